What follows belongs to an exercise in optimizing a design on an open flow for small area; a production flow would make more cautious choices.
Where RTL was checked, it was by simulation tests only, not by an equivalence proof against the original.
Order is by start time. A run may have started before the one above it ended, and the first run may already hold edits.
Some runs may be left out. An edit can pass the tests and still lose a function that they never use.
The RTL of runs 4, 5, 8, 9, 16 and 19 was laid out without a check of its function.
The clock cells of runs 14 to 21 come from the design's own scripts or RTL, not from TritonCTS.
No driver is modelled on the clock port, so clock power and skew are understated where the tree is cut down; a real chip needs a root buffer or a tree.
Power figures rest on the tool's default switching activity, not on a simulated workload.

**design.v**
```verilog
module SimpleSend(dataOut,Ready2Go,Seg,Anode,Go,clk,reset);
  output dataOut, Ready2Go;
  output [0:6] Seg;
  output [3:0] Anode;
  input Go, clk, reset;
  parameter   [3:1]  NumLEDs = 3'b101;
  wire shipGRB, Done, allDone, Run, Flag;
  wire [1:0] qmode;
  wire LoadGRBPattern, ShiftPattern, StartCoding, ClrCounter, IncCounter, theBit, bdone, Cycle, Refresh;
  wire [7:0] Count;
  wire [119:0] GRBSeq, GRBout;
  wire [2:0] Lvl;
  SSStateMachine  sssm(shipGRB,Done,Cycle,clk,reset,allDone,Ready2Go);
  GRBStateMachine grbsm(qmode,Done,LoadGRBPattern,ShiftPattern,StartCoding,ClrCounter,
                        IncCounter,shipGRB,theBit,bdone,Count,NumLEDs,clk,reset,allDone);
  ShiftRegister   shftr(theBit,GRBSeq,LoadGRBPattern,ShiftPattern,clk,reset);
  BitCounter      btcnt(Count,ClrCounter,IncCounter,clk,reset);
  NZRbitGEN       nzrgn(dataOut,bdone,qmode,StartCoding,clk,reset);
  GameEngine1     game1(GRBout,Refresh,Flag,Go,clk,reset,Run,Lvl);
  GameEngine2     game2(GRBSeq,Cycle,Run,Lvl,Go,clk,reset,GRBout,Refresh,Flag);
  Display         dsply(Seg,Anode,clk,reset,Lvl);
endmodule
module SSStateMachine(shipGRB,Done,Cycle,clk,reset,allDone,Ready2Go);
  output shipGRB, Ready2Go;
  input allDone, Done, Cycle;
  input clk, reset;
  reg [1:0] S, nS;
  parameter SWAIT=2'b00, SSHIP=2'b01, SRET=2'b10;
  always @(posedge clk)
    if(reset) S <= SWAIT;
    else S <= nS;
  always @(S, Cycle, Done, allDone)
    case(S)
      SWAIT  : nS = Cycle   ? SSHIP : SWAIT;
      SSHIP  : nS = Done    ? SRET  : SSHIP;
      SRET   : nS = allDone ? SWAIT : SRET;
      default: nS = SWAIT;
    endcase
  assign Ready2Go = (S==SWAIT);   
  assign shipGRB  = (S==SSHIP);   
endmodule
module GRBStateMachine(qmode,Done,LoadGRBPattern,ShiftPattern,StartCoding,
          ClrCounter,IncCounter,ShipGRB,theBit,bdone,Count,NumLEDs,clk,reset,allDone);
  output [1:0] qmode;
  output allDone, Done, LoadGRBPattern, ShiftPattern, StartCoding, ClrCounter, IncCounter;
  input ShipGRB, theBit, bdone;
  input [7:0] Count;
  input [3:1] NumLEDs;
  input clk, reset;
  reg S, nS;
  parameter SSHIPRET=1'b0, SSHIPGRB=1'b1;
  reg [7:0] COMPAREVAL;
  reg [14:0] rCount;   
  always @(posedge clk)
    if(reset) S <= SSHIPRET;
    else S <= nS;
  always @(S, ShipGRB, bdone, Count, COMPAREVAL)
    case(S)
      SSHIPRET: nS = ShipGRB ? SSHIPGRB : SSHIPRET;
      SSHIPGRB: nS = (bdone && (Count==COMPAREVAL)) ? SSHIPRET : SSHIPGRB;
      default : nS = SSHIPRET;
		endcase
  assign LoadGRBPattern = (S==SSHIPRET)&&ShipGRB;
  assign ClrCounter     = (S==SSHIPRET)&&ShipGRB;
  assign StartCoding    = (S==SSHIPRET)&&ShipGRB;
  assign ShiftPattern   = (S==SSHIPGRB)&&bdone;
  assign IncCounter     = (S==SSHIPGRB)&&bdone;
  assign qmode          = (S==SSHIPRET) ? 2'b10 : {1'b0,theBit};
  assign Done           = (S==SSHIPGRB)&&bdone&&(Count==COMPAREVAL);
  assign allDone        = (S==SSHIPRET)&&(rCount==15'd28100);  
  always @(NumLEDs)
    case(NumLEDs)   
      3'b001:  COMPAREVAL = 23;   
      3'b010:  COMPAREVAL = 47;   
      3'b011:  COMPAREVAL = 71;   
      3'b100:  COMPAREVAL = 95;   
      3'b101:  COMPAREVAL = 119;  
      default: COMPAREVAL = 23;   
    endcase
  always @(posedge clk)
    begin
      if(reset || Done)   
        rCount <= 0;
      else if (S==SSHIPRET)
        rCount <= rCount+1; 
      else rCount <= rCount;
    end
endmodule
module ShiftRegister(CurrentBit,GRBSeq,LoadRegister,RotateRegisterLeft,clk,reset);
  output CurrentBit;
  input  [119:0] GRBSeq;
  input  LoadRegister, RotateRegisterLeft;
  input  clk, reset;
  parameter DEFAULTREG=120'h000000_000000_000000_000000_000000;   
  reg [119:0]  TheReg, nTheReg;   
  always @(posedge clk)
    if(reset) TheReg <= DEFAULTREG;
    else  TheReg <= nTheReg;
  always @(TheReg, LoadRegister, RotateRegisterLeft, GRBSeq)
    if(LoadRegister)
      nTheReg = GRBSeq;
    else if(RotateRegisterLeft)
      nTheReg = {TheReg[118:0],TheReg[119]};
    else
      nTheReg = TheReg;
  assign  CurrentBit = TheReg[119];
endmodule
module BitCounter(Count,ClearCounter,IncCounter,clk,reset);
  output  [7:0] Count;
  input   ClearCounter, IncCounter;
  input   clk, reset;
  reg [7:0] Count, nCount;
  always @(posedge clk)
    if(reset) Count <= 0;
    else Count <= nCount;
  always @(reset, Count, ClearCounter, IncCounter)
    if(reset || ClearCounter)
      nCount = 0;
    else if(IncCounter)
      nCount = Count+1;
    else
      nCount = Count;
endmodule
module NZRbitGEN(bout, bdone, qmode, startcoding, clk, reset);
  output  bout, bdone;   
  input   [1:0] qmode;   
  input   startcoding;   
  input   clk, reset;    
  reg     bout;          
  reg     [6:0] bcount;  
  always @(posedge clk)
  begin
    if(reset || startcoding)
      bcount <= 0;
    else
      bcount <= bcount+1; 
   end
  always @(qmode or bcount)  
  begin
    case(qmode)         
      2'b00:  bout = (bcount < 36) ? 1 : 0 ;  
      2'b01:  bout = (bcount < 92) ? 1 : 0 ;  
      2'b10:  bout = 0;  
      2'b11:  bout = 1;  
      default: bout = 0;
    endcase
  end
  assign bdone = (bcount == 127);   
endmodule
module GameEngine1(GRBout,Cycle,Flag,Go,clk,reset,Run,Lvl);
  output reg [119:0] GRBout;
  output Cycle;
  output Flag;
  input [2:0] Lvl; 
  input Go, clk, reset, Run;
  reg [3:0] S, nS;
  reg [15:0] Count, nCount;
  reg [23:0] color;  
  reg [3:0] N;  
  parameter OFF = 24'h000000, RED = 24'h00FF00, ORANGE = 24'h44FF00, GREEN = 24'hFF0000;
  parameter CYAN = 24'hFF00FF, BLUE = 24'h0000FF, VIOLET = 24'h0088FF;
  always @(posedge clk)
    begin
      if(reset) begin
        Count <= 0;
        S <= 0; end
      else if (Go || (Count[15:12]==N)) begin
        S <= nS;
        Count <= nCount; end
      else begin
        S <= S;
        Count <= nCount; end
    end
  always @(*)
    begin
      if((Count[15:12]==N))
        nCount = 0;
      else if (Run)
        nCount = Count+1;
      else
        nCount = Count;
    end
  always @(*)
    case(S)
      4'b0000: begin GRBout = {RED,   color, OFF,   color, color}; nS = (Go ? S : S+1); end
      4'b0001: begin GRBout = {color, RED,   OFF,   color, color}; nS = (Go ? S : S+1); end
      4'b0010: begin GRBout = {color, color, RED,   color, color}; nS = (Go ? 4'b1000 : S+1); end
      4'b0011: begin GRBout = {color, color, OFF,   RED,   color}; nS = (Go ? S : S+1); end
      4'b0100: begin GRBout = {color, color, OFF,   color, RED  }; nS = (Go ? S : S+1); end
      4'b0101: begin GRBout = {color, color, OFF,   RED,   color}; nS = (Go ? S : S+1); end
      4'b0110: begin GRBout = {color, color, RED,   color, color}; nS = (Go ? 4'b1000 : S+1); end
      4'b0111: begin GRBout = {color, RED,   OFF,   color, color}; nS = (Go ? S : 4'b0000); end
      4'b1000: begin GRBout = {color, color, color, color, color}; nS = (Run ? 4'b0000 : 4'b1000); end 
      default: begin GRBout = {OFF,   OFF,   OFF,   OFF,   OFF  }; nS = 4'b0000; end
    endcase
  always @ (Lvl)
    case (Lvl)
      3'b000:  begin color = ORANGE; N = 4'b1110; end
      3'b001:  begin color = GREEN;  N = 4'b1000; end
      3'b010:  begin color = CYAN;   N = 4'b0110; end
      3'b011:  begin color = BLUE;   N = 4'b0100; end
      3'b100:  begin color = VIOLET; N = 4'b0011; end
      default: begin color = OFF;    N = 4'b1100; end
    endcase
  assign Flag = (S==4'b1000) ? 1'b1 : 1'b0;  
  assign Cycle = Count[12];  
endmodule
module GameEngine2(GRBSeq,Refresh,Run,Lvl,Go,clk,reset,GRBin,Cycle,Flag);
  output reg [119:0] GRBSeq;
  output Refresh, Run;
  output [2:0] Lvl;
  input Go, clk, reset, Cycle;
  input [119:0] GRBin;  
  input Flag;  
  reg [1:0] S, nS;
  reg [19:0] Count, nCount;
  reg [2:0] Lvl, nLvl;
  parameter PLAY = 2'b00, FLASH = 2'b01, WIN = 2'b10;
  parameter OFF = 24'h000000_000000_000000_000000_000000;
  always @(posedge clk)
    if (reset) begin
      Count <= 0;
      S <= 0; 
      Lvl <= 0; end
    else begin
      S <= nS;
      Count <= nCount; 
      Lvl <= nLvl; end
  always @(*)
    if (Count[19]) begin
      if (Flag) nLvl = Lvl+1;
      else nLvl = 0; end
    else
      nLvl = Lvl;
  always @(*)
    begin
      if(S!=FLASH || Count[19])
        nCount = 0;
      else if (S==FLASH)
        nCount = Count+1;
      else
        nCount = Count;
    end
  always @(*)
    case(S)
      PLAY   : begin if (Lvl==3'b101) 
                   nS = WIN;
                 else
                   nS = (Go ? FLASH : PLAY); end 
      FLASH  : nS = (Count[19] ? PLAY : FLASH);
      WIN    : nS = (reset ? PLAY : WIN);
      default: nS = PLAY;
    endcase
  always @(*)
    if (S==FLASH && Count[15]) GRBSeq = OFF;
    else GRBSeq = GRBin;	
  assign Refresh = (Cycle || Count[14]);  
  assign Run = (S==PLAY);  
endmodule
module Display(Seg,Anode,clk,reset,Lvl);
  input  clk, reset;
  input  [2:0] Lvl;
  output [0:6] Seg;
  output [3:0] Anode;
  wire [2:0] Dig;
  wire Ghost;
  SevenSegment d1 (Seg,Dig,Ghost);
  Mux4Machine	 m1 (Dig,Anode,Ghost,Lvl,clk,reset);
endmodule
module SevenSegment(Seg,Dig,Ghost);
  input [2:0] Dig;
  input Ghost;
  output reg [0:6] Seg;
  always @(*)
    case(Dig)
      3'b000:  Seg = (Ghost) ? 7'b111_1111 : 7'b000_0001;  
      3'b001:  Seg = (Ghost) ? 7'b111_1111 : 7'b100_1111;  
      3'b010:  Seg = (Ghost) ? 7'b111_1111 : 7'b001_0010;  
      3'b011:  Seg = (Ghost) ? 7'b111_1111 : 7'b000_0110;  
      3'b100:  Seg = (Ghost) ? 7'b111_1111 : 7'b100_1100;  
      3'b101:  Seg = (Ghost) ? 7'b111_1111 : 7'b010_0100;  
      default: Seg = 7'b111_1111;  
    endcase
endmodule
module Mux4Machine(Dig,Anode,Ghost,Lvl,clk,reset);
  output reg [2:0] Dig;  
  output reg [3:0] Anode;   
  output Ghost; 
  input  [2:0] Lvl;
  input  clk, reset;
  parameter NUMSVAR=7;
  reg [15:0] NS, S;  
  reg [1:0] NSel, Sel;  
  always @(posedge clk)
    if (reset) S <= 0;
    else S <= NS;
  always @(posedge clk)
    if (reset) Sel <= 0;
    else if (NS[NUMSVAR] && !S[NUMSVAR]) Sel <= NSel;
  always @(*)
    NS = S + 1;
  always @(*)
    NSel = Sel + 1;
  always @(*)
    case(Sel)
      2'b00:   begin Dig = 3'h0; Anode=4'b1111; end  
      2'b01:   begin Dig = Lvl;  Anode=(Lvl==3'b101 && S[15]) ? 4'b1111 : 4'b1011; end  
      2'b10:   begin Dig = 3'h0; Anode=(Lvl==3'b101 && S[15]) ? 4'b1111 : 4'b1101; end
      2'b11:   begin Dig=3'h0;   Anode=(Lvl==3'b101 && S[15]) ? 4'b1111 : 4'b1110; end
      default: begin Dig=3'h0;   Anode=4'b1111; end
    endcase
  assign Ghost = S[8];  
endmodule
```
**run.sh**
```bash
#!/bin/bash
# synth_recipe.tcl (not shown) runs the flow's synth.tcl, then flattens the netlist and writes it again
# the make line also repeats each setting of config.mk as NAME=value (left out here)
make -C /OpenROAD-flow-scripts/flow DESIGN_CONFIG=/design/flow/config.mk WORK_HOME=/design/flow/orfs CLKGATE_MAP_FILE= SYNTH_SCRIPT=/design/flow/synth_recipe.tcl finish
```
**config.mk**
```make
export PLATFORM = sky130hd
export DESIGN_NAME = SimpleSend
export DESIGN_NICKNAME = SimpleSend
export VERILOG_FILES = /design/flow/design.v
export SDC_FILE = /design/flow/constraint.sdc
export NUM_CORES = 4
export LEC_CHECK = 0
export CAP_MARGIN = 20
export CORE_MARGIN = 2
export CORE_UTILIZATION = 40
export SLEW_MARGIN = 20
```
**constraint.sdc**
```tcl
create_clock -name core_clock -period 10.0 [get_ports {clk}]
set_input_delay 2.0000 -clock core_clock [delete_from_list [all_inputs] [get_ports {clk}]]
set_output_delay 2.0000 -clock core_clock [all_outputs]
set_load 0.01 [all_outputs]
```
==> results.sh, run 1 <==
export IMPL_outcome="complete, no violations"
export IMPL_yosysSeqAreaShare_pct=44.7
export IMPL_drc=0
export IMPL_path_cells="inv_1 > ha_1 > and3_1 > a2111o_1 > clkdlybuf4s50_1"
export IMPL_timing_final_hold_violations=0
export IMPL_yosys_warnings=9
export IMPL_synth_xor_area_share_pct=6.62
export IMPL_numCtsBuffers=24
export IMPL_drt_wl_total_mm=19.9
export IMPL_start_util_pct=40.9
export IMPL_synth_compound_area_share_pct=17.3
export IMPL_p_leak_nw=3.67
export IMPL_cellPowerDensity_mw_per_mm2=169
export IMPL_ios=16
export IMPL_synth_nets=1174
export IMPL_grt_pass1_wl_mm=35.2
export IMPL_area_delta_synth_final_pct=11.6
export IMPL_crit_buf_inv=2
export IMPL_multiInputGateArea_mm2=0.00496
export IMPL_tightest_slew_ps=899
export IMPL_synth_top_family_by_area="simple AND/OR/NAND/NOR gates"
export IMPL_fin_setup_tns_ps=0
export IMPL_critPathMaxFanout=8
export IMPL_muxShareOfSynthArea_pct=1.14
export IMPL_synth_most_common_cell="nor2_1"
export IMPL_grt_max_degree=84
export IMPL_cp_end_kind="output pin"
export IMPL_grt_usage_pct=15.7
export IMPL_rsz0062_at_grt="false"
export IMPL_dp_hpwl_mm=12.1
export IMPL_clk_pin_slew_ps=60
export IMPL_die_area_mm2=0.0254
export IMPL_synth_area_mm2=0.00966
export IMPL_cp_required_ps=8000
export IMPL_place_congestion=0.768
export IMPL_die_x_um=159
export IMPL_register_area_mm2=0.00432
export IMPL_drtPass1Iterations=5
export IMPL_synthArstFlopShare_pct=0
export IMPL_syn_inst=1149
export IMPL_synth_edf_count=0
export IMPL_synth_area_per_cell_um2=8.41
export IMPL_clock_sinks=216
export IMPL_hold_path_class="flip-flop to flip-flop"
export IMPL_yosys_area_share_simple_pct=23.2
export IMPL_synthTopCellsByArea="dfxtp_1 (45%), a211oi_1 (9.3%), nor2_1 (8.7%), xor2_1 (4.4%), a21oi_1 (3.7%)"
export IMPL_critPathLaunchType="flip-flop"
export IMPL_antenna_found_initial=0
export IMPL_slew_viol_final=0
export IMPL_vias=7767
export IMPL_drt_iter0_markers=605
export IMPL_slowest_delay_ps=490
export IMPL_cts_buffer_depth=3
export IMPL_peakVddDrop_uv=102
export IMPL_criticalPathCategory="flip-flop to output pin"
export IMPL_maxCapViolations=0
export IMPL_ctsHoldBuffers=0
export IMPL_portBuffers=14
export IMPL_antenna_left=0
export IMPL_slowest_stage="dfxtp_1"
export IMPL_synth_top_cells_by_count="nor2_1 (225), dfxtp_1 (216), a211oi_1 (120), nand2_1 (94), a21oi_1 (72)"
export IMPL_synth_distinct_cells=64
export IMPL_yosysTopAreaCell="dfxtp_1"
export IMPL_post_route_period_util_pct=45.3
export IMPL_viasPerCell=5.32
export IMPL_grt_overflow_total=0
export IMPL_synthFlopType="dfxtp_1"
export IMPL_first_global_vias=7308
export IMPL_cts_setup_buffers=0
export IMPL_rows=56
export IMPL_nets=1148
export IMPL_cts_tree="built"
export IMPL_max_freq_mhz=221
export IMPL_finClkSkew_ps=15.4
export IMPL_clock_latency_ps=510
export IMPL_place_ws_ps=5620
export IMPL_fillCellCount=2315
export IMPL_wl_per_cell_um=13.6
export IMPL_min_period_ps=4530
export IMPL_ys_ff_latch=216
export IMPL_setup_violations=0
export IMPL_setup_ws_ps=5470
export IMPL_diodes=0
export IMPL_arrival_ps=2530
export IMPL_core_mm2=0.0236
export IMPL_die_y_um=159
export IMPL_synthAdderAreaFrac_pct=2.85
export IMPL_cts_resized=0
export IMPL_cts_root_buf="clkbuf_16"
export IMPL_layout_drive_gt1_share_pct=5.87
export IMPL_cts_max_level=1
export IMPL_cp_top_family="buffers and inverters"
export IMPL_synth_top_area_share_pct=44.7
export IMPL_slew_headroom_pct=40.1
==> logic make-up (layout without fill, tap and decap cells) <==
| kind of cell | after synthesis | after routing |
|---|---|---|
| AO/OA/AOI/OAI | 245 | 245 |
| XOR/XNOR | 73 | 73 |
| adder cells (fa/ha/maj) | 22 | 22 |
| buffers and inverters | 94 | 86 |
| flip-flops | 216 | 216 |
| multiplexers | 11 | 11 |
| other | 1 | 1 |
| AND/OR/NAND/NOR | 487 | 487 |
==> report_power, final <==
part	switching [mW]	internal, mW	leakage (nW)	total, mW
combinational	0.0288	0.0124	1.51	0.0411
sequential	0.00624	0.867	1.74	0.873
clock	0.341	0.566	0.417	0.907
total	0.376	1.45	3.67	1.82
==> state kept, by name, indices dropped and copies added (netlist names) <==
name,cells
game2.Count,20
game2.Lvl,3
btcnt.Count,8
nzrgn.bcount,7
game1.S,4
game2.S,2
dsply.m1.S,16
sssm.S,2
dsply.m1.Sel,2
grbsm.rCount,15
game1.Count,16
grbsm.S,1
shftr.TheReg,120
==> area by class of cell <==
cell class / count / share of cell area [%]
multi-input cells: 839 / 46.0
flip-flops and latches: 216 / 40.1
clock buffers: 36 / 6.93
well taps: 319 / 3.70
repair buffers: 20 / 1.69
clock inverters: 8 / 0.858
inverters: 22 / 0.766
==> stage by stage <==
step	total power [mW]	util (%)	hold WS (ps)	cell area, um^2	instances
6_report	1.82	45.7	450	10800	1460
5_1_grt	1.89	45.7	470	10800	1460
4_1_cts	1.85	45.7	457	10800	1460
3_5_place_dp	0.934	42.1	434	9950	1416
3_3_place_gp	0.933	42.1	427	9950	1416
2_1_floorplan	0.924	-	413	9660	1149
==> cell usage in the layout, fill, tap and decap left out, drive strengths merged, types with 7 or more instances in the layout <==
cell,count
nor2,228
dfxtp,216
a211oi,120
nand2,94
a21oi,73
xor2,48
nor3,40
clkbuf,36
nand3,30
xnor2,25
ha,22
inv,21
and3,19
nand4,16
o21ai,16
clkdlybuf4s50,13
mux2i,11
nor2b,10
nor4,9
nand2b,8
and4,7
buf,7
==> per-layer routing <==
| layer | up-vias | wire length [um] | global-route usage, % |
|---|---|---|---|
| met5 | - | 0 | 0 |
| met4 | 0 | 277 | 3.06 |
| met3 | 27 | 571 | 2.21 |
| met2 | 101 | 8720 | 24.6 |
| met1 | 3664 | 10300 | 23.0 |
| li1 | 3975 | - | - |
==> worst paths after layout <==
| check | startpoint | end | slack, ps | cells past startpoint |
|---|---|---|---|---|
| worst min-delay path | game2.Count[0]$_SDFFE_PP0N_ | game2.Count[0]$_SDFFE_PP0N_ | 450 | 1 |
| worst min register to register | game2.Count[0]$_SDFFE_PP0N_ | game2.Count[0]$_SDFFE_PP0N_ | 450 | 1 |
| worst max-delay path | game2.Lvl[1]$_SDFFE_PP0P_ | Anode[2] | 5470 | 5 |
| worst max register to register | grbsm.S$_SDFF_PP0_ | shftr.TheReg[51]$_SDFFE_PP0P_ | 7000 | 7 |
==> run 2: changes to the inputs <==
==> design.v (replaced) <==
module SimpleSend(dataOut,Ready2Go,Seg,Anode,Go,clk,reset);
  output dataOut, Ready2Go;
  output [0:6] Seg;
  output [3:0] Anode;
  input Go, clk, reset;
  reg        W;         
  reg [2:0]  P;         
  reg [15:0] C1;        
  reg        FL, WN;    
  reg [19:0] C2;        
  reg [2:0]  Lvl;
  reg [15:0] D;         
  reg        A, B;      
  reg [14:0] C;         
  reg [2:0]  rp;        
  reg [2:0]  col;       
  wire Run = !FL & !WN;
  reg [3:0] N;
  always @(*)
    case (Lvl)
      3'd0:    N = 4'd14;
      3'd1:    N = 4'd8;
      3'd2:    N = 4'd6;
      3'd3:    N = 4'd4;
      3'd4:    N = 4'd3;
      default: N = 4'd12;
    endcase
  wire top = (C1[15:12] == N);
  always @(posedge clk)
    if (reset) begin
      W <= 1'b0; P <= 3'd0;
    end else if (Go || top) begin
      if (W) begin
        if (Run) begin W <= 1'b0; P <= 3'd0; end
      end else if (Go) begin
        if (P[1:0] == 2'b10) W <= 1'b1;
      end else
        P <= P + 3'd1;
    end
  always @(posedge clk)
    if (reset || top) C1 <= 16'd0;
    else if (Run) C1 <= C1 + 16'd1;
  wire fend = C2[19];
  always @(posedge clk)
    if (reset || !FL || fend) C2 <= 20'd0;
    else C2 <= C2 + 20'd1;
  always @(posedge clk)
    if (reset) begin
      FL <= 1'b0; WN <= 1'b0; Lvl <= 3'd0;
    end else begin
      if (fend) Lvl <= W ? Lvl + 3'd1 : 3'd0;
      if (FL) begin
        if (fend) FL <= 1'b0;
      end else if (!WN) begin
        if (Lvl == 3'd5) WN <= 1'b1;
        else if (Go) FL <= 1'b1;
      end
    end
  wire off     = FL & C2[15];
  wire Refresh = C1[12] | C2[14];
  wire Done    = A &  B & (&C[13:11]) & (&C[9:0]);                  
  wire allDone = A & !B & C[14] & C[13] & C[11] & C[10] & C[8]
                       & C[7] & C[6] & C[2];                         
  always @(posedge clk)
    if (reset) begin
      A <= 1'b0; B <= 1'b0;
    end else begin
      A <= A ? !allDone | B : B;
      B <= A ? B & !Done : Refresh | B;
    end
  always @(posedge clk)
    if (!A || Done) C <= 15'd0;
    else C <= C + 15'd1;
  reg [2:0] pos;
  always @(*)
    case (P)
      3'd0: pos = 3'd0;
      3'd1: pos = 3'd1;
      3'd2: pos = 3'd2;
      3'd3: pos = 3'd3;
      3'd4: pos = 3'd4;
      3'd5: pos = 3'd3;
      3'd6: pos = 3'd2;
      default: pos = 3'd1;
    endcase
  always @(posedge clk)
    if (!A) begin
      rp  <= (off || W) ? 3'd5 : pos;
      col <= off ? 3'd5 : Lvl;
    end
  wire [6:0] bidx = C[13:7];
  wire [6:0] ph   = C[6:0];
  reg  [2:0] led;
  reg  [4:0] k;
  always @(*) begin
    if      (bidx < 7'd24) begin led = 3'd0; k = bidx[4:0]; end
    else if (bidx < 7'd48) begin led = 3'd1; k = bidx - 7'd24; end
    else if (bidx < 7'd72) begin led = 3'd2; k = bidx - 7'd48; end
    else if (bidx < 7'd96) begin led = 3'd3; k = bidx - 7'd72; end
    else                   begin led = 3'd4; k = bidx - 7'd96; end
  end
  wire redbit = (k[4:3] == 2'b01);
  reg  colbit;
  always @(*)
    case (col)
      3'd0: colbit = (k == 5'd1) || (k == 5'd5) || (k[4:3] == 2'b01);  
      3'd1: colbit = (k[4:3] == 2'b00);                               
      3'd2: colbit = (k[4:3] != 2'b01);                               
      3'd3: colbit = (k[4:3] == 2'b10);                               
      3'd4: colbit = (k == 5'd8) || (k == 5'd12) || (k[4:3] == 2'b10);  
      default: colbit = 1'b0;
    endcase
  wire theBit = (led == rp) ? redbit :
                ((led == 3'd2) && (rp != 3'd5)) ? 1'b0 : colbit;
  assign dataOut  = A & B & (theBit ? (ph < 7'd92) : (ph < 7'd36));
  assign Ready2Go = !A & !B;
  always @(posedge clk)
    if (reset) D <= 16'd0;
    else D <= D + 16'd1;
  wire [1:0] Sel = {D[9] ^ (D[8] & D[7]), D[8] ^ D[7]};
  wire blink = (Lvl == 3'd5) & D[15];
  wire [2:0] Dig = (Sel == 2'd1) ? Lvl : 3'd0;
  reg [3:0] an;
  always @(*)
    case (Sel)
      2'd0: an = 4'b1111;
      2'd1: an = 4'b1011;
      2'd2: an = 4'b1101;
      default: an = 4'b1110;
    endcase
  assign Anode = blink ? 4'b1111 : an;
  reg [0:6] sg;
  always @(*)
    case (Dig)
      3'd0: sg = 7'b000_0001;
      3'd1: sg = 7'b100_1111;
      3'd2: sg = 7'b001_0010;
      3'd3: sg = 7'b000_0110;
      3'd4: sg = 7'b100_1100;
      3'd5: sg = 7'b010_0100;
      default: sg = 7'b111_1111;
    endcase
  assign Seg = D[8] ? 7'b111_1111 : sg;
endmodule
==> results.sh, run 2 <==
export IMPL_max_freq_mhz=189
export IMPL_outcome="complete, no violations"
export IMPL_diodes=0
export IMPL_numCtsBuffers=9
export IMPL_place_congestion=0.834
export IMPL_synth_top_cells_by_count="nor2_1 (100), dfxtp_1 (78), nand2_1 (40), xor2_1 (37), xnor2_1 (28)"
export IMPL_area_delta_synth_final_pct=9.83
export IMPL_die_y_um=107
export IMPL_yosysTopAreaCell="dfxtp_1"
export IMPL_grt_usage_pct=14.6
export IMPL_yosysSeqAreaShare_pct=41.0
export IMPL_critPathMaxFanout=16
export IMPL_arrival_ps=3290
export IMPL_finClkSkew_ps=7.84
export IMPL_setup_violations=0
export IMPL_min_path_cells=1
export IMPL_dp_hpwl_mm=5.46
export IMPL_nets=532
export IMPL_core_mm2=0.0103
export IMPL_syn_inst=511
export IMPL_wl_per_cell_um=11.8
export IMPL_drtPass1Iterations=7
export IMPL_peakVddDrop_uv=70.2
export IMPL_largestRegisters="C2: 20 flops, C1: 16 flops, D: 16 flops"
export IMPL_cp_required_ps=8000
export IMPL_maxCapViolations=0
export IMPL_cp_end_kind="output pin"
export IMPL_grt_pass1_wl_mm=13.7
export IMPL_synth_top_area_share_pct=36.7
export IMPL_cts_buffer_depth=2
export IMPL_die_x_um=107
export IMPL_cts_resized=0
export IMPL_die_area_mm2=0.0115
export IMPL_synthTopCellsByArea="dfxtp_1 (37%), nor2_1 (8.8%), xor2_1 (7.6%), xnor2_1 (5.8%), ha_1 (4.7%)"
export IMPL_synth_edf_count=6
export IMPL_rsz0062_at_grt="false"
export IMPL_hold_path_class="flip-flop to flip-flop"
export IMPL_start_util_pct=41.2
export IMPL_final_util_pct=45.2
export IMPL_criticalPathCategory="flip-flop to output pin"
export IMPL_cts_root_buf="clkbuf_8"
export IMPL_ys_ff_latch=84
export IMPL_cellPowerDensity_mw_per_mm2=133
export IMPL_clock_sinks=84
export IMPL_placed_area_mm2=0.00446
export IMPL_min_period_ps=5290
export IMPL_synthArstFlopShare_pct=0
export IMPL_critPathLaunchType="flip-flop"
export IMPL_whs_ps=450
export IMPL_viasPerCell=5.02
export IMPL_cts_max_level=3
export IMPL_layout_common_cells="nor2_1 (100), dfxtp_1 (78), nand2_1 (40)"
export IMPL_min_delay_start="C[0]$_SDFF_PP0_"
export IMPL_cts_setup_buffers=0
export IMPL_fin_setup_tns_ps=0
export IMPL_timing_final_hold_violations=0
export IMPL_r2r_start="Lvl[1]$_SDFFE_PP0P_"
export IMPL_vias=3284
export IMPL_rows=37
export IMPL_grt_max_degree=31
export IMPL_dp_cells=638
export IMPL_setup_ws_ps=4710
export IMPL_place_ws_ps=5100
export IMPL_top_register="C2"
export IMPL_drt_iter0_markers=205
export IMPL_final_common_cell="nor2_1"
export IMPL_slew_viol_final=0
export IMPL_first_global_vias=3042
export IMPL_grt_overflow_total=0
export IMPL_drt_wl_total_mm=7.74
export IMPL_clk_pin_slew_ps=80
export IMPL_synth_nets=530
export IMPL_synth_most_common_cell="nor2_1"
export IMPL_layout_cells_non_filler=654
export IMPL_synthFlopType="dfxtp_1"
export IMPL_synth_area_per_cell_um2=8.32
export IMPL_yosys_warnings=1
export IMPL_largest_reg_flops=20
export IMPL_slew_headroom_pct=30.4
export IMPL_cts_tree="built"
export IMPL_drc=0
export IMPL_final_area_mm2=0.00467
export IMPL_clock_latency_ps=350
export IMPL_post_route_period_util_pct=52.9
export IMPL_p_leak_nw=1.57
export IMPL_antenna_left=0
export IMPL_antenna_found_initial=0
export IMPL_synth_area_mm2=0.00425
export IMPL_crit_start="C[11]$_SDFF_PP0_"
export IMPL_tightest_slew_ps=1040
export IMPL_synth_distinct_cells=53
export IMPL_ctsHoldBuffers=0
export IMPL_reg2reg_depth=8
export IMPL_ios=16
export IMPL_portBuffers=14
export IMPL_power_mw=0.621
export IMPL_layout_drive_gt1_share_pct=3.86
-- run 2: final timing paths --
check	end	slack, ps
setup / recovery	dataOut	4710
hold / removal	C[0]$_SDFF_PP0_	450
setup reg to reg	P[2]$_SDFFE_PP0P_	7380
hold reg to reg	C[0]$_SDFF_PP0_	450
-- run 2: metal layers --
layer	vias to the layer above	share of wire [%]	global-route usage [%]
met5	-	0	0
met4	0	0.96	5.01
met3	8	2.4	3.10
met2	29	48	23.7
met1	1505	49	19.2
li1	1742	-	-
-- run 2: power breakdown --
group / leakage (nW) / internal (mW) / switching [mW]
clock: 0.105 / 0.141 / 0.119
combinational: 0.765 / 0.00522 / 0.0100
sequential: 0.704 / 0.341 / 0.00394
-- run 2: logic make-up after synthesis --
family	Yosys count	share of synthesized area, %
AO/OA/AOI/OAI	68	10.4
multiplexers	3	0.736
other	1	0.0882
flip-flops	84	41.0
AND/OR/NAND/NOR	232	25.6
XOR/XNOR	65	13.4
buffers and inverters	41	3.86
adder cells (fa/ha/maj)	17	4.95
-- run 2: area by class of cell --
class                           count  area (um^2)
Clock buffer                       12          135
Tap cell                          136          170
Clock inverter                      4         73.8
Inverter                           18         67.6
Fill cell                         993         5660
Timing Repair Buffer               14          135
Sequential cell                    84         1740
Multi-Input combinational cell    386         2340
-- run 2: worst max-delay path, stage by stage, from the launching register on --
cell and delay, ps:
dfxtp_1 640, inv_1 120, ha_1 350, nor2_1 110, o21ai_0 80, a311oi_1 560, maj3_1 250, a31oi_1 90
a31oi_1 200, clkdlybuf4s50_1 560
==> run 3: changes to the inputs <==
==> design.v (replaced) <==
module SimpleSend(dataOut,Ready2Go,Seg,Anode,Go,clk,reset);
  output dataOut, Ready2Go;
  output [0:6] Seg;
  output [3:0] Anode;
  input Go, clk, reset;
  reg        W;         
  reg [2:0]  P;         
  reg [15:0] C1;        
  reg        FL, WN;    
  reg [19:0] C2;        
  reg [2:0]  Lvl;
  reg [15:0] D;         
  reg [1:0]  Q;
  reg [2:0]  j;
  reg [1:0]  y;
  reg        h;
  reg [1:0]  kb;
  reg [6:0]  ph;
  reg [2:0]  rp;        
  reg [2:0]  col;       
  wire Run = !FL & !WN;
  reg [3:0] N;
  always @(*)
    case (Lvl)
      3'd0:    N = 4'd14;
      3'd1:    N = 4'd8;
      3'd2:    N = 4'd6;
      3'd3:    N = 4'd4;
      3'd4:    N = 4'd3;
      default: N = 4'd12;
    endcase
  wire top = (C1[15:12] == N);
  always @(posedge clk)
    if (reset) begin
      W <= 1'b0; P <= 3'd0;
    end else if (Go || top) begin
      if (W) begin
        if (Run) begin W <= 1'b0; P <= 3'd0; end
      end else if (Go) begin
        if (P[1:0] == 2'b10) W <= 1'b1;
      end else
        P <= P + 3'd1;
    end
  wire [15:0] C1i, Di;
  wire [19:0] C2i;
  wire [6:0]  phi;
  wire        phc;
  Inc #(16) i_c1 (C1, Run,  C1i, );
  Inc #(20) i_c2 (C2, 1'b1, C2i, );
  Inc #(16) i_d  (D,  1'b1, Di,  );
  always @(posedge clk)
    if (reset || top) C1 <= 16'd0;
    else C1 <= C1i;
  wire fend = C2[19];
  always @(posedge clk)
    if (reset || !FL || fend) C2 <= 20'd0;
    else C2 <= C2i;
  always @(posedge clk)
    if (reset) begin
      FL <= 1'b0; WN <= 1'b0; Lvl <= 3'd0;
    end else begin
      if (fend) Lvl <= W ? Lvl + 3'd1 : 3'd0;
      if (FL) begin
        if (fend) FL <= 1'b0;
      end else if (!WN) begin
        if (Lvl == 3'd5) WN <= 1'b1;
        else if (Go) FL <= 1'b1;
      end
    end
  wire off     = FL & C2[15];
  wire Refresh = C1[12] | C2[14];
  wire idle  = (Q == 2'd0) & !ph[0];
  wire cin   = (Q != 2'd0) | ph[0] | Refresh;
  Inc #(7) i_ph (ph, cin, phi, phc);
  wire ckb   = phc & kb[1] & kb[0];
  wire ch    = ckb & h;
  wire cy    = ch & y[1];           
  wire cj    = cy & j[2];           
  wire allDone = (Q == 2'd3) & j[2] & kb[1] & kb[0] & ph[6] & ph[2];
  wire setIdle = reset | allDone;
  always @(posedge clk)
    if (setIdle) begin
      Q <= 2'd0; j <= 3'd4; y <= 2'd2; h <= 1'b1; kb <= 2'd3; ph <= 7'd126;
    end else begin
      Q  <= Q + cj;
      ph <= phi;
      if (phc) kb <= kb + 2'd1;
      if (ckb) h <= !h;
      if (ch)  y <= {y[0], !y[1] & !y[0]};
      if (cy)  j <= j[2] ? 3'd0 : j + 3'd1;
    end
  reg [2:0] pos;
  always @(*)
    case (P)
      3'd0: pos = 3'd0;
      3'd1: pos = 3'd1;
      3'd2: pos = 3'd2;
      3'd3: pos = 3'd3;
      3'd4: pos = 3'd4;
      3'd5: pos = 3'd3;
      3'd6: pos = 3'd2;
      default: pos = 3'd1;
    endcase
  reg [2:0] lcol;
  always @(*)
    case (Lvl)
      3'd0: lcol = 3'b100;    
      3'd1: lcol = 3'b010;    
      3'd2: lcol = 3'b011;    
      3'd3: lcol = 3'b001;    
      3'd4: lcol = 3'b101;    
      default: lcol = 3'b000;
    endcase
  always @(posedge clk)
    if (Q == 2'd0) begin
      rp  <= (off || W) ? 3'd7 : pos;
      col <= off ? 3'b000 : lcol;
    end
  wire cx = col[2], cg = col[1], cb = col[0];
  wire isRed = (j == rp);
  wire isOff = j[1] & !j[0] & !(rp[2] & rp[1]);      
  wire G = cg | (cx & !cb & !kb[1] & kb[0]);
  wire R = cx & (!cb | (!kb[1] & !kb[0]));
  wire theBit = isRed ? y[0] : !isOff & (y[1] ? cb : y[0] ? R : G);
  wire lt36 = !ph[6] & !(ph[5] & (ph[4] | ph[3] | ph[2]));
  wire lt92 = !(ph[6] & (ph[5] | (ph[4] & ph[3] & ph[2])));
  assign dataOut  = (Q == 2'd1) & (theBit ? lt92 : lt36);
  assign Ready2Go = idle;
  always @(posedge clk)
    if (reset) D <= 16'd0;
    else D <= Di;
  wire [1:0] Sel = {D[9] ^ (D[8] & D[7]), D[8] ^ D[7]};
  wire blink = (Lvl == 3'd5) & D[15];
  wire [2:0] Dig = (Sel == 2'd1) ? Lvl : 3'd0;
  reg [3:0] an;
  always @(*)
    case (Sel)
      2'd0: an = 4'b1111;
      2'd1: an = 4'b1011;
      2'd2: an = 4'b1101;
      default: an = 4'b1110;
    endcase
  assign Anode = blink ? 4'b1111 : an;
  reg [0:6] sg;
  always @(*)
    case (Dig)
      3'd0: sg = 7'b000_0001;
      3'd1: sg = 7'b100_1111;
      3'd2: sg = 7'b001_0010;
      3'd3: sg = 7'b000_0110;
      3'd4: sg = 7'b100_1100;
      3'd5: sg = 7'b010_0100;
      default: sg = 7'b111_1111;
    endcase
  assign Seg = D[8] ? 7'b111_1111 : sg;
endmodule
module Inc #(parameter W = 8) (input [W-1:0] q, input ci, output [W-1:0] n, output co);
  wire [W:0] c;
  assign c[0] = ci;
  genvar i;
  generate for (i = 0; i < W; i = i + 1) begin : g
    assign n[i]   = q[i] ^ c[i];
    assign c[i+1] = q[i] & c[i];
  end endgenerate
  assign co = c[W];
endmodule
==> results.sh, run 3 <==
export IMPL_outcome="complete, no violations"
export IMPL_yosysSeqAreaShare_pct=44.3
export IMPL_post_route_period_util_pct=46.2
export IMPL_cts_tree="built"
export IMPL_portBuffers=14
export IMPL_dp_hpwl_mm=3.99
export IMPL_cp_required_ps=8000
export IMPL_setup_ws_ps=5380
export IMPL_slew_viol_final=0
export IMPL_nets=452
export IMPL_cts_resized=0
export IMPL_antenna_left=0
export IMPL_drc=0
export IMPL_synth_area_mm2=0.00393
export IMPL_cellPowerDensity_mw_per_mm2=134
export IMPL_synth_distinct_cells=50
export IMPL_rsz0062_at_grt="false"
export IMPL_rows=36
export IMPL_clock_sinks=84
export IMPL_synth_top_area_share_pct=39.7
export IMPL_die_x_um=103
export IMPL_cts_buffer_depth=2
export IMPL_criticalPathCategory="flip-flop to output pin"
export IMPL_ys_ff_latch=84
export IMPL_synthTopCellsByArea="dfxtp_1 (40%), ha_1 (21%), and2_1 (5.9%), edfxtp_1 (4.6%), nor2b_1 (3.0%)"
export IMPL_vias=2442
export IMPL_layout_cells_non_filler=520
export IMPL_core_mm2=0.00964
export IMPL_synthFlopType="dfxtp_1"
export IMPL_drt_wl_total_mm=5.60
export IMPL_wl_per_cell_um=10.8
export IMPL_clock_latency_ps=340
export IMPL_synth_most_common_cell="dfxtp_1"
export IMPL_place_congestion=0.796
export IMPL_drtPass1Iterations=5
export IMPL_antenna_found_initial=0
export IMPL_synth_edf_count=6
export IMPL_setup_violations=0
export IMPL_syn_inst=369
export IMPL_grt_overflow_total=0
export IMPL_peakVddDrop_uv=77.7
export IMPL_slew_headroom_pct=58.1
export IMPL_synthArstFlopShare_pct=0
export IMPL_tightest_slew_ps=629
export IMPL_area_delta_synth_final_pct=11.1
export IMPL_clk_pin_slew_ps=90
export IMPL_ctsHoldBuffers=0
export IMPL_arrival_ps=2620
export IMPL_synth_top_cells_by_count="dfxtp_1 (78), ha_1 (67), and2_1 (37), nor2_1 (19), nor2b_1 (19)"
export IMPL_yosysTopAreaCell="dfxtp_1"
export IMPL_grt_pass1_wl_mm=10.2
export IMPL_place_ws_ps=5720
export IMPL_fin_setup_tns_ps=0
export IMPL_p_leak_nw=2.01
export IMPL_die_area_mm2=0.0106
export IMPL_synth_nets=439
export IMPL_layout_drive_gt1_share_pct=8.01
export IMPL_viasPerCell=4.70
export IMPL_first_global_vias=2358
export IMPL_max_freq_mhz=216
export IMPL_hold_path_class="flip-flop to flip-flop"
export IMPL_layout_common_cells="dfxtp_1 (78), ha_1 (67), and2_1 (37)"
export IMPL_final_common_cell="dfxtp_1"
export IMPL_timing_final_hold_violations=0
export IMPL_largest_reg_flops=20
export IMPL_top_register="C2"
export IMPL_critPathLaunchType="flip-flop"
export IMPL_yosys_warnings=1
export IMPL_drt_iter0_markers=42
export IMPL_dp_cells=504
export IMPL_finClkSkew_ps=13.0
export IMPL_diodes=0
export IMPL_largestRegisters="C2: 20 flops, C1: 16 flops, D: 16 flops"
export IMPL_maxCapViolations=0
export IMPL_critPathMaxFanout=3
export IMPL_cts_max_level=3
export IMPL_min_period_ps=4620
export IMPL_grt_max_degree=30
export IMPL_ios=16
export IMPL_synth_area_per_cell_um2=10.7
export IMPL_cts_setup_buffers=0
export IMPL_cp_end_kind="output pin"
export IMPL_die_y_um=103
export IMPL_start_util_pct=40.8
export IMPL_numCtsBuffers=9
export IMPL_grt_usage_pct=12.2
export IMPL_cts_root_buf="clkbuf_8"
==> run 3: cell types whose count changed in the layout (fill, tap and decap cells not counted), sizes merged, moves of 5 or more <==
cell / before / now
nand2: 40 / 13
xnor2: 28 / 11
and4: 5 / 0
a21oi: 16 / 10
nor2b: 4 / 19
o21ai: 15 / 7
and2: 3 / 37
nand4: 14 / 0
nor2: 100 / 20
nand3: 27 / 7
xor2: 37 / 1
ha: 16 / 67
==> run 3: area by class of cell <==
cell class | instances | area [um^2]
fillers | 929 | 5270
multi-input cells | 259 | 2080
flip-flops and latches | 84 | 1740
well taps | 133 | 166
repair buffers | 16 | 155
clock buffers | 10 | 138
clock inverters | 6 | 45.0
inverters | 12 | 45.0
==> run 3: critical path: stages, from the launching register on <==
cell	delay (ps)
dfxtp_1	340
inv_1	80
ha_1	150
nor2b_1	40
o32ai_1	110
a221oi_1	110
o32ai_1	390
nand2_1	110
a2111oi_2	360
clkdlybuf4s50_1	590
==> run 3: cell families (layout without fill, tap and decap cells) <==
logic type	count (synthesis)	in the layout	synth area share, %
muxes	3	3	0.859
buffers and inverters	26	44	3.02
DFF	84	84	44.3
adders and majority gates	67	67	21.3
AOI/OAI and AO/OA	50	50	9.57
other	1	1	0.0953
and+or+nand+nor	126	126	17.8
xor gates and xnor gates	12	12	3.05
==> run 3: final timing paths <==
path                                          from                 to  slack, ps  cells after the start
worst max-delay path            kb[0]$_SDFFE_PP1P_            dataOut       5380                      9
worst min-delay path              C2[0]$_SDFF_PP0_   C2[0]$_SDFF_PP0_        430                      1
worst max register to register    C2[0]$_SDFF_PP0_  C2[18]$_SDFF_PP0_       6110                     19
worst min register to register    C2[0]$_SDFF_PP0_   C2[0]$_SDFF_PP0_        430                      1
==> run 3: metrics by stage <==
stage / area (um^2) / utilization [%] / total power [mW] / hold slack, ps
3_3_place_gp: 4180 / 43.4 / 0.372 / 407
4_1_cts: 4360 / 45.3 / 0.595 / 430
6_report: 4370 / 45.4 / 0.585 / 426
5_1_grt: 4370 / 45.4 / 0.612 / 451
2_1_floorplan: 3930 / - / 0.368 / 398
3_5_place_dp: 4180 / 43.4 / 0.373 / 418
==> run 3: where the power goes <==
group	total, mW	switching [mW]	internal, mW	leakage [nW]
Clock	0.221	0.122	0.0989	0.0936
Sequential	0.346	0.00267	0.343	0.699
Combinational	0.0189	0.0111	0.00781	1.22
Total	0.585	0.136	0.450	2.01
==> run 3: metal layers <==
metal / wire length, um / GRT usage, % / vias up
li1: - / - / 1293
met1: 2750 / 14.8 / 1128
met3: 102 / 2.62 / 7
met4: 115 / 6.07 / 0
met2: 2620 / 20.6 / 14
met5: 0 / 0 / -
==> run 4: changes to the inputs <==
--- a/design.v
+++ b/design.v
@@ -7,8 +7,10 @@
   reg [2:0]  P;         
   reg [15:0] C1;        
-  reg        FL, WN;    
-  reg [19:0] C2;        
-  reg [2:0]  Lvl;
-  reg [15:0] D;         
+  reg        FL;        
+  reg [2:0]  Lvl;       
+  reg [13:0] L2;        
+  reg [5:0]  U2;        
+  reg [6:0]  DL;        
+  reg [15:7] D;         
   reg [1:0]  Q;
   reg [2:0]  j;
@@ -19,5 +21,7 @@
   reg [2:0]  rp;        
   reg [2:0]  col;       
-  wire Run = !FL & !WN;
+  wire isL5  = Lvl[2] & !Lvl[1] & Lvl[0];
+  wire isWIN = Lvl[2] & Lvl[1];
+  wire Run   = !FL & !isWIN;
   reg [3:0] N;
   always @(*)
@@ -31,62 +35,63 @@
     endcase
   wire top = (C1[15:12] == N);
-  always @(posedge clk)
-    if (reset) begin
-      W <= 1'b0; P <= 3'd0;
-    end else if (Go || top) begin
-      if (W) begin
-        if (Run) begin W <= 1'b0; P <= 3'd0; end
-      end else if (Go) begin
-        if (P[1:0] == 2'b10) W <= 1'b1;
-      end else
-        P <= P + 3'd1;
-    end
-  wire [15:0] C1i, Di;
-  wire [19:0] C2i;
-  wire [6:0]  phi;
-  wire        phc;
-  Inc #(16) i_c1 (C1, Run,  C1i, );
-  Inc #(20) i_c2 (C2, 1'b1, C2i, );
-  Inc #(16) i_d  (D,  1'b1, Di,  );
+  wire upd = Go | top;
+  wire [2:0] Pi;
+  Inc #(3) i_p (P, top & !Go & !W, Pi, );
+  always @(posedge clk) begin
+    if (reset || (upd && W && Run)) P <= 3'd0;
+    else P <= Pi;
+    W <= !reset & (W ? !(upd & Run) : (Go & P[1] & !P[0]));
+  end
+  wire [15:0] C1i;
+  Inc #(16) i_c1 (C1, Run, C1i, );
   always @(posedge clk)
     if (reset || top) C1 <= 16'd0;
     else C1 <= C1i;
-  wire fend = C2[19];
+  wire fend = U2[5];
+  wire nz2  = ~|L2[12:0];
+  wire T2   = L2[13] & nz2;               
   always @(posedge clk)
-    if (reset || !FL || fend) C2 <= 20'd0;
-    else C2 <= C2i;
+    if (reset) L2 <= 14'd0;
+    else L2 <= {L2[12:0], L2[13] ^ L2[12] ^ L2[11] ^ L2[1] ^ (nz2 & FL & !fend)};
+  wire [5:0] U2i;
+  Inc #(6) i_u2 (U2, T2, U2i, );
   always @(posedge clk)
-    if (reset) begin
-      FL <= 1'b0; WN <= 1'b0; Lvl <= 3'd0;
-    end else begin
-      if (fend) Lvl <= W ? Lvl + 3'd1 : 3'd0;
-      if (FL) begin
-        if (fend) FL <= 1'b0;
-      end else if (!WN) begin
-        if (Lvl == 3'd5) WN <= 1'b1;
-        else if (Go) FL <= 1'b1;
-      end
-    end
-  wire off     = FL & C2[15];
-  wire Refresh = C1[12] | C2[14];
+    if (reset || fend) U2 <= 6'd0;
+    else U2 <= U2i;
+  wire [2:0] Lvli;
+  Inc #(3) i_l (Lvl, (fend & W) | isL5, Lvli, );
+  always @(posedge clk) begin
+    if (reset || (fend && !W)) Lvl <= 3'd0;
+    else Lvl <= Lvli;
+    FL <= !reset & (FL ? !fend : (Run & !isL5 & Go));
+  end
+  wire off     = U2[1];                   
+  wire Refresh = C1[12] | U2[0];
   wire idle  = (Q == 2'd0) & !ph[0];
   wire cin   = (Q != 2'd0) | ph[0] | Refresh;
+  wire [6:0] phi;
+  wire phc;
   Inc #(7) i_ph (ph, cin, phi, phc);
-  wire ckb   = phc & kb[1] & kb[0];
+  wire [1:0] kbi;
+  wire ckb;
+  Inc #(2) i_kb (kb, phc, kbi, ckb);
   wire ch    = ckb & h;
   wire cy    = ch & y[1];           
   wire cj    = cy & j[2];           
-  wire allDone = (Q == 2'd3) & j[2] & kb[1] & kb[0] & ph[6] & ph[2];
-  wire setIdle = reset | allDone;
+  wire allDone = Q[1] & Q[0] & j[2] & kb[1] & kb[0] & ph[6] & ph[2];
+  wire [1:0] Qi;
+  Inc #(2) i_q (Q, cj, Qi, );
+  wire [2:0] ji;
+  Inc #(3) i_j (j, cy, ji, );
   always @(posedge clk)
-    if (setIdle) begin
+    if (reset || allDone) begin
       Q <= 2'd0; j <= 3'd4; y <= 2'd2; h <= 1'b1; kb <= 2'd3; ph <= 7'd126;
     end else begin
-      Q  <= Q + cj;
+      Q  <= Qi;
       ph <= phi;
-      if (phc) kb <= kb + 2'd1;
-      if (ckb) h <= !h;
-      if (ch)  y <= {y[0], !y[1] & !y[0]};
-      if (cy)  j <= j[2] ? 3'd0 : j + 3'd1;
+      kb <= kbi;
+      h  <= h ^ ckb;
+      y  <= ch ? {y[0], !y[1] & !y[0]} : y;
+      j  <= cj ? 3'd0 : ji;
     end
   reg [2:0] pos;
@@ -125,11 +130,17 @@
   wire lt36 = !ph[6] & !(ph[5] & (ph[4] | ph[3] | ph[2]));
   wire lt92 = !(ph[6] & (ph[5] | (ph[4] & ph[3] & ph[2])));
-  assign dataOut  = (Q == 2'd1) & (theBit ? lt92 : lt36);
+  assign dataOut  = !Q[1] & Q[0] & (theBit ? lt92 : lt36);
   assign Ready2Go = idle;
+  wire nz7 = ~|DL[5:0];
   always @(posedge clk)
-    if (reset) D <= 16'd0;
+    if (reset) DL <= 7'd0;
+    else DL <= {DL[5:0], DL[6] ^ DL[5] ^ nz7};
+  wire [15:7] Di;
+  Inc #(9) i_d (D, DL[6] & nz7, Di, );
+  always @(posedge clk)
+    if (reset) D <= 9'd0;
     else D <= Di;
   wire [1:0] Sel = {D[9] ^ (D[8] & D[7]), D[8] ^ D[7]};
-  wire blink = (Lvl == 3'd5) & D[15];
+  wire blink = Lvl[2] & (Lvl[1] ^ Lvl[0]) & D[15];    
   wire [2:0] Dig = (Sel == 2'd1) ? Lvl : 3'd0;
   reg [3:0] an;
@@ -151,4 +162,5 @@
       3'd4: sg = 7'b100_1100;
       3'd5: sg = 7'b010_0100;
+      3'd6: sg = 7'b010_0100;
       default: sg = 7'b111_1111;
     endcase
--- a/config.mk
+++ b/config.mk
@@ -8,4 +8,5 @@
 export CAP_MARGIN = 20
 export CORE_MARGIN = 2
-export CORE_UTILIZATION = 40
+export CORE_UTILIZATION = 60
+export CTS_BUF_LIST = sky130_fd_sc_hd__clkbuf_8
 export SLEW_MARGIN = 20
==> results.sh, run 4 <==
export IMPL_outcome="complete, no violations"
export IMPL_yosysTopAreaCell="dfxtp_1"
export IMPL_vias=2393
export IMPL_slowest_delay_ps=780
export IMPL_synthFlopType="dfxtp_1"
export IMPL_yosys_warnings=1
export IMPL_finClkSkew_ps=8.04
export IMPL_place_congestion=0.829
export IMPL_clk_pin_slew_ps=80
export IMPL_timing_final_hold_violations=0
export IMPL_ys_ff_latch=83
export IMPL_cts_resized=0
export IMPL_first_global_vias=2335
export IMPL_largest_reg_flops=16
export IMPL_p_leak_nw=1.88
export IMPL_grt_overflow_total=0
export IMPL_layout_drive_gt1_share_pct=9.07
export IMPL_critPathMaxFanout=21
export IMPL_synth_nets=408
export IMPL_tightest_slew_ps=703
export IMPL_cts_setup_buffers=0
export IMPL_antenna_found_initial=0
export IMPL_post_route_period_util_pct=42.8
export IMPL_nets=423
export IMPL_yosysSeqAreaShare_pct=45.5
export IMPL_area_delta_synth_final_pct=10.2
export IMPL_synth_top_area_share_pct=40.7
export IMPL_min_period_ps=4280
export IMPL_synth_most_common_cell="dfxtp_1"
export IMPL_die_area_mm2=0.00696
export IMPL_cp_required_ps=8000
export IMPL_cellPowerDensity_mw_per_mm2=147
export IMPL_layout_common_cells="dfxtp_1 (77), ha_1 (50), nor2b_1 (33)"
export IMPL_rows=28
export IMPL_rsz0062_at_grt="false"
export IMPL_ios=16
export IMPL_synth_area_mm2=0.00379
export IMPL_grt_usage_pct=18.3
export IMPL_grt_max_degree=40
export IMPL_maxCapViolations=0
export IMPL_fin_setup_tns_ps=0
export IMPL_clock_latency_ps=340
export IMPL_synth_top_cells_by_count="dfxtp_1 (77), ha_1 (50), nor2b_1 (33), nor2_1 (24), and2_1 (18)"
export IMPL_max_freq_mhz=234
export IMPL_drtPass1Iterations=4
export IMPL_slew_viol_final=0
export IMPL_wl_per_cell_um=13.2
export IMPL_arrival_ps=2280
export IMPL_path_cells="nand2_1 > nor2_1 > a21oi_1 > o21bai_1 > clkdlybuf4s50_1"
export IMPL_slew_headroom_pct=53.1
export IMPL_portBuffers=14
export IMPL_numCtsBuffers=9
export IMPL_viasPerCell=5.32
export IMPL_final_common_cell="dfxtp_1"
export IMPL_antenna_left=0
export IMPL_drc=0
export IMPL_peakVddDrop_uv=128
export IMPL_final_util_pct=69.3
export IMPL_criticalPathCategory="flip-flop to output pin"
export IMPL_synth_area_per_cell_um2=10.7
export IMPL_critPathLaunchType="flip-flop"
export IMPL_start_util_pct=62.9
export IMPL_ctsHoldBuffers=0
export IMPL_timing_reg2reg_setup_slack_ps=5900
export IMPL_die_y_um=83.5
export IMPL_slowest_stage="dfxtp_1"
export IMPL_core_mm2=0.00603
export IMPL_drt_iter0_markers=100
export IMPL_drt_wl_total_mm=5.93
export IMPL_diodes=0
export IMPL_setup_violations=0
export IMPL_cts_root_buf="clkbuf_8"
export IMPL_top_register="C1"
export IMPL_synthArstFlopShare_pct=0
export IMPL_die_x_um=83.5
export IMPL_place_ws_ps=5880
export IMPL_cts_max_level=3
export IMPL_largestRegisters="C1: 16 flops, L2: 14 flops, D: 9 flops"
export IMPL_clock_sinks=83
export IMPL_power_mw=0.615
export IMPL_synth_edf_count=6
export IMPL_synth_distinct_cells=53
export IMPL_dp_hpwl_mm=4.15
export IMPL_grt_pass1_wl_mm=10.4
export IMPL_setup_ws_ps=5720
export IMPL_syn_inst=355
export IMPL_synthTopCellsByArea="dfxtp_1 (41%), ha_1 (17%), nor2b_1 (5.5%), edfxtp_1 (4.8%), and2_1 (3.0%)"
export IMPL_hold_path_class="flip-flop to flip-flop"
export IMPL_cts_buffer_depth=2
export IMPL_cp_end_kind="output pin"
export IMPL_cts_tree="built"
run 4: kinds of logic (layout without fill, tap and decap cells):
family / count (synthesis) / in the layout / synth area share (%)
fa+ha+maj: 50 / 50 / 16.5
mux: 4 / 4 / 1.19
other cells: 1 / 1 / 0.0990
xor+xnor: 15 / 15 / 3.47
compound gates: 40 / 40 / 8.26
simple gates: 143 / 143 / 22.4
buf+inv: 19 / 39 / 2.61
flops: 83 / 83 / 45.5
run 4: power by group:
| part | switching, mW | internal [mW] | total, mW |
|---|---|---|---|
| clock | 0.118 | 0.140 | 0.258 |
| combinational | 0.0101 | 0.00727 | 0.0174 |
| sequential | 0.00184 | 0.338 | 0.339 |
run 4: layout make-up:
cell class / instances / area (um^2)
Timing Repair Buffer: 15 / 148
Multi-Input combinational cell: 253 / 1970
Sequential cell: 83 / 1720
Fill cell: 483 / 1850
Clock buffer: 9 / 124
Tap cell: 75 / 93.8
Inverter: 8 / 30.0
Clock inverter: 7 / 91.3
run 4: per-stage QoR:
| stage | area [um^2] | cells | hold WS (ps) |
|---|---|---|---|
| after floorplan | 3790 | 355 | 428 |
| after global placement | 3960 | 434 | 436 |
| after detailed placement | 3960 | 434 | 456 |
| after CTS | 4180 | 450 | 463 |
| after global routing | 4180 | 450 | 475 |
| final | 4180 | 450 | 461 |
run 4: routing by layer:
layer / wire (um) / track usage, % / vias up
li1: - / - / 1249
met1: 2900 / 23.2 / 1116
met2: 2800 / 30.1 / 18
met3: 136 / 5.84 / 10
met4: 93 / 5.43 / 0
met5: 0 / 0 / -
run 4: path summary, 6_finish.rpt:
kind                     start                 to  cells after the start
min reg2reg   DL[3]$_SDFF_PP0_   DL[4]$_SDFF_PP0_                      1
max reg2reg  Lvl[2]$_SDFF_PP0_  C1[15]$_SDFF_PP0_                     18
min           DL[3]$_SDFF_PP0_   DL[4]$_SDFF_PP0_                      1
max          Lvl[2]$_SDFF_PP0_             Seg[3]                      5
run 4: worst max-delay path, delay by kind of cell, from the launching register on:
| kind | cells | cell delay (ps) |
|---|---|---|
| AND/OR/NAND/NOR | 2 | 360 |
| flip-flops | 1 | 780 |
| AO/OA/AOI/OAI | 2 | 230 |
| buffers and inverters | 1 | 560 |
==> run 5: changes to the inputs <==
--- a/config.mk
+++ b/config.mk
@@ -8,5 +8,7 @@
 export CAP_MARGIN = 20
 export CORE_MARGIN = 2
-export CORE_UTILIZATION = 60
-export CTS_BUF_LIST = sky130_fd_sc_hd__clkbuf_8
+export CORE_UTILIZATION = 70
+export CTS_BUF_LIST = sky130_fd_sc_hd__clkbuf_4
+export CTS_CLUSTER_DIAMETER = 30
+export CTS_CLUSTER_SIZE = 10
 export SLEW_MARGIN = 20
==> results.sh, run 5 <==
export IMPL_slowest_delay_ps=790
export IMPL_vias=2422
export IMPL_rows=26
export IMPL_cellPowerDensity_mw_per_mm2=129
export IMPL_synthTopCellsByArea="dfxtp_1 (41%), ha_1 (17%), nor2b_1 (5.5%), edfxtp_1 (4.8%), and2_1 (3.0%)"
export IMPL_ctsHoldBuffers=0
export IMPL_power_mw=0.525
export IMPL_synth_nets=408
export IMPL_synthArstFlopShare_pct=0
export IMPL_yosysTopAreaCell="dfxtp_1"
export IMPL_r2r_start="Lvl[2]$_SDFF_PP0_"
export IMPL_synth_distinct_cells=53
export IMPL_cts_root_buf="clkbuf_4"
export IMPL_maxCapViolations=0
export IMPL_regToRegEndpoint="C1[15]$_SDFF_PP0_"
export IMPL_die_x_um=77.6
export IMPL_arrival_ps=2400
export IMPL_finClkSkew_ps=12.3
export IMPL_wl_per_cell_um=13.4
export IMPL_path_cells="nand2_1 > nor2_1 > a21oi_1 > o21bai_1 > clkdlybuf4s50_1"
export IMPL_yosysSeqAreaShare_pct=45.5
export IMPL_antenna_found_initial=0
export IMPL_largest_reg_flops=16
export IMPL_place_congestion=0.795
export IMPL_rsz0062_at_grt="false"
export IMPL_holdPathEnd="DL[4]$_SDFF_PP0_"
export IMPL_critPathLaunchType="flip-flop"
export IMPL_nets=423
export IMPL_drc=0
export IMPL_clock_latency_ps=420
export IMPL_synth_area_per_cell_um2=10.7
export IMPL_start_util_pct=73.2
export IMPL_criticalPathCategory="flip-flop to output pin"
export IMPL_slowest_stage="dfxtp_1"
export IMPL_max_freq_mhz=227
export IMPL_synth_area_mm2=0.00379
export IMPL_min_period_ps=4400
export IMPL_post_route_period_util_pct=44.0
export IMPL_cts_max_level=3
export IMPL_slew_viol_final=0
export IMPL_ys_ff_latch=83
export IMPL_clk_pin_slew_ps=120
export IMPL_outcome="complete, no violations"
export IMPL_layout_drive_gt1_share_pct=9.07
export IMPL_place_ws_ps=5880
export IMPL_cp_required_ps=8000
export IMPL_tightest_slew_ps=736
export IMPL_setup_ws_ps=5600
export IMPL_cts_tree="built"
export IMPL_grt_max_degree=40
export IMPL_portBuffers=14
export IMPL_grt_usage_pct=23.0
export IMPL_final_area_mm2=0.00407
export IMPL_critPathMaxFanout=21
export IMPL_top_register="C1"
export IMPL_grt_pass1_wl_mm=10.8
export IMPL_drtPass1Iterations=4
export IMPL_synthFlopType="dfxtp_1"
export IMPL_numCtsBuffers=9
export IMPL_drt_wl_total_mm=5.95
export IMPL_setup_violations=0
export IMPL_area_delta_synth_final_pct=7.37
export IMPL_diodes=0
export IMPL_placed_area_mm2=0.00395
export IMPL_grt_overflow_total=0
export IMPL_min_delay_start="DL[3]$_SDFF_PP0_"
export IMPL_dp_hpwl_mm=4.31
export IMPL_synth_most_common_cell="dfxtp_1"
export IMPL_drt_iter0_markers=102
export IMPL_reg2reg_depth=18
export IMPL_fin_setup_tns_ps=0
export IMPL_yosys_warnings=1
export IMPL_first_global_vias=2424
export IMPL_fillCellCount=358
export IMPL_synth_edf_count=6
export IMPL_timing_reg2reg_setup_slack_ps=5830
export IMPL_die_area_mm2=0.00601
export IMPL_synth_top_cells_by_count="dfxtp_1 (77), ha_1 (50), nor2b_1 (33), nor2_1 (24), and2_1 (18)"
export IMPL_hold_path_class="flip-flop to flip-flop"
export IMPL_core_mm2=0.00517
export IMPL_clock_sinks=83
export IMPL_p_leak_nw=1.83
export IMPL_timing_final_hold_violations=0
export IMPL_ios=16
export IMPL_largestRegisters="C1: 16 flops, L2: 14 flops, D: 9 flops"
export IMPL_viasPerCell=5.44
export IMPL_cts_buffer_depth=2
export IMPL_final_common_cell="dfxtp_1"
export IMPL_slew_headroom_pct=50.9
export IMPL_cts_resized=0
export IMPL_die_y_um=77.6
export IMPL_cts_setup_buffers=0
export IMPL_antenna_left=0
export IMPL_cp_end_kind="output pin"
export IMPL_layout_common_cells="dfxtp_1 (77), ha_1 (50), nor2b_1 (33)"
export IMPL_synth_top_area_share_pct=40.7
export IMPL_min_path_cells=1
export IMPL_peakVddDrop_uv=113
export IMPL_syn_inst=355
-- run 5: how the worst max path moves through the flow --
stage | startpoint | end | cells past startpoint
global placement | Lvl[2]$_SDFF_PP0_ | C1[15]$_SDFF_PP0_ | 18
floorplan | Lvl[2]$_SDFF_PP0_ | C1[15]$_SDFF_PP0_ | 19
global route | Lvl[2]$_SDFF_PP0_ | Seg[0] | 5
finish | Lvl[2]$_SDFF_PP0_ | Seg[3] | 5
CTS | Lvl[2]$_SDFF_PP0_ | Seg[3] | 5
detailed placement | Lvl[2]$_SDFF_PP0_ | C1[15]$_SDFF_PP0_ | 18
-- run 5: cell type report --
| class | count | area (um^2) | share of cell area (%) |
|---|---|---|---|
| Inverter | 8 | 30.0 | 0.738 |
| Timing Repair Buffer | 15 | 148 | 3.63 |
| Tap cell | 70 | 87.6 | 2.15 |
| Multi-Input combinational cell | 253 | 1970 | 48.4 |
| Sequential cell | 83 | 1720 | 42.3 |
| Clock inverter | 3 | 15.0 | 0.369 |
| Clock buffer | 13 | 97.6 | 2.40 |
-- run 5: cell families after synthesis --
kind of cell | after synthesis | synth area share, %
AND/OR/NAND/NOR | 143 | 22.4
flip-flops | 83 | 45.5
adder cells (fa/ha/maj) | 50 | 16.5
AO/OA/AOI/OAI | 40 | 8.26
buffers and inverters | 19 | 2.61
XOR/XNOR | 15 | 3.47
multiplexers | 4 | 1.19
other | 1 | 0.0990
-- run 5: routing by layer --
metal / vias to the layer above / part of all wire, % / routed length (um) / GRT usage (%)
li1: 1242 / - / - / -
met1: 1144 / 46 / 2760 / 27.5
met2: 28 / 50 / 2990 / 39.4
met3: 8 / 2.0 / 119 / 5.58
met4: 0 / 1.3 / 80 / 9.82
met5: - / 0 / 0 / 0
-- run 5: worst max-delay path: cells and delay by family (launching register included) --
family,cells,cell delay [ps]
flip-flops,1,790
buffers and inverters,1,580
AND/OR/NAND/NOR,2,360
AO/OA/AOI/OAI,2,260
-- run 5: report_power, final --
group / switching [mW] / internal (mW)
logic: 0.0104 / 0.00747
registers: 0.00188 / 0.338
clock network: 0.106 / 0.0617
-- run 5: per-stage QoR --
step	utilization (%)	hold slack [ps]	std cells
finish	78.6	463	445
global route	78.6	473	445
CTS	78.6	458	445
detailed placement	76.4	454	429
global placement	76.4	441	429
floorplan	-	428	355
==> run 6: changes to the inputs <==
--- a/design.v
+++ b/design.v
@@ -34,5 +34,10 @@
       default: N = 4'd12;
     endcase
-  wire top = (C1[15:12] == N);
+  wire [3:0] H = C1[15:12];
+  wire n1 = !Lvl[0] & !isWIN;                       
+  wire n0 = Lvl[2] & !Lvl[1] & !Lvl[0];             
+  wire n3 = (!Lvl[1] & (!Lvl[2] | Lvl[0])) | isWIN;  
+  wire n2 = Lvl[2] ? (Lvl[0] | Lvl[1]) : (Lvl[1] | !Lvl[0]);  
+  wire top = (H[3] ~^ n3) & (H[2] ~^ n2) & (H[1] ~^ n1) & (H[0] ~^ n0);
   wire upd = Go | top;
   wire [2:0] Pi;
==> results.sh, run 6 <==
export IMPL_rows=26
export IMPL_drtPass1Iterations=4
export IMPL_die_area_mm2=0.00587
export IMPL_synthAdderAreaFrac_pct=16.9
export IMPL_synth_compound_area_share_pct=7.42
export IMPL_vias=2343
export IMPL_critPathCapture="Anode[1]"
export IMPL_die_y_um=76.6
export IMPL_synth_top_family_by_area="simple AND/OR/NAND/NOR gates"
export IMPL_arrival_ps=2450
export IMPL_regToRegEndpoint="C1[15]$_SDFF_PP0_"
export IMPL_peakVddDrop_uv=107
export IMPL_ys_ff_latch=83
export IMPL_nets=421
export IMPL_setup_violations=0
export IMPL_largest_reg_flops=16
export IMPL_cts_max_level=3
export IMPL_slew_viol_final=0
export IMPL_timing_final_hold_violations=0
export IMPL_clock_sinks=83
export IMPL_cts_root_buf="clkbuf_4"
export IMPL_min_delay_start="DL[4]$_SDFF_PP0_"
export IMPL_numCtsBuffers=9
export IMPL_muxShareOfSynthArea_pct=0.271
export IMPL_synth_distinct_cells=52
export IMPL_start_util_pct=72.3
export IMPL_rsz0062_at_grt="false"
export IMPL_largestRegisters="C1: 16 flops, L2: 14 flops, D: 9 flops"
export IMPL_synthFlopType="dfxtp_1"
export IMPL_place_congestion=0.866
export IMPL_clock_latency_ps=410
export IMPL_max_freq_mhz=225
export IMPL_dp_hpwl_mm=4.15
export IMPL_outcome="complete, no violations"
export IMPL_yosys_area_share_simple_pct=21.2
export IMPL_layout_cells_non_filler=442
export IMPL_post_route_period_util_pct=44.5
export IMPL_synth_nets=405
export IMPL_grt_pass1_wl_mm=10.3
export IMPL_synth_top_area_share_pct=41.7
export IMPL_syn_inst=352
export IMPL_grt_usage_pct=22.4
export IMPL_finClkSkew_ps=12.9
export IMPL_drt_wl_total_mm=5.65
export IMPL_reg2reg_depth=18
export IMPL_core_mm2=0.00511
export IMPL_ctsHoldBuffers=0
export IMPL_wl_per_cell_um=12.8
export IMPL_viasPerCell=5.30
export IMPL_cellPowerDensity_mw_per_mm2=140
export IMPL_cp_end_kind="output pin"
export IMPL_antenna_found_initial=0
export IMPL_fin_setup_tns_ps=0
export IMPL_diodes=0
export IMPL_r2r_start="Lvl[2]$_SDFF_PP0_"
export IMPL_grt_max_degree=38
export IMPL_crit_start="Lvl[0]$_SDFF_PP0_"
export IMPL_yosysSeqAreaShare_pct=46.6
export IMPL_critPathLaunchType="flip-flop"
export IMPL_hold_path_class="flip-flop to flip-flop"
export IMPL_criticalPathCategory="flip-flop to output pin"
export IMPL_first_global_vias=2358
export IMPL_cts_buffer_depth=2
export IMPL_top_register="C1"
export IMPL_synth_area_per_cell_um2=10.5
export IMPL_layout_common_cells="dfxtp_1 (77), ha_1 (50), nor2b_1 (30)"
export IMPL_critPathMaxFanout=13
export IMPL_drc=0
export IMPL_yosys_warnings=1
export IMPL_synthTopCellsByArea="dfxtp_1 (42%), ha_1 (17%), nor2b_1 (5.1%), edfxtp_1 (4.9%), and2_1 (3.4%)"
export IMPL_portBuffers=14
export IMPL_area_delta_synth_final_pct=8.98
export IMPL_die_x_um=76.6
export IMPL_register_area_mm2=0.00172
export IMPL_maxCapViolations=0
export IMPL_slew_headroom_pct=56.1
export IMPL_timing_reg2reg_setup_slack_ps=5870
export IMPL_cts_tree="built"
export IMPL_synth_area_mm2=0.00369
export IMPL_layout_drive_gt1_share_pct=7.80
export IMPL_synth_most_common_cell="dfxtp_1"
export IMPL_antenna_left=0
export IMPL_min_period_ps=4450
export IMPL_final_common_cell="dfxtp_1"
export IMPL_cts_resized=0
export IMPL_cts_setup_buffers=0
export IMPL_min_path_cells=1
export IMPL_multiInputGateArea_mm2=0.00185
export IMPL_p_leak_nw=1.84
export IMPL_synth_xor_area_share_pct=4.03
export IMPL_tightest_slew_ps=650
export IMPL_drt_iter0_markers=131
export IMPL_synthArstFlopShare_pct=0
export IMPL_synth_edf_count=6
export IMPL_dp_cells=427
export IMPL_grt_overflow_total=0
export IMPL_cp_required_ps=8000
export IMPL_synth_top_cells_by_count="dfxtp_1 (77), ha_1 (50), nor2b_1 (30), nor2_1 (23), and2_1 (20)"
export IMPL_ios=16
export IMPL_yosysTopAreaCell="dfxtp_1"
export IMPL_clk_pin_slew_ps=110
export IMPL_fillCellCount=341
-- run 6: cell type report --
cell class / count / area share, %
flip-flops and latches: 83 / 42.8
inverters: 16 / 1.49
repair buffers: 16 / 3.85
clock buffers: 10 / 1.87
well taps: 70 / 2.18
clock inverters: 5 / 1.96
multi-input cells: 242 / 45.9
-- run 6: worst min path at each step --
stage / to
after CTS: DL[5]$_SDFF_PP0_
after detailed placement: DL[5]$_SDFF_PP0_
final: DL[5]$_SDFF_PP0_
after global placement: DL[5]$_SDFF_PP0_
after global routing: DL[5]$_SDFF_PP0_
after floorplan: ph[0]$_SDFF_PP0_
-- run 6: cell families (layout without fill, tap and decap cells) --
group | Yosys count | in the layout
multiplexers | 1 | 1
AO/OA/AOI/OAI | 39 | 39
flip-flops | 83 | 83
buffers and inverters | 27 | 47
AND/OR/NAND/NOR | 134 | 134
other | 1 | 1
adder cells (fa/ha/maj) | 50 | 50
XOR/XNOR | 17 | 17
-- run 6: worst max-delay path: stages (launching register included) --
cell	delay (ps)
dfxtp_1	630
inv_1	190
ha_1	320
nand3_1	90
nor2b_1	190
nand2b_1	90
clkdlybuf4s50_1	530
-- run 6: metrics by stage --
stage	setup slack (ps)	area (um^2)	utilization [%]	hold WS (ps)	power, mW
2_1_floorplan	6410	3690	-	428	0.360
6_report	5550	4030	78.8	461	0.563
3_5_place_dp	5890	3870	75.8	446	0.364
5_1_grt	5380	4030	78.8	477	0.584
4_1_cts	5560	4030	78.8	464	0.569
3_3_place_gp	6000	3870	75.8	436	0.364
-- run 6: routing by layer --
metal  global-route usage (%)  vias to the layer above  share of wire (%)
met5                        0                        -                  0
met4                     6.55                        0                1.2
met3                     7.82                        7                3.5
met2                     36.8                       31                 48
met1                     27.9                     1079                 47
li1                         -                     1226                  -
-- run 6: where the power goes --
part           leakage [nW]  switching [mW]  internal, mW  total (mW)
clock                0.0862           0.103         0.103       0.206
sequential            0.692         0.00182         0.338       0.340
combinational          1.06         0.00990       0.00743      0.0173
total                  1.84           0.115         0.448       0.563
==> run 7: changes to the inputs <==
==> flow/run.sh (new file) <==
#!/bin/bash
# The standard layout, with two changes: the ports get the smallest
# buffer, and clock tree synthesis inserts no dummy loads.
set -o pipefail
bash standard.sh \
  BUFFER_PORTS_ARGS="-buffer_cell sky130_fd_sc_hd__buf_1" \
  CTS_ARGS="-sink_clustering_enable -repair_clock_nets -sink_clustering_size 10 -sink_clustering_max_diameter 30 -buf_list sky130_fd_sc_hd__clkbuf_4 -dont_use_dummy_load" \
  finish > standard.log 2>&1
==> standard.sh (new file) <==
#!/bin/bash
# synth_recipe.tcl (not shown) runs the flow's synth.tcl, then flattens the netlist and writes it again
# the make line also repeats each setting of config.mk as NAME=value (left out here)
make -C /OpenROAD-flow-scripts/flow DESIGN_CONFIG=/design/flow/config.mk WORK_HOME=/design/flow/orfs CLKGATE_MAP_FILE= SYNTH_SCRIPT=/design/flow/synth_recipe.tcl "${@:-finish}"
removed: run.sh
==> results.sh, run 7 <==
export IMPL_outcome="complete, no violations"
export IMPL_layout_drive_gt1_share_pct=6.28
export IMPL_post_route_period_util_pct=40.5
export IMPL_start_util_pct=72.3
export IMPL_final_util_pct=75.4
export IMPL_crit_buf_inv=2
export IMPL_yosys_warnings=1
export IMPL_synth_nets=405
export IMPL_critPathMaxFanout=13
export IMPL_die_y_um=76.6
export IMPL_grt_pass1_wl_mm=9.96
export IMPL_synth_top_cells_by_count="dfxtp_1 (77), ha_1 (50), nor2b_1 (30), nor2_1 (23), and2_1 (20)"
export IMPL_hold_path_class="flip-flop to flip-flop"
export IMPL_cts_buffer_depth=2
export IMPL_synth_most_common_cell="dfxtp_1"
export IMPL_synthFlopType="dfxtp_1"
export IMPL_largestRegisters="C1: 16 flops, L2: 14 flops, D: 9 flops"
export IMPL_portBuffers=14
export IMPL_top_usage_layer="met2"
export IMPL_largest_reg_flops=16
export IMPL_place_congestion=0.795
export IMPL_grt_usage_pct=21.8
export IMPL_power_mw=0.489
export IMPL_final_common_cell="dfxtp_1"
export IMPL_register_area_mm2=0.00172
export IMPL_first_global_vias=2322
export IMPL_slew_headroom_pct=57.2
export IMPL_timing_final_hold_violations=0
export IMPL_synth_distinct_cells=52
export IMPL_met3_usage_pct=8.77
export IMPL_die_x_um=76.6
export IMPL_grt_max_degree=38
export IMPL_whs_ps=462
export IMPL_vias=2347
export IMPL_ctsHoldBuffers=0
export IMPL_p_leak_nw=1.76
export IMPL_drt_iter0_markers=131
export IMPL_layout_common_cells="dfxtp_1 (77), ha_1 (50), nor2b_1 (30)"
export IMPL_antenna_found_initial=0
export IMPL_place_ws_ps=5960
export IMPL_core_mm2=0.00511
export IMPL_nets=421
export IMPL_final_area_mm2=0.00385
export IMPL_top_register="C1"
export IMPL_synth_area_per_cell_um2=10.5
export IMPL_die_area_mm2=0.00587
export IMPL_gr_usage_met1_pct=26.1
export IMPL_max_freq_mhz=247
export IMPL_multiInputGateArea_mm2=0.00185
export IMPL_drt_wl_total_mm=5.54
export IMPL_cp_end_kind="output pin"
export IMPL_peakVddDrop_uv=115
export IMPL_slowest_stage="dfxtp_1"
export IMPL_synth_edf_count=6
export IMPL_viasPerCell=5.38
export IMPL_synth_top_area_share_pct=41.7
export IMPL_slew_viol_final=0
export IMPL_finClkSkew_ps=22.4
export IMPL_synthTopCellsByArea="dfxtp_1 (42%), ha_1 (17%), nor2b_1 (5.1%), edfxtp_1 (4.9%), and2_1 (3.4%)"
export IMPL_syn_inst=352
export IMPL_diodes=0
export IMPL_dp_cells=427
export IMPL_wl_per_cell_um=12.7
export IMPL_clk_pin_slew_ps=110
export IMPL_grt_met2_usage_pct=34.4
export IMPL_cts_setup_buffers=0
export IMPL_numCtsBuffers=9
export IMPL_rsz0062_at_grt="false"
export IMPL_cts_resized=0
export IMPL_cts_root_buf="clkbuf_4"
export IMPL_cellPowerDensity_mw_per_mm2=127
export IMPL_min_period_ps=4050
export IMPL_cp_required_ps=8000
export IMPL_ios=16
export IMPL_critPathLaunchType="flip-flop"
export IMPL_yosysSeqAreaShare_pct=46.6
export IMPL_layout_cells_non_filler=436
export IMPL_dp_hpwl_mm=4.05
export IMPL_yosysTopAreaCell="dfxtp_1"
export IMPL_clock_sinks=83
export IMPL_ys_ff_latch=83
export IMPL_area_delta_synth_final_pct=4.27
export IMPL_fin_setup_tns_ps=0
export IMPL_fillCellCount=379
export IMPL_rows=26
export IMPL_setup_ws_ps=5950
export IMPL_drtPass1Iterations=4
export IMPL_tightest_slew_ps=634
export IMPL_path_cells="inv_1 > ha_1 > nand3_1 > nor2b_1 > nand2_1 > buf_1"
export IMPL_maxCapViolations=0
export IMPL_antenna_left=0
export IMPL_drc=0
export IMPL_grt_overflow_total=0
export IMPL_slowest_delay_ps=620
export IMPL_criticalPathCategory="flip-flop to output pin"
export IMPL_setup_violations=0
export IMPL_cts_tree="built"
export IMPL_placed_area_mm2=0.00378
export IMPL_cp_top_family="flip-flops"
export IMPL_synthArstFlopShare_pct=0
export IMPL_arrival_ps=2050
export IMPL_synth_area_mm2=0.00369
export IMPL_cts_max_level=3
export IMPL_clock_latency_ps=420
[run 7: cell counts after synthesis]
No cell type changed its count.
[run 7: cells by family after synthesis]
logic type | share of synthesized area [%]
simple gates | 21.2
flops | 46.6
fa+ha+maj | 16.9
compound gates | 7.42
buf+inv | 3.39
xor+xnor | 4.03
other cells | 0.102
mux | 0.271
[run 7: power breakdown]
group          internal, mW  switching, mW
registers             0.338        0.00188
logic               0.00681        0.00956
clock network        0.0418         0.0910
[run 7: final cells by class]
type | instances | share of cell area [%]
tap | 70 | 2.27
sequential | 83 | 44.7
clock buffer | 9 | 1.75
timing repair buffer | 16 | 1.75
inverter | 16 | 1.56
multi-input combinational | 242 | 48.0
[run 7: routing by layer]
| metal | part of all wire [%] | vias up |
|---|---|---|
| li1 | - | 1230 |
| met4 | 2.5 | 0 |
| met2 | 45 | 29 |
| met5 | 0 | - |
| met1 | 49 | 1075 |
| met3 | 3.8 | 13 |
[run 7: path summary, 6_finish.rpt]
path / startpoint / slack, ps / to / cells past startpoint
max: Lvl[0]$_SDFF_PP0_ / 5950 / Anode[0] / 6
min: ph[0]$_SDFF_PP0_ / 460 / ph[0]$_SDFF_PP0_ / 1
max reg2reg: Lvl[2]$_SDFF_PP0_ / 5980 / C1[15]$_SDFF_PP0_ / 18
min reg2reg: ph[0]$_SDFF_PP0_ / 460 / ph[0]$_SDFF_PP0_ / 1
==> run 8: changes to the inputs <==
--- a/design.v
+++ b/design.v
@@ -146,29 +146,19 @@
     if (reset) D <= 9'd0;
     else D <= Di;
-  wire [1:0] Sel = {D[9] ^ (D[8] & D[7]), D[8] ^ D[7]};
-  wire blink = Lvl[2] & (Lvl[1] ^ Lvl[0]) & D[15];    
-  wire [2:0] Dig = (Sel == 2'd1) ? Lvl : 3'd0;
-  reg [3:0] an;
-  always @(*)
-    case (Sel)
-      2'd0: an = 4'b1111;
-      2'd1: an = 4'b1011;
-      2'd2: an = 4'b1101;
-      default: an = 4'b1110;
-    endcase
-  assign Anode = blink ? 4'b1111 : an;
-  reg [0:6] sg;
-  always @(*)
-    case (Dig)
-      3'd0: sg = 7'b000_0001;
-      3'd1: sg = 7'b100_1111;
-      3'd2: sg = 7'b001_0010;
-      3'd3: sg = 7'b000_0110;
-      3'd4: sg = 7'b100_1100;
-      3'd5: sg = 7'b010_0100;
-      3'd6: sg = 7'b010_0100;
-      default: sg = 7'b111_1111;
-    endcase
-  assign Seg = D[8] ? 7'b111_1111 : sg;
+  wire s1 = !D[9] & (D[8] ^ D[7]);
+  wire s2 = (D[9] ^ D[8]) & (D[8] ~^ D[7]);
+  wire s3 = D[9] & (D[8] ^ D[7]);
+  wire l5 = Lvl[2] & (Lvl[1] | Lvl[0]);              
+  wire blink = l5 & D[15];
+  assign Anode = {1'b1, !s1 | blink, !s2 | blink, !s3 | blink};
+  wire a = !D[8] & !D[9] & D[7];
+  wire f14  = !Lvl[1] & (Lvl[2] ^ Lvl[0]);          
+  wire f2   = !Lvl[2] & Lvl[1] & !Lvl[0];           
+  wire f1x  = Lvl[2] | Lvl[0];                      
+  wire f123 = !Lvl[2] & (Lvl[1] | Lvl[0]);          
+  wire f01  = !Lvl[2] & !Lvl[1];                    
+  wire g = D[8];
+  assign Seg = {g | (a & f14), g | (a & l5), g | (a & f2), g | (a & f14), g | (a & f1x),
+                g | (a & f123), !a | f01};
 endmodule
 module Inc #(parameter W = 8) (input [W-1:0] q, input ci, output [W-1:0] n, output co);
==> flow/run.sh (replaced) <==
#!/bin/bash
# The standard layout, with two changes: the ports get the smallest
# buffer, and clock tree synthesis inserts no dummy loads.
set -o pipefail
bash standard.sh \
  BUFFER_PORTS_ARGS="-buffer_cell sky130_fd_sc_hd__buf_1" \
  CTS_ARGS="-sink_clustering_enable -repair_clock_nets -sink_clustering_size 30 -sink_clustering_max_diameter 80 -buf_list sky130_fd_sc_hd__clkbuf_8 -dont_use_dummy_load" \
  finish > standard.log 2>&1
==> results.sh, run 8 <==
export IMPL_syn_inst=333
export IMPL_setup_violations=0
export IMPL_cp_end_kind="flip-flop"
export IMPL_grt_usage_pct=21.3
export IMPL_arrival_ps=4180
export IMPL_layout_drive_gt1_share_pct=3.76
export IMPL_largest_reg_flops=16
export IMPL_p_leak_nw=1.72
export IMPL_yosysSeqAreaShare_pct=48.1
export IMPL_diodes=0
export IMPL_antenna_left=0
export IMPL_hold_path_class="flip-flop to flip-flop"
export IMPL_tightest_slew_ps=618
export IMPL_place_congestion=0.741
export IMPL_timing_final_hold_violations=0
export IMPL_final_common_cell="dfxtp_1"
export IMPL_synth_top_area_share_pct=43.0
export IMPL_post_route_period_util_pct=39.6
export IMPL_area_delta_synth_final_pct=5.83
export IMPL_drtPass1Iterations=4
export IMPL_largestRegisters="C1: 16 flops, L2: 14 flops, D: 9 flops"
export IMPL_regToRegEndpoint="C1[14]$_SDFF_PP0_"
export IMPL_portBuffers=14
export IMPL_min_period_ps=3960
export IMPL_synth_top_cells_by_count="dfxtp_1 (77), ha_1 (47), and2_1 (27), nor2b_1 (27), nor2_1 (16)"
export IMPL_synthArstFlopShare_pct=0
export IMPL_r2r_start="Lvl[2]$_SDFF_PP0_"
export IMPL_drt_wl_total_mm=5.36
export IMPL_cp_required_ps=10220
export IMPL_critPathLaunchType="flip-flop"
export IMPL_ctsHoldBuffers=0
export IMPL_die_y_um=75.5
export IMPL_critPathCapture="C1[14]$_SDFF_PP0_"
export IMPL_crit_start="Lvl[2]$_SDFF_PP0_"
export IMPL_synthTopCellsByArea="dfxtp_1 (43%), ha_1 (16%), edfxtp_1 (5.0%), and2_1 (4.7%), nor2b_1 (4.7%)"
export IMPL_peakVddDrop_uv=105
export IMPL_wl_per_cell_um=12.9
export IMPL_criticalPathCategory="flip-flop to flip-flop"
export IMPL_grt_overflow_total=0
export IMPL_synth_distinct_cells=50
export IMPL_nets=398
export IMPL_min_path_cells=1
export IMPL_yosys_warnings=1
export IMPL_grt_pass1_wl_mm=9.06
export IMPL_cts_resized=0
export IMPL_grt_max_degree=41
export IMPL_cts_root_buf="clkbuf_8"
export IMPL_slew_headroom_pct=58.2
export IMPL_cts_tree="built"
export IMPL_cts_setup_buffers=0
export IMPL_timing_reg2reg_setup_slack_ps=6040
export IMPL_synth_edf_count=6
export IMPL_max_freq_mhz=253
export IMPL_final_area_mm2=0.00379
export IMPL_synth_nets=383
export IMPL_drt_iter0_markers=91
export IMPL_layout_common_cells="dfxtp_1 (77), ha_1 (47), and2_1 (27), nor2b_1 (27), nor2_1 (16)"
export IMPL_fin_setup_tns_ps=0
export IMPL_synth_most_common_cell="dfxtp_1"
export IMPL_viasPerCell=5.46
export IMPL_numCtsBuffers=9
export IMPL_synthFlopType="dfxtp_1"
export IMPL_clock_latency_ps=340
export IMPL_reg2reg_depth=17
export IMPL_die_x_um=75.5
export IMPL_clock_sinks=83
export IMPL_ios=16
export IMPL_outcome="complete, no violations"
export IMPL_critPathMaxFanout=16
export IMPL_vias=2271
export IMPL_clk_pin_slew_ps=80
export IMPL_first_global_vias=2142
export IMPL_core_mm2=0.00501
export IMPL_placed_area_mm2=0.00367
export IMPL_synth_area_per_cell_um2=10.8
export IMPL_synth_area_mm2=0.00358
export IMPL_finClkSkew_ps=27.2
export IMPL_ys_ff_latch=83
export IMPL_rsz0062_at_grt="false"
export IMPL_antenna_found_initial=0
export IMPL_cts_max_level=3
export IMPL_die_area_mm2=0.00570
export IMPL_cts_buffer_depth=2
export IMPL_start_util_pct=71.5
export IMPL_rows=26
export IMPL_cellPowerDensity_mw_per_mm2=140
export IMPL_slew_viol_final=0
export IMPL_yosysTopAreaCell="dfxtp_1"
export IMPL_top_register="C1"
export IMPL_drc=0
export IMPL_fillCellCount=369
export IMPL_dp_hpwl_mm=3.87
export IMPL_maxCapViolations=0
## run 8: changes by cell type after synthesis, moves of 3 or more
cell	before	now
and2_1	20	27
and2_4	9	0
and3b_1	0	3
ha_1	50	47
inv_1	16	11
nand2_1	13	10
nor2_1	23	16
nor2b_1	30	27
o21ai_0	11	5
## run 8: how the worst min path moves through the flow
stage | from | end | slack (ps)
3_5_place_dp | DL[0]$_SDFF_PP0_ | DL[1]$_SDFF_PP0_ | 440
4_1_cts | DL[2]$_SDFF_PP0_ | DL[3]$_SDFF_PP0_ | 450
3_3_place_gp | DL[2]$_SDFF_PP0_ | DL[3]$_SDFF_PP0_ | 440
5_1_grt | DL[2]$_SDFF_PP0_ | DL[3]$_SDFF_PP0_ | 470
2_1_floorplan | DL[4]$_SDFF_PP0_ | DL[5]$_SDFF_PP0_ | 430
6_report | DL[2]$_SDFF_PP0_ | DL[3]$_SDFF_PP0_ | 440
## run 8: kinds of logic after synthesis
| logic type | after synthesis | share of synthesized area [%] |
|---|---|---|
| and+or+nand+nor | 126 | 20.9 |
| muxes | 1 | 0.280 |
| buffers and inverters | 23 | 3.11 |
| adders and majority gates | 47 | 16.4 |
| DFF | 83 | 48.1 |
| AOI/OAI and AO/OA | 33 | 6.46 |
| xor gates and xnor gates | 19 | 4.65 |
| other | 1 | 0.105 |
## run 8: routing by layer
layer  vias up  track usage, %  share of wire (%)
li1       1169               -                  -
met1      1069            24.1                 45
met2        25            37.0                 50
met3         8            7.14                3.3
met4         0            8.77                1.3
met5         -               0                  0
## run 8: layout make-up
class / instances / area [um^2] / share of cell area (%)
clock buffers: 9 / 124 / 3.27
multi-input cells: 227 / 1750 / 46.1
inverters: 11 / 41.3 / 1.09
flip-flops and latches: 83 / 1720 / 45.4
repair buffers: 16 / 67.6 / 1.78
well taps: 70 / 87.6 / 2.31
## run 8: per-stage QoR
step	util [%]	std cells	power, mW	setup WS [ps]	hold WS [ps]
after floorplan	-	333	0.359	6330	429
after global placement	73.2	407	0.363	6180	436
after detailed placement	73.2	407	0.363	6060	445
after CTS	75.6	416	0.540	6040	446
after global routing	75.6	416	0.554	5790	467
final	75.6	416	0.532	6040	443
## run 8: power by group
group	leakage [nW]	total, mW	internal [mW]	switching (mW)
Sequential	0.692	0.340	0.338	0.00184
Clock	0.0647	0.177	0.0804	0.0962
Combinational	0.967	0.0157	0.00636	0.00933
Total	1.72	0.532	0.425	0.107
## run 8: critical path: stages (launching register included)
cell,delay [ps]
dfxtp_1,650
a21oi_1,220
ha_1,230
ha_1,180
ha_1,180
ha_1,180
ha_1,180
ha_1,180
ha_1,180
ha_1,170
ha_1,170
ha_1,170
ha_1,190
ha_1,190
ha_1,190
ha_1,180
ha_1,260
and2_1,140
==> run 9: changes to the inputs <==
==> flow/run.sh (replaced) <==
#!/bin/bash
# The standard layout with three changes:
#  1. after the standard synthesis, the combinational logic (not the
#     flip-flops, which keep their instances, names and cells) is mapped again
#     with area-oriented ABC scripts, and the smallest result is kept;
#  2. the ports get the smallest buffer;
#  3. clock tree synthesis uses clkbuf_8 and inserts no dummy loads.
# Each tool's output goes to a log file of its own in this folder.
set -euo pipefail
here=$(pwd)
R=$here/orfs/results/$FLOW_PLATFORM/SimpleSend/base
LIB=$FLOW_HOME/platforms/$FLOW_PLATFORM/lib/sky130_fd_sc_hd__tt_025C_1v80.lib

bash standard.sh synth > 1_standard_synth.log 2>&1
cp "$R/1_2_yosys.v" "$here/standard_synth.v"

SEQ=$(grep -oE 'sky130_fd_sc_hd__[a-z0-9]*(df|dl)[a-z0-9_]*' standard_synth.v | sort -u | tr '\n' ' ')
DONTUSE=$(sed 's/^/-dont_use /' flow/dont_use.txt | tr '\n' ' ')
best=""; best_area=""
for s in a b c; do
  sed -e "s#@LIB@#$LIB#g" -e "s#@IN@#$here/standard_synth.v#" -e "s#@TOP@#$FLOW_TOP#g" \
      -e "s#@SEQ@#$SEQ#" -e "s#@SCRIPT@#$here/flow/map_$s.abc#" -e "s#@DONTUSE@#$DONTUSE#" \
      -e "s#@STAT@#$here/resyn_$s.stat#" -e "s#@OUT@#$here/resyn_$s.v#" flow/resyn.ys.in > resyn_$s.ys
  if yosys -s resyn_$s.ys > 2_resyn_$s.log 2>&1; then
    area=$(grep -oE 'Chip area for module .*: [0-9.]+' resyn_$s.stat | awk '{print $NF}')
    echo "script $s: area $area" >> 2_resyn_choice.log
    if [[ -z "$best" ]] || awk -v a="$area" -v b="$best_area" 'BEGIN{exit !(a<b)}'; then
      best=$s; best_area=$area
    fi
  fi
done
if [[ -n "$best" ]]; then
  echo "kept script $best ($best_area)" >> 2_resyn_choice.log
  cp "resyn_$best.v" "$R/1_2_yosys.v"
  touch "$R/1_2_yosys.v"
fi

bash standard.sh \
  BUFFER_PORTS_ARGS="-buffer_cell sky130_fd_sc_hd__buf_1" \
  CTS_ARGS="-sink_clustering_enable -repair_clock_nets -sink_clustering_size 30 -sink_clustering_max_diameter 80 -buf_list sky130_fd_sc_hd__clkbuf_8 -dont_use_dummy_load" \
  finish > 3_standard_layout.log 2>&1
==> flow/dont_use.txt (new file) <==
sky130_fd_sc_hd__lpflow_bleeder_1
sky130_fd_sc_hd__lpflow_clkbufkapwr_1
sky130_fd_sc_hd__lpflow_clkbufkapwr_16
sky130_fd_sc_hd__lpflow_clkbufkapwr_2
sky130_fd_sc_hd__lpflow_clkbufkapwr_4
sky130_fd_sc_hd__lpflow_clkbufkapwr_8
sky130_fd_sc_hd__lpflow_clkinvkapwr_1
sky130_fd_sc_hd__lpflow_clkinvkapwr_16
sky130_fd_sc_hd__lpflow_clkinvkapwr_2
sky130_fd_sc_hd__lpflow_clkinvkapwr_4
sky130_fd_sc_hd__lpflow_clkinvkapwr_8
sky130_fd_sc_hd__lpflow_decapkapwr_12
sky130_fd_sc_hd__lpflow_decapkapwr_3
sky130_fd_sc_hd__lpflow_decapkapwr_4
sky130_fd_sc_hd__lpflow_decapkapwr_6
sky130_fd_sc_hd__lpflow_decapkapwr_8
sky130_fd_sc_hd__lpflow_inputiso0n_1
sky130_fd_sc_hd__lpflow_inputiso0p_1
sky130_fd_sc_hd__lpflow_inputiso1n_1
sky130_fd_sc_hd__lpflow_inputiso1p_1
sky130_fd_sc_hd__lpflow_inputisolatch_1
sky130_fd_sc_hd__lpflow_isobufsrc_1
sky130_fd_sc_hd__lpflow_isobufsrc_16
sky130_fd_sc_hd__lpflow_isobufsrc_2
sky130_fd_sc_hd__lpflow_isobufsrc_4
sky130_fd_sc_hd__lpflow_isobufsrc_8
sky130_fd_sc_hd__lpflow_isobufsrckapwr_16
sky130_fd_sc_hd__lpflow_lsbuf_lh_hl_isowell_tap_1
sky130_fd_sc_hd__lpflow_lsbuf_lh_hl_isowell_tap_2
sky130_fd_sc_hd__lpflow_lsbuf_lh_hl_isowell_tap_4
sky130_fd_sc_hd__lpflow_lsbuf_lh_isowell_4
sky130_fd_sc_hd__lpflow_lsbuf_lh_isowell_tap_1
sky130_fd_sc_hd__lpflow_lsbuf_lh_isowell_tap_2
sky130_fd_sc_hd__lpflow_lsbuf_lh_isowell_tap_4
sky130_fd_sc_hd__probe_p_8
sky130_fd_sc_hd__probec_p_8
==> flow/map_a.abc (new file) <==
strash
dch -f
amap
topo
==> flow/map_b.abc (new file) <==
strash
dch -f
map -a
mfs2
strash
dch -f
map -a
topo
==> flow/map_c.abc (new file) <==
strash
&get -n
&st
&dch
&nf -a
&put
topo
==> flow/resyn.ys.in (new file) <==
# Re-map the combinational logic of the standard synthesis for area.
# The flip-flops are kept as they are: same instances, names and cells.
read_liberty -ignore_miss_func @LIB@
read_verilog @IN@
hierarchy -top @TOP@
blackbox @SEQ@
flatten
delete t:$scopeinfo
hierarchy -top @TOP@
opt_clean -purge
abc -script @SCRIPT@ -liberty @LIB@ @DONTUSE@
opt_clean -purge
hilomap -singleton -hicell sky130_fd_sc_hd__conb_1 HI -locell sky130_fd_sc_hd__conb_1 LO
insbuf -buf sky130_fd_sc_hd__buf_1 A X
splitnets
opt_clean -purge
tee -o @STAT@ stat -liberty @LIB@
write_verilog -noattr -noexpr -nohex -nodec @OUT@
==> results.sh, run 9 <==
export IMPL_outcome="complete, no violations"
export IMPL_portBuffers=14
export IMPL_first_global_vias=2524
export IMPL_synth_nets=398
export IMPL_drt_wl_total_mm=5.98
export IMPL_placed_area_mm2=0.00339
export IMPL_final_util_pct=79.7
export IMPL_reg2reg_depth=14
export IMPL_largestRegisters="C1: 16 flops, L2: 14 flops, D: 9 flops"
export IMPL_cts_max_level=3
export IMPL_dp_hpwl_mm=4.24
export IMPL_drtPass1Iterations=5
export IMPL_grt_overflow_total=0
export IMPL_setup_ws_ps=6120
export IMPL_tightest_slew_ps=861
export IMPL_p_int_mw=0.423
export IMPL_nets=423
export IMPL_wl_per_cell_um=12.7
export IMPL_slew_viol_final=0
export IMPL_diodes=0
export IMPL_viasPerCell=5.71
export IMPL_seqPwrFrac_pct=63.1
export IMPL_cts_root_buf="clkbuf_8"
export IMPL_final_area_mm2=0.00352
export IMPL_critPathCapture="Anode[0]"
export IMPL_crit_start="Lvl[2]$_SDFF_PP0_"
export IMPL_setup_violations=0
export IMPL_path_cells="clkinv_1 > nor2_1 > clkinv_1 > o21ai_0 > or2_0 > buf_1"
export IMPL_top_register="C1"
export IMPL_cp_end_kind="output pin"
export IMPL_max_freq_mhz=257
export IMPL_switching_share_pct=21.3
export IMPL_cts_setup_buffers=0
export IMPL_cellPowerDensity_mw_per_mm2=153
export IMPL_rsz0062_at_grt="false"
export IMPL_ios=16
export IMPL_rows=24
export IMPL_largest_reg_flops=16
export IMPL_start_util_pct=74.0
export IMPL_r2r_start="Lvl[1]$_SDFF_PP0_"
export IMPL_maxCapViolations=0
export IMPL_cp_required_ps=8000
export IMPL_p_sw_mw=0.115
export IMPL_syn_inst=395
export IMPL_dp_cells=461
export IMPL_layout_drive_gt1_share_pct=2.63
export IMPL_cts_resized=0
export IMPL_place_congestion=0.829
export IMPL_p_leak_nw=1.28
export IMPL_arrival_ps=1880
export IMPL_die_x_um=72.3
export IMPL_grt_usage_pct=25.2
export IMPL_whs_ps=423
export IMPL_drt_iter0_markers=102
export IMPL_drc=0
export IMPL_layout_common_cells="dfxtp_1 (77), nor2_1 (74), clkinv_1 (48)"
export IMPL_ctsHoldBuffers=0
export IMPL_finClkSkew_ps=25.5
export IMPL_regToRegEndpoint="C1[15]$_SDFF_PP0_"
export IMPL_power_mw=0.538
export IMPL_fin_setup_tns_ps=0
export IMPL_peakVddDrop_uv=110
export IMPL_antenna_found_initial=0
export IMPL_post_route_period_util_pct=38.8
export IMPL_criticalPathCategory="flip-flop to output pin"
export IMPL_cts_tree="built"
export IMPL_critPathLaunchType="flip-flop"
export IMPL_slowest_delay_ps=410
export IMPL_slew_headroom_pct=42.6
export IMPL_yosys_warnings=1
export IMPL_grt_pass1_wl_mm=10.4
export IMPL_multiInputGateArea_mm2=0.00136
export IMPL_grt_max_degree=34
export IMPL_core_mm2=0.00441
export IMPL_area_delta_synth_final_pct=7.62
export IMPL_critPathMaxFanout=9
export IMPL_min_path_cells=2
export IMPL_timing_final_hold_violations=0
export IMPL_place_ws_ps=6520
export IMPL_crit_top_cell="clkinv_1"
export IMPL_numCtsBuffers=9
export IMPL_cts_buffer_depth=2
export IMPL_clock_sinks=83
export IMPL_min_period_ps=3880
export IMPL_timing_reg2reg_setup_slack_ps=7040
export IMPL_p_comb_share_pct=3.1
export IMPL_layout_cells_non_filler=470
export IMPL_die_area_mm2=0.00523
export IMPL_register_area_mm2=0.00172
export IMPL_hold_path_class="flip-flop to flip-flop"
export IMPL_die_y_um=72.3
export IMPL_fillCellCount=300
export IMPL_vias=2686
export IMPL_synth_area_per_cell_um2=8.27
export IMPL_final_common_cell="dfxtp_1"
export IMPL_slowest_stage="dfxtp_1"
export IMPL_clk_pin_slew_ps=80
export IMPL_clock_latency_ps=360
export IMPL_clkPwrFrac_pct=33.9
export IMPL_antenna_left=0
export IMPL_synth_area_mm2=0.00327
==> run 9: changes by cell type in the layout (fill, tap and decap cells not counted), moves of 9 or more <==
cell,before,now
nor2_1,16,74
clkinv_1,0,48
ha_1,47,0
nor3_1,5,35
and2_1,27,0
o21ai_0,5,24
a211oi_1,1,15
nand2_1,10,24
nor2b_1,27,14
xnor2_1,13,0
inv_1,11,0
nand2b_1,10,0
and3_1,4,13
==> run 9: how the worst min path moves through the flow <==
stage          slack [ps]              from          endpoint
2_1_floorplan         400  DL[4]$_SDFF_PP0_  DL[5]$_SDFF_PP0_
3_3_place_gp          410  DL[1]$_SDFF_PP0_  DL[2]$_SDFF_PP0_
3_5_place_dp          410  DL[1]$_SDFF_PP0_  DL[2]$_SDFF_PP0_
4_1_cts               430  DL[1]$_SDFF_PP0_  DL[2]$_SDFF_PP0_
5_1_grt               460  DL[1]$_SDFF_PP0_  DL[2]$_SDFF_PP0_
6_report              420  DL[1]$_SDFF_PP0_  DL[2]$_SDFF_PP0_
==> run 9: worst max-delay path, delay by kind of cell (launching register included) <==
kind                   cells  cell delay (ps)
AO/OA/AOI/OAI              1              220
flip-flops                 1              410
AND/OR/NAND/NOR            2              350
buffers and inverters      3              570
==> run 9: per-layer routing <==
metal / share of wire [%] / global-route usage [%]
met5: 0 / 0
met2: 46 / 40.6
met3: 4.7 / 7.92
met4: 1.8 / 9.64
met1: 47 / 31.8
==> run 9: cell type report <==
class	count	area share, %
tap	52	1.85
timing repair buffer	16	1.92
inverter	48	5.12
sequential	83	49.0
clock buffer	9	3.52
multi-input combinational	262	38.6
==> run 9: power by group through the flow <==
| stage | registers (mW) | logic (mW) | clock network [mW] |
|---|---|---|---|
| 6_report | 0.339 | 0.0165 | 0.182 |
| 5_1_grt | 0.339 | 0.0186 | 0.197 |
| 4_1_cts | 0.339 | 0.0164 | 0.185 |
| 3_5_place_dp | 0.347 | 0.0162 | 0 |
| 3_3_place_gp | 0.346 | 0.0155 | 0 |
| 2_1_floorplan | 0.346 | 0.0108 | 0 |
==> run 10: changes to the inputs <==
--- a/design.v
+++ b/design.v
@@ -9,7 +9,7 @@
   reg        FL;        
   reg [2:0]  Lvl;       
-  reg [13:0] L2;        
+  reg [13:0] L2s;       
   reg [5:0]  U2;        
-  reg [6:0]  DL;        
+  reg [6:0]  DLs;       
   reg [15:7] D;         
   reg [1:0]  Q;
@@ -21,4 +21,8 @@
   reg [2:0]  rp;        
   reg [2:0]  col;       
+  localparam [13:0] M14 = 14'b10101010101010;
+  localparam [6:0]  M7  = 7'b0101010;
+  wire [13:0] L2 = L2s ^ M14;
+  wire [6:0]  DL = DLs ^ M7;
   wire isL5  = Lvl[2] & !Lvl[1] & Lvl[0];
   wire isWIN = Lvl[2] & Lvl[1];
@@ -57,6 +61,6 @@
   wire T2   = L2[13] & nz2;               
   always @(posedge clk)
-    if (reset) L2 <= 14'd0;
-    else L2 <= {L2[12:0], L2[13] ^ L2[12] ^ L2[11] ^ L2[1] ^ (nz2 & FL & !fend)};
+    if (reset) L2s <= M14;
+    else L2s <= {L2[12:0], L2[13] ^ L2[12] ^ L2[11] ^ L2[1] ^ (nz2 & FL & !fend)} ^ M14;
   wire [5:0] U2i;
   Inc #(6) i_u2 (U2, T2, U2i, );
@@ -139,6 +143,6 @@
   wire nz7 = ~|DL[5:0];
   always @(posedge clk)
-    if (reset) DL <= 7'd0;
-    else DL <= {DL[5:0], DL[6] ^ DL[5] ^ nz7};
+    if (reset) DLs <= M7;
+    else DLs <= {DL[5:0], DL[6] ^ DL[5] ^ nz7} ^ M7;
   wire [15:7] Di;
   Inc #(9) i_d (D, DL[6] & nz7, Di, );
==> results.sh, run 10 <==
export IMPL_setup_violations=0
export IMPL_power_mw=0.538
export IMPL_rsz0062_at_grt="false"
export IMPL_grt_max_degree=26
export IMPL_yosys_warnings=1
export IMPL_final_area_mm2=0.00346
export IMPL_rows=24
export IMPL_largest_reg_flops=16
export IMPL_crit_start="Lvl[1]$_SDFF_PP0_"
export IMPL_whs_ps=374
export IMPL_place_congestion=0.829
export IMPL_layout_cells_non_filler=427
export IMPL_vias=2511
export IMPL_cts_root_buf="clkbuf_8"
export IMPL_clock_sinks=83
export IMPL_die_area_mm2=0.00514
export IMPL_drt_iter0_markers=107
export IMPL_cts_resized=0
export IMPL_antenna_found_initial=0
export IMPL_area_delta_synth_final_pct=7.76
export IMPL_fillCellCount=308
export IMPL_antenna_left=0
export IMPL_viasPerCell=5.88
export IMPL_maxCapViolations=0
export IMPL_grt_overflow_total=0
export IMPL_diodes=0
export IMPL_cts_buffer_depth=2
export IMPL_ctsHoldBuffers=0
export IMPL_reg2reg_depth=6
export IMPL_min_period_ps=3820
export IMPL_switching_share_pct=21.2
export IMPL_post_route_period_util_pct=38.2
export IMPL_final_common_cell="dfxtp_1"
export IMPL_regToRegEndpoint="C1[2]$_SDFF_PP0_"
export IMPL_final_util_pct=78.8
export IMPL_multiInputGateArea_mm2=0.00147
export IMPL_hold_path_class="flip-flop to flip-flop"
export IMPL_core_mm2=0.00438
export IMPL_drt_wl_total_mm=5.84
export IMPL_nets=380
export IMPL_grt_usage_pct=25.2
export IMPL_clkPwrFrac_pct=33.6
export IMPL_clk_pin_slew_ps=70
export IMPL_timing_final_hold_violations=0
export IMPL_clock_latency_ps=340
export IMPL_synth_nets=356
export IMPL_die_y_um=71.7
export IMPL_p_leak_nw=1.30
export IMPL_r2r_start="Lvl[1]$_SDFF_PP0_"
export IMPL_timing_reg2reg_setup_slack_ps=7150
export IMPL_critPathLaunchType="flip-flop"
export IMPL_cp_required_ps=8000
export IMPL_wl_per_cell_um=13.7
export IMPL_place_ws_ps=6330
export IMPL_max_freq_mhz=262
export IMPL_cellPowerDensity_mw_per_mm2=156
export IMPL_p_sw_mw=0.114
export IMPL_outcome="complete, no violations"
export IMPL_cts_tree="built"
export IMPL_register_area_mm2=0.00172
export IMPL_cts_max_level=3
export IMPL_finClkSkew_ps=19.7
export IMPL_seqPwrFrac_pct=63.2
export IMPL_criticalPathCategory="flip-flop to output pin"
export IMPL_start_util_pct=73.1
export IMPL_setup_ws_ps=6180
export IMPL_tightest_slew_ps=822
export IMPL_peakVddDrop_uv=111
export IMPL_slew_headroom_pct=44.4
export IMPL_cp_end_kind="output pin"
export IMPL_arrival_ps=1820
export IMPL_critPathMaxFanout=13
export IMPL_drtPass1Iterations=5
export IMPL_placed_area_mm2=0.00332
export IMPL_grt_pass1_wl_mm=10.2
export IMPL_fin_setup_tns_ps=0
export IMPL_layout_common_cells="dfxtp_1 (77), nor2_1 (49), nand2_1 (40)"
export IMPL_synth_area_per_cell_um2=9.08
export IMPL_p_comb_share_pct=3.1
export IMPL_ios=16
export IMPL_p_int_mw=0.424
export IMPL_critPathCapture="Anode[0]"
export IMPL_cts_setup_buffers=0
export IMPL_top_register="C1"
export IMPL_numCtsBuffers=9
export IMPL_die_x_um=71.7
export IMPL_synth_area_mm2=0.00321
export IMPL_drc=0
export IMPL_dp_hpwl_mm=4.11
export IMPL_largestRegisters="C1: 16 flops, L2s: 14 flops, D: 9 flops"
export IMPL_syn_inst=353
export IMPL_portBuffers=14
export IMPL_slew_viol_final=0
export IMPL_layout_drive_gt1_share_pct=2.93
export IMPL_first_global_vias=2384
export IMPL_dp_cells=418
==> run 10: worst max-delay path, stage by stage, from the launching register on <==
cell	delay, ps
dfxtp_1	430
o21ai_0	430
nand2b_1	190
o21ai_0	80
a21oi_1	160
nand2_1	70
buf_1	130
==> run 10: worst min path at each step <==
stage | endpoint | startpoint | slack, ps | cells after the start
after floorplan | DLs[5]$_SDFF_PP1_ | DLs[4]$_SDFF_PP0_ | 350 | 1
after global placement | DLs[1]$_SDFF_PP1_ | DLs[0]$_SDFF_PP0_ | 360 | 1
after detailed placement | L2s[11]$_SDFF_PP1_ | L2s[10]$_SDFF_PP0_ | 360 | 1
after CTS | DLs[5]$_SDFF_PP1_ | DLs[4]$_SDFF_PP0_ | 380 | 1
after global routing | L2s[10]$_SDFF_PP0_ | L2s[9]$_SDFF_PP1_ | 400 | 1
final | DLs[5]$_SDFF_PP1_ | DLs[4]$_SDFF_PP0_ | 370 | 1
==> run 10: per-layer routing <==
metal	global-route usage, %	routed length [um]	up-vias	share of wire (%)
met4	10.5	51	0	0.87
li1	-	-	1295	-
met2	42.0	2810	47	48
met3	7.31	227	6	3.9
met1	30.6	2750	1163	47
met5	0	0	-	0
==> run 10: cell type report <==
| class | instances | area share, % |
|---|---|---|
| tap | 52 | 1.88 |
| sequential | 83 | 49.8 |
| inverter | 4 | 0.434 |
| multi-input combinational | 264 | 42.5 |
| timing repair buffer | 15 | 1.74 |
| clock buffer | 9 | 3.58 |
==> run 10: power by group through the flow <==
stage	clock network [mW]	registers (mW)	logic, mW
detailed placement	0	0.348	0.0169
floorplan	0	0.347	0.0118
global placement	0	0.348	0.0163
finish	0.181	0.340	0.0169
global route	0.199	0.341	0.0195
CTS	0.184	0.340	0.0169
==> run 11: changes to the inputs <==
--- a/flow/run.sh
+++ b/flow/run.sh
@@ -3,5 +3,6 @@
 #  1. after the standard synthesis, the combinational logic (not the
 #     flip-flops, which keep their instances, names and cells) is mapped again
-#     with area-oriented ABC scripts, and the smallest result is kept;
+#     with area-oriented ABC scripts (run side by side), and the smallest
+#     result is kept;
 #  2. the ports get the smallest buffer;
 #  3. clock tree synthesis uses clkbuf_8 and inserts no dummy loads.
@@ -18,14 +19,19 @@
 DONTUSE=$(sed 's/^/-dont_use /' flow/dont_use.txt | tr '\n' ' ')
 best=""; best_area=""
-for s in a b c; do
+scripts="a d e"
+for s in $scripts; do
   sed -e "s#@LIB@#$LIB#g" -e "s#@IN@#$here/standard_synth.v#" -e "s#@TOP@#$FLOW_TOP#g" \
       -e "s#@SEQ@#$SEQ#" -e "s#@SCRIPT@#$here/flow/map_$s.abc#" -e "s#@DONTUSE@#$DONTUSE#" \
       -e "s#@STAT@#$here/resyn_$s.stat#" -e "s#@OUT@#$here/resyn_$s.v#" flow/resyn.ys.in > resyn_$s.ys
-  if yosys -s resyn_$s.ys > 2_resyn_$s.log 2>&1; then
-    area=$(grep -oE 'Chip area for module .*: [0-9.]+' resyn_$s.stat | awk '{print $NF}')
-    echo "script $s: area $area" >> 2_resyn_choice.log
-    if [[ -z "$best" ]] || awk -v a="$area" -v b="$best_area" 'BEGIN{exit !(a<b)}'; then
-      best=$s; best_area=$area
-    fi
+  (yosys -s resyn_$s.ys > 2_resyn_$s.log 2>&1 || true) &
+done
+wait
+for s in $scripts; do
+  [[ -f resyn_$s.stat && -f resyn_$s.v ]] || continue
+  area=$(grep -oE 'Chip area for module .*: [0-9.]+' resyn_$s.stat | awk '{print $NF}')
+  [[ -n "$area" ]] || continue
+  echo "script $s: area $area" >> 2_resyn_choice.log
+  if [[ -z "$best" ]] || awk -v a="$area" -v b="$best_area" 'BEGIN{exit !(a<b)}'; then
+    best=$s; best_area=$area
   fi
 done
==> flow/map_d.abc (new file) <==
strash
&get -n
&deepsyn -T 90
&put
dch -f
amap
topo
==> flow/map_e.abc (new file) <==
strash
&get -n
&deepsyn -T 90 -S 3
&put
dch -f
amap
mfs2
strash
dch -f
amap
topo
removed: flow/map_b.abc
removed: flow/map_c.abc
==> results.sh, run 11 <==
export IMPL_core_mm2=0.00435
export IMPL_cellPowerDensity_mw_per_mm2=160
export IMPL_die_area_mm2=0.00507
export IMPL_clk_pin_slew_ps=80
export IMPL_synth_area_per_cell_um2=8.30
export IMPL_cts_max_level=3
export IMPL_power_mw=0.544
export IMPL_largestRegisters="C1: 16 flops, L2s: 14 flops, D: 9 flops"
export IMPL_area_delta_synth_final_pct=7.64
export IMPL_die_y_um=71.2
export IMPL_hold_path_class="flip-flop to flip-flop"
export IMPL_slew_headroom_pct=41.0
export IMPL_min_delay_start="L2s[2]$_SDFF_PP0_"
export IMPL_post_route_period_util_pct=40.1
export IMPL_place_congestion=0.846
export IMPL_slew_viol_final=0
export IMPL_top_register="C1"
export IMPL_wl_per_cell_um=12.7
export IMPL_r2r_start="Lvl[1]$_SDFF_PP0_"
export IMPL_cts_setup_buffers=0
export IMPL_viasPerCell=5.65
export IMPL_cp_top_family="buffers and inverters"
export IMPL_drt_wl_total_mm=5.79
export IMPL_antenna_left=0
export IMPL_layout_common_cells="nor2_1 (81), dfxtp_1 (77), clkinv_1 (39)"
export IMPL_placed_area_mm2=0.00328
export IMPL_numCtsBuffers=9
export IMPL_timing_final_hold_violations=0
export IMPL_maxCapViolations=0
export IMPL_diodes=0
export IMPL_drt_iter0_markers=166
export IMPL_whs_ps=376
export IMPL_max_freq_mhz=249
export IMPL_ctsHoldBuffers=0
export IMPL_finClkSkew_ps=16.5
export IMPL_final_common_cell="nor2_1"
export IMPL_p_leak_nw=1.29
export IMPL_rsz0062_at_grt="false"
export IMPL_min_period_ps=4010
export IMPL_cts_resized=0
export IMPL_portBuffers=14
export IMPL_timing_reg2reg_setup_slack_ps=7010
export IMPL_peakVddDrop_uv=155
export IMPL_drc=0
export IMPL_syn_inst=381
export IMPL_cts_tree="built"
export IMPL_grt_max_degree=23
export IMPL_largest_reg_flops=16
export IMPL_final_util_pct=78.2
export IMPL_tightest_slew_ps=885
export IMPL_criticalPathCategory="flip-flop to output pin"
export IMPL_critPathLaunchType="flip-flop"
export IMPL_final_area_mm2=0.00340
export IMPL_layout_drive_gt1_share_pct=2.48
export IMPL_cts_buffer_depth=2
export IMPL_ios=16
export IMPL_setup_violations=0
export IMPL_crit_start="Lvl[2]$_SDFF_PP0_"
export IMPL_vias=2570
export IMPL_fin_setup_tns_ps=0
export IMPL_cts_root_buf="clkbuf_8"
export IMPL_clock_latency_ps=350
export IMPL_cp_required_ps=8000
export IMPL_outcome="complete, no violations"
export IMPL_clock_sinks=83
export IMPL_grt_usage_pct=24.5
export IMPL_drtPass1Iterations=4
export IMPL_synth_area_mm2=0.00316
export IMPL_slowest_delay_ps=460
export IMPL_first_global_vias=2292
export IMPL_antenna_found_initial=0
export IMPL_slowest_stage="dfxtp_1"
export IMPL_die_x_um=71.2
export IMPL_nets=408
export IMPL_arrival_ps=2010
export IMPL_path_cells="clkinv_1 > nor2_1 > clkinv_1 > o22ai_1 > nor2_1 > a21oi_1 > nand2_1 > buf_1"
export IMPL_synth_nets=384
export IMPL_crit_buf_inv=3
export IMPL_critPathMaxFanout=7
export IMPL_start_util_pct=72.6
export IMPL_yosys_warnings=1
export IMPL_grt_overflow_total=0
export IMPL_fillCellCount=299
export IMPL_cp_end_kind="output pin"
export IMPL_rows=24
export IMPL_grt_pass1_wl_mm=9.72
export IMPL_dp_hpwl_mm=4.27
==> run 11: layout make-up <==
type | instances | area, um^2 | area share [%]
Sequential cell | 83 | 1720 | 50.6
Timing Repair Buffer | 15 | 60.1 | 1.76
Tap cell | 52 | 65.1 | 1.91
Clock buffer | 9 | 124 | 3.64
Inverter | 39 | 146 | 4.30
Multi-Input combinational cell | 257 | 1290 | 37.8
==> run 11: stage by stage <==
step           instances  setup slack (ps)
5_1_grt              455              5830
3_3_place_gp         446              6230
3_5_place_dp         446              6110
6_report             455              5990
2_1_floorplan        381              6560
4_1_cts              455              6020
==> run 11: report_power, final <==
part | switching (mW) | internal, mW
clock network | 0.100 | 0.0804
logic | 0.0131 | 0.00638
registers | 0.00394 | 0.340
total | 0.117 | 0.427
==> run 11: per-layer routing <==
layer  up-vias  part of all wire (%)  track usage (%)  routed length [um]
met3        14                   3.4             4.84                 199
met5         -                     0                0                   0
met2        37                    45             39.7                2610
li1       1352                     -                -                   -
met1      1167                    49             30.9                2850
met4         0                   2.3             13.4                 132
==> run 11: final timing paths <==
check / end / cells after the start
max: Anode[1] / 8
min: L2s[3]$_SDFF_PP1_ / 1
max reg2reg: C1[15]$_SDFF_PP0_ / 13
min reg2reg: L2s[3]$_SDFF_PP1_ / 1
==> run 12: changes to the inputs <==
--- a/flow/run.sh
+++ b/flow/run.sh
@@ -44,4 +44,5 @@
 bash standard.sh \
   BUFFER_PORTS_ARGS="-buffer_cell sky130_fd_sc_hd__buf_1" \
-  CTS_ARGS="-sink_clustering_enable -repair_clock_nets -sink_clustering_size 30 -sink_clustering_max_diameter 80 -buf_list sky130_fd_sc_hd__clkbuf_8 -dont_use_dummy_load" \
+  CTS_ARGS="-sink_clustering_enable -repair_clock_nets -sink_clustering_size 10 -sink_clustering_max_diameter 30 -buf_list sky130_fd_sc_hd__clkbuf_4 -dont_use_dummy_load" \
+  POST_CTS_TCL="$here/flow/post_cts.tcl" \
   finish > 3_standard_layout.log 2>&1
==> flow/post_cts.tcl (new file) <==
set n 0
foreach inst [get_cells *] {
  if {[get_property $inst ref_name] != "sky130_fd_sc_hd__clkbuf_4"} { continue }
  set out [get_pins -of_objects $inst -filter "direction == output"]
  set net [get_nets -of_objects $out]
  set fo [llength [get_pins -of_objects $net -filter "direction == input"]]
  if {$fo > 9} {
    replace_cell $inst sky130_fd_sc_hd__clkbuf_8
    incr n
  }
}
puts "post_cts: sized up $n clock buffers"
detailed_placement
check_placement -verbose
==> results.sh, run 12 <==
export IMPL_ios=16
export IMPL_slowest_stage="dfxtp_1"
export IMPL_drt_iter0_markers=164
export IMPL_core_mm2=0.00435
export IMPL_crit_buf_inv=3
export IMPL_grt_pass1_wl_mm=9.74
export IMPL_dp_hpwl_mm=4.27
export IMPL_cp_end_kind="output pin"
export IMPL_die_area_mm2=0.00507
export IMPL_clock_latency_ps=420
export IMPL_die_x_um=71.2
export IMPL_start_util_pct=72.6
export IMPL_tightest_slew_ps=894
export IMPL_portBuffers=14
export IMPL_rsz0062_at_grt="false"
export IMPL_grt_overflow_total=0
export IMPL_arrival_ps=2060
export IMPL_post_route_period_util_pct=40.6
export IMPL_criticalPathCategory="flip-flop to output pin"
export IMPL_cp_required_ps=8000
export IMPL_hold_path_class="flip-flop to flip-flop"
export IMPL_cellPowerDensity_mw_per_mm2=153
export IMPL_p_leak_nw=1.28
export IMPL_min_delay_start="L2s[10]$_SDFF_PP0_"
export IMPL_viasPerCell=5.69
export IMPL_diodes=0
export IMPL_drt_wl_total_mm=5.76
export IMPL_min_path_cells=1
export IMPL_antenna_left=0
export IMPL_maxCapViolations=0
export IMPL_slowest_delay_ps=460
export IMPL_reg2reg_depth=13
export IMPL_clk_pin_slew_ps=100
export IMPL_setup_violations=0
export IMPL_path_cells="clkinv_1 > nor2_1 > clkinv_1 > o22ai_1 > nor2_1 > a21oi_1 > nand2_1 > buf_1"
export IMPL_fin_setup_tns_ps=0
export IMPL_synth_area_per_cell_um2=8.30
export IMPL_worst_path_stages=8
export IMPL_slew_viol_final=0
export IMPL_nets=408
export IMPL_drtPass1Iterations=4
export IMPL_place_congestion=0.846
export IMPL_critPathLaunchType="flip-flop"
export IMPL_grt_max_degree=23
export IMPL_syn_inst=381
export IMPL_finClkSkew_ps=25.5
export IMPL_final_common_cell="nor2_1"
export IMPL_cts_tree="built"
export IMPL_clock_sinks=83
export IMPL_layout_common_cells="nor2_1 (81), dfxtp_1 (77), clkinv_1 (39)"
export IMPL_largest_reg_flops=16
export IMPL_vias=2589
export IMPL_crit_start="Lvl[2]$_SDFF_PP0_"
export IMPL_area_delta_synth_final_pct=6.65
export IMPL_synth_nets=384
export IMPL_max_freq_mhz=246
export IMPL_fillCellCount=302
export IMPL_yosys_warnings=1
export IMPL_min_period_ps=4060
export IMPL_largestRegisters="C1: 16 flops, L2s: 14 flops, D: 9 flops"
export IMPL_synth_area_mm2=0.00316
export IMPL_slew_headroom_pct=40.4
export IMPL_rows=24
export IMPL_timing_final_hold_violations=0
export IMPL_top_register="C1"
export IMPL_layout_drive_gt1_share_pct=2.48
export IMPL_die_y_um=71.2
export IMPL_grt_usage_pct=24.6
export IMPL_peakVddDrop_uv=141
export IMPL_antenna_found_initial=0
export IMPL_drc=0
export IMPL_cp_top_family="buffers and inverters"
export IMPL_first_global_vias=2298
export IMPL_final_util_pct=77.4
export IMPL_critPathMaxFanout=7
export IMPL_r2r_start="Lvl[1]$_SDFF_PP0_"
export IMPL_wl_per_cell_um=12.7
export IMPL_outcome="complete, no violations"
[run 12: report_power, final]
group | internal [mW] | switching (mW) | total [mW]
clock | 0.0587 | 0.0950 | 0.154
sequential | 0.340 | 0.00395 | 0.344
combinational | 0.00638 | 0.0131 | 0.0195
[run 12: routing by layer]
layer  vias to the layer above  global-route usage [%]  routed length (um)
met2                        36                    40.4                2670
met1                      1189                    31.2                2830
li1                       1353                       -                   -
met5                         -                       0                   0
met4                         0                    11.9                 108
met3                        11                    4.70                 144
[run 12: cell type report]
class / instances / area (um^2) / area share [%]
Sequential cell: 83 / 1720 / 51.1
Multi-Input combinational cell: 257 / 1290 / 38.1
Inverter: 39 / 146 / 4.34
Clock buffer: 9 / 92.6 / 2.75
Tap cell: 52 / 65.1 / 1.93
Timing Repair Buffer: 15 / 60.1 / 1.78
[run 12: worst paths after layout]
path | to | slack, ps
max | Anode[1] | 5940
min | L2s[11]$_SDFF_PP1_ | 360
max reg2reg | C1[15]$_SDFF_PP0_ | 7070
min reg2reg | L2s[11]$_SDFF_PP1_ | 360
[run 12: worst register-to-register path: cells and delay by family (launching register included)]
| kind | cells | cell delay (ps) |
|---|---|---|
| simple gates | 11 | 1890 |
| compound gates | 2 | 570 |
| flops | 1 | 400 |
[run 12: stage by stage]
| stage | setup WS, ps | instance area [um^2] | total power, mW | hold WS (ps) | std cells |
|---|---|---|---|---|---|
| 2_1_floorplan | 6560 | 3160 | 0.364 | 353 | 381 |
| 3_3_place_gp | 6230 | 3280 | 0.370 | 365 | 446 |
| 3_5_place_dp | 6110 | 3280 | 0.371 | 365 | 446 |
| 5_1_grt | 5770 | 3370 | 0.532 | 378 | 455 |
| 6_report | 5940 | 3370 | 0.517 | 358 | 455 |
==> run 13: changes to the inputs <==
--- a/flow/run.sh
+++ b/flow/run.sh
@@ -6,5 +6,6 @@
 #     result is kept;
 #  2. the ports get the smallest buffer;
-#  3. clock tree synthesis uses clkbuf_8 and inserts no dummy loads.
+#  3. the clock tree is rebuilt as a single level of clkbuf_16 buffers
+#     (flow/post_cts.tcl).
 # Each tool's output goes to a log file of its own in this folder.
 set -euo pipefail
==> flow/post_cts.tcl (replaced) <==
# Rebuild the clock tree that clock tree synthesis made as one level of
# NCLUSTERS clkbuf_16 buffers: the flip-flops are split into NCLUSTERS groups
# of equal size by position, each group is driven by one buffer placed at its
# centre, and the clock port drives the buffers.
set ncl 2
set block [ord::get_db_block]
set root [[$block findBTerm clk] getNet]

set sinks {}
set bufs {}
proc walk {net} {
  global sinks bufs
  foreach it [$net getITerms] {
    if {[$it getIoType] != "INPUT"} { continue }
    set inst [$it getInst]
    set m [[$inst getMaster] getName]
    if {[string match "sky130_fd_sc_hd__clkbuf_*" $m] || [string match "sky130_fd_sc_hd__clkinv_*" $m]} {
      lappend bufs $inst
      walk [[$inst findITerm X] getNet]
    } else {
      lappend sinks $it
    }
  }
}
walk $root
puts "post_cts: [llength $sinks] clock sinks behind [llength $bufs] buffers"

# take the old tree apart
foreach it $sinks { $it disconnect }
foreach b $bufs {
  set onet [[$b findITerm X] getNet]
  odb::dbInst_destroy $b
  if {$onet != "NULL" && [llength [$onet getITerms]] == 0 && [llength [$onet getBTerms]] == 0} {
    odb::dbNet_destroy $onet
  }
}

# split the sinks into groups of equal size: along x for two groups
set pts {}
foreach it $sinks {
  set bb [[$it getInst] getBBox]
  lappend pts [list [expr {([$bb xMin] + [$bb xMax]) / 2}] [expr {([$bb yMin] + [$bb yMax]) / 2}] $it]
}
set pts [lsort -integer -index 0 $pts]
set n [llength $pts]
set master [[ord::get_db] findMaster sky130_fd_sc_hd__clkbuf_16]
for {set g 0} {$g < $ncl} {incr g} {
  set lo [expr {$g * $n / $ncl}]
  set hi [expr {($g + 1) * $n / $ncl - 1}]
  set grp [lrange $pts $lo $hi]
  set sx 0; set sy 0
  foreach p $grp { incr sx [lindex $p 0]; incr sy [lindex $p 1] }
  set cx [expr {$sx / [llength $grp]}]
  set cy [expr {$sy / [llength $grp]}]
  set inst [odb::dbInst_create $block $master "clkbuf_manual_$g"]
  $inst setLocation $cx $cy
  $inst setPlacementStatus PLACED
  set net [odb::dbNet_create $block "clknet_manual_$g"]
  $net setSigType CLOCK
  [$inst findITerm A] connect $root
  [$inst findITerm X] connect $net
  foreach p $grp { [lindex $p 2] connect $net }
  puts "post_cts: buffer $g drives [llength $grp] sinks from ($cx, $cy)"
}
detailed_placement
check_placement -verbose
estimate_parasitics -placement
report_clock_skew
==> results.sh, run 13 <==
export IMPL_dp_hpwl_mm=4.27
export IMPL_outcome="stopped before the end"
export IMPL_place_ws_ps=6110
export IMPL_die_y_um=71.2
export IMPL_start_util_pct=72.6
export IMPL_synth_nets=384
export IMPL_synth_area_mm2=0.00316
export IMPL_yosys_warnings=1
export IMPL_place_congestion=0.846
export IMPL_placed_area_mm2=0.00328
export IMPL_rows=24
export IMPL_stop_stage="clock tree synthesis (4_1_cts)"
export IMPL_error_line="Error: cts.tcl, 90 divide by zero"
export IMPL_portBuffers=14
export IMPL_ios=16
export IMPL_syn_inst=381
export IMPL_die_x_um=71.2
export IMPL_synth_area_per_cell_um2=8.30
run 13: worst max path at each step:
| stage | endpoint | cells after the start | startpoint | slack (ps) |
|---|---|---|---|---|
| after floorplan | Seg[5] | 4 | D[7]$_SDFF_PP0_ | 6560 |
| after global placement | y[1]$_SDFFE_PP1N_ | 7 | reset | 6230 |
| after detailed placement | y[1]$_SDFFE_PP1N_ | 7 | reset | 6110 |
run 13: power groups by stage:
stage	combinational, mW	sequential, mW	clock (mW)
after detailed placement	0.0196	0.352	0
after floorplan	0.0136	0.350	0
after global placement	0.0188	0.351	0
run 13: through the flow:
step	cells	hold WS [ps]	total power, mW
after detailed placement	446	365	0.371
after global placement	446	365	0.370
after floorplan	381	353	0.364
==> run 14: changes to the inputs <==
--- a/flow/post_cts.tcl
+++ b/flow/post_cts.tcl
@@ -1,14 +1,15 @@
 # Rebuild the clock tree that clock tree synthesis made as one level of
-# NCLUSTERS clkbuf_16 buffers: the flip-flops are split into NCLUSTERS groups
-# of equal size by position, each group is driven by one buffer placed at its
+# NCLUSTERS buffers: the flip-flops are split into NCLUSTERS groups of equal
+# size by position, each group is driven by one buffer placed at its
 # centre, and the clock port drives the buffers.
-set ncl 2
+if {![info exists ::cts_ncl]} { set ::cts_ncl 3 }
+if {![info exists ::cts_buf]} { set ::cts_buf sky130_fd_sc_hd__clkbuf_16 }
+set ncl $::cts_ncl
 set block [ord::get_db_block]
 set root [[$block findBTerm clk] getNet]
 
-set sinks {}
-set bufs {}
+set ::cts_sinks {}
+set ::cts_bufs {}
 proc walk {net} {
-  global sinks bufs
   foreach it [$net getITerms] {
     if {[$it getIoType] != "INPUT"} { continue }
@@ -16,12 +17,14 @@
     set m [[$inst getMaster] getName]
     if {[string match "sky130_fd_sc_hd__clkbuf_*" $m] || [string match "sky130_fd_sc_hd__clkinv_*" $m]} {
-      lappend bufs $inst
+      lappend ::cts_bufs $inst
       walk [[$inst findITerm X] getNet]
     } else {
-      lappend sinks $it
+      lappend ::cts_sinks $it
     }
   }
 }
 walk $root
+set sinks $::cts_sinks
+set bufs $::cts_bufs
 puts "post_cts: [llength $sinks] clock sinks behind [llength $bufs] buffers"
 
@@ -42,11 +45,27 @@
   lappend pts [list [expr {([$bb xMin] + [$bb xMax]) / 2}] [expr {([$bb yMin] + [$bb yMax]) / 2}] $it]
 }
+# groups: two halves along x, each cut along y into ncl/2 parts (ncl even),
+# or ncl strips along x (ncl odd)
 set pts [lsort -integer -index 0 $pts]
 set n [llength $pts]
-set master [[ord::get_db] findMaster sky130_fd_sc_hd__clkbuf_16]
-for {set g 0} {$g < $ncl} {incr g} {
-  set lo [expr {$g * $n / $ncl}]
-  set hi [expr {($g + 1) * $n / $ncl - 1}]
-  set grp [lrange $pts $lo $hi]
+set groups {}
+if {$ncl % 2 == 0} {
+  set halves [list [lrange $pts 0 [expr {$n / 2 - 1}]] [lrange $pts [expr {$n / 2}] end]]
+  foreach h $halves {
+    set h [lsort -integer -index 1 $h]
+    set m [llength $h]
+    set k [expr {$ncl / 2}]
+    for {set g 0} {$g < $k} {incr g} {
+      lappend groups [lrange $h [expr {$g * $m / $k}] [expr {($g + 1) * $m / $k - 1}]]
+    }
+  }
+} else {
+  for {set g 0} {$g < $ncl} {incr g} {
+    lappend groups [lrange $pts [expr {$g * $n / $ncl}] [expr {($g + 1) * $n / $ncl - 1}]]
+  }
+}
+set master [[ord::get_db] findMaster $::cts_buf]
+set g 0
+foreach grp $groups {
   set sx 0; set sy 0
   foreach p $grp { incr sx [lindex $p 0]; incr sy [lindex $p 1] }
@@ -62,4 +81,5 @@
   foreach p $grp { [lindex $p 2] connect $net }
   puts "post_cts: buffer $g drives [llength $grp] sinks from ($cx, $cy)"
+  incr g
 }
 detailed_placement
==> results.sh, run 14 <==
export IMPL_timing_final_hold_violations=0
export IMPL_criticalPathCategory="flip-flop to output pin"
export IMPL_fillCellCount=341
export IMPL_layout_common_cells="nor2_1 (90), dfxtp_1 (77), clkinv_1 (43)"
export IMPL_largestRegisters="C1: 16 flops, L2s: 14 flops, D: 9 flops"
export IMPL_clock_sinks=83
export IMPL_cp_end_kind="output pin"
export IMPL_top_register="C1"
export IMPL_p_comb_share_pct=4.4
export IMPL_tightest_slew_ps=800
export IMPL_min_period_ps=3850
export IMPL_grt_pass1_wl_mm=10.1
export IMPL_die_y_um=71.3
export IMPL_peakVddDrop_uv=147
export IMPL_viasPerCell=5.61
export IMPL_synth_area_per_cell_um2=8.14
export IMPL_critPathMaxFanout=5
export IMPL_dp_cells=454
export IMPL_crit_start="kb[0]$_SDFF_PP1_"
export IMPL_synth_nets=392
export IMPL_vias=2566
export IMPL_finClkSkew_ps=5.89
export IMPL_place_ws_ps=6060
export IMPL_layout_cells_non_filler=457
export IMPL_area_delta_synth_final_pct=6.08
export IMPL_slew_headroom_pct=46.7
export IMPL_grt_usage_pct=24.3
export IMPL_maxCapViolations=0
export IMPL_drt_iter0_markers=78
export IMPL_r2r_start="Lvl[2]$_SDFF_PP0_"
export IMPL_clk_pin_slew_ps=100
export IMPL_first_global_vias=2488
export IMPL_diodes=0
export IMPL_rows=24
export IMPL_clkPwrFrac_pct=26.6
export IMPL_cp_required_ps=8000
export IMPL_antenna_found_initial=0
export IMPL_cellPowerDensity_mw_per_mm2=148
export IMPL_synth_area_mm2=0.00317
export IMPL_post_route_period_util_pct=38.5
export IMPL_placed_area_mm2=0.00329
export IMPL_die_x_um=71.3
export IMPL_place_congestion=0.871
export IMPL_p_sw_mw=0.0950
export IMPL_rsz0062_at_grt="false"
export IMPL_fin_setup_tns_ps=0
export IMPL_setup_ws_ps=6150
export IMPL_nets=411
export IMPL_switching_share_pct=19.1
export IMPL_clock_latency_ps=160
export IMPL_grt_overflow_total=0
export IMPL_p_int_mw=0.403
export IMPL_ios=16
export IMPL_drtPass1Iterations=4
export IMPL_min_delay_start="L2s[6]$_SDFF_PP0_"
export IMPL_slew_viol_final=0
export IMPL_wl_per_cell_um=12.4
export IMPL_layout_drive_gt1_share_pct=0.988
export IMPL_drt_wl_total_mm=5.67
export IMPL_seqPwrFrac_pct=69.1
export IMPL_critPathLaunchType="flip-flop"
export IMPL_final_util_pct=77.2
export IMPL_die_area_mm2=0.00508
export IMPL_syn_inst=389
export IMPL_final_area_mm2=0.00336
export IMPL_portBuffers=14
export IMPL_dp_hpwl_mm=4.26
export IMPL_p_leak_nw=1.25
export IMPL_outcome="complete, no violations"
export IMPL_hold_path_class="flip-flop to flip-flop"
export IMPL_largest_reg_flops=16
export IMPL_yosys_warnings=1
export IMPL_start_util_pct=72.8
export IMPL_drc=0
export IMPL_final_common_cell="nor2_1"
export IMPL_antenna_left=0
export IMPL_setup_violations=0
export IMPL_grt_max_degree=29
export IMPL_core_mm2=0.00435
export IMPL_arrival_ps=1850
export IMPL_max_freq_mhz=260
run 14: area by class of cell:
| type | instances | area [um^2] | share of cell area, % |
|---|---|---|---|
| Inverter | 43 | 161 | 4.80 |
| Sequential cell | 83 | 1720 | 51.2 |
| Timing Repair Buffer | 15 | 60.1 | 1.79 |
| Multi-Input combinational cell | 261 | 1280 | 38.0 |
| Tap cell | 52 | 65.1 | 1.94 |
| Buffer | 3 | 75.1 | 2.23 |
run 14: through the flow:
step | power (mW) | hold slack, ps
after floorplan | 0.366 | 355
after global placement | 0.372 | 366
after detailed placement | 0.373 | 366
after global routing | 0.515 | 408
final | 0.498 | 390
run 14: worst paths after layout:
kind | depth (start not counted) | slack [ps] | to
max reg2reg | 13 | 7040 | C1[15]$_SDFF_PP0_
min reg2reg | 1 | 390 | L2s[7]$_SDFF_PP1_
max | 6 | 6150 | dataOut
min | 1 | 390 | L2s[7]$_SDFF_PP1_
run 14: routing by layer:
layer  track usage, %  part of all wire (%)
met4             4.61                  0.51
met3             4.64                   2.4
met2             43.7                    50
met5                0                     0
met1             30.6                    47
run 14: power by group through the flow:
stage                     Combinational (mW)  Sequential, mW  Clock, mW
after floorplan                       0.0158           0.350          0
after global placement                0.0209           0.351          0
after detailed placement              0.0216           0.351          0
after global routing                  0.0249           0.345      0.146
final                                 0.0218           0.344      0.132
run 14: worst max-delay path, stage by stage, from the launching register on:
cell and delay (ps):
dfxtp_1 360, o21a_1 190, nor3b_1 190, a211oi_1 80
or4_1 530, a31oi_1 170, buf_1 170
==> run 15: changes to the inputs <==
--- a/flow/run.sh
+++ b/flow/run.sh
@@ -20,5 +20,5 @@
 DONTUSE=$(sed 's/^/-dont_use /' flow/dont_use.txt | tr '\n' ' ')
 best=""; best_area=""
-scripts="a d e"
+scripts="a d e f g"
 for s in $scripts; do
   sed -e "s#@LIB@#$LIB#g" -e "s#@IN@#$here/standard_synth.v#" -e "s#@TOP@#$FLOW_TOP#g" \
==> flow/map_f.abc (new file) <==
strash
&get -n
&deepsyn -T 90 -S 7
&put
dch -f
amap
topo
==> flow/map_g.abc (new file) <==
strash
&get -n
&deepsyn -T 90 -S 11
&put
dch -f
amap
mfs2
strash
dch -f
amap
topo
==> results.sh, run 15 <==
export IMPL_clock_latency_ps=160
export IMPL_place_congestion=0.832
export IMPL_crit_top_cell="clkinv_1"
export IMPL_start_util_pct=72.4
export IMPL_cp_end_kind="flip-flop"
export IMPL_slowest_delay_ps=730
export IMPL_cp_required_ps=10100
export IMPL_grt_max_degree=29
export IMPL_slew_viol_final=0
export IMPL_arrival_ps=4520
export IMPL_timing_final_hold_violations=0
export IMPL_fin_setup_tns_ps=0
export IMPL_ios=16
export IMPL_path_cells="buf_1 > clkinv_1 > o41ai_1 > clkinv_1 > o21ai_0 > o21bai_1"
export IMPL_largest_reg_flops=16
export IMPL_tightest_slew_ps=836
export IMPL_viasPerCell=5.81
export IMPL_first_global_vias=2482
export IMPL_die_x_um=71.1
export IMPL_grt_usage_pct=25.2
export IMPL_drt_iter0_markers=179
export IMPL_nets=398
export IMPL_layout_drive_gt1_share_pct=0.765
export IMPL_largestRegisters="C1: 16 flops, L2s: 14 flops, D: 9 flops"
export IMPL_max_freq_mhz=226
export IMPL_portBuffers=14
export IMPL_antenna_left=0
export IMPL_layout_common_cells="nor2_1 (85), dfxtp_1 (77), clkinv_1 (35)"
export IMPL_power_mw=0.485
export IMPL_peakVddDrop_uv=170
export IMPL_criticalPathCategory="primary input to flip-flop"
export IMPL_top_register="C1"
export IMPL_wl_per_cell_um=13.1
export IMPL_setup_violations=0
export IMPL_synth_area_mm2=0.00315
export IMPL_cellPowerDensity_mw_per_mm2=145
export IMPL_core_mm2=0.00435
export IMPL_final_area_mm2=0.00334
export IMPL_drtPass1Iterations=4
export IMPL_grt_pass1_wl_mm=10.4
export IMPL_drc=0
export IMPL_p_leak_nw=1.22
export IMPL_area_delta_synth_final_pct=5.88
export IMPL_rows=24
export IMPL_slew_headroom_pct=44.3
export IMPL_yosys_warnings=1
export IMPL_outcome="complete, no violations"
export IMPL_syn_inst=377
export IMPL_diodes=0
export IMPL_synth_nets=380
export IMPL_die_area_mm2=0.00505
export IMPL_clk_pin_slew_ps=100
export IMPL_die_y_um=71.1
export IMPL_dp_hpwl_mm=4.48
export IMPL_critPathMaxFanout=21
export IMPL_critPathLaunchType="primary input"
export IMPL_maxCapViolations=0
export IMPL_hold_path_class="flip-flop to flip-flop"
export IMPL_grt_overflow_total=0
export IMPL_finClkSkew_ps=9.50
export IMPL_vias=2579
export IMPL_placed_area_mm2=0.00326
export IMPL_min_period_ps=4420
export IMPL_synth_area_per_cell_um2=8.36
export IMPL_final_common_cell="nor2_1"
export IMPL_antenna_found_initial=0
export IMPL_rsz0062_at_grt="false"
export IMPL_drt_wl_total_mm=5.82
export IMPL_clock_sinks=83
export IMPL_slowest_stage="clkinv_1"
export IMPL_post_route_period_util_pct=44.2
-- run 15: power breakdown --
part	internal, mW	leakage [nW]	switching [mW]
combinational	0.00443	0.486	0.00999
sequential	0.337	0.692	0.00188
clock	0.0553	0.0370	0.0760
-- run 15: per-stage QoR --
stage | util, % | hold slack [ps] | setup slack, ps | std cells
3_5_place_dp | 74.9 | 366 | 5410 | 441
5_1_grt | 76.6 | 409 | 5320 | 444
2_1_floorplan | - | 353 | 6620 | 377
3_3_place_gp | 74.9 | 362 | 5600 | 441
6_report | 76.6 | 386 | 5580 | 444
-- run 15: routing by layer --
layer / GRT usage (%) / vias to the layer above / part of all wire, %
met5: 0 / - / 0
met4: 8.18 / 0 / 1.8
met3: 3.70 / 11 / 2.2
met2: 46.5 / 39 / 51
met1: 29.9 / 1188 / 45
li1: - / 1341 / -
-- run 15: worst paths after layout --
kind | startpoint | endpoint | slack, ps | depth (start not counted)
worst min register to register | L2s[10]$_SDFF_PP0_ | L2s[11]$_SDFF_PP1_ | 390 | 1
worst min-delay path | L2s[10]$_SDFF_PP0_ | L2s[11]$_SDFF_PP1_ | 390 | 1
worst max-delay path | reset | y[1]$_SDFFE_PP1N_ | 5580 | 6
worst max register to register | Lvl[2]$_SDFF_PP0_ | C1[15]$_SDFF_PP0_ | 6880 | 15
-- run 15: area by class of cell --
type / instances / area (um^2)
plain buffers: 3 / 75.1
fillers: 307 / 1020
inverters: 35 / 131
multi-input cells: 257 / 1290
flip-flops and latches: 83 / 1720
well taps: 52 / 65.1
repair buffers: 14 / 52.6
-- run 15: worst max-delay path, delay by kind of cell --
kind                   cells  cell delay, ps
buffers and inverters      3            1800
AOI/OAI and AO/OA          3             700
==> run 16: changes to the inputs <==
--- a/design.v
+++ b/design.v
@@ -12,5 +12,6 @@
   reg [5:0]  U2;        
   reg [6:0]  DLs;       
-  reg [15:7] D;         
+  reg [2:0]  E;         
+  reg [15:10] D;        
   reg [1:0]  Q;
   reg [2:0]  j;
@@ -145,16 +146,23 @@
     if (reset) DLs <= M7;
     else DLs <= {DL[5:0], DL[6] ^ DL[5] ^ nz7} ^ M7;
-  wire [15:7] Di;
-  Inc #(9) i_d (D, DL[6] & nz7, Di, );
+  wire T7 = DL[6] & nz7;                  
+  wire [2:0] Ei;
+  Inc #(3) i_e (E, T7, Ei, );
+  wire [15:10] Di;
+  Inc #(6) i_d (D, T7 & (E == 3'd0), Di, );
   always @(posedge clk)
-    if (reset) D <= 9'd0;
-    else D <= Di;
-  wire s1 = !D[9] & (D[8] ^ D[7]);
-  wire s2 = (D[9] ^ D[8]) & (D[8] ~^ D[7]);
-  wire s3 = D[9] & (D[8] ^ D[7]);
+    if (reset) begin
+      E <= 3'd1; D <= 6'd0;
+    end else begin
+      E <= Ei; D <= Di;
+    end
+  wire s1 = !E[2] & E[1];
+  wire s2 = E[2] & !E[1];
+  wire s3 = E[2] & E[1];
+  wire ghost = E[1] ~^ E[0];
   wire l5 = Lvl[2] & (Lvl[1] | Lvl[0]);              
   wire blink = l5 & D[15];
   assign Anode = {1'b1, !s1 | blink, !s2 | blink, !s3 | blink};
-  wire a = !D[8] & !D[9] & D[7];
+  wire a = !E[2] & E[1] & !E[0];
   wire f14  = !Lvl[1] & (Lvl[2] ^ Lvl[0]);          
   wire f2   = !Lvl[2] & Lvl[1] & !Lvl[0];           
@@ -162,5 +170,5 @@
   wire f123 = !Lvl[2] & (Lvl[1] | Lvl[0]);          
   wire f01  = !Lvl[2] & !Lvl[1];                    
-  wire g = D[8];
+  wire g = ghost;
   assign Seg = {g | (a & f14), g | (a & l5), g | (a & f2), g | (a & f14), g | (a & f1x),
                 g | (a & f123), !a | f01};
--- a/flow/run.sh
+++ b/flow/run.sh
@@ -6,5 +6,5 @@
 #     result is kept;
 #  2. the ports get the smallest buffer;
-#  3. the clock tree is rebuilt as a single level of clkbuf_16 buffers
+#  3. the clock tree is rebuilt as two levels of inverters
 #     (flow/post_cts.tcl).
 # Each tool's output goes to a log file of its own in this folder.
--- a/flow/post_cts.tcl
+++ b/flow/post_cts.tcl
@@ -1,8 +1,11 @@
-# Rebuild the clock tree that clock tree synthesis made as one level of
-# NCLUSTERS buffers: the flip-flops are split into NCLUSTERS groups of equal
-# size by position, each group is driven by one buffer placed at its
-# centre, and the clock port drives the buffers.
-if {![info exists ::cts_ncl]} { set ::cts_ncl 3 }
-if {![info exists ::cts_buf]} { set ::cts_buf sky130_fd_sc_hd__clkbuf_16 }
+# Rebuild the clock tree that clock tree synthesis made as two levels of
+# inverters: the clock port drives one root inverter, which drives one
+# inverter per group of flip-flops. The flip-flops are split into groups of
+# equal size by position, and each group's inverter is placed at its centre.
+# Two inversions: every flip-flop still sees the clock's rising edge.
+if {![info exists ::cts_ncl]} { set ::cts_ncl 4 }
+if {![info exists ::cts_buf]} { set ::cts_buf sky130_fd_sc_hd__inv_8 }
+# optional root cell between the clock port and the group drivers
+if {![info exists ::cts_root]} { set ::cts_root sky130_fd_sc_hd__inv_4 }
 set ncl $::cts_ncl
 set block [ord::get_db_block]
@@ -66,4 +69,14 @@
 }
 set master [[ord::get_db] findMaster $::cts_buf]
+set drv $root
+if {$::cts_root != ""} {
+  # the root cell sits at the middle of the group drivers, placed below
+  set rinst [odb::dbInst_create $block [[ord::get_db] findMaster $::cts_root] "clkroot_manual"]
+  set drv [odb::dbNet_create $block "clknet_manual_root"]
+  $drv setSigType CLOCK
+  [$rinst findITerm A] connect $root
+  [$rinst findITerm Y] connect $drv
+  set rx 0; set ry 0
+}
 set g 0
 foreach grp $groups {
@@ -77,9 +90,16 @@
   set net [odb::dbNet_create $block "clknet_manual_$g"]
   $net setSigType CLOCK
-  [$inst findITerm A] connect $root
-  [$inst findITerm X] connect $net
+  [$inst findITerm A] connect $drv
+  set out [$inst findITerm X]
+  if {$out == "NULL"} { set out [$inst findITerm Y] }
+  $out connect $net
   foreach p $grp { [lindex $p 2] connect $net }
   puts "post_cts: buffer $g drives [llength $grp] sinks from ($cx, $cy)"
+  if {$::cts_root != ""} { incr rx $cx; incr ry $cy }
   incr g
+}
+if {$::cts_root != ""} {
+  $rinst setLocation [expr {$rx / $g}] [expr {$ry / $g}]
+  $rinst setPlacementStatus PLACED
 }
 detailed_placement
==> results.sh, run 16 <==
export IMPL_whs_ps=387
export IMPL_finClkSkew_ps=9.34
export IMPL_critPathLaunchType="flip-flop"
export IMPL_post_route_period_util_pct=38.6
export IMPL_final_common_cell="dfxtp_1"
export IMPL_max_freq_mhz=259
export IMPL_largestRegisters="C1: 16 flops, L2s: 14 flops"
export IMPL_viasPerCell=5.69
export IMPL_drc=0
export IMPL_min_period_ps=3860
export IMPL_seqPwrFrac_pct=70.6
export IMPL_grt_usage_pct=24.1
export IMPL_antenna_left=0
export IMPL_arrival_ps=1860
export IMPL_largest_reg_flops=16
export IMPL_wl_per_cell_um=12.7
export IMPL_layout_common_cells="dfxtp_1 (77), nor2_1 (75), clkinv_1 (41)"
export IMPL_placed_area_mm2=0.00327
export IMPL_grt_max_degree=22
export IMPL_drt_iter0_markers=165
export IMPL_peakVddDrop_uv=88.1
export IMPL_p_comb_share_pct=3.8
export IMPL_place_congestion=0.871
export IMPL_drt_wl_total_mm=5.65
export IMPL_criticalPathCategory="flip-flop to output pin"
export IMPL_maxCapViolations=0
export IMPL_crit_buf_inv=3
export IMPL_p_leak_nw=1.26
export IMPL_slowest_stage="dfxtp_1"
export IMPL_vias=2522
export IMPL_rsz0062_at_grt="false"
export IMPL_p_sw_mw=0.124
export IMPL_final_area_mm2=0.00332
export IMPL_crit_top_cell="clkinv_1"
export IMPL_synth_area_mm2=0.00315
export IMPL_synth_area_per_cell_um2=8.45
export IMPL_die_y_um=71.1
export IMPL_synth_nets=376
export IMPL_layout_drive_gt1_share_pct=1.53
export IMPL_switching_share_pct=25.5
export IMPL_die_x_um=71.1
export IMPL_p_int_mw=0.362
export IMPL_clock_sinks=83
export IMPL_final_util_pct=76.2
export IMPL_crit_start="Lvl[2]$_SDFF_PP0_"
export IMPL_power_mw=0.486
export IMPL_drtPass1Iterations=4
export IMPL_slew_viol_final=0
export IMPL_hold_path_class="flip-flop to flip-flop"
export IMPL_min_delay_start="L2s[6]$_SDFF_PP0_"
export IMPL_setup_violations=0
export IMPL_syn_inst=373
export IMPL_diodes=0
export IMPL_first_global_vias=2348
export IMPL_yosys_warnings=1
export IMPL_slowest_delay_ps=470
export IMPL_clock_latency_ps=210
export IMPL_slew_headroom_pct=54.2
export IMPL_cp_end_kind="output pin"
export IMPL_top_register="C1"
export IMPL_outcome="complete, no violations"
export IMPL_cellPowerDensity_mw_per_mm2=146
export IMPL_place_ws_ps=5990
export IMPL_path_cells="clkinv_1 > nor2_1 > clkinv_1 > o21ai_0 > or2_0 > buf_1"
export IMPL_tightest_slew_ps=678
export IMPL_nets=397
export IMPL_cp_required_ps=8000
export IMPL_dp_cells=438
export IMPL_layout_cells_non_filler=443
export IMPL_dp_hpwl_mm=4.18
export IMPL_setup_ws_ps=6140
export IMPL_die_area_mm2=0.00505
export IMPL_area_delta_synth_final_pct=5.36
export IMPL_rows=24
export IMPL_cp_top_family="buffers and inverters"
export IMPL_ios=16
export IMPL_r2r_start="Lvl[2]$_SDFF_PP0_"
export IMPL_fin_setup_tns_ps=0
export IMPL_clkPwrFrac_pct=25.6
export IMPL_timing_final_hold_violations=0
export IMPL_grt_overflow_total=0
export IMPL_antenna_found_initial=0
export IMPL_clk_pin_slew_ps=100
export IMPL_core_mm2=0.00435
export IMPL_critPathMaxFanout=8
export IMPL_grt_pass1_wl_mm=10.2
export IMPL_portBuffers=14
export IMPL_start_util_pct=72.4
-- run 16: per-layer routing --
layer	track usage [%]	vias up	wire length, um
li1	-	1338	-
met1	33.7	1130	2690
met2	40.4	46	2630
met3	3.99	8	255
met4	3.98	0	75
met5	0	-	0
-- run 16: area by class of cell --
class	instances	area [um^2]
Fill cell	313	1030
Inverter	46	205
Timing Repair Buffer	15	60.1
Tap cell	52	65.1
Multi-Input combinational cell	247	1270
Sequential cell	83	1720
-- run 16: path summary, 6_finish.rpt --
path              slack [ps]  cells past startpoint                 to
setup / recovery        6140                      6           Anode[0]
hold / removal           390                      1  L2s[7]$_SDFF_PP1_
setup reg to reg        7070                     13  C1[15]$_SDFF_PP0_
hold reg to reg          390                      1  L2s[7]$_SDFF_PP1_
-- run 16: power by group through the flow --
stage	clock network, mW	registers, mW	logic [mW]
global route	0.138	0.344	0.0213
detailed placement	0	0.351	0.0184
global placement	0	0.351	0.0179
floorplan	0	0.350	0.0130
finish	0.124	0.343	0.0183
==> run 17: changes to the inputs <==
--- a/design.v
+++ b/design.v
@@ -29,14 +29,4 @@
   wire isWIN = Lvl[2] & Lvl[1];
   wire Run   = !FL & !isWIN;
-  reg [3:0] N;
-  always @(*)
-    case (Lvl)
-      3'd0:    N = 4'd14;
-      3'd1:    N = 4'd8;
-      3'd2:    N = 4'd6;
-      3'd3:    N = 4'd4;
-      3'd4:    N = 4'd3;
-      default: N = 4'd12;
-    endcase
   wire [3:0] H = C1[15:12];
   wire n1 = !Lvl[0] & !isWIN;                       
==> results.sh, run 17 <==
export IMPL_slew_viol_final=0
export IMPL_finClkSkew_ps=7.34
export IMPL_p_leak_nw=1.22
export IMPL_min_period_ps=3900
export IMPL_maxCapViolations=0
export IMPL_ios=16
export IMPL_final_area_mm2=0.00333
export IMPL_final_util_pct=76.4
export IMPL_cellPowerDensity_mw_per_mm2=144
export IMPL_fin_setup_tns_ps=0
export IMPL_tightest_slew_ps=678
export IMPL_antenna_found_initial=0
export IMPL_diodes=0
export IMPL_core_mm2=0.00435
export IMPL_cp_required_ps=8000
export IMPL_setup_violations=0
export IMPL_dp_cells=451
export IMPL_timing_reg2reg_setup_slack_ps=7020
export IMPL_antenna_left=0
export IMPL_slowest_delay_ps=520
export IMPL_layout_cells_non_filler=456
export IMPL_arrival_ps=1900
export IMPL_cp_top_family="compound AO/OA/AOI/OAI gates"
export IMPL_die_area_mm2=0.00506
export IMPL_dp_hpwl_mm=4.16
export IMPL_path_cells="clkinv_1 > o22ai_1 > a2111oi_0 > a211oi_1 > nor4_1 > buf_1"
export IMPL_vias=2545
export IMPL_start_util_pct=72.5
export IMPL_critPathMaxFanout=2
export IMPL_syn_inst=386
export IMPL_placed_area_mm2=0.00328
export IMPL_slew_headroom_pct=54.2
export IMPL_grt_max_degree=23
export IMPL_clock_sinks=83
export IMPL_drt_iter0_markers=119
export IMPL_peakVddDrop_uv=96.4
export IMPL_hold_path_class="flip-flop to flip-flop"
export IMPL_nets=410
export IMPL_slowest_stage="a2111oi_0"
export IMPL_layout_common_cells="nor2_1 (89), dfxtp_1 (77), clkinv_1 (45)"
export IMPL_crit_buf_inv=2
export IMPL_drt_wl_total_mm=5.66
export IMPL_grt_overflow_total=0
export IMPL_r2r_start="Lvl[2]$_SDFF_PP0_"
export IMPL_clock_latency_ps=220
export IMPL_timing_final_hold_violations=0
export IMPL_max_freq_mhz=257
export IMPL_drc=0
export IMPL_top_register="C1"
export IMPL_grt_usage_pct=23.4
export IMPL_cp_end_kind="output pin"
export IMPL_critPathLaunchType="flip-flop"
export IMPL_clk_pin_slew_ps=100
export IMPL_largest_reg_flops=16
export IMPL_outcome="complete, no violations"
export IMPL_yosys_warnings=1
export IMPL_area_delta_synth_final_pct=5.35
export IMPL_criticalPathCategory="flip-flop to output pin"
export IMPL_place_congestion=0.918
export IMPL_rows=24
export IMPL_post_route_period_util_pct=39.0
export IMPL_synth_area_per_cell_um2=8.18
export IMPL_regToRegEndpoint="C1[15]$_SDFF_PP0_"
export IMPL_die_y_um=71.2
export IMPL_final_common_cell="nor2_1"
export IMPL_portBuffers=14
export IMPL_layout_drive_gt1_share_pct=1.49
export IMPL_critPathCapture="dataOut"
export IMPL_die_x_um=71.2
export IMPL_crit_start="rp[2]$_SDFFCE_PP1P_"
export IMPL_drtPass1Iterations=4
export IMPL_synth_area_mm2=0.00316
export IMPL_viasPerCell=5.58
export IMPL_synth_nets=389
export IMPL_grt_pass1_wl_mm=9.87
export IMPL_wl_per_cell_um=12.4
export IMPL_rsz0062_at_grt="false"
export IMPL_reg2reg_depth=15
export IMPL_largestRegisters="C1: 16 flops, L2s: 14 flops"
export IMPL_worst_path_stages=6
export IMPL_first_global_vias=2323
==> run 17: how the worst min path moves through the flow <==
stage	to	cells after the start	from	slack [ps]
6_report	L2s[1]$_SDFF_PP1_	1	L2s[0]$_SDFF_PP0_	390
3_5_place_dp	L2s[7]$_SDFF_PP1_	1	L2s[6]$_SDFF_PP0_	370
3_3_place_gp	L2s[5]$_SDFF_PP1_	1	L2s[4]$_SDFF_PP0_	360
5_1_grt	L2s[1]$_SDFF_PP1_	1	L2s[0]$_SDFF_PP0_	410
2_1_floorplan	DLs[3]$_SDFF_PP1_	1	DLs[2]$_SDFF_PP0_	350
==> run 17: where the power goes <==
part	leakage [nW]	switching (mW)	internal (mW)
clock	0.0287	0.108	0.0160
sequential	0.692	0.00198	0.337
combinational	0.497	0.0104	0.00472
total	1.22	0.121	0.358
==> run 17: layout make-up <==
| type | instances | area [um^2] |
|---|---|---|
| flip-flops and latches | 83 | 1720 |
| multi-input cells | 256 | 1260 |
| fillers | 330 | 1030 |
| inverters | 50 | 220 |
| well taps | 52 | 65.1 |
| repair buffers | 15 | 60.1 |
==> run 17: metal layers <==
layer | GRT usage [%] | share of wire [%] | wire (um)
met5 | 0 | 0 | 0
met2 | 39.3 | 46 | 2590
met1 | 32.7 | 50 | 2820
met4 | 4.61 | 1.4 | 78
met3 | 3.13 | 2.8 | 159
==> run 17: stage by stage <==
step | setup WS, ps | total power [mW] | hold slack [ps]
3_5_place_dp | 6090 | 0.362 | 366
5_1_grt | 5790 | 0.496 | 405
6_report | 6100 | 0.479 | 391
3_3_place_gp | 6200 | 0.361 | 365
2_1_floorplan | 6500 | 0.357 | 355
==> run 18: changes to the inputs <==
--- a/flow/run.sh
+++ b/flow/run.sh
@@ -20,5 +20,5 @@
 DONTUSE=$(sed 's/^/-dont_use /' flow/dont_use.txt | tr '\n' ' ')
 best=""; best_area=""
-scripts="a d e f g"
+scripts="a d e f g h1 h2 h3 h4"
 for s in $scripts; do
   sed -e "s#@LIB@#$LIB#g" -e "s#@IN@#$here/standard_synth.v#" -e "s#@TOP@#$FLOW_TOP#g" \
==> flow/map_h1.abc (new file) <==
strash
&get -n
&deepsyn -T 150 -S 21
&put
dch -f
amap
mfs2
strash
dch -f
amap
topo
==> flow/map_h2.abc (new file) <==
strash
&get -n
&deepsyn -T 150 -S 22
&put
dch -f
amap
mfs2
strash
dch -f
amap
topo
==> flow/map_h3.abc (new file) <==
strash
&get -n
&deepsyn -T 150 -S 23
&put
dch -f
amap
mfs2
strash
dch -f
amap
topo
==> flow/map_h4.abc (new file) <==
strash
&get -n
&deepsyn -T 150 -S 24
&put
dch -f
amap
mfs2
strash
dch -f
amap
topo
==> results.sh, run 18 <==
export IMPL_setup_violations=0
export IMPL_grt_max_degree=23
export IMPL_max_freq_mhz=257
export IMPL_drc=0
export IMPL_largestRegisters="C1: 16 flops, L2s: 14 flops"
export IMPL_grt_overflow_total=0
export IMPL_arrival_ps=1900
export IMPL_clk_pin_slew_ps=100
export IMPL_outcome="complete, no violations"
export IMPL_clock_latency_ps=220
export IMPL_top_register="C1"
export IMPL_yosys_warnings=1
export IMPL_placed_area_mm2=0.00328
export IMPL_die_y_um=71.2
export IMPL_die_x_um=71.2
export IMPL_tightest_slew_ps=678
export IMPL_slew_headroom_pct=54.2
export IMPL_final_area_mm2=0.00333
export IMPL_final_common_cell="nor2_1"
export IMPL_nets=410
export IMPL_area_delta_synth_final_pct=5.35
export IMPL_cellPowerDensity_mw_per_mm2=144
export IMPL_min_period_ps=3900
export IMPL_drt_wl_total_mm=5.66
export IMPL_grt_usage_pct=23.4
export IMPL_start_util_pct=72.5
export IMPL_layout_common_cells="nor2_1 (89), dfxtp_1 (77), clkinv_1 (45)"
export IMPL_rows=24
export IMPL_slowest_delay_ps=520
export IMPL_vias=2545
export IMPL_synth_area_per_cell_um2=8.18
export IMPL_peakVddDrop_uv=96.4
export IMPL_slew_viol_final=0
export IMPL_rsz0062_at_grt="false"
export IMPL_drt_iter0_markers=119
export IMPL_largest_reg_flops=16
export IMPL_synth_nets=389
export IMPL_syn_inst=386
export IMPL_layout_drive_gt1_share_pct=1.49
export IMPL_core_mm2=0.00435
export IMPL_finClkSkew_ps=7.34
export IMPL_criticalPathCategory="flip-flop to output pin"
export IMPL_maxCapViolations=0
export IMPL_fin_setup_tns_ps=0
export IMPL_die_area_mm2=0.00506
export IMPL_cp_end_kind="output pin"
export IMPL_first_global_vias=2323
export IMPL_portBuffers=14
export IMPL_clock_sinks=83
export IMPL_hold_path_class="flip-flop to flip-flop"
export IMPL_post_route_period_util_pct=39.0
export IMPL_dp_hpwl_mm=4.16
export IMPL_critPathLaunchType="flip-flop"
export IMPL_critPathMaxFanout=2
export IMPL_crit_buf_inv=2
export IMPL_antenna_left=0
export IMPL_p_leak_nw=1.22
export IMPL_wl_per_cell_um=12.4
export IMPL_grt_pass1_wl_mm=9.87
export IMPL_drtPass1Iterations=4
export IMPL_ios=16
export IMPL_antenna_found_initial=0
export IMPL_cp_top_family="compound AO/OA/AOI/OAI gates"
export IMPL_cp_required_ps=8000
export IMPL_slowest_stage="a2111oi_0"
export IMPL_viasPerCell=5.58
export IMPL_synth_area_mm2=0.00316
export IMPL_path_cells="clkinv_1 > o22ai_1 > a2111oi_0 > a211oi_1 > nor4_1 > buf_1"
export IMPL_timing_final_hold_violations=0
export IMPL_diodes=0
export IMPL_place_congestion=0.918
run 18: cell counts in the layout (fill, tap and decap cells not counted):
Identical to the previous run, type by type.
run 18: area by class of cell:
type                    instances  area (um^2)
repair buffers                 15         60.1
well taps                      52         65.1
multi-input cells             256         1260
inverters                      50          220
fillers                       330         1030
flip-flops and latches         83         1720
run 18: final timing paths:
kind,start,to,slack (ps),cells past startpoint
setup / recovery,rp[2]$_SDFFCE_PP1P_,dataOut,6100,6
hold / removal,L2s[0]$_SDFF_PP0_,L2s[1]$_SDFF_PP1_,390,1
setup reg to reg,Lvl[2]$_SDFF_PP0_,C1[15]$_SDFF_PP0_,7020,15
hold reg to reg,L2s[0]$_SDFF_PP0_,L2s[1]$_SDFF_PP1_,390,1
run 18: stage by stage:
step | hold WS [ps] | power (mW) | instances | util (%) | worst slack (ps)
global placement | 365 | 0.361 | 451 | 75.2 | 6200
global route | 405 | 0.496 | 456 | 76.4 | 5790
finish | 391 | 0.479 | 456 | 76.4 | 6100
floorplan | 355 | 0.357 | 386 | - | 6500
detailed placement | 366 | 0.362 | 451 | 75.2 | 6090
run 18: power by group:
group / switching, mW / internal (mW) / total (mW)
clock: 0.108 / 0.0160 / 0.124
sequential: 0.00198 / 0.337 / 0.339
combinational: 0.0104 / 0.00472 / 0.0151
run 18: worst register-to-register path, delay by kind of cell, from the launching register on:
kind	cells	cell delay (ps)
AND/OR/NAND/NOR	13	2180
flip-flops	1	380
AO/OA/AOI/OAI	1	210
buffers and inverters	1	120
run 18: layer usage:
layer  track usage (%)  wire [um]  vias to the layer above
met5                 0          0                        -
met4              4.61         78                        0
met3              3.13        159                        7
met2              39.3       2590                       26
met1              32.7       2820                     1152
li1                  -          -                     1360
==> run 19: changes to the inputs <==
--- a/design.v
+++ b/design.v
@@ -5,18 +5,24 @@
   input Go, clk, reset;
   reg        W;         
-  reg [2:0]  P;         
+  reg [2:0]  P_s;
+  wire [2:0] P = P_s ^ 3'b011;    
   reg [15:0] C1;        
   reg        FL;        
-  reg [2:0]  Lvl;       
+  reg [2:0]  Lvl_s;
+  wire [2:0] Lvl = Lvl_s ^ 3'b111;    
   reg [13:0] L2s;       
   reg [5:0]  U2;        
   reg [6:0]  DLs;       
-  reg [2:0]  E;         
+  reg [2:0]  E_s;
+  wire [2:0] E = E_s ^ 3'b011;    
   reg [15:10] D;        
   reg [1:0]  Q;
-  reg [2:0]  j;
-  reg [1:0]  y;
+  reg [2:0]  j_s;
+  wire [2:0] j = j_s ^ 3'b011;    
+  reg [1:0]  y_s;
+  wire [1:0] y = y_s ^ 2'b11;    
   reg        h;
-  reg [1:0]  kb;
+  reg [1:0]  kb_s;
+  wire [1:0] kb = kb_s ^ 2'b11;    
   reg [6:0]  ph;
   reg [2:0]  rp;        
@@ -39,6 +45,6 @@
   Inc #(3) i_p (P, top & !Go & !W, Pi, );
   always @(posedge clk) begin
-    if (reset || (upd && W && Run)) P <= 3'd0;
-    else P <= Pi;
+    if (reset || (upd && W && Run)) P_s <= (3'd0) ^ 3'b011;
+    else P_s <= (Pi) ^ 3'b011;
     W <= !reset & (W ? !(upd & Run) : (Go & P[1] & !P[0]));
   end
@@ -62,6 +68,6 @@
   Inc #(3) i_l (Lvl, (fend & W) | isL5, Lvli, );
   always @(posedge clk) begin
-    if (reset || (fend && !W)) Lvl <= 3'd0;
-    else Lvl <= Lvli;
+    if (reset || (fend && !W)) Lvl_s <= (3'd0) ^ 3'b111;
+    else Lvl_s <= (Lvli) ^ 3'b111;
     FL <= !reset & (FL ? !fend : (Run & !isL5 & Go));
   end
@@ -86,12 +92,12 @@
   always @(posedge clk)
     if (reset || allDone) begin
-      Q <= 2'd0; j <= 3'd4; y <= 2'd2; h <= 1'b1; kb <= 2'd3; ph <= 7'd126;
+      Q <= 2'd0; j_s <= (3'd4) ^ 3'b011; y_s <= (2'd2) ^ 2'b11; h <= 1'b1; kb_s <= (2'd3) ^ 2'b11; ph <= 7'd126;
     end else begin
       Q  <= Qi;
       ph <= phi;
-      kb <= kbi;
+      kb_s <= (kbi) ^ 2'b11;
       h  <= h ^ ckb;
-      y  <= ch ? {y[0], !y[1] & !y[0]} : y;
-      j  <= cj ? 3'd0 : ji;
+      y_s  <= (ch ? {y[0], !y[1] & !y[0]} : y) ^ 2'b11;
+      j_s  <= (cj ? 3'd0 : ji) ^ 3'b011;
     end
   reg [2:0] pos;
@@ -143,7 +149,7 @@
   always @(posedge clk)
     if (reset) begin
-      E <= 3'd1; D <= 6'd0;
+      E_s <= (3'd1) ^ 3'b011; D <= 6'd0;
     end else begin
-      E <= Ei; D <= Di;
+      E_s <= (Ei) ^ 3'b011; D <= Di;
     end
   wire s1 = !E[2] & E[1];
==> results.sh, run 19 <==
export IMPL_antenna_found_initial=0
export IMPL_clock_sinks=83
export IMPL_cp_end_kind="flip-flop"
export IMPL_grt_overflow_total=0
export IMPL_hold_path_class="flip-flop to flip-flop"
export IMPL_maxCapViolations=0
export IMPL_drt_iter0_markers=140
export IMPL_clk_pin_slew_ps=100
export IMPL_synth_area_per_cell_um2=8.41
export IMPL_arrival_ps=3810
export IMPL_place_congestion=0.972
export IMPL_area_delta_synth_final_pct=5.38
export IMPL_min_period_ps=3710
export IMPL_rsz0062_at_grt="false"
export IMPL_post_route_period_util_pct=37.1
export IMPL_outcome="complete, no violations"
export IMPL_fillCellCount=335
export IMPL_largestRegisters="C1: 16 flops, L2s: 14 flops"
export IMPL_drc=0
export IMPL_core_mm2=0.00432
export IMPL_fin_setup_tns_ps=0
export IMPL_first_global_vias=2455
export IMPL_critPathLaunchType="primary input"
export IMPL_nets=397
export IMPL_layout_common_cells="dfxtp_1 (77), nor2_1 (76), clkinv_1 (39)"
export IMPL_syn_inst=373
export IMPL_clock_latency_ps=210
export IMPL_p_int_mw=0.358
export IMPL_synth_nets=376
export IMPL_ios=16
export IMPL_antenna_left=0
export IMPL_grt_pass1_wl_mm=10.5
export IMPL_switching_share_pct=24.9
export IMPL_diodes=0
export IMPL_setup_ws_ps=6290
export IMPL_dp_cells=438
export IMPL_grt_max_degree=24
export IMPL_clkPwrFrac_pct=25.8
export IMPL_criticalPathCategory="primary input to flip-flop"
export IMPL_seqPwrFrac_pct=71.1
export IMPL_p_sw_mw=0.119
export IMPL_finClkSkew_ps=6.57
export IMPL_peakVddDrop_uv=127
export IMPL_critPathMaxFanout=23
export IMPL_slew_viol_final=0
export IMPL_portBuffers=14
export IMPL_max_freq_mhz=270
export IMPL_start_util_pct=72.5
export IMPL_layout_drive_gt1_share_pct=1.53
export IMPL_setup_violations=0
export IMPL_layout_cells_non_filler=443
export IMPL_p_comb_share_pct=3.1
export IMPL_timing_final_hold_violations=0
export IMPL_vias=2509
export IMPL_p_leak_nw=1.24
export IMPL_die_area_mm2=0.00503
export IMPL_drt_wl_total_mm=5.87
export IMPL_largest_reg_flops=16
export IMPL_tightest_slew_ps=951
export IMPL_cellPowerDensity_mw_per_mm2=144
export IMPL_dp_hpwl_mm=4.42
export IMPL_die_x_um=70.9
export IMPL_top_register="C1"
export IMPL_drtPass1Iterations=4
export IMPL_place_ws_ps=6030
export IMPL_grt_usage_pct=25.1
export IMPL_rows=24
export IMPL_cp_required_ps=10100
export IMPL_wl_per_cell_um=13.3
export IMPL_slew_headroom_pct=35.7
export IMPL_die_y_um=70.9
export IMPL_yosys_warnings=1
export IMPL_synth_area_mm2=0.00314
export IMPL_viasPerCell=5.66
export IMPL_final_util_pct=76.4
export IMPL_final_common_cell="dfxtp_1"
run 19: cell type report:
type | instances | area, um^2 | area share (%)
tap | 52 | 65.1 | 1.97
multi-input combinational | 249 | 1260 | 38.2
inverter | 44 | 198 | 5.98
sequential | 83 | 1720 | 52.1
timing repair buffer | 15 | 60.1 | 1.82
run 19: worst paths after layout:
kind,startpoint,to,slack [ps],cells past startpoint
worst max-delay path,reset,flip-flop,6290,7
worst min-delay path,L2s[0]$_SDFF_PP0_,L2s[1]$_SDFF_PP1_,400,1
worst max register to register,Lvl_s[2]$_SDFF_PP1_,C1[15]$_SDFF_PP0_,6690,14
worst min register to register,L2s[0]$_SDFF_PP0_,L2s[1]$_SDFF_PP1_,400,1
run 19: routing by layer:
metal  global-route usage (%)  up-vias  wire [um]
li1                         -     1335          -
met1                     32.1     1134       2630
met2                     45.2       35       2990
met3                     3.28        5        181
met4                     6.08        0         73
met5                        0        -          0
run 19: critical path: stages:
cell      delay [ps]
buf_1             70
buf_4            250
clkinv_1         390
o41ai_1          330
clkinv_1         470
o21ai_0          230
nor2_1            80
run 19: power groups by stage:
stage               Sequential (mW)  Combinational (mW)  Clock [mW]
floorplan                     0.346              0.0101           0
global placement              0.347              0.0141           0
detailed placement            0.347              0.0146           0
global route                  0.340              0.0171       0.138
finish                        0.339              0.0149       0.123
run 19: metrics by stage:
step           total power [mW]  area (um^2)  hold slack [ps]
5_1_grt                   0.495         3310              405
3_5_place_dp              0.362         3250              375
6_report                  0.477         3310              397
3_3_place_gp              0.361         3250              371
2_1_floorplan             0.356         3140              361
==> run 20: changes to the inputs <==
--- a/design.v
+++ b/design.v
@@ -19,10 +19,10 @@
   reg [1:0]  Q;
   reg [2:0]  j_s;
-  wire [2:0] j = j_s ^ 3'b011;    
+  wire [2:0] j = j_s ^ 3'b011;
   reg [1:0]  y_s;
-  wire [1:0] y = y_s ^ 2'b11;    
+  wire [1:0] y = y_s ^ 2'b11;
   reg        h;
   reg [1:0]  kb_s;
-  wire [1:0] kb = kb_s ^ 2'b11;    
+  wire [1:0] kb = kb_s ^ 2'b11;
   reg [6:0]  ph;
   reg [2:0]  rp;        
==> results.sh, run 20 <==
export IMPL_outcome="complete, no violations"
export IMPL_first_global_vias=2409
export IMPL_finClkSkew_ps=3.66
export IMPL_max_freq_mhz=261
export IMPL_slowest_stage="dfxtp_1"
export IMPL_min_path_cells=1
export IMPL_start_util_pct=72.6
export IMPL_power_mw=0.487
export IMPL_layout_drive_gt1_share_pct=1.52
export IMPL_cp_top_family="compound AO/OA/AOI/OAI gates"
export IMPL_layout_common_cells="nor2_1 (86), dfxtp_1 (77), clkinv_1 (34)"
export IMPL_die_area_mm2=0.00503
export IMPL_grt_pass1_wl_mm=10.3
export IMPL_dp_hpwl_mm=4.33
export IMPL_place_ws_ps=6020
export IMPL_antenna_found_initial=0
export IMPL_holdPathEnd="L2s[7]$_SDFF_PP1_"
export IMPL_nets=400
export IMPL_reg2reg_depth=14
export IMPL_cellPowerDensity_mw_per_mm2=147
export IMPL_min_delay_start="L2s[6]$_SDFF_PP0_"
export IMPL_maxCapViolations=0
export IMPL_hold_path_class="flip-flop to flip-flop"
export IMPL_antenna_left=0
export IMPL_top_register="C1"
export IMPL_grt_overflow_total=0
export IMPL_wl_per_cell_um=13.3
export IMPL_register_area_mm2=0.00172
export IMPL_r2r_start="Lvl_s[2]$_SDFF_PP1_"
export IMPL_largest_reg_flops=16
export IMPL_slew_headroom_pct=33.0
export IMPL_criticalPathCategory="flip-flop to output pin"
export IMPL_place_congestion=0.827
export IMPL_fillCellCount=342
export IMPL_vias=2587
export IMPL_drt_wl_total_mm=5.95
export IMPL_tightest_slew_ps=993
export IMPL_timing_reg2reg_setup_slack_ps=6900
export IMPL_clock_sinks=83
export IMPL_m1WireLength_mm=2.74
export IMPL_area_delta_synth_final_pct=5.38
export IMPL_drt_iter0_markers=142
export IMPL_wl_met3_um=213
export IMPL_dr_wl_met2_mm=2.91
export IMPL_final_area_mm2=0.00331
export IMPL_setup_violations=0
export IMPL_die_y_um=71.0
export IMPL_post_route_period_util_pct=38.3
export IMPL_clk_pin_slew_ps=100
export IMPL_min_period_ps=3830
export IMPL_placed_area_mm2=0.00326
export IMPL_yosys_warnings=1
export IMPL_slowest_delay_ps=420
export IMPL_ios=16
export IMPL_synth_area_mm2=0.00314
export IMPL_setup_ws_ps=6170
export IMPL_final_common_cell="nor2_1"
export IMPL_timing_final_hold_violations=0
export IMPL_grt_usage_pct=24.6
export IMPL_synth_area_per_cell_um2=8.35
export IMPL_rsz0062_at_grt="false"
export IMPL_p_leak_nw=1.22
export IMPL_cp_end_kind="output pin"
export IMPL_core_mm2=0.00432
export IMPL_peakVddDrop_uv=99.7
export IMPL_fin_setup_tns_ps=0
export IMPL_portBuffers=14
export IMPL_top_layer_used="met4"
export IMPL_diodes=0
export IMPL_viasPerCell=5.80
export IMPL_regToRegEndpoint="C1[15]$_SDFF_PP0_"
export IMPL_path_cells="clkinv_1 > o21a_1 > o311ai_0 > a31oi_1 > nor4_1 > buf_1"
export IMPL_cp_required_ps=8000
export IMPL_crit_buf_inv=2
export IMPL_critPathLaunchType="flip-flop"
export IMPL_drc=0
export IMPL_critPathMaxFanout=5
export IMPL_drtPass1Iterations=4
export IMPL_slew_viol_final=0
export IMPL_clock_latency_ps=210
export IMPL_synth_nets=379
export IMPL_rows=24
export IMPL_multiInputGateArea_mm2=0.00128
export IMPL_arrival_ps=1830
export IMPL_die_x_um=71.0
export IMPL_syn_inst=376
export IMPL_grt_max_degree=25
export IMPL_largestRegisters="C1: 16 flops, L2s: 14 flops"
==> run 20: report_power, final <==
part	internal [mW]	switching, mW	leakage, nW	total (mW)
logic	0.00722	0.0144	0.496	0.0216
clock network	0.0161	0.106	0.0287	0.123
registers	0.340	0.00337	0.693	0.343
==> run 20: worst register-to-register path: stages, from the launching register on <==
cell and delay, ps:
dfxtp_1 410, clkinv_1 200, a21oi_1 360, and2_0 230, and3_1 210, and3_1 210
and3_1 200, and3_1 220, and3_1 230, nand2_1 90, nor2_1 200, nand2_1 110
nor2_1 150, o21ai_0 100, a21oi_1 120
==> run 20: layout make-up <==
| class | count | area share [%] |
|---|---|---|
| inverters | 39 | 5.41 |
| repair buffers | 15 | 1.82 |
| multi-input cells | 257 | 38.7 |
| flip-flops and latches | 83 | 52.1 |
| well taps | 52 | 1.97 |
==> run 20: through the flow <==
stage,hold WS [ps],std cells,util (%)
final,401,446,76.5
after global routing,423,446,76.5
after detailed placement,378,441,75.3
after global placement,374,441,75.3
after floorplan,361,376,-
==> run 20: how the worst max path moves through the flow <==
stage	endpoint	start	depth (start not counted)	slack, ps
after floorplan	dataOut	rp[1]$_SDFFCE_PP1P_	7	6590
after global placement	flip-flop	reset	8	6140
after detailed placement	flip-flop	reset	8	6020
after global routing	flip-flop	reset	8	5870
final	dataOut	kb_s[0]$_SDFF_PP0_	6	6170
==> run 20: per-layer routing <==
layer / global-route usage [%] / vias to the layer above
met2: 43.6 / 43
met3: 2.99 / 7
met1: 32.6 / 1203
li1: - / 1334
met5: 0 / -
met4: 5.24 / 0
==> run 21: changes to the inputs <==
--- a/design.v
+++ b/design.v
@@ -4,5 +4,6 @@
   output [3:0] Anode;
   input Go, clk, reset;
-  reg        W;         
+  reg        W_s;
+  wire       W = W_s ^ 1'b1;    
   reg [2:0]  P_s;
   wire [2:0] P = P_s ^ 3'b011;    
@@ -16,6 +17,8 @@
   reg [2:0]  E_s;
   wire [2:0] E = E_s ^ 3'b011;    
-  reg [15:10] D;        
-  reg [1:0]  Q;
+  reg [15:10] D_s;
+  wire [15:10] D = D_s ^ 6'b100000;    
+  reg [1:0]  Q_s;
+  wire [1:0] Q = Q_s ^ 2'b01;
   reg [2:0]  j_s;
   wire [2:0] j = j_s ^ 3'b011;
@@ -25,5 +28,6 @@
   reg [1:0]  kb_s;
   wire [1:0] kb = kb_s ^ 2'b11;
-  reg [6:0]  ph;
+  reg [6:0]  ph_s;
+  wire [6:0] ph = ph_s ^ 7'b0100000;
   reg [2:0]  rp;        
   reg [2:0]  col;       
@@ -47,5 +51,5 @@
     if (reset || (upd && W && Run)) P_s <= (3'd0) ^ 3'b011;
     else P_s <= (Pi) ^ 3'b011;
-    W <= !reset & (W ? !(upd & Run) : (Go & P[1] & !P[0]));
+    W_s <= (!reset & (W ? !(upd & Run) : (Go & P[1] & !P[0]))) ^ 1'b1;
   end
   wire [15:0] C1i;
@@ -92,8 +96,8 @@
   always @(posedge clk)
     if (reset || allDone) begin
-      Q <= 2'd0; j_s <= (3'd4) ^ 3'b011; y_s <= (2'd2) ^ 2'b11; h <= 1'b1; kb_s <= (2'd3) ^ 2'b11; ph <= 7'd126;
+      Q_s <= (2'd0) ^ 2'b01; j_s <= (3'd4) ^ 3'b011; y_s <= (2'd2) ^ 2'b11; h <= 1'b1; kb_s <= (2'd3) ^ 2'b11; ph_s <= (7'd126) ^ 7'b0100000;
     end else begin
-      Q  <= Qi;
-      ph <= phi;
+      Q_s  <= (Qi) ^ 2'b01;
+      ph_s <= (phi) ^ 7'b0100000;
       kb_s <= (kbi) ^ 2'b11;
       h  <= h ^ ckb;
@@ -149,7 +153,7 @@
   always @(posedge clk)
     if (reset) begin
-      E_s <= (3'd1) ^ 3'b011; D <= 6'd0;
+      E_s <= (3'd1) ^ 3'b011; D_s <= (6'd0) ^ 6'b100000;
     end else begin
-      E_s <= (Ei) ^ 3'b011; D <= Di;
+      E_s <= (Ei) ^ 3'b011; D_s <= (Di) ^ 6'b100000;
     end
   wire s1 = !E[2] & E[1];
==> results.sh, run 21 <==
export IMPL_outcome="complete, no violations"
export IMPL_cellPowerDensity_mw_per_mm2=145
export IMPL_synth_area_mm2=0.00313
export IMPL_criticalPathCategory="primary input to flip-flop"
export IMPL_finClkSkew_ps=8.27
export IMPL_die_x_um=70.8
export IMPL_antenna_left=0
export IMPL_drtPass1Iterations=4
export IMPL_crit_buf_inv=4
export IMPL_critPathMaxFanout=20
export IMPL_slowest_delay_ps=500
export IMPL_path_cells="buf_1 > buf_4 > clkinv_1 > o41ai_1 > clkinv_1 > o21ai_0 > nor2_1 > o21ai_0"
export IMPL_setup_violations=0
export IMPL_diodes=0
export IMPL_vias=2535
export IMPL_ios=16
export IMPL_arrival_ps=4020
export IMPL_drt_wl_total_mm=5.79
export IMPL_cp_end_kind="flip-flop"
export IMPL_peakVddDrop_uv=107
export IMPL_antenna_found_initial=0
export IMPL_die_area_mm2=0.00502
export IMPL_drc=0
export IMPL_cp_top_family="buffers and inverters"
export IMPL_slowest_stage="clkinv_1"
export IMPL_syn_inst=369
export IMPL_yosys_warnings=1
export IMPL_timing_final_hold_violations=0
export IMPL_largest_reg_flops=16
export IMPL_layout_common_cells="dfxtp_1 (77), nor2_1 (72), clkinv_1 (38)"
export IMPL_fin_setup_tns_ps=0
export IMPL_first_global_vias=2300
export IMPL_grt_max_degree=22
export IMPL_wl_per_cell_um=13.2
export IMPL_slew_headroom_pct=38.8
export IMPL_nets=393
export IMPL_fillCellCount=321
export IMPL_clk_pin_slew_ps=100
export IMPL_viasPerCell=5.77
export IMPL_max_freq_mhz=258
export IMPL_grt_pass1_wl_mm=9.91
export IMPL_clock_sinks=83
export IMPL_maxCapViolations=0
export IMPL_grt_overflow_total=0
export IMPL_place_congestion=0.834
export IMPL_final_util_pct=76.2
export IMPL_synth_area_per_cell_um2=8.48
export IMPL_core_mm2=0.00432
export IMPL_post_route_period_util_pct=38.8
export IMPL_die_y_um=70.8
export IMPL_largestRegisters="C1: 16 flops, L2s: 14 flops"
export IMPL_area_delta_synth_final_pct=5.40
export IMPL_hold_path_class="flip-flop to flip-flop"
export IMPL_tightest_slew_ps=907
export IMPL_start_util_pct=72.3
export IMPL_min_period_ps=3880
export IMPL_top_register="C1"
export IMPL_slew_viol_final=0
export IMPL_drt_iter0_markers=116
export IMPL_critPathLaunchType="primary input"
export IMPL_layout_drive_gt1_share_pct=1.55
export IMPL_dp_hpwl_mm=4.30
export IMPL_synth_nets=372
export IMPL_rows=24
export IMPL_cp_required_ps=10140
export IMPL_final_common_cell="dfxtp_1"
export IMPL_portBuffers=14
export IMPL_grt_usage_pct=23.9
export IMPL_p_leak_nw=1.20
export IMPL_clock_latency_ps=210
export IMPL_rsz0062_at_grt="false"
run 21: metrics by stage:
step / power [mW] / setup slack [ps] / cell area [um^2] / instances / hold slack (ps)
finish: 0.477 / 6120 / 3300 / 439 / 393
global route: 0.492 / 5830 / 3300 / 439 / 407
detailed placement: 0.361 / 5920 / 3250 / 434 / 370
global placement: 0.361 / 6000 / 3250 / 434 / 366
floorplan: 0.357 / 6680 / 3130 / 369 / 361
run 21: power breakdown:
part / internal (mW) / switching [mW]
Clock: 0.0160 / 0.107
Combinational: 0.00490 / 0.00985
Sequential: 0.337 / 0.00211
Total: 0.358 / 0.119
run 21: worst paths after layout:
check	startpoint	end	slack [ps]	cells after the start
worst max register to register	Lvl_s[2]$_SDFF_PP1_	C1[15]$_SDFF_PP0_	6770	14
worst max-delay path	reset	flip-flop	6120	8
worst min-delay path	L2s[6]$_SDFF_PP0_	L2s[7]$_SDFF_PP1_	390	1
worst min register to register	L2s[6]$_SDFF_PP0_	L2s[7]$_SDFF_PP1_	390	1
run 21: per-layer routing:
metal / part of all wire [%] / vias to the layer above / GRT usage [%]
met1: 47 / 1167 / 32.8
met5: 0 / - / 0
met3: 2.7 / 12 / 2.56
met2: 48 / 34 / 40.8
met4: 2.3 / 0 / 5.87
li1: - / 1322 / -
run 21: cell type report:
cell class                 instances  area (um^2)  share of cell area, %
inverter                          43          194                   5.88
timing repair buffer              15         60.1                   1.82
sequential                        83         1720                   52.2
multi-input combinational        246         1260                   38.1
tap                               52         65.1                   1.97

port drivers added, routing unchanged:
The flow's constraints put no driver on any port. The routed layouts listed below were extracted and timed again, unchanged, in two steps.
Step 1 assumes that a clkbuf_16 drives the clock port and a buf_2 every other input.
Step 2 adds t to the input delays and takes it off the output delays; t is the mean of the earliest and latest rising clock arrival at the registers after step 1. Input paths then give back, and output paths get back, about the clock's delay inside the block.
Three values: no drivers, after step 1, after step 2; two values: the first two.
run	t, ns	setup WS [ns]	latest minus earliest clock arrival (ns)	worst slew at a driven data input, ns
run 1	0.540	5.466 / 5.424 / 5.641	0.016 / 0.016	0.05
run 2	0.375	4.708 / 4.678 / 5.053	0.009 / 0.010	0.03
run 3	0.370	5.377 / 5.345 / 5.715	0.014 / 0.015	0.03
run 4	0.369	5.722 / 5.691 / 5.896	0.008 / 0.009	0.03
run 5	0.438	5.604 / 5.578 / 5.834	0.012 / 0.013	0.03
run 6	0.433	5.550 / 5.523 / 5.870	0.013 / 0.013	0.03
run 7	0.442	5.949 / 5.920 / 5.982	0.022 / 0.022	0.03
run 8	0.358	6.042 / 6.042 / 6.042	0.028 / 0.028	0.03
run 9	0.368	6.115 / 6.090 / 6.458	0.027 / 0.027	0.03
run 10	0.359	6.182 / 6.155 / 6.514	0.020 / 0.020	0.03
run 11	0.375	5.986 / 5.956 / 6.109	0.017 / 0.016	0.03
run 12	0.430	5.941 / 5.912 / 6.106	0.028 / 0.029	0.03
run 14	0.217	6.148 / 6.089 / 6.048	0.006 / 0.006	0.03
run 15	0.218	5.579 / 5.614 / 5.396	0.010 / 0.010	0.03
run 16	0.242	6.142 / 6.109 / 5.996	0.010 / 0.010	0.04
run 17	0.242	6.102 / 6.071 / 6.102	0.009 / 0.009	0.03
run 18	0.242	6.102 / 6.071 / 6.102	0.009 / 0.009	0.03
run 19	0.239	6.290 / 6.257 / 6.060	0.007 / 0.007	0.03
run 20	0.243	6.169 / 6.132 / 5.979	0.004 / 0.004	0.03
run 21	0.241	6.120 / 6.127 / 5.885	0.009 / 0.009	0.03
After both steps every run listed still meets setup and hold. For run 21, which loses most, drivers alone change the setup slack by +0.007 ns; drivers and shift together by -0.235 ns.
